Context: an optimization exercise on an open-source flow, tuned for small area. The choices shown serve that exercise and are no tape-out recipe. Where RTL was checked, it was by simulation tests only, not by an equivalence proof against the original. Runs are listed by start time; runs that overlapped did not see each other's results, and the first one shown may already differ from the original design. Some runs may be left out. An edit can pass the tests and still lose a function that they never use. Function not checked in runs 2 to 4: the RTL went through the layout flow alone. The clock port is modelled as an ideal driver; clocking choices that lean on that would not hold on a real chip. Power and IR drop assume default switching activity.

$ cat run.sh
#!/bin/bash
# synth_recipe.tcl (not shown) runs the flow's synth.tcl, then flattens the netlist and writes it again
# the make line also repeats each setting of config.mk as NAME=value (left out here)
make -C /OpenROAD-flow-scripts/flow DESIGN_CONFIG=/design/flow/config.mk WORK_HOME=/design/flow/orfs CLKGATE_MAP_FILE= SYNTH_SCRIPT=/design/flow/synth_recipe.tcl finish
$ cat config.mk
export PLATFORM = sky130hd
export DESIGN_NAME = datapath_32
export DESIGN_NICKNAME = datapath_32
export VERILOG_FILES = /design/flow/design.v
export SDC_FILE = /design/flow/constraint.sdc
export NUM_CORES = 8
export LEC_CHECK = 0
export CAP_MARGIN = 20
export CORE_MARGIN = 2
export CORE_UTILIZATION = 40
export SETUP_SLACK_MARGIN = 3
export SLEW_MARGIN = 20
$ cat constraint.sdc
create_clock -name core_clock -period 135.0 [get_ports {clk}]
set_input_delay 27.0000 -clock core_clock [delete_from_list [all_inputs] [get_ports {clk}]]
set_output_delay 27.0000 -clock core_clock [all_outputs]
set_load 0.01 [all_outputs]
$ cat design.v
`timescale 1ns / 1ps
module datapath_32(input clk,rst,
  output [31:0]imem_addr,input [31:0]imem_data,
  output [31:0]dmem_addr,output [31:0]dmem_wdata,output dmem_we,input [31:0]dmem_rdata,
  output halted,
  output retire_valid,output [31:0]retire_pc,output retire_we,output [4:0]retire_rd,output [31:0]retire_data);
wire [31:0]wb,mwb,addr_out,rs_out,alu_in,data;
wire [31:0]addr_in,sign_out2,sign_o;
wire wr,rd,w,alusrc,alu_zero,mem_reg,branch,hlt;
wire [1:0]signer,reg_dst,jump,label;
wire [4:0]reg_in;
wire [31:0] aluout,data_in,data_out,rd_out,sign_out,hlouts,writeback;
wire [5:0]alu_con;
wire [5:0]ALUop;
wire [31:0]sign_out3,shbr,adbr,brout,sout_jump,jumpout,h_out,wb2;
wire [25:0]sign_jump;
wire [27:0]s_jump;
wire bout,hiw,low;
wire hlsel,hlwr,hldb;
reg halt_r,halt_q;
assign imem_addr=addr_out;
assign data=imem_data;
pc program_counter(jumpout,addr_out,clk,rst,hlt);
adder add(addr_out,addr_in);
mux5 muxy(data[20:16],data[15:11],data[25:21],reg_in,reg_dst);
mux32_3 muxaddr(wb,addr_in,hlouts,mwb,label);
register_bank ragis(w,clk,data[25:21],data[20:16],reg_in,rst,mwb,rs_out,rd_out);
sign_ex ji(data[15:0],sign_out);
shift_2b tbit(sign_out,shbr);
sign_ex_2 su(data[9:5],sign_out2);
sign_exld ldse(data[20:0],sign_out3);
mux32_3 muxsign(sign_out,sign_out2,sign_out3,sign_o,signer);
mux32 muxalu(rd_out,sign_o,alu_in,alusrc);
mux32 muxbr(addr_in,adbr,brout,bout);
adderbr bitlu(addr_in,shbr,adbr);
and a1(bout,branch,alu_zero);
concat cons(s_jump,addr_in[31:28],sout_jump);
shift_jump tjump(data[25:0],s_jump);
mux32_3 jump_mux(brout,sout_jump,rs_out,jumpout,jump);
ALU_control aluc(data[5:0],ALUop,alu_con,clk);
ALU alum(rs_out,alu_in,aluout,alu_con,alu_zero,wb2);
data_mem dmem(rst,clk,wr,rd,aluout,rd_out,data_out,dmem_addr,dmem_wdata,dmem_we,dmem_rdata);
mux32 muxdata(aluout,data_out,wb,mem_reg);
control_path cp(clk,data[31:26],branch,reg_dst,hlt,jump,rd,mem_reg,signer,ALUop,wr,alusrc,w,label,hlsel,hlwr,hldb);
hilo hregs(clk,rst,hlsel,hlwr,hldb,hlouts,wb,wb2);
reg ret_v,ret_we;
reg [31:0]ret_pc,ret_data;
reg [4:0]ret_rd;
always@(posedge clk)
if(rst) begin
halt_r<=0; halt_q<=0; ret_v<=0;
end
else begin
if(hlt) halt_r<=1;
halt_q<=halt_r;
ret_v<=~halt_r;
end
always@(posedge clk) begin
ret_pc<=addr_out;
ret_we<=w;
ret_rd<=reg_in;
ret_data<=mwb;
end
assign halted=halt_q;
assign retire_valid=ret_v;
assign retire_pc=ret_pc;
assign retire_we=ret_we;
assign retire_rd=ret_rd;
assign retire_data=ret_data;
endmodule
module pc(input [31:0]addr_in,output reg [31:0]addr_out,input clk,rst,hlt);
always@(posedge clk) 
if(rst) addr_out<=0;
else begin 
 if(hlt) addr_out<=addr_out;
else addr_out<=addr_in;
end
endmodule
module adder(input [31:0]addr,output [31:0]addr_o);
assign addr_o=addr+4;
endmodule
module adderbr(input [31:0]adrs,input [31:0]br,output [31:0]adout);
assign adout=adrs+br;
endmodule
module sign_ex_2(input [4:0]ins,output [31:0]outs);
assign outs={26'b0,ins};
endmodule
module concat(input [27:0]ins,input [3:0]d,output [31:0]outs);
assign outs={d,ins};
endmodule
module data_mem(input rst,input clk,input wr,input rd,input [31:0]addr,input [31:0]data,output [31:0]data_out,
output [31:0]maddr,output [31:0]mwdata,output mwe,input [31:0]mrdata);
assign maddr=addr;
assign mwdata=data;
assign mwe=wr&~rst;
assign data_out=(rd==1)?mrdata:0;
endmodule
module mux32(input [31:0]a,input [31:0]b,output [31:0]outs,input sel);
assign outs=sel?b:a;
endmodule
module mux32_3(input [31:0]a,b,c,output reg [31:0]outs,input [1:0]sel);
always@(*)
begin
case(sel)
0:outs=a;
1:outs=b;
2:outs=c;
default:outs=0;
endcase
end
endmodule
module mux5(input [4:0]a,input [4:0]b,input [4:0]c,output reg [4:0]outs,input [1:0]sel);
always@(*)
begin
case(sel)
0:outs=a;
1:outs=b;
2:outs=c;
default:outs=0;
endcase
end
endmodule
module ALU(input [31:0]a,b,output reg [31:0]outs,input [5:0]sel,output reg aluzero,output reg [31:0]wb2);
always@(*)
begin
wb2=0;
case(sel)
6'b000001:begin outs=a+b;aluzero=0; end   
6'b000010:begin outs=a-b;aluzero=0; end   
6'b000011:begin outs=a&b;aluzero=0;       end  
6'b000100:begin outs=a|b;aluzero=0; end 
6'b000101:begin outs=a^b;aluzero=0; end 
6'b000110:begin outs=~a;aluzero=0; end 
6'b010000:begin aluzero=(a==b)?1:0; outs=0; end 
6'b010001:begin aluzero=(a!=b)?1:0; outs=0; end  
6'b010010:begin aluzero=(a>b)?1:0; outs=0;end  
6'b010011:begin aluzero=(a>=b)?1:0; outs=0; end  
6'b010100:begin aluzero=(a<b)?1:0; outs=0; end  
6'b010101:begin aluzero=(a<=b)?1:0; outs=0; end  
6'b000111:begin aluzero=0;outs=0; end 
6'b001000:begin aluzero=0; outs=a<<b;end 
6'b001001:begin aluzero=0; outs=a*b;end 
6'b001010:begin aluzero=0;outs=(b==0)?32'hffffffff:a/b;end 
6'b001011:begin aluzero=0; outs=a>>b; end 
6'b001111:begin aluzero=0; outs=b+0; end  
6'b111000:begin aluzero=0; {outs,wb2}=a*b; end   
6'b111001:begin aluzero=0; outs=(b==0)?a:a%b; wb2=(b==0)?32'hffffffff:a/b; end  
6'b110000:begin aluzero=0; outs=(a<b)?1:0;end    
6'b011001:begin aluzero=0; outs=b<<16;end   
default:begin outs=0; aluzero=0; end 
endcase
end
endmodule
module ALU_control(input [5:0]func,input [5:0]ALUop,output reg [5:0]outs,input clk);
wire [11:0]alu;
assign alu={ALUop,func};
always@(*)
begin
    outs=6'b000000;
    casex(alu) 
    12'b000000000001:outs=6'b000001;    
    12'b000000000010:outs=6'b000010;    
    12'b000000000011:outs=6'b000011;    
    12'b000000000100:outs=6'b000100;    
    12'b000000000101:outs=6'b000101;    
    12'b000000000110:outs=6'b000110;    
    12'b000000001000:outs=6'b001000;    
    12'b000000001001:outs=6'b001001;    
    12'b000000001010:outs=6'b001010;    
    12'b000000001011:outs=6'b001011;    
    12'b000001xxxxxx:outs=6'b000001;    
    12'b000010xxxxxx:outs=6'b000010;    
    12'b000011xxxxxx:outs=6'b000011;    
    12'b000100xxxxxx:outs=6'b000100;    
    12'b000101xxxxxx:outs=6'b000101;    
    12'b001111xxxxxx:outs=6'b001111;    
    12'b010000xxxxxx:outs=6'b010000;    
    12'b010001xxxxxx:outs=6'b010001;    
    12'b010010xxxxxx:outs=6'b010010;    
    12'b010011xxxxxx:outs=6'b010011;    
    12'b010100xxxxxx:outs=6'b010100;    
    12'b010101xxxxxx:outs=6'b010101;    
    12'b111000000001:outs=6'b111000;    
    12'b111000000010:outs=6'b111001;    
    12'b000000110000:outs=6'b110000;     
    12'b101111xxxxxx:outs=6'b110000;     
    12'b011001xxxxxx:outs=6'b011001;     
    endcase
end
endmodule
module sign_ex(input [15:0]ex,output[31:0]ou);
assign ou={16'b0000000000000000,ex};
endmodule
module sign_exld(input [20:0]ins,output [31:0]outs);
assign outs={11'b00000000000,ins};
endmodule
module shift_2b(input [31:0]ins,output [31:0]outs);
assign outs=ins<<2;
endmodule
module shift_jump(input [25:0]ins,output [27:0]outs);
assign outs=ins<<2;
endmodule
module hilo(input clk,input rst,input sel,input wr,double,output [31:0]outs,input [31:0]writeback,wb2);
reg [31:0]hi;
reg [31:0]lo;
always@(posedge clk)
begin
if(rst) begin
hi<=32'h32; lo<=32'h16;
end
else begin
if(double) begin
hi<=writeback;
lo<=wb2;
end
else begin
if(sel)begin
if(wr) hi<=writeback;
else hi<=hi;
end 
else begin
if(wr) lo<=writeback;
else lo<=lo;
end
end
end
end
assign outs=sel?hi:lo;
endmodule
module register_bank(input w,input clk,input [4:0]rs1,input [4:0]rt,input [4:0]rd,input rst,input [31:0]wb,output [31:0]rsout,output [31:0]rdout);
reg [31:0]mem[31:0];
reg [31:0]hi;
reg [31:0]lo;
always@(posedge clk)
begin
if(rst)begin
mem[0]<=1;
mem[1]<=2;
mem[2]<=32'hffff_ffff;
mem[3]<=4;
mem[4]<=5;
mem[5]<=6;
mem[6]<=7;
mem[7]<=32'h22222222;
end
else begin
if(w==1) begin
mem[rd]<=wb;
end
end
end
assign rsout=mem[rs1];
assign rdout=mem[rt];
endmodule
module control_path(input clk,input [5:0]opcode,output reg branch,output reg [1:0]regdest,output reg hlt,output reg [1:0]jump,output reg memrd,memreg,output reg [1:0]signer,output reg [5:0]ALUop,output reg memwr,ALUsrc,regwrite,output reg [1:0]label,output reg hlsel,hlwr,hldb);
always@(*) begin
hlsel<=0; hlwr<=0; hldb<=0;
case(opcode)
6'b000000:begin    
regdest<=1;
signer<=0;
jump<=0;
branch<=0;
ALUsrc<=0;
ALUop<=6'b000000;
memreg<=0;
regwrite<=1;
memrd<=0;
memwr<=0;
hlt<=0;
label<=0;
end
6'b111000:begin    
regdest<=1;
signer<=0;
jump<=0;
branch<=0;
ALUsrc<=0;
ALUop<=6'b111000;
memreg<=0;
regwrite<=0;
memrd<=0;
memwr<=0;
hlt<=0;
label<=0;
hldb<=1;
end
6'b000001:begin    
regdest<=0;
branch<=0;
jump<=0;
signer<=0;
ALUsrc<=0;
ALUop<=0;
memreg<=0;
regwrite<=1;
memrd<=0;
memwr<=0;
hlt<=0;
label<=0;
end
6'b000010:begin    
regdest<=1;
branch<=0;
jump<=0;
signer<=1;
ALUsrc<=1;
ALUop<=0;
memreg<=0;
regwrite<=1;
memrd<=0;
memwr<=0;
hlt<=0;
label<=0;
end
6'b000011:begin     
regdest<=0;
branch<=0;
signer<=0;
jump<=0;
ALUsrc<=1;
ALUop<=1;
memreg<=0;
regwrite<=1;
memrd<=0;
memwr<=0;
hlt<=0;label<=0;
end
6'b000100:begin    
regdest<=0;
branch<=0;
jump<=0;
signer<=0;
ALUsrc<=1;
ALUop<=2;
memreg<=0;
regwrite<=1;
memrd<=0;
memwr<=0;
hlt<=0;label<=0;
end
6'b000101:begin    
regdest<=0;
branch<=0;
jump<=0;
signer<=0;
ALUsrc<=1;
ALUop<=3;
memreg<=0;
regwrite<=1;
memrd<=0;
memwr<=0;
hlt<=0;label<=0;
end
6'b000110: begin    
regdest<=0;
branch<=0;
jump<=0;
signer<=0;
ALUsrc<=1;
ALUop<=4;
memreg<=0;
regwrite<=1;
memrd<=0;
memwr<=0;
hlt<=0;label<=0;
end
6'b000111: begin   
regdest<=0;
branch<=0;
jump<=0;
signer<=0;
ALUsrc<=1;
ALUop<=5;
memreg<=0;
regwrite<=1;
memrd<=0;
memwr<=0;
hlt<=0;label<=0;
end
6'b101111:begin   
regdest<=0;
branch<=0;
jump<=0;
signer<=0;
ALUsrc<=1;
ALUop<=6'b101111;
memreg<=0;
regwrite<=1;
memrd<=0;
memwr<=0;
hlt<=0;
label<=0;
end
6'b001000:begin    
regdest<=0;
branch<=0;
jump<=0;
signer<=0;
ALUsrc<=1;
ALUop<=1;
memreg<=1;
regwrite<=1;
memrd<=1;
memwr<=0;
hlt<=0;label<=0;
end
6'b001001:begin    
regdest<=0;
branch<=0;
jump<=0;
signer<=0;
ALUsrc<=1;
ALUop<=1;
memreg<=0;
regwrite<=0;
memrd<=0;
memwr<=1;
hlt<=0;label<=0;
end
6'b001010:begin    
regdest<=2;
branch<=0;
jump<=0;
signer<=2;
ALUsrc<=1;
ALUop<=6'b001111;   
memreg<=0;
regwrite<=1;
memrd<=0;
memwr<=0;
hlt<=0;label<=0;
end
6'b011001: begin   
regdest<=2;
branch<=0;
jump<=0;
signer<=2;
ALUsrc<=1;
ALUop<=6'b011001;   
memreg<=0;
regwrite<=1;
memrd<=0;
memwr<=0;
hlt<=0;label<=0;
end
6'b001100: begin   
regdest<=2;
branch<=0;
jump<=0;
signer<=0;
ALUsrc<=0;
ALUop<=6'b001100;   
memreg<=0;
regwrite<=1;
memrd<=0;
memwr<=0;
hlt<=0;label<=1;
end
6'b001011:begin   
regdest<=2;
branch<=0;
jump<=0;
signer<=0;
ALUsrc<=0;
ALUop<=6'b001111;
memreg<=0;
regwrite<=1;
memrd<=0;
memwr<=0;
hlt<=0;label<=0;
end
6'b010000:begin    
regdest<=0;
branch<=1;
jump<=0;
signer<=0;
ALUsrc<=0;
ALUop<=6'b010000;
memreg<=0;
regwrite<=0;
memrd<=0;
memwr<=0;
hlt<=0;label<=0;
end
6'b010001:begin    
regdest<=0;
branch<=1;
jump<=0;
signer<=0;
ALUsrc<=0;
ALUop<=6'b010001;
memreg<=0;
regwrite<=0;
memrd<=0;
memwr<=0;
hlt<=0;label<=0;
end
6'b010010: begin    
regdest<=0;
branch<=1;
jump<=0;
signer<=0;
ALUsrc<=0;
ALUop<=6'b010010;
memreg<=0;
regwrite<=0;
memrd<=0;
memwr<=0;
hlt<=0;label<=0;
end
6'b010011:begin    
regdest<=0;
branch<=1;
jump<=0;
signer<=0;
ALUsrc<=0;
ALUop<=6'b010011;
memreg<=0;
regwrite<=0;
memrd<=0;
memwr<=0;
hlt<=0;label<=0;
end
6'b010100: begin   
regdest<=0;
branch<=1;
jump<=0;
signer<=0;
ALUsrc<=0;
ALUop<=6'b010100;
memreg<=0;
regwrite<=0;
memrd<=0;
memwr<=0;
hlt<=0;label<=0;
end
6'b010101:begin   
regdest<=0;
branch<=1;
jump<=0;
signer<=0;
ALUsrc<=0;
ALUop<=6'b010101;
memreg<=0;
regwrite<=0;
memrd<=0;
memwr<=0;
hlt<=0;label<=0;
end
6'b100000:begin    
regdest<=0;
branch<=0;
jump<=1;
signer<=0;
ALUsrc<=0;
ALUop<=0;
memreg<=0;
regwrite<=0;
memrd<=0;
memwr<=0;
hlt<=0;label<=0;
end
6'b100001:begin     
regdest<=0;
branch<=0;
jump<=2;
signer<=0;
ALUsrc<=0;
ALUop<=0;
memreg<=0;
regwrite<=0;
memrd<=0;
memwr<=0;
hlt<=0;label<=0;
end
6'b100011:begin   
regdest<=2;
branch<=0;
jump<=0;
signer<=0;
ALUsrc<=0;
ALUop<=6'b100011;
memreg<=0;
regwrite<=1;
memrd<=0;
memwr<=0;
hlt<=0;label<=2;
hlsel<=1;  hlwr<=0;
hldb<=0;
end
6'b100100:begin    
regdest<=2;
branch<=0;
jump<=0;
signer<=0;
ALUsrc<=0;
ALUop<=6'b100011;
memreg<=0;
regwrite<=1;
memrd<=0;
memwr<=0;
hlt<=0;label<=2;
hlsel<=0;  hlwr<=0;
hldb<=0;
end
6'b111111: begin    
regdest<=0;
branch<=0;
jump<=0;
signer<=0;
ALUsrc<=0;
ALUop<=0;
memreg<=0;
regwrite<=0;
memrd<=0;
memwr<=0;
hlt<=1;label<=0;
end
default: begin
regdest<=0;
branch<=0;
jump<=0;
signer<=0;
ALUsrc<=0;
ALUop<=6'b0;
memreg<=0;
regwrite<=0;
memrd<=0;
memwr<=0;
hlt<=0;label<=0;
end
endcase
end
endmodule
==> results_dict.tcl, run 1 <==
set metrics [dict create \
    cts_buffer_depth 4 \
    stdcell_count 18789 \
    htreeDepth 4 \
    final_nets 16198 \
    grt_pass1_vias 116690 \
    tightest_slew_ns 1.35 \
    setup_viol 0 \
    grt_usage_pct 40.1 \
    ys_seq_elements 1193 \
    ys_top_cells_by_area "edfxtp_1, fa_1, ha_1, mux4_2, nand2_1" \
    drive_above_1_share_pct 15.5 \
    die_area_sq_mm 0.331 \
    grt_overflow 0 \
    reg2reg_from "ragis.mem[27][6]" \
    required_ns 108.00 \
    first_pass_iters 9 \
    grt_max_degree 71 \
    fin_worst_skew_ns 0.102 \
    synth_common_cells "nand2_1, inv_1, nor2_1" \
    cts-root-buf "clkbuf_16" \
    grt_setup_unrepaired "false" \
    initialDrtViolationCount 16078 \
    holdCritPathClass "flop to flop" \
    hold_end "ret_pc[14]" \
    synth_top_area_cell "edfxtp_1" \
    r2r_cells 346 \
    num_rows 209 \
    die_x_um 575 \
    area_growth_pct 14.6 \
    cp.depth 351 \
    start_util_pct 40.2 \
    critPathKind "input pin to output pin" \
    yosys.area.top_type_share_pct 23.6 \
    globalplace.congestion 1.12 \
    antenna_found_initial 85 \
    clock-sinks 1193 \
    wl_per_cell_um 36.4 \
    dp.cells 18374 \
    max-cap-violations 0 \
    slew_violations 0 \
    drc_errors 0 \
    r2r_end "ragis.mem[17][4]" \
    critPathMaxStageDelay_ns 0.69 \
    clk-insertion-delay-late_ns 0.89 \
    r2r_slack_ns 57.33 \
    ys.flop_type "edfxtp_1" \
    clkSlewWorstSetupHoldPaths_ns 0.06 \
    arrival_ns 102.87 \
    ios 235 \
    hold_depth 0 \
    min_from "program_counter.addr_out[14]" \
    timing_hold_violations_final 0 \
    largest_reg_flops 1024 \
    syn_area_sq_mm 0.130 \
    syn_avg_cell_area_sq_um 9.39 \
    synthCells 13894 \
    die_h_um 575 \
    totalWireLength_um 683000 \
    status "finished clean" \
    worstPathMaxFanout 38 \
    vias 122310 \
    yosysMostFrequentCell "nand2_1" \
    synthArstFlopShare_pct 0 \
    holdBufCountCts 0 \
    finalCritPeriodShare_pct 96.2 \
    hpwlAfterDp_um 504000 \
    syn_nets 15768 \
    crit_slowest_cell "or4b_2" \
    max_freq_ghz 0.00770 \
    yosysSeqAreaShare_pct 26.2 \
    coreArea_sq_mm 0.324 \
    start_kind "input pin" \
    cp_top_family "compound AO/OA/AOI/OAI gates" \
    critPathBufInv 43 \
    cts_buffers 139 \
    ant_nets 0 \
    grt_pass1_wl_um 932000 \
    crit_path_end_kind "output pin" \
    place.port_buffers 234 \
    synth_edf_count 1024 \
    ys_types 120 \
    ys_warn_count 9 \
    slew_headroom_pct 9.39 \
    period_needed_ns 129.87 \
    cts_tree "done" \
    vias_per_cell 6.51 \
    cpMostUsedCell "buf_4" \
]
## layer usage
metal / global-route usage (%) / part of all wire [%] / vias up
met1: 49.7 / 37 / 61500
met3: 11.2 / 12 / 2124
met4: 31.8 / 9.7 / 48
met2: 58.8 / 42 / 8123
met5: 0 / 0.045 / -
li1: - / - / 50515
## area by class of cell
cell class | count | area [sq um]
Inverter | 1355 | 5090
Tap cell | 4325 | 5410
Sequential cell | 1193 | 34100
Timing Repair Buffer | 1094 | 9480
Clock inverter | 56 | 771
Antenna cell | 49 | 123
Multi-Input combinational cell | 10541 | 90700
Clock buffer | 176 | 3790
Fill cell | 31299 | 175000
## kinds of logic after synthesis
family	count (synthesis)	synth area share, %
flip-flops	1193	26.2
AO/OA/AOI/OAI	3051	15.7
AND/OR/NAND/NOR	4197	14.3
XOR/XNOR	452	3.04
buffers and inverters	2163	6.62
adder cells (fa/ha/maj)	1808	22.5
multiplexers	1030	11.7
## how the worst max path moves through the flow
| stage | startpoint | to | slack, ns |
|---|---|---|---|
| 6_report | imem_data[16] | dmem_addr[30] | 5.13 |
| 3_3_place_gp | imem_data[17] | dmem_addr[30] | -3.41 |
| 3_5_place_dp | imem_data[17] | dmem_addr[30] | -3.81 |
| 4_1_cts | imem_data[17] | dmem_addr[30] | 3.03 |
| 2_1_floorplan | imem_data[17] | dmem_addr[30] | 3.03 |
| 5_1_grt | imem_data[17] | dmem_addr[30] | 2.42 |
## through the flow
stage | utilization, % | cell area [sq um] | hold slack, ns | setup TNS [ns] | setup WS (ns)
floorplan | - | 131000 | 0.392 | 0 | 3.03
global placement | 43.5 | 141000 | 0.416 | -87.16 | -3.41
detailed placement | 43.5 | 141000 | 0.413 | -101.77 | -3.81
CTS | 45.2 | 147000 | 0.419 | 0 | 3.03
global route | 46.1 | 149000 | 0.434 | 0 | 2.42
finish | 46.1 | 149000 | 0.412 | 0 | 5.13
## repair_timing
item / 4_1_cts / 5_1_grt
pin swaps: 13 / 102
resized for setup: 151 / 381
buffers inserted: 16 / 103
cloned: 4 / 9
setup endpoints to repair: 32 / 32
## cells in the final DEF (no fill, tap or decap), types with 383 or more instances in the layout
cell type / n
buf_4: 801
edfxtp_1: 1024
a21oi_1: 722
nand2_1: 1599
inv_1: 1316
o21ai_0: 425
mux4_2: 383
mux2i_1: 526
ha_1: 891
nor2_1: 1214
fa_1: 900
Power of run 1 is not shown: default switching activity piles up to over one toggle a cycle in this logic, so the estimate is an artifact.
==> run 2, diff against run 1 <==
==> design.v (replaced) <==
`timescale 1ns / 1ps
module datapath_32(input clk,rst,
  output [31:0]imem_addr,input [31:0]imem_data,
  output [31:0]dmem_addr,output [31:0]dmem_wdata,output dmem_we,input [31:0]dmem_rdata,
  output halted,
  output retire_valid,output [31:0]retire_pc,output retire_we,output [4:0]retire_rd,output [31:0]retire_data);
localparam [4:0] S_INIT=0, S_A=1, S_B=2, S_C=3, S_L=4, S_H=5, S_COPY=6, S_SH=7, S_LD=8,
                 S_FIN=9, S_LNA=10, S_HALT=11,
                 S_PCN=16, S_PCB=17, S_PCJ=18, S_PCR=19, S_PCK=20;
reg [4:0] st;
reg [4:0] ph;
reg [4:0] it;             
reg c;                    
reg d;                    
reg f;                    
reg [31:0] hi, lo, t1, t2, pc;
wire [31:0] ins = imem_data;
wire [5:0] op = ins[31:26];
wire [4:0] rs = ins[25:21];
wire [4:0] rt = ins[20:16];
wire [4:0] rd = ins[15:11];
wire [5:0] fn = ins[5:0];
wire ph0 = (ph == 5'd0);
wire ph31 = (ph == 5'd31);
wire op_r0 = (op == 6'h00);
wire op_r1 = (op == 6'h01);
wire op_r2 = (op == 6'h02);
wire rtype = op_r0 | op_r1 | op_r2;
wire immalu = (op == 6'h03) | (op == 6'h04) | (op == 6'h05) | (op == 6'h06) | (op == 6'h07) | (op == 6'h2f);
wire op_lw = (op == 6'h08);
wire op_sw = (op == 6'h09);
wire op_li = (op == 6'h0a);
wire op_mov = (op == 6'h0b);
wire op_lna = (op == 6'h0c);
wire op_lui = (op == 6'h19);
wire op_br = (op[5:3] == 3'b010) & (op[2:1] != 2'b11);
wire op_j = (op == 6'h20);
wire op_jr = (op == 6'h21);
wire op_mfhi = (op == 6'h23);
wire op_mflo = (op == 6'h24);
wire op_md = (op == 6'h38);
wire op_hlt = (op == 6'h3f);
reg [5:0] ef;
always @(*) begin
  case (op)
    6'h03: ef = 6'd1;
    6'h04: ef = 6'd2;
    6'h05: ef = 6'd3;
    6'h06: ef = 6'd4;
    6'h07: ef = 6'd5;
    6'h2f: ef = 6'h30;
    default: ef = fn;
  endcase
end
wire is_mul = (rtype & (fn == 6'd9)) | (op_md & (fn == 6'd1));
wire is_div = (rtype & (fn == 6'd10)) | (op_md & (fn == 6'd2));
wire is_md = op_md | (rtype & ((fn == 6'd9) | (fn == 6'd10)));
wire is_sll = rtype & (fn == 6'd8);
wire is_srl = rtype & (fn == 6'd11);
wire is_sh = is_sll | is_srl;
wire is_slt = (rtype | immalu) & (ef == 6'h30);
wire is_inv = (ef == 6'd2) | (ef == 6'h30);    
wire writes = rtype | immalu | op_lw | op_li | op_lui | op_lna | op_mov | op_mfhi | op_mflo;
wire [4:0] dst = (op_r0 | op_r2) ? rd : (op_r1 | immalu | op_lw) ? rt : rs;
reg immb;
always @(*) begin
  immb = 1'b0;
  if (op_r2) begin
    if (ph < 5) immb = ins[ph + 5'd5];
  end else if (op_li) begin
    if (ph < 21) immb = ins[ph];
  end else if (op_lui) begin
    if (ph >= 16) immb = ins[ph - 5'd16];
  end else if (op_j) begin
    if (ph >= 2 && ph < 28) immb = ins[ph - 5'd2];
  end else if (op_br) begin
    if (ph >= 2 && ph < 18) immb = ins[ph - 5'd2];
  end else begin
    if (ph < 16) immb = ins[ph];
  end
end
wire sA = (st == S_A), sB = (st == S_B), sL = (st == S_L), sH = (st == S_H);
wire sPC = st[4];
wire use_rs = (sA & (op_lw | op_sw | op_jr | is_div)) | (sB & ~op_sw) | (sL & is_mul);
wire [4:0] raddr = use_rs ? rs : rt;
wire [31:0] taps;
wire rp = taps[raddr];
wire bsrc = (op_r0 | op_r1 | op_md) ? rp : immb;
wire pc0 = pc[0];
reg ax, ay, ac0;
always @(*) begin
  ax = rp; ay = 1'b0; ac0 = 1'b0;
  if (sPC | (st == S_LNA)) begin
    ax = pc0; ay = (st == S_PCB) & t2[0];
  end else if (st == S_COPY) begin
    ax = t1[0]; ay = is_div & op_md & f & rp;
  end else if (sL & is_div) begin
    ax = ph0 ? t2[31] : d; ay = bsrc ^ ~f; ac0 = ~f;
  end else if (sL) begin
    ax = ph0 ? 1'b0 : d; ay = f & rp;
  end else if (sH) begin
    ax = d;
  end else if (sA) begin
    ax = rp; ay = immb;
  end else begin
    ax = rp; ay = t1[0] ^ (is_inv | op_br); ac0 = is_inv | op_br;
  end
end
wire cont = sH;    
wire cin = ((ph0 & ~cont) ? ac0 : c) | ((sPC | (st == S_LNA)) & (ph == 5'd2));
wire sum = ax ^ ay ^ cin;
wire cout = (ax & ay) | (ax & cin) | (ay & cin);
reg res;
always @(*) begin
  case (ef)
    6'd1, 6'd2: res = sum;
    6'd3: res = rp & t1[0];
    6'd4: res = rp | t1[0];
    6'd5: res = rp ^ t1[0];
    6'd6: res = ~rp;
    default: res = 1'b0;
  endcase
end
wire neq = (~ph0 & f) | (rp ^ t1[0]);
wire ge = cout;
reg tk;
always @(*) begin
  case (op[2:0])
    3'd0: tk = ~neq;
    3'd1: tk = neq;
    3'd2: tk = ge & neq;
    3'd3: tk = ge;
    3'd4: tk = ~ge;
    default: tk = ~ge | ~neq;
  endcase
end
reg t1in;
always @(*) begin
  t1in = t1[0];
  if (sA) begin
    if (is_md) t1in = 1'b0;
    else if (op_lw | op_sw) t1in = sum;
    else if (op_br) t1in = rp;
    else if (rtype | immalu) t1in = bsrc;
  end else if ((sL & is_div) | (sH & ~is_div)) t1in = sum;
end
reg t2in;
always @(*) begin
  t2in = t2[0];
  case (st)
    S_A: begin
      if (is_md) t2in = is_div & rp;
      else if (op_li | op_lui | op_j) t2in = immb;
      else if (op_mov | op_jr) t2in = rp;
      else if (op_mfhi) t2in = hi[0];
      else if (op_mflo) t2in = lo[0];
    end
    S_B: begin
      if (is_sh) t2in = ~f & rp;
      else if (op_sw) t2in = rp;
      else if (op_br) t2in = immb;
      else if (~is_slt) t2in = res;
    end
    S_C: t2in = ph0 & f;
    S_L: if (~is_div) t2in = sum;
    S_H: if (is_div) t2in = ph0 ? ~f : d;
    S_SH: t2in = is_sll ? (~ph0 & d) : (~ph31 & t2[1]);
    S_LD: t2in = ph0 ? dmem_rdata[it] : d;
    S_LNA: t2in = sum;
    default: ;
  endcase
end
wire init = (st == S_INIT);
reg kbit;
always @(*) begin
  case (it[2:0])
    3'd0: kbit = (ph == 5'd0);
    3'd1: kbit = (ph == 5'd1);
    3'd2: kbit = 1'b1;
    3'd3: kbit = (ph == 5'd2);
    3'd4: kbit = (ph == 5'd0) | (ph == 5'd2);
    3'd5: kbit = (ph == 5'd1) | (ph == 5'd2);
    3'd6: kbit = (ph <= 5'd2);
    default: kbit = (ph[1:0] == 2'd1);
  endcase
end
wire khi = (ph == 5'd1) | (ph == 5'd4) | (ph == 5'd5);    
wire klo = (ph == 5'd1) | (ph == 5'd2) | (ph == 5'd4);    
wire wen = init | (st == S_FIN);
wire [4:0] waddr = init ? {2'b00, it[2:0]} : dst;
wire wbit = init ? kbit : t2[0];
genvar g;
generate
  for (g = 0; g < 32; g = g + 1) begin : R
    reg [31:0] q;
    always @(posedge clk) q <= {(wen && waddr == g) ? wbit : q[0], q[31:1]};
    assign taps[g] = q[0];
  end
endgenerate
always @(posedge clk) begin
  hi <= {init ? khi : (st == S_COPY) ? sum : hi[0], hi[31:1]};
  lo <= {init ? klo : (st == S_COPY) ? t2[0] : lo[0], lo[31:1]};
  t1 <= {t1in, t1[31:1]};
  t2 <= {t2in, t2[31:1]};
end
reg pcin;
always @(*) begin
  case (st)
    S_PCJ: pcin = (ph < 28) ? t2[0] : sum;
    S_PCR: pcin = t2[0];
    S_PCK, S_LNA: pcin = pc0;
    S_INIT: pcin = 1'b0;
    default: pcin = sum;
  endcase
end
wire pc_en = sPC | init | (st == S_LNA);
always @(posedge clk)
  if (pc_en) pc <= {pcin, pc[31:1]};
wire [4:0] it_dec = it - 5'd1;
wire sh_done = (~it_dec == t1[5:1]);
always @(posedge clk) begin
  c <= cout;
  d <= ((sL & is_div) | (sH & ~is_div)) ? t1[0] : t2[0];
  if (sA & is_sh) f <= (~ph0 & f) | (bsrc & (ph >= 5));
  else if (sA & is_md & ph31) f <= ~is_div & bsrc;
  else if (sB & op_br) f <= neq;
  else if (sB & is_slt & ph31) f <= ~cout;
  else if (sL & is_div & ph31) f <= t1[0] ^ ~f ^ cout;
  else if (sH & ~is_div & (ph == it_dec)) f <= bsrc;
  if (rst) begin
    st <= S_INIT;
    ph <= 5'd0;
    it <= 5'd7;
  end else begin
    ph <= ph + 5'd1;
    if (ph31) begin
      case (st)
        S_INIT: begin
          it <= it_dec;
          if (it == 5'd0) st <= S_A;
        end
        S_A: begin
          it <= 5'd31;
          if (is_md) st <= (is_mul | is_div) ? S_L : S_COPY;
          else if (rtype | immalu | op_sw | op_br) st <= S_B;
          else if (op_lw) st <= S_LD;
          else if (op_li | op_lui | op_mov | op_mfhi | op_mflo) st <= S_FIN;
          else if (op_lna) st <= S_LNA;
          else if (op_j) st <= S_PCJ;
          else if (op_jr) st <= S_PCR;
          else if (op_hlt) st <= S_PCK;
          else st <= S_PCN;
        end
        S_B: begin
          if (is_slt) st <= S_C;
          else if (is_sh) st <= (f | (t1[5:1] == 5'd0)) ? S_FIN : S_SH;
          else if (op_sw) st <= S_PCN;
          else if (op_br) st <= tk ? S_PCB : S_PCN;
          else st <= S_FIN;
        end
        S_C: st <= S_FIN;
        S_L: st <= S_H;
        S_H: begin
          it <= it_dec;
          if (it == 5'd0) st <= op_md ? S_COPY : S_FIN;
          else st <= S_L;
        end
        S_COPY: st <= S_PCN;
        S_SH: begin
          it <= it_dec;
          if (sh_done) st <= S_FIN;
        end
        S_LD: begin
          it <= it_dec;
          if (it == 5'd0) st <= S_FIN;
        end
        S_FIN: st <= S_PCN;
        S_LNA: st <= S_FIN;
        S_PCK: st <= S_HALT;
        S_HALT: st <= S_HALT;
        default: st <= S_A;    
      endcase
    end
  end
end
assign imem_addr = pc;
assign retire_pc = pc;
assign dmem_addr = t1;
assign dmem_wdata = t2;
assign retire_data = t2;
assign retire_valid = sPC & ph0;
assign dmem_we = (st == S_PCN) & ph0 & op_sw;
assign retire_we = writes;
assign retire_rd = dst;
assign halted = (st == S_HALT);
endmodule
==> run 2 against run 1 <==
Fmax rose by 130%; cell count decreased by 82%; final area is 75% lower; non-clock buffer count shrank 850; still clean; setup slack improved by 72 ns; register-to-register slack better by 71 ns; via count shrank 88%; wire length decreased by 91%; first-iteration DRC count down 94%; synthesized area is 77% lower; flip-flop and latch count up 9; sequential share of layout area rose by 44 points.
==> results_dict.tcl, run 2 <==
set metrics [dict create \
    status "finished clean" \
    grt_usage_pct 15.2 \
    cts_buffers 106 \
    leakagePower_nw 14.3 \
    p_comb_share_pct 2.4 \
    power_density_mw_per_mm2 18.5 \
    syn_nets 2100 \
    die_x_um 278 \
    critPathKind "input pin to output pin" \
    synthArstFlopShare_pct 0 \
    tightest_slew_ns 1.10 \
    cts_buffer_depth 3 \
    fin_worst_skew_ns 0.0606 \
    layout_commonest_cell "dfxtp_1" \
    grt_setup_unrepaired "false" \
    p_int_mw 0.542 \
    synth_edf_count 33 \
    drive_above_1_share_pct 11.7 \
    setup_tns_ns 0 \
    filler_cell_count 6274 \
    start_kind "input pin" \
    htreeDepth 3 \
    yosysSeqAreaShare_pct 81.0 \
    ys_top_cells_by_area "dfxtp_1, edfxtp_1, mux4_2, buf_4, nand2_1" \
    place.port_buffers 234 \
    coreArea_sq_mm 0.0744 \
    slew_violations 0 \
    wl_per_cell_um 17.7 \
    pwr-share-seq_pct 53.3 \
    holdCritPathClass "flop to flop" \
    hold_end "R[2].q[18]" \
    grt_pass1_vias 14984 \
    hpwlAfterDp_um 40500 \
    r2r_cells 18 \
    worstPathMaxFanout 26 \
    totalWireLength_um 58700 \
    grt_pass1_wl_um 89900 \
    multi_input_area_sq_mm 0.00492 \
    slew_headroom_pct 26.0 \
    regArea_sq_mm 0.0244 \
    grt_max_degree 33 \
    initialDrtViolationCount 913 \
    max-vdd-ir-drop_mv 0.0152 \
    ys.flop_type "dfxtp_1" \
    clkPwrFrac_pct 44.3 \
    die_h_um 278 \
    fin_total_pwr_mw 0.679 \
    ys_warn_count 1 \
    start_util_pct 40.5 \
    syn_avg_cell_area_sq_um 14.9 \
    synth_top_area_cell "dfxtp_1" \
    area_growth_pct 21.7 \
    critPathMaxStageDelay_ns 1.13 \
    die_area_sq_mm 0.0775 \
    synthCells 2018 \
    vias_per_cell 4.53 \
    post_cts_buffers 0 \
    num_rows 100 \
    fin_area_sq_mm 0.0367 \
    reg2reg_from "st[4]" \
    swShare_pct 20.2 \
    min_from "R[2].q[19]" \
    cts-root-buf "clkbuf_16" \
    largest_reg_flops 1024 \
    yosys.area.top_type_share_pct 77.7 \
    crit_path_end_kind "output pin" \
    r2r_end "t2[31]" \
    cpMostUsedCell "clkdlybuf4s50_1" \
    synth_common_cells "dfxtp_1, nand2_1, nor2_1" \
    cts_tree "done" \
    mostFrequentLayoutCells "dfxtp_1, clkdlybuf4s50_1, clkbuf_16" \
    final_nets 2332 \
    ys_types 84 \
    clkSlewWorstSetupHoldPaths_ns 0.06 \
    timing_hold_violations_final 0 \
    ys_seq_elements 1202 \
    period_needed_ns 57.66 \
    holdBufCountCts 0 \
    fin_ws_ns 77.34 \
    crit_slowest_cell "clkdlybuf4s50_1" \
    antenna_found_initial 2 \
    ant_nets 0 \
    hold_depth 0 \
    arrival_ns 30.66 \
    drc_errors 0 \
    place_area_sq_mm 0.0330 \
    first_pass_iters 5 \
    setup_viol 0 \
    vias 14974 \
    syn_area_sq_mm 0.0301 \
    finalCritPeriodShare_pct 42.7 \
    max_freq_ghz 0.0173 \
    cts_resized 0 \
    clock-sinks 1202 \
    dp_worst_setup_slack_ns 77.27 \
    path_cells "clkdlybuf4s50_1, nand2_1, nor2_1, o21ai_1, a21oi_1, mux2i_1, o21ai_0, clkdlybuf4s50_1" \
    ios 235 \
    switchingPower_mw 0.137 \
    required_ns 108.00 \
    grt_overflow 0 \
    clk-insertion-delay-late_ns 0.68 \
    max-cap-violations 0 \
    top_register "R.q" \
    globalplace.congestion 0.872 \
    r2r_slack_ns 128.58 \
    yosysMostFrequentCell "dfxtp_1" \
]
-- run 2: cell types whose count changed after synthesis, sizes merged, moves of 464 or more --
| cell | delta |
|---|---|
| edfxtp | -991 |
| a21oi | -750 |
| o21ai | -464 |
| fa | -899 |
| inv | -1314 |
| nand2 | -1535 |
| mux2i | -522 |
| nor2 | -1199 |
| dfxtp | +1000 |
| ha | -893 |
-- run 2: worst max-delay path by stage --
stage	cells past startpoint	slack (ns)	from	endpoint
global route	8	77.05	imem_data[27]	retire_rd[4]
finish	8	77.34	imem_data[27]	retire_rd[4]
floorplan	9	79.44	imem_data[30]	retire_we
global placement	8	77.37	imem_data[27]	retire_rd[3]
CTS	8	77.27	imem_data[27]	retire_rd[4]
detailed placement	7	77.27	imem_data[31]	retire_rd[4]
-- run 2: final cells by class --
| class | count | area share, % |
|---|---|---|
| Multi-Input combinational cell | 676 | 13.4 |
| Timing Repair Buffer | 244 | 6.59 |
| Sequential cell | 1202 | 66.5 |
| Clock buffer | 151 | 8.40 |
| Antenna cell | 3 | 0.0205 |
| Clock inverter | 43 | 1.54 |
| Tap cell | 969 | 3.31 |
| Inverter | 20 | 0.205 |
-- run 2: per-stage QoR --
step	cells	hold WS [ns]	util, %
global placement	3111	0.310	44.3
global route	3305	0.283	49.2
finish	3308	0.272	49.3
detailed placement	3111	0.312	44.3
floorplan	2018	0.310	-
CTS	3305	0.269	49.2
-- run 2: critical path: cells and delay by family --
kind,cells,cell delay (ns)
buffers and inverters,2,1.78
AO/OA/AOI/OAI,3,1.23
AND/OR/NAND/NOR,2,0.43
multiplexers,1,0.21
-- run 2: logic make-up (layout without fill, tap and decap cells) --
logic type / after synthesis / in the layout / synth area share (%)
AO/OA/AOI/OAI: 218 / 218 / 4.95
XOR/XNOR: 23 / 23 / 0.669
adder cells (fa/ha/maj): 16 / 16 / 0.690
buffers and inverters: 140 / 458 / 2.73
flip-flops: 1202 / 1202 / 81.0
multiplexers: 83 / 83 / 4.24
other: 0 / 3 / 0
AND/OR/NAND/NOR: 336 / 336 / 5.74
-- run 2: layer usage --
| layer | vias to the layer above | track usage (%) | part of all wire (%) |
|---|---|---|---|
| met3 | 129 | 3.21 | 5.2 |
| met1 | 7168 | 19.7 | 46 |
| li1 | 7200 | - | - |
| met2 | 475 | 24.8 | 46 |
| met4 | 2 | 6.40 | 3.5 |
| met5 | - | 0 | 0.022 |
-- run 2: power groups by stage --
stage / logic [mW] / registers, mW / clock network (mW)
global placement: 0.0164 / 0.370 / 0
CTS: 0.0165 / 0.362 / 0.310
global route: 0.0176 / 0.362 / 0.324
finish: 0.0164 / 0.362 / 0.301
detailed placement: 0.0164 / 0.370 / 0
floorplan: 0.00939 / 0.369 / 0
==> run 3, diff against run 2 <==
==> flow/run.sh (new file) <==
#!/bin/bash
# Standard ORFS layout, with the port buffers made of the smallest buffer cell and a
# clock tree without dummy loads.
set -euo pipefail
bash standard.sh \
  "BUFFER_PORTS_ARGS=-buffer_cell sky130_fd_sc_hd__buf_1" \
  "CTS_ARGS=-sink_clustering_enable -repair_clock_nets -dont_use_dummy_load" \
  finish > orfs_flow.log 2>&1
==> standard.sh (new file) <==
#!/bin/bash
# synth_recipe.tcl (not shown) runs the flow's synth.tcl, then flattens the netlist and writes it again
# the make line also repeats each setting of config.mk as NAME=value (left out here)
make -C /OpenROAD-flow-scripts/flow DESIGN_CONFIG=/design/flow/config.mk WORK_HOME=/design/flow/orfs CLKGATE_MAP_FILE= SYNTH_SCRIPT=/design/flow/synth_recipe.tcl "${@:-finish}"
removed: run.sh
==> run 3 against run 2 <==
Wire length about the same; non-clock buffer count increased by 4; fmax up 2.2%; core utilization is 3.3 points lower; synthesized area unchanged; first-iteration DRC count fell by 15%; critical path type unchanged; critical endpoint unchanged; largest cell class unchanged; largest power group unchanged.
==> results_dict.tcl, run 3 <==
set metrics [dict create \
    status "finished clean" \
    post_cts_buffers 0 \
    grt_pass1_wl_um 89500 \
    synth_common_cells "dfxtp_1, nand2_1, nor2_1" \
    final_nets 2336 \
    crit_slowest_cell "a21oi_1" \
    totalWireLength_um 58700 \
    die_area_sq_mm 0.0775 \
    largest_reg_flops 1024 \
    initialDrtViolationCount 777 \
    synthArstFlopShare_pct 0 \
    wl_per_cell_um 18.2 \
    ys_top_cells_by_area "dfxtp_1, edfxtp_1, mux4_2, buf_4, nand2_1" \
    mostFrequentLayoutCells "dfxtp_1, buf_1, clkbuf_16" \
    yosysSeqAreaShare_pct 81.0 \
    grt_setup_unrepaired "false" \
    setup_tns_ns 0 \
    cts-root-buf "clkbuf_16" \
    vias 14938 \
    cts_buffers 106 \
    top_register "R.q" \
    die_x_um 278 \
    die_h_um 278 \
    timing_hold_violations_final 0 \
    ys.flop_type "dfxtp_1" \
    antenna_found_initial 1 \
    globalplace.congestion 0.909 \
    synth_edf_count 33 \
    synth_top_area_cell "dfxtp_1" \
    cp_top_family "compound AO/OA/AOI/OAI gates" \
    critPathKind "input pin to output pin" \
    grt_max_degree 33 \
    critPathMaxStageDelay_ns 0.71 \
    slew_violations 0 \
    fin_worst_skew_ns 0.0717 \
    area_growth_pct 13.7 \
    cts_resized 0 \
    slew_headroom_pct 27.4 \
    ys_seq_elements 1202 \
    hpwlAfterDp_um 40400 \
    htreeDepth 3 \
    cts_tree "done" \
    ios 235 \
    ys_types 84 \
    grt_pass1_vias 14813 \
    power_density_mw_per_mm2 18.2 \
    place_area_sq_mm 0.0316 \
    tightest_slew_ns 1.08 \
    fin_area_sq_mm 0.0342 \
    whs_ns 0.274 \
    syn_avg_cell_area_sq_um 14.9 \
    finalCritPeriodShare_pct 41.8 \
    layout_commonest_cell "dfxtp_1" \
    worstPathMaxFanout 23 \
    grt_overflow 0 \
    vias_per_cell 4.64 \
    synthCells 2018 \
    fin_total_pwr_mw 0.624 \
    clock-sinks 1202 \
    clkSlewWorstSetupHoldPaths_ns 0.06 \
    syn_area_sq_mm 0.0301 \
    syn_nets 2100 \
    arrival_ns 29.40 \
    cts_buffer_depth 3 \
    max-cap-violations 0 \
    required_ns 108.00 \
    grt_usage_pct 15.2 \
    yosysMostFrequentCell "dfxtp_1" \
    cpMostUsedCell "buf_1" \
    leakagePower_nw 13.3 \
    first_pass_iters 5 \
    coreArea_sq_mm 0.0744 \
    period_needed_ns 56.40 \
    holdBufCountCts 0 \
    holdCritPathClass "flop to flop" \
    path_cells "buf_1, buf_4, nor2_1, o21ai_1, a21oi_1, mux2i_1, o21ai_0, buf_1" \
    drive_above_1_share_pct 9.28 \
    max-vdd-ir-drop_mv 0.00992 \
    setup_viol 0 \
    place.port_buffers 234 \
    max_freq_ghz 0.0177 \
    start_kind "input pin" \
    ys_warn_count 1 \
    clk-insertion-delay-late_ns 0.65 \
    finalCoreUtilization_pct 46.0 \
    yosys.area.top_type_share_pct 77.7 \
    drc_errors 0 \
    num_rows 100 \
    critPathBufInv 3 \
    crit_path_end_kind "output pin" \
    ant_nets 0 \
    start_util_pct 40.5 \
]
-- run 3: cell counts after synthesis --
Identical to the previous run, type by type.
-- run 3: final timing paths --
check	startpoint	to	slack, ns	cells past startpoint
setup / recovery	imem_data[29]	retire_rd[4]	78.60	8
hold / removal	R[19].q[3]	R[19].q[2]	0.27	0
setup reg to reg	st[1]	t2[31]	128.38	18
hold reg to reg	R[19].q[3]	R[19].q[2]	0.27	0
-- run 3: cell families after synthesis --
family | synth area share [%]
DFF | 81.0
buffers and inverters | 2.73
muxes | 4.24
AOI/OAI and AO/OA | 4.95
adders and majority gates | 0.690
xor gates and xnor gates | 0.669
and+or+nand+nor | 5.74
-- run 3: through the flow --
step                cells  setup WS, ns
global placement     3115         78.60
finish               3222         78.60
global route         3221         78.40
floorplan            2018         79.44
detailed placement   3115         78.61
CTS                  3221         78.59
-- run 3: area by class of cell --
| class | count | area [sq um] |
|---|---|---|
| tap | 969 | 1210 |
| clock buffer | 106 | 2650 |
| antenna | 1 | 2.50 |
| timing repair buffer | 248 | 983 |
| fill | 6482 | 40200 |
| inverter | 20 | 75.1 |
| sequential | 1202 | 24400 |
| multi-input combinational | 676 | 4920 |
-- run 3: metal layers --
metal	track usage [%]	vias up	wire, um
met3	3.11	130	3100
met2	24.4	477	26800
met1	19.9	7193	26700
li1	-	7136	-
met4	6.28	2	2120
met5	0	-	14
-- run 3: power breakdown --
group	leakage (nW)	switching (mW)	internal, mW
Combinational	2.12	0.00908	0.00556
Sequential	9.85	0.00159	0.361
Clock	1.31	0.110	0.137
Total	13.3	0.120	0.503
-- run 3: worst register-to-register path: cells and delay by family, from the launching register on --
family / cells / cell delay, ns
fa+ha+maj: 1 / 0.86
simple gates: 5 / 1.78
mux: 2 / 0.87
compound gates: 9 / 1.94
buf+inv: 1 / 0.33
flops: 1 / 0.75
==> run 4, diff against run 3 <==
==> flow/run.sh (replaced) <==
#!/bin/bash
set -euo pipefail
bash standard.sh \
  "BUFFER_PORTS_ARGS=-buffer_cell sky130_fd_sc_hd__buf_1" \
  "CTS_ARGS=-sink_clustering_enable -repair_clock_nets -dont_use_dummy_load -buf_list sky130_fd_sc_hd__clkbuf_16 -sink_clustering_size 36 -sink_clustering_max_diameter 100" \
  finish > orfs_flow.log 2>&1
==> run 4 against run 3 <==
Still clean on timing, DRC and antenna; cell count down 1.9%; setup slack stayed put; sequential share of layout area grew 3.4 points; die area unchanged; power decreased by 15%; largest power group unchanged.
==> results_dict.tcl, run 4 <==
set metrics [dict create \
    ys_seq_elements 1202 \
    whs_ns 0.248 \
    holdBufCountCts 0 \
    grt_pass1_wl_um 86300 \
    die_h_um 278 \
    synth_edf_count 33 \
    period_needed_ns 56.40 \
    cp-startpoint "imem_data[28]" \
    totalWireLength_um 57100 \
    tightest_slew_ns 1.09 \
    antenna_found_initial 1 \
    largest_reg_flops 1024 \
    status "finished clean" \
    r2r_slack_ns 128.40 \
    yosys.area.top_type_share_pct 77.7 \
    swShare_pct 19.6 \
    die_x_um 278 \
    vias_per_cell 4.59 \
    min_from "R[27].q[17]" \
    yosysMostFrequentCell "dfxtp_1" \
    grt_max_degree 37 \
    ios 235 \
    ys.flop_type "dfxtp_1" \
    htreeDepth 2 \
    initialDrtViolationCount 868 \
    leakagePower_nw 12.5 \
    synthCells 2018 \
    fin_total_pwr_mw 0.527 \
    cts_buffers 43 \
    max-cap-violations 0 \
    drive_above_1_share_pct 6.67 \
    synth_common_cells "dfxtp_1, nand2_1, nor2_1" \
    crit_path_end_kind "output pin" \
    clkPwrFrac_pct 28.6 \
    ys_top_cells_by_area "dfxtp_1, edfxtp_1, mux4_2, buf_4, nand2_1" \
    grt_overflow 0 \
    required_ns 108.00 \
    holdCritPathClass "flop to flop" \
    die_area_sq_mm 0.0775 \
    layout_commonest_cell "dfxtp_1" \
    yosysSeqAreaShare_pct 81.0 \
    grt_pass1_vias 14039 \
    r2r_cells 18 \
    syn_area_sq_mm 0.0301 \
    ys_types 84 \
    final_nets 2273 \
    coreArea_sq_mm 0.0744 \
    slew_violations 0 \
    crit_slowest_cell "a21oi_1" \
    top_register "R.q" \
    setup_tns_ns 0 \
    slew_headroom_pct 27.1 \
    cts-root-buf "clkbuf_16" \
    critPathMaxStageDelay_ns 0.74 \
    cpMostUsedCell "buf_1" \
    p_comb_share_pct 2.8 \
    cts_buffer_depth 3 \
    grt_usage_pct 14.6 \
    clock-sinks 1202 \
    setup_viol 0 \
    start_kind "input pin" \
    power_density_mw_per_mm2 16.1 \
    timing_hold_violations_final 0 \
    path_cells "buf_1, buf_4, nand2_1, nor2_1, o21ai_1, a21oi_1, mux2i_1, o21ai_0, buf_1" \
    fin_worst_skew_ns 0.101 \
    r2r_end "t2[31]" \
    place.port_buffers 234 \
    filler_cell_count 6639 \
    synth_top_area_cell "dfxtp_1" \
    max-vdd-ir-drop_mv 0.0108 \
    mostFrequentLayoutCells "dfxtp_1, buf_1, nor2_1, nand2_1, a21oi_1" \
    wl_per_cell_um 18.1 \
    grt_setup_unrepaired "false" \
    switchingPower_mw 0.104 \
    reg2reg_from "st[1]" \
    arrival_ns 29.40 \
    dp_worst_setup_slack_ns 78.61 \
    first_pass_iters 7 \
    clk-insertion-delay-late_ns 0.61 \
    ant_nets 0 \
    ys_warn_count 1 \
    syn_avg_cell_area_sq_um 14.9 \
    cts_resized 0 \
    finalCritPeriodShare_pct 41.8 \
    area_growth_pct 8.44 \
    clkSlewWorstSetupHoldPaths_ns 0.11 \
    start_util_pct 40.5 \
    critPathKind "input pin to output pin" \
    worstPathMaxFanout 30 \
    critPathCapture "retire_rd[4]" \
    globalplace.congestion 0.909 \
    fin_ws_ns 78.60 \
    syn_nets 2100 \
    post_cts_buffers 0 \
    hpwlAfterDp_um 40400 \
    max_freq_ghz 0.0177 \
    vias 14492 \
    cts_tree "done" \
    drc_errors 0 \
    num_rows 100 \
    p_int_mw 0.423 \
    synthArstFlopShare_pct 0 \
    pwr-share-seq_pct 68.7 \
]
-- run 4: cell types whose count changed in the layout (fill, tap and decap cells not counted) --
cell	change
clkbuf_16	-63
diode_2	+1
-- run 4: power groups by stage --
stage          sequential (mW)  combinational, mW  clock [mW]
3_3_place_gp             0.370             0.0147           0
3_5_place_dp             0.370             0.0146           0
2_1_floorplan            0.369            0.00939           0
6_report                 0.362             0.0147       0.151
4_1_cts                  0.362             0.0147       0.157
5_1_grt                  0.362             0.0160       0.168
-- run 4: through the flow --
| step | area [sq um] | std cells | utilization, % |
|---|---|---|---|
| 4_1_cts | 32600 | 3158 | 43.9 |
| 2_1_floorplan | 30100 | 2018 | - |
| 6_report | 32700 | 3160 | 43.9 |
| 3_5_place_dp | 31600 | 3115 | 42.4 |
| 3_3_place_gp | 31600 | 3115 | 42.4 |
| 5_1_grt | 32700 | 3158 | 43.9 |
-- run 4: layer usage --
| layer | GRT usage, % | vias up | wire length, um |
|---|---|---|---|
| met3 | 2.32 | 84 | 3130 |
| met4 | 4.67 | 0 | 1590 |
| met1 | 19.7 | 6998 | 26300 |
| met2 | 24.0 | 424 | 26100 |
| met5 | 0 | - | 0 |
| li1 | - | 6986 | - |
-- run 4: cell type report --
| class | instances | area, sq um | share of cell area, % |
|---|---|---|---|
| inverters | 20 | 75.1 | 0.230 |
| flip-flops and latches | 1202 | 24400 | 74.7 |
| multi-input cells | 676 | 4920 | 15.1 |
| diodes | 2 | 5.00 | 0.0153 |
| repair buffers | 248 | 983 | 3.01 |
| clock buffers | 43 | 1080 | 3.29 |
| well taps | 969 | 1210 | 3.71 |
-- run 4: worst max-delay path: cells and delay by family --
kind | cells | cell delay [ns]
buf+inv | 3 | 0.61
simple gates | 2 | 0.34
mux | 1 | 0.21
compound gates | 3 | 1.21
-- run 4: cells by family (layout without fill, tap and decap cells) --
group                      after synthesis  after routing  synth area share (%)
AOI/OAI and AO/OA                      218            218                  4.95
xor gates and xnor gates                23             23                 0.669
adders and majority gates               16             16                 0.690
buffers and inverters                  140            311                  2.73
DFF                                   1202           1202                  81.0
muxes                                   83             83                  4.24
other                                    0              2                     0
and+or+nand+nor                        336            336                  5.74
-- run 4: worst min-delay path by stage --
stage,to,cells past startpoint
finish,R[27].q[16],0
CTS,R[27].q[16],0
global placement,R[17].q[9],0
floorplan,R[0].q[0],0
global route,R[30].q[29],0
detailed placement,R[10].q[27],0
==> run 5, diff against run 4 <==
==> design.v (replaced) <==
`timescale 1ns / 1ps
module datapath_32(input clk,rst,
  output [31:0]imem_addr,input [31:0]imem_data,
  output [31:0]dmem_addr,output [31:0]dmem_wdata,output dmem_we,input [31:0]dmem_rdata,
  output halted,
  output retire_valid,output [31:0]retire_pc,output retire_we,output [4:0]retire_rd,output [31:0]retire_data);
localparam [4:0] S_INIT=0, S_A=1, S_B=2, S_C=3, S_MD=4, S_MDQ=5, S_COPY=6, S_SH=7, S_LD=8,
                 S_FIN=9, S_LNA=10, S_HALT=11,
                 S_PCN=16, S_PCB=17, S_PCJ=18, S_PCR=19, S_PCK=20;
reg [4:0] st;
reg [4:0] ph;
reg [4:0] it;             
reg c;                    
reg d;                    
reg e;                    
reg f;                    
reg [31:0] hi, lo, t1, t2, pc;
wire [31:0] ins = imem_data;
wire [5:0] op = ins[31:26];
wire [4:0] rs = ins[25:21];
wire [4:0] rt = ins[20:16];
wire [4:0] rd = ins[15:11];
wire [5:0] fn = ins[5:0];
wire ph0 = (ph == 5'd0);
wire ph31 = (ph == 5'd31);
wire op_r0 = (op == 6'h00);
wire op_r1 = (op == 6'h01);
wire op_r2 = (op == 6'h02);
wire rtype = op_r0 | op_r1 | op_r2;
wire immalu = ((op[5:3] == 3'b000) & (op[2:0] >= 3'd3)) | (op == 6'h2f);
wire op_lw = (op == 6'h08);
wire op_sw = (op == 6'h09);
wire op_li = (op == 6'h0a);
wire op_mov = (op == 6'h0b);
wire op_lna = (op == 6'h0c);
wire op_lui = (op == 6'h19);
wire op_br = (op[5:3] == 3'b010) & (op[2:1] != 2'b11);
wire op_j = (op == 6'h20);
wire op_jr = (op == 6'h21);
wire op_mfhi = (op == 6'h23);
wire op_mflo = (op == 6'h24);
wire op_md = (op == 6'h38);
wire op_hlt = (op == 6'h3f);
wire [5:0] ef = (op == 6'h2f) ? 6'h30 : immalu ? {3'b000, op[2:0] - 3'd2} : fn;
wire is_mul = (rtype & (fn == 6'd9)) | (op_md & (fn == 6'd1));
wire is_div = (rtype & (fn == 6'd10)) | (op_md & (fn == 6'd2));
wire is_md = op_md | is_mul | is_div;
wire is_sll = rtype & (fn == 6'd8);
wire is_srl = rtype & (fn == 6'd11);
wire is_sh = is_sll | is_srl;
wire is_slt = (rtype | immalu) & (ef == 6'h30);
wire is_sub = (ef == 6'd2) | is_slt | op_br;
wire immsrc = immalu | op_r2;                  
wire writes = rtype | immalu | op_lw | op_li | op_lui | op_lna | op_mov | op_mfhi | op_mflo;
wire [4:0] dst = (op_r0 | op_r2) ? rd : (op_r1 | immalu | op_lw) ? rt : rs;
wire [4:0] iadj = op_r2 ? 5'd5 : (op_j | op_br) ? 5'd30 : 5'd0;
wire [4:0] iidx = ph + iadj;
wire [15:0] ilo = ins[15:0];
wire [9:0] ihi = ins[25:16];
wire m16 = ilo[iidx[3:0]];
wire mhi = (iidx[3:0] < 4'd10) & ihi[iidx[3:0]];
reg ivalid;
always @(*) begin
  if (op_r2) ivalid = (ph < 5);
  else if (op_li) ivalid = (ph < 21);
  else if (op_lui) ivalid = ph[4];
  else if (op_j) ivalid = (ph >= 2) && (ph < 28);
  else if (op_br) ivalid = (ph >= 2) && (ph < 18);
  else ivalid = ~ph[4];
end
wire immb = ivalid & ((iidx[4] & ~op_lui) ? mhi : m16);
wire sA = (st == S_A), sB = (st == S_B), sMD = (st == S_MD), sCOPY = (st == S_COPY);
wire sLNA = (st == S_LNA), init = (st == S_INIT), sFIN = (st == S_FIN);
wire sPC = st[4];
wire use_rs = (sA & (op_lw | op_sw | op_jr | is_div)) | (sB & ~op_sw) | (sMD & is_mul);
wire [4:0] raddr = use_rs ? rs : rt;
wire [31:0] taps;
wire rp = taps[raddr];
wire bsrc = immsrc ? immb : rp;                
wire pc0 = pc[0];
wire mbit = ph0 ? t2[0] : f;                   
wire phi = ph31 ? e : t1[1];                   
reg ax, ay, ac0;
always @(*) begin
  ax = rp; ay = t1[0] ^ is_sub; ac0 = is_sub;    
  if (sPC | sLNA) begin
    ax = pc0; ay = (st == S_PCB) & t2[0]; ac0 = 1'b0;
  end else if (sCOPY) begin
    ax = is_div ? t1[0] : phi; ay = is_div & f & rp; ac0 = 1'b0;
  end else if (sMD & is_div) begin
    ax = ph0 ? t2[31] : d; ay = bsrc ^ ~f; ac0 = ~f;
  end else if (sMD) begin
    ax = phi; ay = mbit & rp; ac0 = 1'b0;
  end else if (sA) begin
    ax = rp & ~(immsrc | is_md); ay = immb & (immsrc | op_lw | op_sw) & ~is_md; ac0 = 1'b0;
  end
end
wire cin = (ph0 ? ac0 : c) | ((sPC | sLNA) & (ph == 5'd2));
wire sum = ax ^ ay ^ cin;
wire cout = (ax & ay) | (ax & cin) | (ay & cin);
reg res;
always @(*) begin
  if (op_sw) res = rp;
  else if (op_br) res = immb;
  else if (is_sh) res = ~f & rp;
  else case (ef)
    6'd1, 6'd2: res = sum;
    6'd3: res = rp & t1[0];
    6'd4: res = rp | t1[0];
    6'd5: res = rp ^ t1[0];
    6'd6: res = ~rp;
    default: res = 1'b0;
  endcase
end
wire neq = (~ph0 & f) | (rp ^ t1[0]);
wire ge = cout;
reg tk;
always @(*) begin
  case (op[2:0])
    3'd0: tk = ~neq;
    3'd1: tk = neq;
    3'd2: tk = ge & neq;
    3'd3: tk = ge;
    3'd4: tk = ~ge;
    default: tk = ~ge | ~neq;
  endcase
end
wire t1in = (sA | sMD) ? sum : t1[0];
reg t2in;
always @(*) begin
  t2in = t2[0];
  case (st)
    S_A: begin
      if (op_mfhi) t2in = hi[0];
      else if (op_mflo) t2in = lo[0];
      else if (op_li | op_lui | op_j | op_br) t2in = immb;
      else if (is_md) t2in = (is_mul & bsrc) | (is_div & rp);
      else t2in = rp;
    end
    S_B: t2in = res;
    S_C: t2in = ph0 & f;
    S_MD: t2in = is_div ? (ph0 ? ~f : e) : (ph31 ? t1[1] : t2[1]);
    S_MDQ: t2in = ph0 ? ~f : e;
    S_SH: t2in = is_sll ? (~ph0 & e) : (~ph31 & t2[1]);
    S_LD: t2in = ph0 ? dmem_rdata[it] : e;
    S_LNA: t2in = sum;
    default: ;
  endcase
end
reg kbit;
always @(*) begin
  case (it[2:0])
    3'd0: kbit = (ph == 5'd0);
    3'd1: kbit = (ph == 5'd1);
    3'd2: kbit = 1'b1;
    3'd3: kbit = (ph == 5'd2);
    3'd4: kbit = (ph == 5'd0) | (ph == 5'd2);
    3'd5: kbit = (ph == 5'd1) | (ph == 5'd2);
    3'd6: kbit = (ph <= 5'd2);
    default: kbit = (ph[1:0] == 2'd1);
  endcase
end
wire khi = (ph == 5'd1) | (ph == 5'd4) | (ph == 5'd5);    
wire klo = (ph == 5'd1) | (ph == 5'd2) | (ph == 5'd4);    
wire wen = init | sFIN;
wire [4:0] waddr = init ? {2'b00, it[2:0]} : dst;
wire wbit = init ? kbit : t2[0];
genvar g;
generate
  for (g = 0; g < 32; g = g + 1) begin : R
    reg [31:0] q;
    always @(posedge clk) q <= {(wen && waddr == g) ? wbit : q[0], q[31:1]};
    assign taps[g] = q[0];
  end
endgenerate
always @(posedge clk) begin
  hi <= {init ? khi : sCOPY ? sum : hi[0], hi[31:1]};
  lo <= {init ? klo : sCOPY ? t2[0] : lo[0], lo[31:1]};
  t1 <= {t1in, t1[31:1]};
  t2 <= {t2in, t2[31:1]};
end
reg pcin;
always @(*) begin
  case (st)
    S_PCJ: pcin = (ph < 28) ? t2[0] : sum;
    S_PCR: pcin = t2[0];
    S_PCK, S_LNA: pcin = pc0;
    S_INIT: pcin = 1'b0;
    default: pcin = sum;
  endcase
end
wire pc_en = sPC | init | sLNA;
always @(posedge clk)
  if (pc_en) pc <= {pcin, pc[31:1]};
wire [4:0] it_dec = it - 5'd1;
wire sh_done = (~it_dec == t1[5:1]);
always @(posedge clk) begin
  c <= cout;
  d <= t1[0];
  if ((sMD | sCOPY) & ~is_div) begin
    if (sMD & ph31) e <= cout;
  end else if (sA) e <= 1'b0;
  else e <= t2[0];
  if (sA) f <= is_sh & ((~ph0 & f) | (bsrc & (ph >= 5)));
  else if (sB & op_br) f <= neq;
  else if (sB & is_slt & ph31) f <= ~cout;
  else if (sMD & is_div & ph31) f <= t1[0] ^ ~f ^ cout;
  else if (sMD & is_mul & ph0) f <= t2[0];
  if (rst) begin
    st <= S_INIT;
    ph <= 5'd0;
    it <= 5'd7;
  end else begin
    ph <= ph + 5'd1;
    if (ph31) begin
      case (st)
        S_INIT: begin
          it <= it_dec;
          if (it == 5'd0) st <= S_A;
        end
        S_A: begin
          it <= 5'd31;
          if (is_md) st <= (is_mul | is_div) ? S_MD : S_COPY;
          else if (rtype | immalu | op_sw | op_br) st <= S_B;
          else if (op_lw) st <= S_LD;
          else if (op_li | op_lui | op_mov | op_mfhi | op_mflo) st <= S_FIN;
          else if (op_lna) st <= S_LNA;
          else if (op_j) st <= S_PCJ;
          else if (op_jr) st <= S_PCR;
          else if (op_hlt) st <= S_PCK;
          else st <= S_PCN;
        end
        S_B: begin
          if (is_slt) st <= S_C;
          else if (is_sh) st <= (f | (t1[5:1] == 5'd0)) ? S_FIN : S_SH;
          else if (op_sw) st <= S_PCN;
          else if (op_br) st <= tk ? S_PCB : S_PCN;
          else st <= S_FIN;
        end
        S_C: st <= S_FIN;
        S_MD: begin
          it <= it_dec;
          if (it == 5'd0) st <= is_div ? S_MDQ : op_md ? S_COPY : S_FIN;
        end
        S_MDQ: st <= op_md ? S_COPY : S_FIN;
        S_COPY: st <= S_PCN;
        S_SH: begin
          it <= it_dec;
          if (sh_done) st <= S_FIN;
        end
        S_LD: begin
          it <= it_dec;
          if (it == 5'd0) st <= S_FIN;
        end
        S_FIN: st <= S_PCN;
        S_LNA: st <= S_FIN;
        S_PCK: st <= S_HALT;
        S_HALT: st <= S_HALT;
        default: st <= S_A;    
      endcase
    end
  end
end
assign imem_addr = pc;
assign retire_pc = pc;
assign dmem_addr = t1;
assign dmem_wdata = t2;
assign retire_data = t2;
assign retire_valid = sPC & ph0;
assign dmem_we = (st == S_PCN) & ph0 & op_sw;
assign retire_we = writes;
assign retire_rd = dst;
assign halted = (st == S_HALT);
endmodule
--- a/flow/run.sh
+++ b/flow/run.sh
@@ -1,4 +1,7 @@
 #!/bin/bash
+# The standard ORFS layout (standard.sh) with two changes: the port buffers are the
+# smallest buffer cell, and the clock tree is built from clkbuf_16 clusters of up to 36 sinks,
+# without dummy loads. ORFS's full output goes to orfs_flow.log.
 set -euo pipefail
 bash standard.sh \
   "BUFFER_PORTS_ARGS=-buffer_cell sky130_fd_sc_hd__buf_1" \
==> run 5 against run 4 <==
Still clean; cell count fell by 2.5%; power decreased by 0.71%; flip-flop and latch count is 1 higher; sequential share of layout area up 1.0 points; worst hold slack worse by 0.0021 ns; clock power barely moved; critical path type unchanged; largest cell class unchanged; largest power group unchanged; highest routed layer is now met5.
==> results_dict.tcl, run 5 <==
set metrics [dict create \
    cts_resized 0 \
    cts_buffers 42 \
    ant_nets 0 \
    fin_worst_skew_ns 0.0860 \
    regArea_sq_mm 0.0244 \
    power_density_mw_per_mm2 16.2 \
    start_util_pct 40.2 \
    period_needed_ns 56.56 \
    synth_common_cells "dfxtp_1, nor2_1, buf_4" \
    syn_avg_cell_area_sq_um 15.4 \
    required_ns 108.00 \
    clock-sinks 1203 \
    finalCritPeriodShare_pct 41.9 \
    fin_area_sq_mm 0.0323 \
    drive_above_1_share_pct 6.58 \
    synth_top_family_by_area "simple AND/OR/NAND/NOR gates" \
    drc_errors 0 \
    cts_buffer_depth 3 \
    post_cts_buffers 0 \
    vias_per_cell 4.51 \
    hold_depth 0 \
    timing_hold_violations_final 0 \
    grt_pass1_vias 13208 \
    synthSimpleGateAreaFrac_pct 5.23 \
    synthArstFlopShare_pct 0 \
    grt_overflow 0 \
    status "finished clean" \
    yosys.area_share.adder_pct 0.890 \
    totalWireLength_um 55600 \
    max-cap-violations 0 \
    layout_commonest_cell "dfxtp_1" \
    slew_headroom_pct 28.9 \
    holdBufCountCts 0 \
    synth_edf_count 34 \
    clkSlewWorstSetupHoldPaths_ns 0.11 \
    final_nets 2199 \
    synthCells 1941 \
    yosysMostFrequentCell "dfxtp_1" \
    grt_pass1_wl_um 83200 \
    ios 235 \
    hpwlAfterDp_um 40200 \
    ys_seq_elements 1203 \
    synthMuxAreaShare_pct 4.63 \
    top_register "R.q" \
    die_x_um 277 \
    syn_area_sq_mm 0.0298 \
    grt_max_degree 37 \
    synth-compound-area-share_pct 3.93 \
    max-vdd-ir-drop_mv 0.0132 \
    slew_violations 0 \
    r2r_cells 17 \
    yosysSeqAreaShare_pct 81.9 \
    synth_top_area_cell "dfxtp_1" \
    synth-xor-area-share_pct 0.605 \
    cts_tree "done" \
    ys.flop_type "dfxtp_1" \
    grt_usage_pct 14.3 \
    coreArea_sq_mm 0.0741 \
    antenna_found_initial 5 \
    min_from "hi[21]" \
    p_int_mw 0.421 \
    fin_total_pwr_mw 0.523 \
    mostFrequentLayoutCells "dfxtp_1, buf_1, nor2_1" \
    ys_warn_count 1 \
    holdCritPathClass "flop to flop" \
    ys_top_cells_by_area "dfxtp_1, edfxtp_1, mux4_2, buf_4, mux2_2" \
    pwr-share-seq_pct 69.2 \
    first_pass_iters 7 \
    clkPwrFrac_pct 28.5 \
    setup_viol 0 \
    filler_cell_count 6654 \
    reg2reg_from "st[0]" \
    ys_types 87 \
    syn_nets 2027 \
    die_area_sq_mm 0.0767 \
    cts-root-buf "clkbuf_16" \
    r2r_end "t2[31]" \
    r2r_slack_ns 128.97 \
    place.port_buffers 234 \
    swShare_pct 19.5 \
    wl_per_cell_um 18.0 \
    largest_reg_flops 1024 \
    globalplace.congestion 0.905 \
    tightest_slew_ns 1.07 \
    multi_input_area_sq_mm 0.00456 \
    hold_end "hi[20]" \
    critPathKind "input pin to output pin" \
    max_freq_ghz 0.0177 \
    worstPathMaxFanout 21 \
    clk-insertion-delay-late_ns 0.61 \
    setup_tns_ns 0 \
    initialDrtViolationCount 831 \
    vias 13893 \
    die_h_um 277 \
    start_kind "input pin" \
    htreeDepth 2 \
    num_rows 100 \
    area_growth_pct 8.24 \
    leakagePower_nw 12.4 \
    crit_path_end_kind "output pin" \
    p_comb_share_pct 2.3 \
    arrival_ns 29.56 \
    switchingPower_mw 0.102 \
    grt_setup_unrepaired "false" \
    yosys.area.top_type_share_pct 78.5 \
    whs_ns 0.246 \
    place_area_sq_mm 0.0312 \
]
==> run 5: cell count changes in the layout (fill, tap and decap cells not counted), sizes merged, moves of 6 or more <==
cell | previous run | this run
a21boi | 18 | 1
a31oi | 18 | 4
a211oi | 21 | 10
o32ai | 8 | 1
mux2i | 15 | 31
xor2 | 12 | 5
nor2b | 22 | 13
nor3 | 28 | 22
buf | 248 | 242
nand2 | 87 | 67
o21ai | 46 | 31
==> run 5: area by class of cell <==
cell class,count,area share [%]
repair buffers,242,2.91
diodes,2,0.0155
flip-flops and latches,1203,75.7
inverters,19,0.221
multi-input cells,605,14.1
clock buffers,42,3.26
well taps,969,3.76
==> run 5: worst max-delay path by stage <==
stage	from	endpoint	slack, ns	cells after the start
floorplan	imem_data[28]	retire_rd[3]	79.21	9
global placement	imem_data[26]	retire_rd[2]	78.55	7
detailed placement	imem_data[26]	retire_rd[2]	78.46	7
CTS	imem_data[26]	retire_rd[2]	78.44	7
global route	imem_data[26]	retire_rd[2]	78.25	7
finish	imem_data[26]	retire_rd[2]	78.44	7
==> run 5: cell families (layout without fill, tap and decap cells) <==
group | Yosys count | after routing
fa+ha+maj | 20 | 20
compound gates | 170 | 170
simple gates | 300 | 300
flops | 1203 | 1203
other cells | 0 | 2
mux | 96 | 96
buf+inv | 133 | 303
xor+xnor | 19 | 19
==> run 5: worst max-delay path, cell delays in order <==
cell     delay, ns
buf_1         0.68
nand4_1       0.34
or3b_1        0.51
nand3_2       0.25
mux2i_1       0.16
o21ai_2       0.31
buf_1         0.30
==> run 5: per-stage QoR <==
stage | cells | utilization, % | setup WS [ns]
floorplan | 1941 | - | 79.21
global placement | 3038 | 42.1 | 78.55
detailed placement | 3038 | 42.1 | 78.46
CTS | 3080 | 43.5 | 78.44
global route | 3080 | 43.5 | 78.25
finish | 3082 | 43.6 | 78.44
==> run 5: routing by layer <==
| metal | share of wire (%) | up-vias | track usage, % |
|---|---|---|---|
| met5 | 0.041 | - | 0 |
| met4 | 2.6 | 4 | 4.19 |
| met3 | 5.6 | 82 | 2.67 |
| met2 | 44 | 369 | 22.4 |
| met1 | 48 | 6746 | 20.2 |
| li1 | - | 6692 | - |
==> run 5: power by group through the flow <==
stage	Combinational, mW	Clock [mW]	Sequential [mW]
finish	0.0119	0.149	0.362
CTS	0.0119	0.156	0.362
global placement	0.0119	0	0.370
floorplan	0.00754	0	0.370
global route	0.0128	0.168	0.363
detailed placement	0.0119	0	0.370
==> run 6, diff against run 5 <==
--- a/design.v
+++ b/design.v
@@ -53,22 +53,20 @@
 wire immsrc = immalu | op_r2;                  
 wire writes = rtype | immalu | op_lw | op_li | op_lui | op_lna | op_mov | op_mfhi | op_mflo;
 wire [4:0] dst = (op_r0 | op_r2) ? rd : (op_r1 | immalu | op_lw) ? rt : rs;
-wire [4:0] iadj = op_r2 ? 5'd5 : (op_j | op_br) ? 5'd30 : 5'd0;
-wire [4:0] iidx = ph + iadj;
 wire [15:0] ilo = ins[15:0];
 wire [9:0] ihi = ins[25:16];
-wire m16 = ilo[iidx[3:0]];
-wire mhi = (iidx[3:0] < 4'd10) & ihi[iidx[3:0]];
-reg ivalid;
-always @(*) begin
-  if (op_r2) ivalid = (ph < 5);
-  else if (op_li) ivalid = (ph < 21);
-  else if (op_lui) ivalid = ph[4];
-  else if (op_j) ivalid = (ph >= 2) && (ph < 28);
-  else if (op_br) ivalid = (ph >= 2) && (ph < 18);
-  else ivalid = ~ph[4];
-end
-wire immb = ivalid & ((iidx[4] & ~op_lui) ? mhi : m16);
+wire [4:0] isa = ins[9:5];
+wire m16 = ilo[ph[3:0]];
+wire mhi = (ph[3:0] < 4'd10) & ihi[ph[3:0]];
+wire msh = (ph < 5) & isa[ph[2:0]];
+reg immb;
+always @(*) begin
+  if (op_r2) immb = msh;
+  else if (op_li) immb = (ph < 21) & (ph[4] ? mhi : m16);
+  else if (op_j) immb = (ph < 26) & (ph[4] ? mhi : m16);
+  else if (op_lui) immb = ph[4] & m16;
+  else immb = ~ph[4] & m16;
+end
 wire sA = (st == S_A), sB = (st == S_B), sMD = (st == S_MD), sCOPY = (st == S_COPY);
 wire sLNA = (st == S_LNA), init = (st == S_INIT), sFIN = (st == S_FIN);
 wire sPC = st[4];
@@ -84,7 +82,7 @@
 always @(*) begin
   ax = rp; ay = t1[0] ^ is_sub; ac0 = is_sub;    
   if (sPC | sLNA) begin
-    ax = pc0; ay = (st == S_PCB) & t2[0]; ac0 = 1'b0;
+    ax = pc0; ay = (st == S_PCB) & t2[30]; ac0 = 1'b0;
   end else if (sCOPY) begin
     ax = is_div ? t1[0] : phi; ay = is_div & f & rp; ac0 = 1'b0;
   end else if (sMD & is_div) begin
@@ -142,7 +140,7 @@
     S_MD: t2in = is_div ? (ph0 ? ~f : e) : (ph31 ? t1[1] : t2[1]);
     S_MDQ: t2in = ph0 ? ~f : e;
     S_SH: t2in = is_sll ? (~ph0 & e) : (~ph31 & t2[1]);
-    S_LD: t2in = ph0 ? dmem_rdata[it] : e;
+    S_LD: t2in = ph0 ? dmem_rdata[~it] : e;
     S_LNA: t2in = sum;
     default: ;
   endcase
@@ -182,7 +180,7 @@
 reg pcin;
 always @(*) begin
   case (st)
-    S_PCJ: pcin = (ph < 28) ? t2[0] : sum;
+    S_PCJ: pcin = (ph < 28) ? t2[30] : sum;
     S_PCR: pcin = t2[0];
     S_PCK, S_LNA: pcin = pc0;
     S_INIT: pcin = 1'b0;
@@ -192,8 +190,8 @@
 wire pc_en = sPC | init | sLNA;
 always @(posedge clk)
   if (pc_en) pc <= {pcin, pc[31:1]};
-wire [4:0] it_dec = it - 5'd1;
-wire sh_done = (~it_dec == t1[5:1]);
+wire [4:0] it_inc = it + 5'd1;
+wire it_last = (it == 5'd31);
 always @(posedge clk) begin
   c <= cout;
   d <= t1[0];
@@ -209,17 +207,17 @@
   if (rst) begin
     st <= S_INIT;
     ph <= 5'd0;
-    it <= 5'd7;
+    it <= 5'd0;
   end else begin
     ph <= ph + 5'd1;
     if (ph31) begin
       case (st)
         S_INIT: begin
-          it <= it_dec;
-          if (it == 5'd0) st <= S_A;
+          it <= it_inc;
+          if (it == 5'd7) st <= S_A;
         end
         S_A: begin
-          it <= 5'd31;
+          it <= 5'd0;
           if (is_md) st <= (is_mul | is_div) ? S_MD : S_COPY;
           else if (rtype | immalu | op_sw | op_br) st <= S_B;
           else if (op_lw) st <= S_LD;
@@ -239,18 +237,18 @@
         end
         S_C: st <= S_FIN;
         S_MD: begin
-          it <= it_dec;
-          if (it == 5'd0) st <= is_div ? S_MDQ : op_md ? S_COPY : S_FIN;
+          it <= it_inc;
+          if (it_last) st <= is_div ? S_MDQ : op_md ? S_COPY : S_FIN;
         end
         S_MDQ: st <= op_md ? S_COPY : S_FIN;
         S_COPY: st <= S_PCN;
         S_SH: begin
-          it <= it_dec;
-          if (sh_done) st <= S_FIN;
+          it <= it_inc;
+          if (it_inc == t1[5:1]) st <= S_FIN;
         end
         S_LD: begin
-          it <= it_dec;
-          if (it == 5'd0) st <= S_FIN;
+          it <= it_inc;
+          if (it_last) st <= S_FIN;
         end
         S_FIN: st <= S_PCN;
         S_LNA: st <= S_FIN;
==> run 6 against run 5 <==
Setup slack got worse by 0.39 ns; still clean on timing, DRC and antenna; largest power group unchanged; largest cell class unchanged; critical path type unchanged; non-clock buffer count is 3 higher; die area down 1.8%; synthesized area decreased by 1.9%; global-route usage fell by 1.1 points; worst hold slack got worse by 0.0076 ns; first-iteration DRC count down 7.2%; synthesized cell count down 1.0%.
==> results_dict.tcl, run 6 <==
set metrics [dict create \
    stdcell_count 3057 \
    grt_pass1_vias 12806 \
    grt_pass1_wl_um 76000 \
    hold_depth 0 \
    num_rows 99 \
    synth-compound-area-share_pct 3.45 \
    worstPathMaxFanout 19 \
    syn_nets 2002 \
    top_layer "met4" \
    top_register "R.q" \
    filler_cell_count 6473 \
    cts_buffers 43 \
    min_from "R[6].q[18]" \
    synth_top_area_cell "dfxtp_1" \
    grt_usage_pct 13.2 \
    initialDrtViolationCount 771 \
    synth_edf_count 34 \
    critPathKind "input pin to output pin" \
    grt_overflow 0 \
    die_h_um 274 \
    slew_violations 0 \
    reg2reg_from "st[1]" \
    syn_area_sq_mm 0.0292 \
    syn_avg_cell_area_sq_um 15.2 \
    ys.flop_type "dfxtp_1" \
    timing_hold_violations_final 0 \
    finalCritPeriodShare_pct 42.2 \
    ys_seq_elements 1203 \
    mostFrequentLayoutCells "dfxtp_1, buf_1, nor2_1" \
    drc_errors 0 \
    tightest_slew_ns 0.988 \
    max_freq_ghz 0.0176 \
    clk-insertion-delay-late_ns 0.62 \
    yosysSeqAreaShare_pct 83.5 \
    synthCells 1921 \
    critPathMaxStageDelay_ns 0.64 \
    arrival_ns 29.95 \
    drive_above_1_share_pct 5.91 \
    ys_types 72 \
    synth-xor-area-share_pct 0.509 \
    met1Wirelength_um 24300 \
    fin_worst_skew_ns 0.0983 \
    cts_tree "done" \
    synth_common_cells "dfxtp_1, nor2_1, nand2_1" \
    power_density_mw_per_mm2 16.5 \
    max-cap-violations 0 \
    start_kind "input pin" \
    yosysMostFrequentCell "dfxtp_1" \
    leakagePower_nw 12.2 \
    wl_per_cell_um 16.6 \
    largest_reg_flops 1024 \
    layout_commonest_cell "dfxtp_1" \
    start_util_pct 40.2 \
    required_ns 108.00 \
    yosys.area.top_type_share_pct 80.0 \
    clock-sinks 1203 \
    vias_per_cell 4.40 \
    synthArstFlopShare_pct 0 \
    final_nets 2180 \
    dp.cells 3013 \
    r2r_cells 19 \
    antenna_found_initial 1 \
    die_area_sq_mm 0.0753 \
    cts-root-buf "clkbuf_16" \
    wl_met2_um 22600 \
    first_pass_iters 7 \
    synth_top_family_by_area "simple AND/OR/NAND/NOR gates" \
    cts_buffer_depth 3 \
    r2r_slack_ns 128.10 \
    holdCritPathClass "flop to flop" \
    clkSlewWorstSetupHoldPaths_ns 0.11 \
    setup_viol 0 \
    path_cells "buf_1, nand2_1, nor3_1, nor2b_1, nand2_1, mux2i_1, o21a_1, inv_1, buf_1" \
    regArea_sq_mm 0.0244 \
    holdBufCountCts 0 \
    area_growth_pct 8.68 \
    post_cts_buffers 0 \
    synthMuxAreaShare_pct 4.34 \
    globalplace.congestion 0.885 \
    htreeDepth 2 \
    grt_setup_unrepaired "false" \
    r2r_end "t2[31]" \
    synthSimpleGateAreaFrac_pct 4.77 \
    cts_resized 0 \
    finalCoreUtilization_pct 43.7 \
    die_x_um 274 \
    hold_end "R[6].q[17]" \
    vias 13457 \
    ys_warn_count 1 \
    ant_nets 0 \
    max-vdd-ir-drop_mv 0.0127 \
    ys_top_cells_by_area "dfxtp_1, edfxtp_1, buf_4, mux2_2, mux2i_1" \
    setup_tns_ns 0 \
    status "finished clean" \
    crit_path_end_kind "output pin" \
    slew_headroom_pct 34.0 \
    grt_max_degree 37 \
    coreArea_sq_mm 0.0727 \
    multi_input_area_sq_mm 0.00403 \
    place.port_buffers 234 \
    ios 235 \
    period_needed_ns 56.95 \
    crit_slowest_cell "buf_1" \
    totalWireLength_um 50800 \
    wl_met3_um 2590 \
    hpwlAfterDp_um 35200 \
    yosys.area_share.adder_pct 0.667 \
]
[run 6: cell count changes after synthesis, moves of 10 or more]
cell     change
mux2i_1     +11
mux4_2      -11
nand2_1     +17
o22ai_1     +10
o21ai_0     +21
a21oi_1     -11
[run 6: stage by stage]
| step | instance area (sq um) | hold WS, ns | setup WS, ns | total power [mW] |
|---|---|---|---|---|
| 2_1_floorplan | 29200 | 0.310 | 79.10 | 0.376 |
| 3_3_place_gp | 30700 | 0.310 | 78.12 | 0.380 |
| 3_5_place_dp | 30700 | 0.312 | 78.07 | 0.380 |
| 4_1_cts | 31800 | 0.238 | 78.07 | 0.530 |
| 5_1_grt | 31800 | 0.234 | 77.69 | 0.543 |
| 6_report | 31800 | 0.239 | 78.05 | 0.523 |
[run 6: cell families after synthesis]
family,count (synthesis)
multiplexers,98
adder cells (fa/ha/maj),15
AO/OA/AOI/OAI,159
flip-flops,1203
XOR/XNOR,17
buffers and inverters,137
AND/OR/NAND/NOR,292
[run 6: worst max path at each step]
stage             startpoint            to  slack (ns)  cells after the start
6_report       imem_data[26]  retire_rd[2]       78.05                      9
5_1_grt        imem_data[26]  retire_rd[2]       77.69                      9
4_1_cts        imem_data[26]  retire_rd[2]       78.07                      9
3_5_place_dp   imem_data[26]  retire_rd[2]       78.07                      9
3_3_place_gp   imem_data[26]  retire_rd[2]       78.12                      9
2_1_floorplan  imem_data[28]  retire_rd[4]       79.10                     10
[run 6: metal layers]
metal | vias up | global-route usage, %
li1 | 6556 | -
met1 | 6452 | 17.9
met2 | 376 | 21.4
met3 | 73 | 2.44
met4 | 0 | 4.42
met5 | - | 0
[run 6: worst max-delay path: cells and delay by family]
kind,cells,cell delay [ns]
compound gates,1,0.34
buf+inv,3,0.99
mux,1,0.30
simple gates,4,1.32
[run 6: power breakdown]
group          switching (mW)  internal [mW]
clock                  0.0934         0.0578
sequential            0.00156          0.361
combinational         0.00588        0.00320
[run 6: cell type report]
cell class / count / area share [%]
antenna: 1 / 0.00787
clock buffer: 43 / 3.39
inverter: 25 / 0.295
multi-input combinational: 581 / 12.7
sequential: 1203 / 76.8
tap: 959 / 3.78
timing repair buffer: 245 / 3.02
==> run 7, diff against run 6 <==
==> flow/run.sh (replaced) <==
#!/bin/bash
set -euo pipefail
bash standard.sh \
  "BUFFER_PORTS_ARGS=-buffer_cell sky130_fd_sc_hd__buf_1" \
  "CTS_ARGS=-sink_clustering_enable -repair_clock_nets -dont_use_dummy_load -buf_list sky130_fd_sc_hd__clkbuf_16 -sink_clustering_size 38 -sink_clustering_max_diameter 90" \
  finish > orfs_flow.log 2>&1
--- a/config.mk
+++ b/config.mk
@@ -8,5 +8,5 @@
 export CAP_MARGIN = 20
 export CORE_MARGIN = 2
 export CORE_UTILIZATION = 40
-export SETUP_SLACK_MARGIN = 3
+export PLACE_DENSITY = 0.6
 export SLEW_MARGIN = 20
==> run 7 against run 6 <==
Clock skew is 0.0024 ns higher; die area stayed put; sequential power about the same; combinational power about the same; fmax barely moved; synthesized cell count unchanged; critical path depth unchanged; flip-flop and latch count did not move; critical path type unchanged; critical endpoint unchanged; largest cell class unchanged.
==> results_dict.tcl, run 7 <==
set metrics [dict create \
    synthArstFlopShare_pct 0 \
    synth_edf_count 34 \
    cts-root-buf "clkbuf_16" \
    mostFrequentLayoutCells "dfxtp_1, buf_1, nor2_1" \
    die_h_um 274 \
    vias_per_cell 4.39 \
    synth_common_cells "dfxtp_1, nor2_1, nand2_1" \
    fin_worst_skew_ns 0.101 \
    critPathKind "input pin to output pin" \
    die_area_sq_mm 0.0753 \
    power_density_mw_per_mm2 16.4 \
    cts_buffer_depth 3 \
    final_nets 2179 \
    crit_path_end_kind "output pin" \
    p_comb_share_pct 1.7 \
    p_int_mw 0.421 \
    ys_top_cells_by_area "dfxtp_1, edfxtp_1, buf_4, mux2_2, mux2i_1" \
    switchingPower_mw 0.101 \
    critPathMaxStageDelay_ns 0.66 \
    max_freq_ghz 0.0175 \
    period_needed_ns 56.99 \
    post_cts_buffers 0 \
    slew_violations 0 \
    synth_top_area_cell "dfxtp_1" \
    grt_pass1_vias 12762 \
    setup_tns_ns 0 \
    holdBufCountCts 0 \
    cp_top_family "simple AND/OR/NAND/NOR gates" \
    finalCritPeriodShare_pct 42.2 \
    fin_total_pwr_mw 0.522 \
    antenna_found_initial 0 \
    clk-insertion-delay-late_ns 0.64 \
    max-cap-violations 0 \
    clkPwrFrac_pct 28.7 \
    path_cells "buf_1, nand2_1, nor3_1, nor2b_1, nand2_1, mux2i_1, o21a_1, inv_1, buf_1" \
    yosys.area.top_type_share_pct 80.0 \
    max-vdd-ir-drop_mv 0.0118 \
    min_from "R[18].q[21]" \
    start_util_pct 40.2 \
    swShare_pct 19.3 \
    ios 235 \
    coreArea_sq_mm 0.0727 \
    die_x_um 274 \
    top_register "R.q" \
    filler_cell_count 6478 \
    grt_pass1_wl_um 75800 \
    syn_avg_cell_area_sq_um 15.2 \
    clock-sinks 1203 \
    globalplace.congestion 0.885 \
    holdCritPathClass "flop to flop" \
    layout_commonest_cell "dfxtp_1" \
    syn_area_sq_mm 0.0292 \
    ys_types 72 \
    cp-startpoint "imem_data[26]" \
    cts_tree "done" \
    grt_setup_unrepaired "false" \
    num_rows 99 \
    leakagePower_nw 12.2 \
    hpwlAfterDp_um 35200 \
    tightest_slew_ns 0.975 \
    start_kind "input pin" \
    required_ns 108.00 \
    drc_errors 0 \
    status "finished clean" \
    place.port_buffers 234 \
    multi_input_area_sq_mm 0.00403 \
    totalWireLength_um 50800 \
    htreeDepth 2 \
    critPathBufInv 3 \
    setup_viol 0 \
    reg2reg_from "st[4]" \
    first_pass_iters 5 \
    syn_nets 2002 \
    drive_above_1_share_pct 5.87 \
    timing_hold_violations_final 0 \
    ys_warn_count 1 \
    largest_reg_flops 1024 \
    pwr-share-seq_pct 69.5 \
    yosysSeqAreaShare_pct 83.5 \
    grt_overflow 0 \
    r2r_slack_ns 128.07 \
    ys.flop_type "dfxtp_1" \
    wl_per_cell_um 16.6 \
    synthCells 1921 \
    ys_seq_elements 1203 \
    area_growth_pct 8.58 \
    grt_usage_pct 13.2 \
    clkSlewWorstSetupHoldPaths_ns 0.12 \
    ant_nets 0 \
    vias 13398 \
    cts_buffers 42 \
    grt_max_degree 39 \
    slew_headroom_pct 34.9 \
    yosysMostFrequentCell "dfxtp_1" \
    initialDrtViolationCount 809 \
    antennaDiodeCount 0 \
    regArea_sq_mm 0.0244 \
    crit_slowest_cell "nor3_1" \
    worstPathMaxFanout 19 \
    arrival_ns 29.99 \
    cts_resized 0 \
]
## run 7: cell counts after synthesis
No cell type changed its count.
## run 7: logic make-up (layout without fill, tap and decap cells)
family                     count (synthesis)  count (layout)  share of synthesized area [%]
adders and majority gates                 15              15                          0.667
AOI/OAI and AO/OA                        159             159                           3.45
and+or+nand+nor                          292             292                           4.77
DFF                                     1203            1203                           83.5
muxes                                     98              98                           4.34
buffers and inverters                    137             312                           2.76
xor gates and xnor gates                  17              17                          0.509
## run 7: path summary, 6_finish.rpt
check | depth (start not counted) | endpoint
min reg2reg | 0 | R[18].q[20]
max reg2reg | 19 | t2[31]
max | 9 | retire_rd[2]
min | 0 | R[18].q[20]
## run 7: layer usage
metal | part of all wire, % | GRT usage, % | vias to the layer above | routed length [um]
met5 | 0 | 0 | - | 0
met4 | 2.8 | 4.38 | 0 | 1450
met3 | 4.8 | 2.36 | 83 | 2450
met2 | 44 | 21.3 | 368 | 22300
met1 | 48 | 18.0 | 6398 | 24600
li1 | - | - | 6549 | -
## run 7: worst register-to-register path: cells and delay by family (launching register included)
family                     cells  cell delay, ns
and+or+nand+nor                5            1.66
muxes                          4            1.70
AOI/OAI and AO/OA              8            1.98
adders and majority gates      1            0.72
DFF                            1            0.52
buffers and inverters          1            0.18
## run 7: area by class of cell
type | count | share of cell area, %
sequential | 1203 | 76.9
timing repair buffer | 245 | 3.03
clock buffer | 42 | 3.31
multi-input combinational | 581 | 12.7
tap | 959 | 3.78
inverter | 25 | 0.295
## run 7: power groups by stage
stage	Sequential [mW]	Combinational, mW	Clock [mW]
global placement	0.371	0.00905	0
floorplan	0.370	0.00545	0
finish	0.363	0.00910	0.150
detailed placement	0.371	0.00900	0
global route	0.364	0.00989	0.168
CTS	0.363	0.00908	0.156
## run 7: per-stage QoR
| stage | hold WS [ns] | utilization, % | worst slack [ns] | area, sq um | instances |
|---|---|---|---|---|---|
| 4_1_cts | 0.235 | 43.7 | 78.08 | 31800 | 3055 |
| 2_1_floorplan | 0.310 | - | 79.10 | 29200 | 1921 |
| 6_report | 0.236 | 43.7 | 78.01 | 31800 | 3055 |
| 5_1_grt | 0.227 | 43.7 | 77.68 | 31800 | 3055 |
| 3_3_place_gp | 0.310 | 42.2 | 78.12 | 30700 | 3013 |
| 3_5_place_dp | 0.312 | 42.2 | 78.07 | 30700 | 3013 |
==> run 8, diff against run 7 <==
==> flow/run.sh (replaced) <==
#!/bin/bash
# Own layout flow:
#  1. the standard synthesis (standard.sh synth), unchanged;
#  2. the combinational logic of its netlist is mapped again by ABC with an area script
#     (flow/remap.tcl, flow/remap.abc); every flip-flop keeps its cell and instance name;
#  3. the rest of the standard ORFS flow (standard.sh finish) from that netlist, with the
#     port buffers made of the smallest buffer cell and a clock tree of clkbuf_16 clusters
#     of up to 36 sinks without dummy loads.
# Each tool's full output goes to a log file in this folder.
set -euo pipefail
ARGS=(
  "BUFFER_PORTS_ARGS=-buffer_cell sky130_fd_sc_hd__buf_1"
  "CTS_ARGS=-sink_clustering_enable -repair_clock_nets -dont_use_dummy_load -buf_list sky130_fd_sc_hd__clkbuf_16 -sink_clustering_size 36 -sink_clustering_max_diameter 100"
)
bash standard.sh "${ARGS[@]}" synth > orfs_synth.log 2>&1

PLAT=${FLOW_PLATFORM:-sky130hd}
R=orfs/results/$PLAT/datapath_32/base
PDIR=$FLOW_HOME/platforms/$PLAT
YOSYS=$FLOW_HOME/../tools/install/yosys/bin/yosys
[[ -x $YOSYS ]] || YOSYS=$(command -v yosys)
cp $R/1_2_yosys.v $R/1_2_yosys_standard.v
REMAP_LIB=$PDIR/lib/sky130_fd_sc_hd__tt_025C_1v80.lib \
REMAP_IN=$R/1_2_yosys_standard.v \
REMAP_OUT=$R/1_2_yosys_remap.v \
REMAP_TOP=${FLOW_TOP:-datapath_32} \
REMAP_SCRIPT=$PWD/flow/remap.abc \
REMAP_DONT_USE="$(sed -n '/DONT_USE_CELLS/,/^#/p' $PDIR/config.mk | grep -o 'sky130_fd_sc_hd__[a-z0-9_]*' | sort -u | tr '\n' ' ')" \
  $YOSYS -c flow/remap.tcl > remap.log 2>&1
cp $R/1_2_yosys_remap.v $R/1_2_yosys.v
rm -f $R/1_synth.odb

bash standard.sh "${ARGS[@]}" finish > orfs_flow.log 2>&1
==> flow/remap.abc (new file) <==
strash
dc2
dch -f
map -a
strash
dch -f
map -a
topo
==> flow/remap.tcl (new file) <==
# Re-map the combinational logic of the standard synthesis netlist for area.
# Every cell with a state element (flip-flops, latches) is kept as it is, with its instance
# name, so the registers stay those of the standard synthesis; the rest is turned back into
# gates and mapped again by ABC with an area-oriented script (no buffering or upsizing,
# which a 135 ns clock does not need).
yosys -import
set lib $::env(REMAP_LIB)
read_liberty -ignore_miss_func $lib
read_verilog $::env(REMAP_IN)
hierarchy -top $::env(REMAP_TOP)
setattr -mod -set keep_hierarchy 1 {*_df*} {*_edf*} {*_sdf*} {*_sedf*} {*_dl*}
flatten
opt_clean -purge
set dont_use {}
foreach c $::env(REMAP_DONT_USE) { lappend dont_use -dont_use $c }
abc -liberty $lib {*}$dont_use -script $::env(REMAP_SCRIPT)
opt_clean -purge
hilomap -singleton -hicell sky130_fd_sc_hd__conb_1 HI -locell sky130_fd_sc_hd__conb_1 LO
insbuf -buf sky130_fd_sc_hd__buf_4 A X
splitnets
opt_clean -purge
stat -liberty $lib
select $::env(REMAP_TOP)
write_verilog -selected -noattr -nohex -nodec $::env(REMAP_OUT)
--- a/config.mk
+++ b/config.mk
@@ -8,5 +8,5 @@
 export CAP_MARGIN = 20
 export CORE_MARGIN = 2
 export CORE_UTILIZATION = 40
-export PLACE_DENSITY = 0.6
+export SETUP_SLACK_MARGIN = 3
 export SLEW_MARGIN = 20
==> run 8 against run 7 <==
Critical endpoint is now retire_rd[4]; still clean; largest cell class unchanged; clock skew decreased by 0.020 ns; critical path type unchanged; worst hold slack improved by 0.054 ns; setup slack improved by 0.16 ns; power fell by 0.21%; highest routed layer unchanged.
==> results_dict.tcl, run 8 <==
set metrics [dict create \
    swShare_pct 19.5 \
    path_cells "buf_1, nor2_1, clkinv_1, nor2_1, clkinv_1, nor2_1, o21ai_0, o21bai_1, o21ai_0, nand2_1, o21ai_0, clkinv_1, buf_1" \
    timing_hold_violations_final 0 \
    grt_overflow 0 \
    grt_usage_pct 14.1 \
    r2r_cells 18 \
    slew_headroom_pct 30.4 \
    die_h_um 273 \
    first_pass_iters 5 \
    finalCoreUtilization_pct 43.5 \
    power_density_mw_per_mm2 16.7 \
    post_cts_buffers 0 \
    num_rows 98 \
    period_needed_ns 56.83 \
    holdBufCountCts 0 \
    wl_per_cell_um 16.8 \
    antenna_found_initial 1 \
    syn_area_sq_mm 0.0290 \
    syn_nets 2138 \
    status "finished clean" \
    p_int_mw 0.419 \
    ios 235 \
    pwr-share-seq_pct 69.7 \
    regArea_sq_mm 0.0244 \
    switchingPower_mw 0.102 \
    hpwlAfterDp_um 38400 \
    start_kind "input pin" \
    clkSlewWorstSetupHoldPaths_ns 0.12 \
    grt_pass1_wl_um 80800 \
    synthCells 2072 \
    drc_errors 0 \
    globalplace.congestion 0.876 \
    drive_above_1_share_pct 2.52 \
    r2r_end "pc[31]" \
    cp.depth 13 \
    cts-root-buf "clkbuf_16" \
    syn_avg_cell_area_sq_um 14.0 \
    clkPwrFrac_pct 28.6 \
    reg2reg_from "st[0]" \
    htreeDepth 2 \
    fin_worst_skew_ns 0.0806 \
    top_register "R.q" \
    filler_cell_count 6527 \
    finalCritPeriodShare_pct 42.1 \
    crit_slowest_cell "o21bai_1" \
    clock-sinks 1203 \
    leakagePower_nw 11.8 \
    ys_warn_count 1 \
    critPathKind "input pin to output pin" \
    place.port_buffers 234 \
    fin_ws_ns 78.17 \
    cts_buffer_depth 3 \
    crit_path_end_kind "output pin" \
    max-cap-violations 0 \
    cts_tree "done" \
    holdCritPathClass "flop to flop" \
    final_nets 2288 \
    grt_max_degree 37 \
    die_x_um 273 \
    vias_per_cell 4.38 \
    cts_resized 0 \
    critPathCapture "retire_rd[4]" \
    layout_commonest_cell "dfxtp_1" \
    max_freq_ghz 0.0176 \
    start_util_pct 40.5 \
    max-vdd-ir-drop_mv 0.0129 \
    initialDrtViolationCount 807 \
    cp-startpoint "imem_data[30]" \
    p_comb_share_pct 1.8 \
    area_growth_pct 7.44 \
    largest_reg_flops 1024 \
    dp_worst_setup_slack_ns 78.17 \
    setup_viol 0 \
    critPathMaxStageDelay_ns 0.60 \
    coreArea_sq_mm 0.0716 \
    arrival_ns 29.83 \
    vias 13888 \
    critPathBufInv 5 \
    cp_top_family "compound AO/OA/AOI/OAI gates" \
    grt_setup_unrepaired "false" \
    ant_nets 0 \
    die_area_sq_mm 0.0746 \
    tightest_slew_ns 1.03 \
    required_ns 108.00 \
    setup_tns_ns 0 \
    cts_buffers 41 \
    clk-insertion-delay-late_ns 0.60 \
    multi_input_area_sq_mm 0.00311 \
    mostFrequentLayoutCells "dfxtp_1, buf_1, nor2_1" \
    slew_violations 0 \
    grt_pass1_vias 13510 \
    totalWireLength_um 53200 \
    worstPathMaxFanout 10 \
    r2r_slack_ns 127.90 \
]
## run 8: cell types whose count changed in the layout (fill, tap and decap cells not counted), sizes merged, moves of 23 or more
cell    change
a21oi      +40
a22oi      +29
clkinv    +121
inv        -25
mux2       -36
mux2i      -43
nand2      +23
nor2       +91
## run 8: stage by stage
stage	hold WS [ns]	instance area [sq um]	power [mW]	std cells
2_1_floorplan	0.310	29000	0.375	2072
3_3_place_gp	0.310	30100	0.380	3129
3_5_place_dp	0.312	30100	0.380	3129
4_1_cts	0.300	31100	0.528	3170
5_1_grt	0.297	31100	0.541	3170
6_report	0.290	31100	0.521	3172
## run 8: how the worst min path moves through the flow
stage | cells past startpoint | start | end
3_5_place_dp | 0 | R[0].q[11] | R[0].q[10]
2_1_floorplan | 0 | R[0].q[1] | R[0].q[0]
6_report | 0 | R[9].q[14] | R[9].q[13]
3_3_place_gp | 0 | R[12].q[20] | R[12].q[19]
4_1_cts | 0 | R[9].q[14] | R[9].q[13]
5_1_grt | 0 | R[9].q[14] | R[9].q[13]
## run 8: layout make-up
| class | instances | area share, % |
|---|---|---|
| sequential | 1203 | 78.4 |
| multi-input combinational | 614 | 9.97 |
| tap | 950 | 3.82 |
| clock buffer | 41 | 3.30 |
| timing repair buffer | 241 | 2.99 |
| inverter | 121 | 1.46 |
| antenna | 2 | 0.0161 |
## run 8: per-layer routing
| metal | vias up | global-route usage [%] | routed length (um) | share of wire [%] |
|---|---|---|---|---|
| met2 | 324 | 22.6 | 23400 | 44 |
| met3 | 79 | 2.37 | 2480 | 4.7 |
| met5 | - | 0 | 0 | 0 |
| met4 | 0 | 4.50 | 1420 | 2.7 |
| met1 | 6626 | 19.6 | 25900 | 49 |
| li1 | 6859 | - | - | - |
## run 8: power groups by stage
stage	clock (mW)	sequential [mW]	combinational (mW)
after floorplan	0	0.370	0.00485
after global placement	0	0.371	0.00932
after detailed placement	0	0.371	0.00920
after CTS	0.155	0.363	0.00925
after global routing	0.167	0.364	0.0100
final	0.149	0.363	0.00919
==> run 9, diff against run 8 <==
--- a/design.v
+++ b/design.v
@@ -4,10 +4,9 @@
   output [31:0]dmem_addr,output [31:0]dmem_wdata,output dmem_we,input [31:0]dmem_rdata,
   output halted,
   output retire_valid,output [31:0]retire_pc,output retire_we,output [4:0]retire_rd,output [31:0]retire_data);
-localparam [4:0] S_INIT=0, S_A=1, S_B=2, S_C=3, S_MD=4, S_MDQ=5, S_COPY=6, S_SH=7, S_LD=8,
-                 S_FIN=9, S_LNA=10, S_HALT=11,
-                 S_PCN=16, S_PCB=17, S_PCJ=18, S_PCR=19, S_PCK=20;
-reg [4:0] st;
+localparam [3:0] S_INIT=0, S_A=1, S_B=2, S_LOOP=3, S_Q=4, S_FIN=5, S_LNA=6, S_HALT=7,
+                 S_PCN=8, S_PCB=9, S_PCJ=10, S_PCR=11, S_PCK=12;
+reg [3:0] st;
 reg [4:0] ph;
 reg [4:0] it;             
 reg c;                    
@@ -67,9 +66,10 @@
   else if (op_lui) immb = ph[4] & m16;
   else immb = ~ph[4] & m16;
 end
-wire sA = (st == S_A), sB = (st == S_B), sMD = (st == S_MD), sCOPY = (st == S_COPY);
+wire sA = (st == S_A), sB = (st == S_B), sLOOP = (st == S_LOOP), sQ = (st == S_Q);
 wire sLNA = (st == S_LNA), init = (st == S_INIT), sFIN = (st == S_FIN);
-wire sPC = st[4];
+wire sPC = st[3];
+wire sMD = sLOOP & is_md;
 wire use_rs = (sA & (op_lw | op_sw | op_jr | is_div)) | (sB & ~op_sw) | (sMD & is_mul);
 wire [4:0] raddr = use_rs ? rs : rt;
 wire [31:0] taps;
@@ -83,7 +83,7 @@
   ax = rp; ay = t1[0] ^ is_sub; ac0 = is_sub;    
   if (sPC | sLNA) begin
     ax = pc0; ay = (st == S_PCB) & t2[30]; ac0 = 1'b0;
-  end else if (sCOPY) begin
+  end else if (sFIN) begin
     ax = is_div ? t1[0] : phi; ay = is_div & f & rp; ac0 = 1'b0;
   end else if (sMD & is_div) begin
     ax = ph0 ? t2[31] : d; ay = bsrc ^ ~f; ac0 = ~f;
@@ -136,11 +136,12 @@
       else t2in = rp;
     end
     S_B: t2in = res;
-    S_C: t2in = ph0 & f;
-    S_MD: t2in = is_div ? (ph0 ? ~f : e) : (ph31 ? t1[1] : t2[1]);
-    S_MDQ: t2in = ph0 ? ~f : e;
-    S_SH: t2in = is_sll ? (~ph0 & e) : (~ph31 & t2[1]);
-    S_LD: t2in = ph0 ? dmem_rdata[~it] : e;
+    S_LOOP: begin
+      if (is_md) t2in = is_div ? (ph0 ? ~f : e) : (ph31 ? t1[1] : t2[1]);
+      else if (op_lw) t2in = ph0 ? dmem_rdata[~it] : e;
+      else t2in = is_sll ? (~ph0 & e) : (~ph31 & t2[1]);
+    end
+    S_Q: t2in = ph0 ? ~f : e;
     S_LNA: t2in = sum;
     default: ;
   endcase
@@ -160,7 +161,7 @@
 end
 wire khi = (ph == 5'd1) | (ph == 5'd4) | (ph == 5'd5);    
 wire klo = (ph == 5'd1) | (ph == 5'd2) | (ph == 5'd4);    
-wire wen = init | sFIN;
+wire wen = init | (sFIN & writes);
 wire [4:0] waddr = init ? {2'b00, it[2:0]} : dst;
 wire wbit = init ? kbit : t2[0];
 genvar g;
@@ -172,8 +173,8 @@
   end
 endgenerate
 always @(posedge clk) begin
-  hi <= {init ? khi : sCOPY ? sum : hi[0], hi[31:1]};
-  lo <= {init ? klo : sCOPY ? t2[0] : lo[0], lo[31:1]};
+  hi <= {init ? khi : (sFIN & op_md) ? sum : hi[0], hi[31:1]};
+  lo <= {init ? klo : (sFIN & op_md) ? t2[0] : lo[0], lo[31:1]};
   t1 <= {t1in, t1[31:1]};
   t2 <= {t2in, t2[31:1]};
 end
@@ -195,13 +196,13 @@
 always @(posedge clk) begin
   c <= cout;
   d <= t1[0];
-  if ((sMD | sCOPY) & ~is_div) begin
+  if ((sMD | sFIN) & ~is_div) begin
     if (sMD & ph31) e <= cout;
   end else if (sA) e <= 1'b0;
   else e <= t2[0];
   if (sA) f <= is_sh & ((~ph0 & f) | (bsrc & (ph >= 5)));
   else if (sB & op_br) f <= neq;
-  else if (sB & is_slt & ph31) f <= ~cout;
+  else if (sB & is_slt) f <= cout;
   else if (sMD & is_div & ph31) f <= t1[0] ^ ~f ^ cout;
   else if (sMD & is_mul & ph0) f <= t2[0];
   if (rst) begin
@@ -218,9 +219,9 @@
         end
         S_A: begin
           it <= 5'd0;
-          if (is_md) st <= (is_mul | is_div) ? S_MD : S_COPY;
+          if (is_md) st <= (is_mul | is_div) ? S_LOOP : S_FIN;
           else if (rtype | immalu | op_sw | op_br) st <= S_B;
-          else if (op_lw) st <= S_LD;
+          else if (op_lw) st <= S_LOOP;
           else if (op_li | op_lui | op_mov | op_mfhi | op_mflo) st <= S_FIN;
           else if (op_lna) st <= S_LNA;
           else if (op_j) st <= S_PCJ;
@@ -229,27 +230,17 @@
           else st <= S_PCN;
         end
         S_B: begin
-          if (is_slt) st <= S_C;
-          else if (is_sh) st <= (f | (t1[5:1] == 5'd0)) ? S_FIN : S_SH;
+          if (is_slt) st <= S_Q;
+          else if (is_sh) st <= (f | (t1[5:1] == 5'd0)) ? S_FIN : S_LOOP;
           else if (op_sw) st <= S_PCN;
           else if (op_br) st <= tk ? S_PCB : S_PCN;
           else st <= S_FIN;
         end
-        S_C: st <= S_FIN;
-        S_MD: begin
+        S_LOOP: begin
           it <= it_inc;
-          if (it_last) st <= is_div ? S_MDQ : op_md ? S_COPY : S_FIN;
-        end
-        S_MDQ: st <= op_md ? S_COPY : S_FIN;
-        S_COPY: st <= S_PCN;
-        S_SH: begin
-          it <= it_inc;
-          if (it_inc == t1[5:1]) st <= S_FIN;
-        end
-        S_LD: begin
-          it <= it_inc;
-          if (it_last) st <= S_FIN;
-        end
+          if (is_sh ? (it_inc == t1[5:1]) : it_last) st <= is_div ? S_Q : S_FIN;
+        end
+        S_Q: st <= S_FIN;
         S_FIN: st <= S_PCN;
         S_LNA: st <= S_FIN;
         S_PCK: st <= S_HALT;
--- a/flow/run.sh
+++ b/flow/run.sh
@@ -10,7 +10,7 @@
 set -euo pipefail
 ARGS=(
   "BUFFER_PORTS_ARGS=-buffer_cell sky130_fd_sc_hd__buf_1"
-  "CTS_ARGS=-sink_clustering_enable -repair_clock_nets -dont_use_dummy_load -buf_list sky130_fd_sc_hd__clkbuf_16 -sink_clustering_size 36 -sink_clustering_max_diameter 100"
+  "CTS_ARGS=-sink_clustering_enable -repair_clock_nets -dont_use_dummy_load -buf_list sky130_fd_sc_hd__clkbuf_8 -sink_clustering_size 20 -sink_clustering_max_diameter 80"
 )
 bash standard.sh "${ARGS[@]}" synth > orfs_synth.log 2>&1
 
@@ -24,7 +24,7 @@
 REMAP_IN=$R/1_2_yosys_standard.v \
 REMAP_OUT=$R/1_2_yosys_remap.v \
 REMAP_TOP=${FLOW_TOP:-datapath_32} \
-REMAP_SCRIPT=$PWD/flow/remap.abc \
+REMAP_SCRIPTS="$(ls $PWD/flow/remap*.abc | tr "\n" " ")" \
 REMAP_DONT_USE="$(sed -n '/DONT_USE_CELLS/,/^#/p' $PDIR/config.mk | grep -o 'sky130_fd_sc_hd__[a-z0-9_]*' | sort -u | tr '\n' ' ')" \
   $YOSYS -c flow/remap.tcl > remap.log 2>&1
 cp $R/1_2_yosys_remap.v $R/1_2_yosys.v
==> flow/remap.tcl (replaced) <==
# Re-map the combinational logic of the standard synthesis netlist for area.
# Every cell with a state element (flip-flops, latches) is kept as it is, with its instance
# name, so the registers stay those of the standard synthesis; the rest is turned back into
# gates and mapped again by ABC with several area-oriented scripts (no buffering or
# upsizing, which a 135 ns clock does not need); the smallest result is kept.
yosys -import
set lib $::env(REMAP_LIB)
read_liberty -ignore_miss_func $lib
read_verilog $::env(REMAP_IN)
hierarchy -top $::env(REMAP_TOP)
setattr -mod -set keep_hierarchy 1 {*_df*} {*_edf*} {*_sdf*} {*_sedf*} {*_dl*}
flatten
opt_clean -purge
set dont_use {}
foreach c $::env(REMAP_DONT_USE) { lappend dont_use -dont_use $c }
design -save base
set best_area 1e30
set best_script ""
foreach script $::env(REMAP_SCRIPTS) {
  design -load base
  abc -liberty $lib {*}$dont_use -script $script
  opt_clean -purge
  tee -q -o remap_stat.txt stat -liberty $lib
  set fh [open remap_stat.txt r]
  set st [read $fh]
  close $fh
  set area 1e30
  regexp "Chip area for module '.$::env(REMAP_TOP)': (\[0-9.\]+)" $st -> area
  puts "REMAP $script area $area"
  if {$area < $best_area} { set best_area $area; set best_script $script }
}
puts "REMAP best $best_script area $best_area"
design -load base
abc -liberty $lib {*}$dont_use -script $best_script
opt_clean -purge
hilomap -singleton -hicell sky130_fd_sc_hd__conb_1 HI -locell sky130_fd_sc_hd__conb_1 LO
insbuf -buf sky130_fd_sc_hd__buf_4 A X
splitnets
opt_clean -purge
stat -liberty $lib
select $::env(REMAP_TOP)
write_verilog -selected -noattr -nohex -nodec $::env(REMAP_OUT)
==> flow/remap1.abc (new file) <==
strash
dc2
dch -f
map -a
strash
dc2
dch -f
map -a
strash
dch -f
map -a
amap
topo
==> flow/remap2.abc (new file) <==
strash
dc2
dch -f
map -a
strash
dc2
dch -f
amap
strash
dch -f
amap
topo
==> flow/remap3.abc (new file) <==
strash
dc2
dch -f
map -a
strash
dc2
dch -f
map -a
strash
dc2
dch -f
map -a
strash
dc2
dch -f
map -a
strash
dch -f
amap
topo
==> flow/remap4.abc (new file) <==
strash
dc2
dch -f
map -a
strash
dch -f
map -a
topo
==> flow/remap5.abc (new file) <==
strash
dc2
dch -f
map -a
mfs -a
strash
dc2
dch -f
map -a
topo
--- a/config.mk
+++ b/config.mk
@@ -5,8 +5,8 @@
 export SDC_FILE = /design/flow/constraint.sdc
 export NUM_CORES = 8
 export LEC_CHECK = 0
+export ABC_AREA = 1
 export CAP_MARGIN = 20
 export CORE_MARGIN = 2
 export CORE_UTILIZATION = 40
-export SETUP_SLACK_MARGIN = 3
 export SLEW_MARGIN = 20
removed: flow/remap.abc
==> run 9 against run 8 <==
Combinational power rose by 7.8%; critical path type unchanged; flip-flop and latch count fell by 1; power fell by 1.2%; register-to-register slack got worse by 1.4 ns; sequential share of layout area rose by 0.73 points; still clean on timing, DRC and antenna; clock skew rose by 0.016 ns; core utilization fell by 0.21 points; largest power group unchanged; highest routed layer unchanged; synthesized area fell by 1.1%; fmax fell by 0.83%.
==> results_dict.tcl, run 9 <==
set metrics [dict create \
    top_register "R.q" \
    power_density_mw_per_mm2 16.7 \
    vias_per_cell 4.50 \
    initialDrtViolationCount 777 \
    vias 13898 \
    path_cells "buf_1, clkinv_1, nor2_1, nand3_1, nor3_1, nor2_1, nand2_1, o22ai_1, a21oi_1, clkinv_1, buf_1" \
    drive_above_1_share_pct 3.89 \
    grt_max_degree 33 \
    fin_ws_ns 77.69 \
    post_cts_buffers 0 \
    fin_worst_skew_ns 0.0969 \
    cts-root-buf "clkbuf_8" \
    crit_slowest_cell "nor3_1" \
    dp_worst_setup_slack_ns 77.72 \
    mostFrequentLayoutCells "dfxtp_1, buf_1, nor2_1" \
    place.port_buffers 234 \
    period_needed_ns 57.31 \
    slew_headroom_pct 29.8 \
    clkSlewWorstSetupHoldPaths_ns 0.11 \
    syn_avg_cell_area_sq_um 14.7 \
    hold_end "R[7].q[15]" \
    holdCritPathClass "flop to flop" \
    max_freq_ghz 0.0174 \
    die_area_sq_mm 0.0738 \
    min_from "R[7].q[16]" \
    hold_depth 0 \
    reg2reg_from "st[3]" \
    grt_setup_unrepaired "false" \
    hpwlAfterDp_um 37600 \
    arrival_ns 30.31 \
    setup_viol 0 \
    finalCritPeriodShare_pct 42.5 \
    critPathKind "input pin to output pin" \
    htreeDepth 3 \
    num_rows 98 \
    start_kind "input pin" \
    r2r_end "t2[31]" \
    cp_top_family "simple AND/OR/NAND/NOR gates" \
    drc_errors 0 \
    critPathBufInv 4 \
    cp.depth 11 \
    syn_area_sq_mm 0.0287 \
    totalWireLength_um 53100 \
    wl_per_cell_um 17.2 \
    cts_resized 0 \
    layout_commonest_cell "dfxtp_1" \
    globalplace.congestion 0.972 \
    largest_reg_flops 1024 \
    area_growth_pct 7.53 \
    clk-insertion-delay-late_ns 0.67 \
    antenna_found_initial 2 \
    setup_tns_ns 0 \
    ant_nets 0 \
    slew_violations 0 \
    grt_overflow 0 \
    coreArea_sq_mm 0.0712 \
    die_h_um 272 \
    r2r_slack_ns 126.46 \
    cts_buffers 73 \
    die_x_um 272 \
    worstPathMaxFanout 7 \
    ios 235 \
    syn_nets 2020 \
    leakagePower_nw 11.6 \
    synthCells 1954 \
    ys_warn_count 1 \
    status "finished clean" \
    timing_hold_violations_final 0 \
    cts_buffer_depth 3 \
    crit_path_end_kind "output pin" \
    final_nets 2203 \
    r2r_cells 31 \
    max-cap-violations 0 \
    start_util_pct 40.2 \
    tightest_slew_ns 1.05 \
    cts_tree "done" \
    max-vdd-ir-drop_mv 0.0117 \
    first_pass_iters 5 \
    filler_cell_count 6528 \
    grt_usage_pct 14.3 \
    grt_pass1_wl_um 80300 \
    whs_ns 0.280 \
    holdBufCountCts 0 \
    finalCoreUtilization_pct 43.3 \
    clock-sinks 1202 \
    critPathMaxStageDelay_ns 0.60 \
    required_ns 108.00 \
    grt_pass1_vias 13487 \
]
-- run 9: power by group --
group	internal, mW	leakage, nW	switching, mW
Combinational	0.00273	1.23	0.00718
Clock	0.0490	0.525	0.0940
Sequential	0.361	9.86	0.00136
-- run 9: worst register-to-register path: cells and delay by family, from the launching register on --
kind	cells	cell delay [ns]
DFF	1	0.36
and+or+nand+nor	10	2.21
buffers and inverters	7	1.95
AOI/OAI and AO/OA	14	3.87
-- run 9: layout make-up --
type,instances,area [sq um],share of cell area (%)
Antenna cell,3,7.51,0.0244
Clock buffer,73,1000,3.26
Inverter,86,323,1.05
Multi-Input combinational cell,532,2960,9.59
Sequential cell,1202,24400,79.2
Tap cell,950,1190,3.86
Timing Repair Buffer,242,938,3.04
-- run 9: worst max path at each step --
stage / end / start / slack [ns]
floorplan: retire_rd[2] / imem_data[27] / 79.20
global placement: retire_rd[2] / imem_data[26] / 77.74
detailed placement: retire_rd[2] / imem_data[26] / 77.72
CTS: retire_rd[2] / imem_data[26] / 77.71
global route: retire_rd[2] / imem_data[26] / 77.38
finish: retire_rd[2] / imem_data[26] / 77.69
-- run 9: per-stage QoR --
| step | power, mW | std cells | instance area, sq um |
|---|---|---|---|
| floorplan | 0.375 | 1954 | 28700 |
| global placement | 0.380 | 3012 | 29800 |
| detailed placement | 0.380 | 3012 | 29800 |
| CTS | 0.522 | 3085 | 30800 |
| global route | 0.537 | 3087 | 30800 |
| finish | 0.515 | 3088 | 30800 |
-- run 9: layer usage --
metal  share of wire [%]  vias up  GRT usage [%]
met5                   0        -              0
met2                  46      430           23.0
met1                  46     6721           18.8
li1                    -     6647              -
met4                 3.0        0           5.48
met3                 4.9      100           3.11
==> run 10, diff against run 9 <==
--- a/flow/run.sh
+++ b/flow/run.sh
@@ -10,7 +10,7 @@
 set -euo pipefail
 ARGS=(
   "BUFFER_PORTS_ARGS=-buffer_cell sky130_fd_sc_hd__buf_1"
-  "CTS_ARGS=-sink_clustering_enable -repair_clock_nets -dont_use_dummy_load -buf_list sky130_fd_sc_hd__clkbuf_8 -sink_clustering_size 20 -sink_clustering_max_diameter 80"
+  "CTS_ARGS=-sink_clustering_enable -repair_clock_nets -dont_use_dummy_load -buf_list sky130_fd_sc_hd__clkbuf_16 -sink_clustering_size 36 -sink_clustering_max_diameter 100"
 )
 bash standard.sh "${ARGS[@]}" synth > orfs_synth.log 2>&1
 
==> run 10 against run 9 <==
Global-route usage fell by 0.21 points; flip-flop and latch count did not move; fmax barely moved; synthesized area unchanged; core utilization about the same; sequential power barely moved; power is 0.93% higher; combinational power hardly changed; critical path depth did not move; clock power is 3% higher; worst hold slack got worse by 0.022 ns; critical endpoint unchanged; largest cell class unchanged; largest power group unchanged.
==> results_dict.tcl, run 10 <==
set metrics [dict create \
    ios 235 \
    largest_reg_flops 1024 \
    grt_pass1_wl_um 79400 \
    syn_nets 2020 \
    dp_worst_setup_slack_ns 77.72 \
    reg2reg_from "st[3]" \
    mostFrequentLayoutCells "dfxtp_1, buf_1, nor2_1" \
    slew_violations 0 \
    hpwlAfterDp_um 37600 \
    wl_met2_um 24000 \
    totalWireLength_um 52600 \
    ys_warn_count 1 \
    power_density_mw_per_mm2 16.8 \
    drc_errors 0 \
    coreArea_sq_mm 0.0712 \
    grt_max_degree 37 \
    grt_setup_unrepaired "false" \
    r2r_slack_ns 126.64 \
    start_kind "input pin" \
    place.port_buffers 234 \
    grt_overflow 0 \
    finalCoreUtilization_pct 43.3 \
    leakagePower_nw 11.6 \
    path_cells "buf_1, clkinv_1, nor2_1, nand3_1, nor3_1, nor2_1, nand2_1, o22ai_1, a21oi_1, clkinv_1, buf_1" \
    cts_tree "done" \
    num_rows 98 \
    cp-startpoint "imem_data[26]" \
    dp.cells 3012 \
    fin_ws_ns 77.66 \
    arrival_ns 30.34 \
    max-cap-violations 0 \
    critPathKind "input pin to output pin" \
    setup_tns_ns 0 \
    min_from "R[5].q[12]" \
    worstPathMaxFanout 7 \
    clock-sinks 1202 \
    wl_met3_um 2710 \
    drive_above_1_share_pct 2.43 \
    tightest_slew_ns 1.08 \
    cts_resized 0 \
    vias 13651 \
    crit_slowest_cell "nor3_1" \
    synthCells 1954 \
    area_growth_pct 7.60 \
    top_register "R.q" \
    die_area_sq_mm 0.0738 \
    fin_total_pwr_mw 0.520 \
    grt_pass1_vias 13174 \
    die_x_um 272 \
    start_util_pct 40.2 \
    syn_area_sq_mm 0.0287 \
    clkSlewWorstSetupHoldPaths_ns 0.11 \
    initialDrtViolationCount 819 \
    antenna_found_initial 2 \
    first_pass_iters 5 \
    htreeDepth 2 \
    critPathMaxStageDelay_ns 0.60 \
    setup_viol 0 \
    ant_nets 0 \
    max-vdd-ir-drop_mv 0.0105 \
    stdcell_count 3055 \
    clk-insertion-delay-late_ns 0.62 \
    top_layer "met4" \
    finalCritPeriodShare_pct 42.5 \
    wl_per_cell_um 17.2 \
    die_h_um 272 \
    holdCritPathClass "flop to flop" \
    required_ns 108.00 \
    fin_worst_skew_ns 0.103 \
    globalplace.congestion 0.972 \
    max_freq_ghz 0.0174 \
    layout_commonest_cell "dfxtp_1" \
    holdBufCountCts 0 \
    timing_hold_violations_final 0 \
    slew_headroom_pct 28.0 \
    vias_per_cell 4.47 \
    cts-root-buf "clkbuf_16" \
    met1Wirelength_um 24400 \
    crit_path_end_kind "output pin" \
    status "finished clean" \
    syn_avg_cell_area_sq_um 14.7 \
    grt_usage_pct 14.1 \
    cts_buffers 41 \
    cts_buffer_depth 3 \
    period_needed_ns 57.34 \
    final_nets 2171 \
    post_cts_buffers 0 \
]
## run 10: worst paths after layout
path / to / depth (start not counted)
hold / removal: R[5].q[11] / 0
setup reg to reg: t2[31] / 31
setup / recovery: retire_rd[2] / 11
hold reg to reg: R[5].q[11] / 0
## run 10: area by class of cell
cell class                      instances  area [sq um]
Antenna cell                            2          5.00
Clock buffer                           41          1030
Fill cell                            6492         40400
Inverter                               86           323
Multi-Input combinational cell        532          2960
Sequential cell                      1202         24400
Tap cell                              950          1190
Timing Repair Buffer                  242           938
## run 10: power by group
group | internal (mW) | switching (mW)
clock | 0.0553 | 0.0924
sequential | 0.361 | 0.00136
combinational | 0.00272 | 0.00717
total | 0.419 | 0.101
## run 10: stage by stage
| step | hold WS, ns | cell area, sq um |
|---|---|---|
| 2_1_floorplan | 0.310 | 28700 |
| 3_3_place_gp | 0.310 | 29800 |
| 3_5_place_dp | 0.312 | 29800 |
| 4_1_cts | 0.248 | 30800 |
| 5_1_grt | 0.247 | 30800 |
| 6_report | 0.259 | 30800 |
## run 10: routing by layer
layer / track usage [%] / vias to the layer above
li1: - / 6590
met1: 18.8 / 6576
met2: 22.9 / 385
met3: 2.77 / 100
met4: 4.53 / 0
met5: 0 / -
## run 10: critical path: cells and delay by family
kind / cells / cell delay [ns]
buffers and inverters: 4 / 1.14
AOI/OAI and AO/OA: 2 / 0.64
and+or+nand+nor: 5 / 1.55
==> run 11, diff against run 10 <==
--- a/flow/remap.tcl
+++ b/flow/remap.tcl
@@ -13,25 +13,44 @@
 opt_clean -purge
 set dont_use {}
 foreach c $::env(REMAP_DONT_USE) { lappend dont_use -dont_use $c }
-design -save base
-set best_area 1e30
-set best_script ""
-foreach script $::env(REMAP_SCRIPTS) {
-  design -load base
-  abc -liberty $lib {*}$dont_use -script $script
+design -save cur
+set cur_area 1e30
+for {set round 0} {$round < 4} {incr round} {
+  set best_area 1e30
+  foreach script $::env(REMAP_SCRIPTS) {
+    design -load cur
+    abc -liberty $lib {*}$dont_use -script $script
+    opt_clean -purge
+    tee -q -o remap_stat.txt stat -liberty $lib
+    set fh [open remap_stat.txt r]
+    set st [read $fh]
+    close $fh
+    set area 1e30
+    foreach {m a} [regexp -all -inline {Chip area for module '[^']*': ([0-9.]+)} $st] {
+      if {$area == 1e30 || $a > $area} { set area $a }
+    }
+    puts "REMAP round $round $script area $area"
+    if {$area < $best_area} { set best_area $area; design -save best }
+  }
+  puts "REMAP round $round best area $best_area"
+  if {$best_area >= $cur_area - 1.0} { break }
+  set cur_area $best_area
+  # start the next round from the best netlist, read again as gates
+  design -load best
+  design -save final
+  select $::env(REMAP_TOP)
+  write_verilog -selected -noattr remap_round.v
+  select -clear
+  design -reset
+  read_liberty -ignore_miss_func $lib
+  read_verilog remap_round.v
+  hierarchy -top $::env(REMAP_TOP)
+  setattr -mod -set keep_hierarchy 1 {*_df*} {*_edf*} {*_sdf*} {*_sedf*} {*_dl*}
+  flatten
   opt_clean -purge
-  tee -q -o remap_stat.txt stat -liberty $lib
-  set fh [open remap_stat.txt r]
-  set st [read $fh]
-  close $fh
-  set area 1e30
-  regexp "Chip area for module '.$::env(REMAP_TOP)': (\[0-9.\]+)" $st -> area
-  puts "REMAP $script area $area"
-  if {$area < $best_area} { set best_area $area; set best_script $script }
+  design -save cur
 }
-puts "REMAP best $best_script area $best_area"
-design -load base
-abc -liberty $lib {*}$dont_use -script $best_script
+design -load final
 opt_clean -purge
 hilomap -singleton -hicell sky130_fd_sc_hd__conb_1 HI -locell sky130_fd_sc_hd__conb_1 LO
 insbuf -buf sky130_fd_sc_hd__buf_4 A X
==> flow/remap6.abc (new file) <==
strash
&get -n
&deepsyn -T 60 -S 1
&put
dch -f
map -a
strash
dch -f
map -a
amap
topo
==> run 11 against run 10 <==
Critical path depth did not move; clock power about the same; power hardly changed; sequential power barely moved; final area down 0.42%; via count is 2.2% lower; sequential share of layout area increased by 0.34 points; synthesized cell count rose by 0.67%; clock-buffer cell count did not move; critical path type unchanged; largest power group unchanged.
==> results_dict.tcl, run 11 <==
set metrics [dict create \
    wl_per_cell_um 16.2 \
    drc_errors 0 \
    critPathBufInv 5 \
    holdCritPathClass "flop to flop" \
    cts_tree "done" \
    htreeDepth 2 \
    grt_overflow 0 \
    syn_nets 2033 \
    whs_ns 0.269 \
    arrival_ns 30.69 \
    die_area_sq_mm 0.0735 \
    ys_warn_count 1 \
    syn_avg_cell_area_sq_um 14.5 \
    dp.cells 3016 \
    die_x_um 271 \
    hpwlAfterDp_um 35400 \
    slew_headroom_pct 27.1 \
    cts_buffer_depth 3 \
    ios 235 \
    crit_path_end_kind "output pin" \
    critPathMaxStageDelay_ns 0.90 \
    clkPwrFrac_pct 28.4 \
    finalCritPeriodShare_pct 42.7 \
    path_cells "buf_1, clkinv_1, nor2_1, nand3_1, nor3_1, nor2_1, nand2_1, clkinv_1, a222oi_1, clkinv_1, buf_1" \
    crit_slowest_cell "a222oi_1" \
    totalWireLength_um 49700 \
    fin_worst_skew_ns 0.0711 \
    place_area_sq_mm 0.0297 \
    globalplace.congestion 0.899 \
    grt_usage_pct 13.4 \
    largest_reg_flops 1024 \
    final_nets 2185 \
    cts_resized 0 \
    ant_nets 0 \
    period_needed_ns 57.69 \
    clk-insertion-delay-late_ns 0.61 \
    post_cts_buffers 0 \
    worstPathMaxFanout 10 \
    clkSlewWorstSetupHoldPaths_ns 0.11 \
    place.port_buffers 234 \
    critPathKind "input pin to output pin" \
    grt_pass1_vias 13135 \
    finalCoreUtilization_pct 43.7 \
    area_growth_pct 7.66 \
    antenna_found_initial 1 \
    mostFrequentLayoutCells "dfxtp_1, buf_1, nor2_1" \
    p_int_mw 0.419 \
    start_util_pct 40.6 \
    max_freq_ghz 0.0173 \
    initialDrtViolationCount 776 \
    grt_pass1_wl_um 76300 \
    max-vdd-ir-drop_mv 0.0110 \
    grt_max_degree 37 \
    switchingPower_mw 0.101 \
    layout_commonest_cell "dfxtp_1" \
    syn_area_sq_mm 0.0285 \
    first_pass_iters 5 \
    cts-root-buf "clkbuf_16" \
    vias_per_cell 4.36 \
    leakagePower_nw 11.7 \
    clock-sinks 1202 \
    swShare_pct 19.4 \
    cts_buffers 41 \
    stdcell_count 3061 \
    dp_worst_setup_slack_ns 77.33 \
    synthCells 1967 \
    drive_above_1_share_pct 2.46 \
    required_ns 108.00 \
    power_density_mw_per_mm2 16.9 \
    coreArea_sq_mm 0.0703 \
    max-cap-violations 0 \
    fin_total_pwr_mw 0.520 \
    cpMostUsedCell "clkinv_1" \
    cp_top_family "buffers and inverters" \
    die_h_um 271 \
    status "finished clean" \
    pwr-share-seq_pct 69.7 \
    top_register "R.q" \
    start_kind "input pin" \
    timing_hold_violations_final 0 \
    fin_area_sq_mm 0.0307 \
    grt_setup_unrepaired "false" \
    tightest_slew_ns 1.09 \
    fin_ws_ns 77.31 \
    num_rows 97 \
    slew_violations 0 \
    vias 13356 \
    setup_tns_ns 0 \
    holdBufCountCts 0 \
    setup_viol 0 \
    p_comb_share_pct 1.9 \
]
run 11: cell count changes in the layout (fill, tap and decap cells not counted), sizes merged, moves of 5 or more:
cell	before	now
a21oi	27	59
a222oi	0	8
a22oi	11	4
clkinv	86	92
nand2	50	45
nand3	18	12
nor2	157	185
nor3	41	48
o221ai	11	3
o22ai	51	29
o32a	35	0
or2	10	1
or3	5	12
run 11: per-layer routing:
| metal | wire length (um) | vias to the layer above | track usage, % |
|---|---|---|---|
| li1 | - | 6558 | - |
| met1 | 24400 | 6393 | 18.6 |
| met2 | 21900 | 326 | 21.2 |
| met3 | 2090 | 79 | 2.29 |
| met4 | 1310 | 0 | 4.22 |
| met5 | 0 | - | 0 |
run 11: path summary, 6_finish.rpt:
kind | cells past startpoint | end | slack (ns) | startpoint
worst max-delay path | 11 | retire_rd[2] | 77.31 | imem_data[27]
worst min-delay path | 0 | lo[24] | 0.27 | lo[25]
worst max register to register | 26 | t2[31] | 126.62 | st[0]
worst min register to register | 0 | lo[24] | 0.27 | lo[25]
run 11: layout make-up:
cell class                 count  area [sq um]
timing repair buffer         243           953
inverter                      92           345
clock buffer                  41          1030
fill                        6387         39600
sequential                  1202         24400
multi-input combinational    539          2800
antenna                        4          10.0
tap                          940          1180
run 11: power by group through the flow:
stage	registers, mW	logic [mW]	clock network, mW
floorplan	0.370	0.00527	0
global placement	0.370	0.0100	0
detailed placement	0.370	0.00989	0
CTS	0.363	0.00994	0.154
global route	0.363	0.0108	0.166
finish	0.362	0.00991	0.147
==> run 12, diff against run 11 <==
--- a/flow/run.sh
+++ b/flow/run.sh
@@ -10,7 +10,7 @@
 set -euo pipefail
 ARGS=(
   "BUFFER_PORTS_ARGS=-buffer_cell sky130_fd_sc_hd__buf_1"
-  "CTS_ARGS=-sink_clustering_enable -repair_clock_nets -dont_use_dummy_load -buf_list sky130_fd_sc_hd__clkbuf_16 -sink_clustering_size 36 -sink_clustering_max_diameter 100"
+  "CTS_ARGS=-sink_clustering_enable -repair_clock_nets -dont_use_dummy_load -buf_list {sky130_fd_sc_hd__clkbuf_8 sky130_fd_sc_hd__clkbuf_16} -sink_clustering_size 36 -sink_clustering_max_diameter 100"
 )
 bash standard.sh "${ARGS[@]}" synth > orfs_synth.log 2>&1
 
==> run 12 against run 11 <==
Wire length did not move; largest cell class unchanged; still clean on timing, DRC and antenna; die area did not move; fmax did not move; power is the same.
==> results_dict.tcl, run 12 <==
set metrics [dict create \
    power_density_mw_per_mm2 16.9 \
    r2r_cells 26 \
    holdBufCountCts 0 \
    slew_headroom_pct 27.1 \
    cts_buffer_depth 3 \
    place.port_buffers 234 \
    layout_commonest_cell "dfxtp_1" \
    drc_errors 0 \
    dp.cells 3016 \
    arrival_ns 30.69 \
    vias 13356 \
    start_kind "input pin" \
    critPathKind "input pin to output pin" \
    wl_per_cell_um 16.2 \
    syn_area_sq_mm 0.0285 \
    crit_path_end_kind "output pin" \
    setup_viol 0 \
    cts-root-buf "clkbuf_16" \
    hpwlAfterDp_um 35400 \
    finalCritPeriodShare_pct 42.7 \
    grt_max_degree 37 \
    cts_buffers 41 \
    max_freq_ghz 0.0173 \
    num_rows 97 \
    grt_pass1_vias 13135 \
    synthCells 1967 \
    dp_worst_setup_slack_ns 77.33 \
    place_area_sq_mm 0.0297 \
    htreeDepth 2 \
    r2r_end "t2[31]" \
    fin_ws_ns 77.31 \
    fin_area_sq_mm 0.0307 \
    critPathCapture "retire_rd[2]" \
    syn_nets 2033 \
    clk-insertion-delay-late_ns 0.61 \
    area_growth_pct 7.66 \
    grt_overflow 0 \
    vias_per_cell 4.36 \
    die_area_sq_mm 0.0735 \
    clock-sinks 1202 \
    coreArea_sq_mm 0.0703 \
    holdCritPathClass "flop to flop" \
    clkSlewWorstSetupHoldPaths_ns 0.11 \
    max-cap-violations 0 \
    leakagePower_nw 11.7 \
    timing_hold_violations_final 0 \
    largest_reg_flops 1024 \
    post_cts_buffers 0 \
    syn_avg_cell_area_sq_um 14.5 \
    start_util_pct 40.6 \
    grt_usage_pct 13.4 \
    cp-startpoint "imem_data[27]" \
    globalplace.congestion 0.899 \
    tightest_slew_ns 1.09 \
    antenna_found_initial 1 \
    die_x_um 271 \
    required_ns 108.00 \
    fin_worst_skew_ns 0.0711 \
    status "finished clean" \
    ant_nets 0 \
    slew_violations 0 \
    worstPathMaxFanout 10 \
    grt_setup_unrepaired "false" \
    ios 235 \
    cts_resized 0 \
    r2r_slack_ns 126.62 \
    drive_above_1_share_pct 2.46 \
    first_pass_iters 5 \
    cts_tree "done" \
    totalWireLength_um 49700 \
    initialDrtViolationCount 776 \
    whs_ns 0.269 \
    final_nets 2185 \
    period_needed_ns 57.69 \
    mostFrequentLayoutCells "dfxtp_1, buf_1, nor2_1" \
    grt_pass1_wl_um 76300 \
    fin_total_pwr_mw 0.520 \
    max-vdd-ir-drop_mv 0.0110 \
    setup_tns_ns 0 \
    stdcell_count 3061 \
    die_h_um 271 \
    reg2reg_from "st[0]" \
    top_register "R.q" \
    finalCoreUtilization_pct 43.7 \
    ys_warn_count 1 \
]
-- run 12: power by group --
part	internal, mW	switching [mW]
sequential	0.361	0.00150
combinational	0.00284	0.00706
clock	0.0553	0.0921
-- run 12: how the worst min path moves through the flow --
stage          slack [ns]        from  depth (start not counted)          to
6_report             0.27      lo[25]                          0      lo[24]
5_1_grt              0.27       lo[6]                          0       lo[5]
4_1_cts              0.27       lo[6]                          0       lo[5]
3_5_place_dp         0.31  R[4].q[25]                          0  R[4].q[24]
3_3_place_gp         0.31  R[24].q[3]                          0  R[24].q[2]
2_1_floorplan        0.31   R[0].q[1]                          0   R[0].q[0]
-- run 12: area by class of cell --
cell class	count	area [sq um]
multi-input combinational	539	2800
antenna	4	10.0
tap	940	1180
inverter	92	345
clock buffer	41	1030
sequential	1202	24400
fill	6387	39600
timing repair buffer	243	953
-- run 12: critical path, stage by stage --
cell	delay (ns)
buf_1	0.50
clkinv_1	0.31
nor2_1	0.31
nand3_1	0.15
nor3_1	0.38
nor2_1	0.18
nand2_1	0.21
clkinv_1	0.18
a222oi_1	0.90
clkinv_1	0.30
buf_1	0.27
-- run 12: per-layer routing --
metal / global-route usage, % / wire, um / vias up
li1: - / - / 6558
met1: 18.6 / 24400 / 6393
met2: 21.2 / 21900 / 326
met3: 2.29 / 2090 / 79
met4: 4.22 / 1310 / 0
met5: 0 / 0 / -
==> run 13, diff against run 12 <==
--- a/flow/run.sh
+++ b/flow/run.sh
@@ -10,7 +10,8 @@
 set -euo pipefail
 ARGS=(
   "BUFFER_PORTS_ARGS=-buffer_cell sky130_fd_sc_hd__buf_1"
-  "CTS_ARGS=-sink_clustering_enable -repair_clock_nets -dont_use_dummy_load -buf_list {sky130_fd_sc_hd__clkbuf_8 sky130_fd_sc_hd__clkbuf_16} -sink_clustering_size 36 -sink_clustering_max_diameter 100"
+  "POST_CTS_TCL=$PWD/flow/post_cts.tcl"
+  "CTS_ARGS=-sink_clustering_enable -repair_clock_nets -dont_use_dummy_load -buf_list sky130_fd_sc_hd__clkbuf_16 -sink_clustering_size 36 -sink_clustering_max_diameter 100"
 )
 bash standard.sh "${ARGS[@]}" synth > orfs_synth.log 2>&1
 
==> flow/post_cts.tcl (new file) <==
# After CTS: clock-tree leaf buffers that drive few flip-flops are swapped for smaller
# clock buffers (clkbuf_8 up to 16 sinks, clkbuf_4 up to 7), then placement is legalised.
set n_small 0
foreach inst [get_cells *] {
  set ref [get_property $inst ref_name]
  if {$ref ne "sky130_fd_sc_hd__clkbuf_16"} { continue }
  set out [get_pins -of_objects $inst -filter "direction == output"]
  set net [get_nets -of_objects $out]
  set loads 0
  set to_flops 1
  foreach p [get_pins -of_objects $net -filter "direction == input"] {
    incr loads
    set lc [get_property [get_property $p cell] ref_name]
    if {![string match "*df*" $lc]} { set to_flops 0 }
  }
  if {!$to_flops} { continue }
  if {$loads <= 7} {
    replace_cell $inst sky130_fd_sc_hd__clkbuf_4
    incr n_small
  } elseif {$loads <= 16} {
    replace_cell $inst sky130_fd_sc_hd__clkbuf_8
    incr n_small
  }
}
puts "post_cts: resized $n_small clock buffers"
detailed_placement
check_placement -verbose
==> run 13 against run 12 <==
The run now fails in clock tree synthesis (4_1_cts); synthesized cell count did not move; synthesized area did not move.
==> results_dict.tcl, run 13 <==
set metrics [dict create \
    hpwlAfterDp_um 35400 \
    status "did not finish" \
    synthCells 1967 \
    die_h_um 271 \
    place_area_sq_mm 0.0297 \
    syn_avg_cell_area_sq_um 14.5 \
    syn_area_sq_mm 0.0285 \
    globalplace.congestion 0.899 \
    first-error "Error: cts.tcl, 90 pin objects do not have a cell property." \
    start_util_pct 40.6 \
    lastStage "clock tree synthesis (4_1_cts)" \
    die_x_um 271 \
    ys_warn_count 1 \
    ios 235 \
    syn_nets 2033 \
    place.port_buffers 234 \
    num_rows 97 \
]
==> run 13: worst max-delay path by stage <==
| stage | startpoint | to | slack (ns) | depth (start not counted) |
|---|---|---|---|---|
| 3_3_place_gp | imem_data[27] | retire_rd[2] | 77.43 | 11 |
| 2_1_floorplan | imem_data[31] | retire_rd[2] | 79.33 | 6 |
| 3_5_place_dp | imem_data[27] | retire_rd[2] | 77.33 | 11 |
==> run 13: per-stage QoR <==
stage | hold slack (ns) | instances | utilization [%] | setup WS, ns
after global placement | 0.310 | 3015 | 42.2 | 77.43
after floorplan | 0.310 | 1967 | - | 79.33
after detailed placement | 0.312 | 3016 | 42.2 | 77.33
==> run 14, diff against run 13 <==
--- a/flow/run.sh
+++ b/flow/run.sh
@@ -10,7 +10,6 @@
 set -euo pipefail
 ARGS=(
   "BUFFER_PORTS_ARGS=-buffer_cell sky130_fd_sc_hd__buf_1"
-  "POST_CTS_TCL=$PWD/flow/post_cts.tcl"
   "CTS_ARGS=-sink_clustering_enable -repair_clock_nets -dont_use_dummy_load -buf_list sky130_fd_sc_hd__clkbuf_16 -sink_clustering_size 36 -sink_clustering_max_diameter 100"
 )
 bash standard.sh "${ARGS[@]}" synth > orfs_synth.log 2>&1
--- a/config.mk
+++ b/config.mk
@@ -5,7 +5,6 @@
 export SDC_FILE = /design/flow/constraint.sdc
 export NUM_CORES = 8
 export LEC_CHECK = 0
-export ABC_AREA = 1
 export CAP_MARGIN = 20
 export CORE_MARGIN = 2
 export CORE_UTILIZATION = 40
removed: flow/post_cts.tcl
==> run 14 against run 13 <==
Now clean on timing, DRC and antenna; synthesized cell count increased by 0.31%; synthesized area up 0.39%.
==> results_dict.tcl, run 14 <==
set metrics [dict create \
    grt_overflow 0 \
    cts_resized 0 \
    syn_area_sq_mm 0.0286 \
    totalWireLength_um 54100 \
    setup_tns_ns 0 \
    die_area_sq_mm 0.0737 \
    synthCells 1973 \
    max-cap-violations 0 \
    ant_nets 0 \
    worstPathMaxFanout 8 \
    holdCritPathClass "flop to flop" \
    initialDrtViolationCount 1105 \
    grt_pass1_wl_um 79600 \
    layout_commonest_cell "dfxtp_1" \
    grt_max_degree 37 \
    syn_nets 2039 \
    syn_avg_cell_area_sq_um 14.5 \
    place.port_buffers 234 \
    cts_buffer_depth 3 \
    required_ns 108.00 \
    globalplace.congestion 0.890 \
    grt_setup_unrepaired "false" \
    period_needed_ns 57.19 \
    final_nets 2191 \
    ios 235 \
    setup_viol 0 \
    clkSlewWorstSetupHoldPaths_ns 0.12 \
    clk-insertion-delay-late_ns 0.60 \
    tightest_slew_ns 0.961 \
    filler_cell_count 6426 \
    power_density_mw_per_mm2 17.1 \
    grt_pass1_vias 13018 \
    cts-root-buf "clkbuf_16" \
    cts_tree "done" \
    htreeDepth 2 \
    area_growth_pct 7.67 \
    finalCritPeriodShare_pct 42.4 \
    leakagePower_nw 11.7 \
    max-vdd-ir-drop_mv 0.0124 \
    num_rows 98 \
    cts_buffers 42 \
    fin_worst_skew_ns 0.0673 \
    holdBufCountCts 0 \
    start_util_pct 40.2 \
    clock-sinks 1202 \
    wl_per_cell_um 17.6 \
    largest_reg_flops 1024 \
    drive_above_1_share_pct 2.45 \
    top_register "R.q" \
    vias_per_cell 4.45 \
    grt_usage_pct 14.4 \
    timing_hold_violations_final 0 \
    hpwlAfterDp_um 39600 \
    slew_headroom_pct 35.9 \
    vias 13688 \
    antenna_found_initial 2 \
    die_x_um 272 \
    max_freq_ghz 0.0175 \
    ys_warn_count 1 \
    arrival_ns 30.19 \
    first_pass_iters 7 \
    start_kind "input pin" \
    drc_errors 0 \
    crit_path_end_kind "output pin" \
    status "finished clean" \
    slew_violations 0 \
    die_h_um 272 \
    critPathKind "input pin to output pin" \
    finalCoreUtilization_pct 43.3 \
    post_cts_buffers 0 \
    mostFrequentLayoutCells "dfxtp_1, buf_1, nor2_1" \
    coreArea_sq_mm 0.0712 \
]
## run 14: worst max-delay path: stages
cell,delay [ns]
buf_1,0.40
clkinv_1,0.25
nor2_1,0.25
nand3_1,0.14
nor2_1,0.32
nor2_1,0.16
o21ai_0,0.32
nand2_1,0.25
a21oi_1,0.69
buf_1,0.39
## run 14: cell type report
cell class                      instances  area [sq um]  share of cell area (%)
Sequential cell                      1202         24400                    79.1
Multi-Input combinational cell        554          2940                    9.53
Tap cell                              950          1190                    3.86
Clock buffer                           42          1050                    3.41
Timing Repair Buffer                  242           938                    3.04
Inverter                               83           312                    1.01
Antenna cell                            1          2.50                 0.00812
## run 14: layer usage
layer  track usage [%]  part of all wire, %
met4              4.05                  2.6
met5                 0                0.039
met1              19.9                   48
met2              22.3                   43
met3              3.61                  7.0
## run 14: path summary, 6_finish.rpt
kind,slack (ns),cells past startpoint,to,start
setup / recovery,77.81,10,retire_rd[3],imem_data[27]
hold / removal,0.27,0,R[10].q[5],R[10].q[6]
setup reg to reg,127.29,27,t2[31],st[0]
hold reg to reg,0.27,0,R[10].q[5],R[10].q[6]
## run 14: through the flow
stage | power, mW | worst slack [ns] | std cells | area [sq um] | hold WS [ns]
floorplan | 0.379 | 79.37 | 1973 | 28600 | 0.310
global placement | 0.385 | 77.78 | 3031 | 29800 | 0.310
detailed placement | 0.385 | 77.85 | 3031 | 29800 | 0.312
CTS | 0.533 | 77.82 | 3073 | 30800 | 0.272
global route | 0.547 | 77.40 | 3073 | 30800 | 0.262
finish | 0.527 | 77.81 | 3074 | 30800 | 0.272
## run 14: power by group
group	switching (mW)	total, mW	internal (mW)
clock	0.0937	0.150	0.0565
combinational	0.00856	0.0119	0.00334
sequential	0.00217	0.365	0.363
total	0.104	0.527	0.423
==> run 15, diff against run 14 <==
==> flow/remap7.abc (new file) <==
strash
&get -n
&deepsyn -T 60 -S 7
&put
dch -f
map -a
strash
dch -f
map -a
amap
topo
==> flow/remap8.abc (new file) <==
strash
&get -n
&deepsyn -T 120 -S 3
&put
dch -f
map -a
strash
dch -f
map -a
amap
topo
--- a/config.mk
+++ b/config.mk
@@ -5,6 +5,7 @@
 export SDC_FILE = /design/flow/constraint.sdc
 export NUM_CORES = 8
 export LEC_CHECK = 0
+export ABC_AREA = 1
 export CAP_MARGIN = 20
 export CORE_MARGIN = 2
 export CORE_UTILIZATION = 40
==> run 15 against run 14 <==
Still clean; synthesized cell count decreased by 1.5%; sequential power about the same; core utilization grew 0.42 points; critical path depth up 1; fmax barely moved; clock power barely moved; critical endpoint is now retire_rd[4].
==> results_dict.tcl, run 15 <==
set metrics [dict create \
    status "finished clean" \
    coreArea_sq_mm 0.0701 \
    fin_area_sq_mm 0.0307 \
    ios 235 \
    ys_warn_count 1 \
    arrival_ns 30.22 \
    cts_tree "done" \
    initialDrtViolationCount 747 \
    synthCells 1944 \
    vias_per_cell 4.38 \
    die_area_sq_mm 0.0732 \
    drive_above_1_share_pct 2.72 \
    htreeDepth 2 \
    grt_setup_unrepaired "false" \
    path_cells "buf_1, clkinv_1, nor4_1, o211ai_1, o21ai_0, nand2_1, o22a_1, o21ai_0, buf_4, clkinv_1, buf_1" \
    clk-insertion-delay-late_ns 0.64 \
    start_kind "input pin" \
    grt_pass1_wl_um 84000 \
    period_needed_ns 57.22 \
    cts_resized 0 \
    worstPathMaxFanout 7 \
    cp_top_family "buffers and inverters" \
    largest_reg_flops 1024 \
    tightest_slew_ns 0.954 \
    slew_violations 0 \
    syn_avg_cell_area_sq_um 14.6 \
    place.port_buffers 234 \
    post_cts_buffers 0 \
    cts-root-buf "clkbuf_16" \
    clkSlewWorstSetupHoldPaths_ns 0.12 \
    slew_headroom_pct 35.9 \
    area_growth_pct 7.84 \
    ant_nets 0 \
    antenna_found_initial 4 \
    grt_pass1_vias 13141 \
    syn_nets 2010 \
    grt_usage_pct 15.4 \
    setup_tns_ns 0 \
    crit_path_end_kind "output pin" \
    start_util_pct 40.5 \
    max-vdd-ir-drop_mv 0.0131 \
    max_freq_ghz 0.0175 \
    clock-sinks 1202 \
    vias 13311 \
    leakagePower_nw 11.7 \
    mostFrequentLayoutCells "dfxtp_1, buf_1, nor2_1" \
    layout_commonest_cell "dfxtp_1" \
    crit_slowest_cell "nor4_1" \
    power_density_mw_per_mm2 17.2 \
    drc_errors 0 \
    num_rows 97 \
    hpwlAfterDp_um 41400 \
    place_area_sq_mm 0.0296 \
    holdBufCountCts 0 \
    critPathBufInv 5 \
    die_x_um 271 \
    finalCritPeriodShare_pct 42.4 \
    top_register "R.q" \
    timing_hold_violations_final 0 \
    critPathMaxStageDelay_ns 0.56 \
    wl_per_cell_um 18.6 \
    globalplace.congestion 0.987 \
    max-cap-violations 0 \
    setup_viol 0 \
    fin_worst_skew_ns 0.118 \
    totalWireLength_um 56500 \
    grt_max_degree 37 \
    required_ns 108.00 \
    first_pass_iters 6 \
    syn_area_sq_mm 0.0284 \
    die_h_um 271 \
    final_nets 2167 \
    cts_buffer_depth 3 \
    holdCritPathClass "flop to flop" \
    grt_overflow 0 \
    cts_buffers 43 \
    critPathKind "input pin to output pin" \
]
-- run 15: through the flow --
step	hold WS, ns	std cells	setup slack [ns]	utilization, %	power, mW
floorplan	0.310	1944	79.38	-	0.376
global placement	0.310	2996	77.68	42.2	0.383
detailed placement	0.312	2996	77.72	42.2	0.383
finish	0.284	3042	77.78	43.7	0.526
global route	0.276	3039	77.37	43.7	0.547
CTS	0.281	3039	77.72	43.7	0.533
-- run 15: routing by layer --
layer / routed length (um) / track usage (%) / share of wire, % / vias up
met5: 17 / 0 / 0.030 / -
met4: 2160 / 5.71 / 3.8 / 4
met3: 3870 / 4.69 / 6.8 / 110
met2: 23800 / 23.2 / 42 / 365
met1: 26600 / 20.9 / 47 / 6316
li1: - / - / - / 6516
-- run 15: layout make-up --
cell class              count  area (sq um)
diodes                      3          7.51
clock buffers              43          1080
fillers                  6376         39500
inverters                  79           297
multi-input cells         529          2730
flip-flops and latches   1202         24400
well taps                 940          1180
repair buffers            246           968
-- run 15: final timing paths --
kind	startpoint	end	slack, ns	cells after the start
max	imem_data[26]	retire_rd[4]	77.78	11
min	R[21].q[25]	R[21].q[24]	0.28	0
max reg2reg	st[1]	f	127.11	25
min reg2reg	R[21].q[25]	R[21].q[24]	0.28	0
-- run 15: worst register-to-register path: stages (launching register included) --
cell and delay (ns):
dfxtp_1 0.72, clkinv_1 0.38, nor2_1 0.34, nand3_1 0.28
nor2_1 0.40, nor2_1 0.07, o32ai_1 0.23, buf_4 0.24
clkinv_1 0.19, o22ai_1 0.67, clkinv_1 0.38, nor4_1 0.37
o21a_1 0.17, o21ai_0 0.09, a31oi_1 0.38, clkinv_1 0.32
o22ai_1 0.36, nand3_1 0.12, a31oi_1 0.31, nor2_1 0.09
nor2_1 0.43, clkinv_1 0.32, o21ai_0 0.35, a31oi_1 0.15
o311ai_0 0.14, o31ai_1 0.14
-- run 15: power by group --
group	total [mW]	leakage [nW]	switching [mW]	internal (mW)
sequential	0.364	9.86	0.00185	0.362
clock	0.152	0.530	0.0939	0.0577
combinational	0.0105	1.28	0.00776	0.00278
total	0.526	11.7	0.104	0.423

-- what the ideal ports hide --
In the flow no input, the clock included, has a driving cell. The finished layouts below were timed again as built, in two steps.
Step 1 sets driving cells, clkbuf_16 on the clock port and buf_2 on the other inputs (assumed; they add their load-dependent delay and slew).
Step 2 moves the port delays by t, midway between the first and last clock arrival at a register: inputs arrive t later, outputs are due t later. That takes back most of the time a late clock gives input paths.
Three values: ideal, step 1, step 2; two values: the first two.
run	t, ns	setup slack, ns	hold WS [ns]	latest minus earliest clock arrival (ns)	cell pins on the clock port's net
run 1	0.928	5.135 / 4.967 / 4.967	0.412 / 0.412 / 0.412	0.106 / 0.106	1
run 2	0.712	77.342 / 77.315 / 77.315	0.272 / 0.272 / 0.272	0.060 / 0.061	1
run 3	0.678	78.605 / 78.584 / 78.584	0.274 / 0.274 / 0.274	0.078 / 0.077	1
run 4	0.617	78.605 / 78.582 / 78.582	0.248 / 0.248 / 0.248	0.101 / 0.101	1
run 5	0.627	78.436 / 78.402 / 78.402	0.246 / 0.246 / 0.246	0.087 / 0.087	1
run 6	0.627	78.046 / 77.992 / 77.992	0.239 / 0.239 / 0.239	0.102 / 0.102	1
run 7	0.631	78.009 / 77.955 / 77.955	0.236 / 0.236 / 0.236	0.122 / 0.122	1
run 8	0.621	78.166 / 78.128 / 78.128	0.290 / 0.290 / 0.290	0.081 / 0.081	1
run 9	0.682	77.689 / 77.663 / 77.663	0.280 / 0.280 / 0.280	0.111 / 0.112	1
run 10	0.623	77.664 / 77.638 / 77.638	0.259 / 0.259 / 0.259	0.103 / 0.102	1
run 11	0.623	77.314 / 77.271 / 77.271	0.269 / 0.269 / 0.269	0.081 / 0.081	1
run 12	0.623	77.314 / 77.271 / 77.271	0.269 / 0.269 / 0.269	0.081 / 0.081	1
run 14	0.635	77.813 / 77.730 / 77.730	0.272 / 0.272 / 0.272	0.081 / 0.081	1
run 15	0.643	77.780 / 77.736 / 77.736	0.284 / 0.284 / 0.284	0.120 / 0.120	1
After both steps setup and hold are still met in every run listed. The setup slack of run 1, which loses most, moves by -0.168 ns with the drivers and by -0.168 ns with both steps.
